This is an optimization exercise on Yosys and OpenROAD, whose aim is a short achievable clock period and few clock cycles, not a production implementation. RTL that was checked went through simulation tests only; none was proved equivalent to the original. Order is by start time. A run may have started before the one above it ended, and the first run may already hold edits. The series may have gaps, and a smaller design here may also do less where the tests do not look. The RTL of runs 1 to 9 and 12 to 14 was laid out without a check of its function.

<file path="design/flow/run.sh">
#!/bin/bash
# synth_recipe.tcl (not shown) runs the flow's synth.tcl, then flattens the netlist and writes it again
# the make line also repeats each setting of config.mk as NAME=value (left out here)
make -C /OpenROAD-flow-scripts/flow DESIGN_CONFIG=/design/flow/config.mk WORK_HOME=/design/flow/orfs CLKGATE_MAP_FILE= SYNTH_SCRIPT=/design/flow/synth_recipe.tcl finish
</file>
<file path="design/flow/config.mk">
export PLATFORM = sky130hd
export DESIGN_NAME = calc_didactic
export DESIGN_NICKNAME = calc_didactic
export VERILOG_FILES = /design/flow/design.v
export SDC_FILE = /design/flow/constraint.sdc
export NUM_CORES = 4
export LEC_CHECK = 0
export CAP_MARGIN = 20
export CORE_MARGIN = 2
export CORE_UTILIZATION = 40
export SLEW_MARGIN = 20
</file>
<file path="design/flow/constraint.sdc">
create_clock -name core_clock -period 10.0 [get_ports {clk}]
set_input_delay 2.0000 -clock core_clock [delete_from_list [all_inputs] [get_ports {clk}]]
set_output_delay 2.0000 -clock core_clock [all_outputs]
set_load 0.01 [all_outputs]
</file>
<file path="design/flow/design.v">
`timescale 1ns / 1ps
module alu(
        oe,
        opcode,
        in1,
        in2,
        carry,
        out,
        flags
    );
parameter width = 16;
parameter flags_width = 5;
input                       oe;
input [3:0]                 opcode;
input [width-1 : 0]         in1;
input [width-1 : 0]         in2;
input                       carry;
output[width-1 : 0]         out;
output[flags_width-1 : 0]   flags;   
reg [width-1 : 0]           result;
reg                         p, s, z, o, c;
always @(*) begin
    case(opcode)
        0: begin
            {c, result} = in1 + in2 + carry;
            o = (in1[width-1] == in2[width-1]) && (in1[width-1] != result[width-1]);
        end
        1: begin
            {c, result} = in1 - in2 - carry;
            o = (in1[width-1] != in2[width-1]) && (in1[width-1] != result[width-1]);
        end
        2: begin
            {c, result} = in2 - in1 - carry;
            o = (in2[width-1] != in1[width-1]) && (in2[width-1] != result[width-1]);
        end
        4: begin
            result = in1 & in2;
            c = 0;
            o = 0;
        end
        5: begin
            result = in1 | in2;
            c = 0;
            o = 0;
        end
        6: begin
            result = in1 ^ in2;
            c = 0;
            o = 0;
        end
        3: begin
            result = ~(in1 | in2);
            c = 0;
            o = 0;
        end
        7: begin
            result = (in1 << 1) | (in2 << 1);
            c = in1[width-1] | in2[width - 1];
            o = result[width-1] != c;
        end
        8: begin
            result = (in1 >> 1) | (in2 >> 1);
            c = in1[0] | in2[0];
            o = in1[width-1] | in2[width-1];
        end
        9: begin
            result = {in1[width-1], in1[width-1:1]} | {in2[width-1], in2[width-1:1]};
            c = in1[0] | in2[0];
            o = 0;
        end
        default: begin
            result = 0;
            c = 0;
            o = 0;
        end
    endcase
    z = result == 0;
    s = result[width-1];
    p = ~^result;
end
assign out = oe ? result : 0;
assign flags = {p, s, z, o, c};
endmodule
`timescale 1ns / 1ps
module bus(
        alu_in,
        ram_in,
        ram_out,
        io_in,
        io_out,
        regs_in,
        regs_out,
        cp_in,
        cp_out,
        ind_in,
        ind_out,
        am_out,
        aie_out,
        t1_out,
        t2_out,
        offset_in,
        ri_out,
        disp_out
    );
parameter width = 16;
input [width-1 : 0] alu_in;
input [width-1 : 0] ram_in;
input [width-1 : 0] io_in;
input [width-1 : 0] regs_in;
input [width-1 : 0] cp_in;
input [width-1 : 0] ind_in;
input [width-1 : 0] offset_in;
output[width-1 : 0] am_out;
output[width-1 : 0] aie_out;
output[width-1 : 0] t1_out;
output[width-1 : 0] t2_out;
output[width-1 : 0] ri_out;
output[width-1 : 0] ram_out;
output[width-1 : 0] io_out;
output[width-1 : 0] regs_out;
output[width-1 : 0] cp_out;
output[width-1 : 0] ind_out;
output[width-1 : 0] disp_out;
wire [width-1 : 0]  bus;
assign bus = alu_in | ram_in | io_in | regs_in | cp_in | ind_in | offset_in;
assign am_out = bus;
assign aie_out = bus;
assign ram_out = bus;
assign io_out = bus;
assign regs_out = bus;
assign cp_out = bus;
assign ind_out = bus;
assign t1_out = bus;
assign t2_out = bus;
assign ri_out = bus;
assign disp_out = bus;
endmodule
`timescale 1ns / 1ps
module register(
        clk,
        rst,
        oe,
        we,
        in,
        out,
        disp_out
    );
parameter width = 16;
input               clk;
input               rst;
input               oe;
input               we;
input [width-1 : 0] in;
output[width-1 : 0] out;
output[width-1 : 0] disp_out;
reg [width-1 : 0]   data;
always @(posedge clk) begin
    if(rst)
        data <= 0;
    else if(we)
        data <= in;
end
assign out = oe ? data : 0;
assign disp_out = data;
endmodule
`timescale 1ns / 1ps
module registers(
        clk,
        oe,
        we,
        addr,
        in,
        out,
        disp_addr,
        disp_out
    );
parameter width = 16;
parameter depth = 8;
parameter addr_width = 3;
input clk;
input oe;
input we;
input [addr_width-1 : 0]    addr;
input [width-1 : 0]         in;
output[width-1 : 0]         out;
input [addr_width-1 : 0]    disp_addr;
output[width-1 : 0]         disp_out;
reg [width-1 : 0]           regs[depth-1 : 0];
always @(posedge clk) begin
    if(we)
        regs[addr] <= in;
end
assign out = oe ? regs[addr] : 0;
assign disp_out = regs[disp_addr];
endmodule
`timescale 1ns / 1ps
module uc(
        clk,
        rst,
        ri,
        ind,
        regs_addr,
        regs_oe,
        regs_we,
        alu_oe,
        alu_carry,
        alu_opcode,
        ram_oe,
        ram_we,
        io_oe,
        io_we,
        cp_oe,
        cp_we,
        ind_sel,
        ind_oe,
        ind_we,
        am_oe,
        am_we,
        aie_oe,
        aie_we,
        t1_oe,
        t1_we,
        t2_oe,
        t2_we,
        ri_oe,
        ri_we,
        disp_state
    );
parameter word_width =          16;
parameter state_width =         16;
input                           clk;
input                           rst;
input [word_width-1 : 0]        ri;
input [word_width-1 : 0]        ind;
output reg                      alu_oe;
output reg                      alu_carry;
output reg[3 : 0]               alu_opcode;
output reg                      ram_oe;
output reg                      ram_we;
output reg                      io_oe;
output reg                      io_we;
output reg[2 : 0]               regs_addr;
output reg                      regs_oe;
output reg                      regs_we;
output reg                      cp_oe;
output reg                      cp_we;
output reg                      ind_sel;         
output reg                      ind_oe;
output reg                      ind_we;
output reg                      am_oe;
output reg                      am_we;
output reg                      aie_oe;
output reg                      aie_we;
output reg                      t1_oe;
output reg                      t1_we;
output reg                      t2_oe;
output reg                      t2_we;
output reg                      ri_oe;           
output reg                      ri_we;
output[state_width-1 : 0]       disp_state;
wire [0:6]                      cop;
wire                            d;
wire [0:1]                      mod;
wire [0:2]                      rg;
wire [0:2]                      rm;
wire [0:3]							  jump_val;
assign jump_val = {ri[4], ri[5], ri[6], ri[7]};
assign cop  = {ri[0], ri[1], ri[2], ri[3], ri[4], ri[5], ri[6]};
assign d    = {ri[7]};
assign mod  = {ri[8], ri[9]};
assign rg   = {ri[10], ri[11], ri[12]};
assign rm   = {ri[13], ri[14], ri[15]};
reg [state_width-1 : 0] state, state_next;
reg [state_width-1 : 0] decoded_src, decoded_src_next;       
reg [state_width-1 : 0] decoded_dst, decoded_dst_next;       
reg [state_width-1 : 0] decoded_exec, decoded_exec_next;     
reg [state_width-1 : 0] decoded_store, decoded_store_next;   
reg decoded_d, decoded_d_next;                               
always @(posedge clk) begin
    state <= 'h00;
    if(!rst) begin
        state <= state_next;
        if(state == 'h20) begin
            decoded_src <= decoded_src_next;
            decoded_dst <= decoded_dst_next;
            decoded_exec <= decoded_exec_next;
            decoded_store <= decoded_store_next;
            decoded_d <= decoded_d_next;
        end
    end
end
always @(*) begin
    state_next = 'h00;
    decoded_src_next = 'h00;
    decoded_dst_next = 'h00;
    decoded_exec_next = 'h00;
    decoded_store_next = 'h00;
    decoded_d_next = 0;
    alu_oe = 0;
    alu_carry = 0;
    alu_opcode = 0;
    ram_oe = 0;
    ram_we = 0;
    io_oe = 0;
    io_we = 0;
    regs_addr = 0;
    regs_oe = 0;
    regs_we = 0;
    cp_oe = 0;
    cp_we = 0;
    ind_sel = 0;
    ind_oe = 0;
    ind_we = 0;
    am_oe = 0;
    am_we = 0;
    aie_oe = 0;
    aie_we = 0;
    t1_oe = 0;
    t1_we = 0;
    t2_oe = 0;
    t2_we = 0;
    ri_oe = 0;
    ri_we = 0;
    case(state)
        'h00: begin
            state_next = 'h10;
        end
        'h10: begin
            cp_oe = 1;
            am_we = 1;
            state_next = 'h10 + 1;
        end
        'h10 + 'd1: begin
            am_oe = 1;
            state_next = 'h10 + 2;
        end
        'h10 + 'd2: begin
            ram_oe = 1;
            ri_we = 1;
            state_next = 'h20;
        end
        'h20: begin
				if(cop[1] == 0)begin		 
					if(cop[3] == 0) begin	 
						if(cop[0] == 0) begin	 
							if(cop[2] == 0) begin	 
								if(cop[5] == 1)begin				 
									decoded_d_next      = d;
									decoded_dst_next    = (mod == 2'b11) || (d == 1) ? 'h50 : 'h54;
									decoded_exec_next   = 'h60;
									decoded_src_next    = (cop[0:6] == 7'b0000011 && mod != 2'b11) ? 'h130 : ((mod == 2'b11) || (d == 1) ? 'h50 : 'h54);
									decoded_store_next  = (mod == 2'b11) || (d == 1) ? 'h70 : 'h74;
								end
								else begin							 
									decoded_d_next      = d;
									decoded_dst_next    = (mod == 2'b11) || (d == 1) ? 'h50 : 'h54;
									decoded_exec_next   = 'h60;
									decoded_src_next    = (cop[4:6]== 3'b101 && mod != 2'b11) ? 'h60 : ((mod == 2'b11) || (d == 0) ? 'h40 : 'h44);
									decoded_store_next  =  cop[4:6]== 3'b101 ? 'h10 : ((mod == 2'b11) || (d == 1) ? 'h70 : 'h74);
								end
							end
							if(cop[2] == 1) begin	 
								if(cop[5] == 1)begin				 
									decoded_d_next      = d;
									decoded_dst_next    = (mod == 2'b11) || (d == 1) ? 'h50 : 'h54;
									decoded_exec_next   = 'h60;
									decoded_src_next    = 'h110;
									decoded_store_next  = (mod == 2'b11) || (d == 1) ? 'h70 : 'h74;
								end
								else begin							 
									decoded_d_next      = d;
									decoded_dst_next    = (mod == 2'b11) || (d == 1) ? 'h50 : 'h54;
									decoded_exec_next   = 'h60;
									decoded_src_next    = 'h110;
									decoded_store_next  =  cop[4:6]== 3'b101 ? 'h10 : ((mod == 2'b11) || (d == 1) ? 'h70 : 'h74);
								end
							end
						end
						if(cop[0] == 1) begin	 
									decoded_d_next      = d;
									decoded_dst_next    = (mod == 2'b11) || (d == 1) ? 'h50 : 'h54;
									decoded_exec_next   = 'h60;
									decoded_src_next    = (cop[0:6] == 7'b1000011 && mod != 2'b11) ? 'h160 : ((mod == 2'b11) || (d == 1) ? 'h50 : 'h54);
									decoded_store_next  = 'h80;
						end
					end
					if(cop[3] == 1) begin	 
						if(cop[0] == 0) begin	 
							if(cop[2] == 0) begin	 
								 decoded_d_next      = 0;
								 decoded_dst_next    = mod == 2'b11 ? 'h50 : 'h54;
								 decoded_src_next    = mod == 2'b11 ? 'h40 : 'h44;
								 decoded_exec_next   = 'h60;
								 decoded_store_next  = mod == 2'b11 ? 'h70 : 'h74; 
							end
						end
						if(cop[0] == 1) begin	 
							if(cop[2] == 0) begin	 
								decoded_src_next	  = 'h60;
							end
						end
					end
				end
				if(cop[1] == 1)begin		 
					if(cop[3] == 0) begin	 
						if(cop[0] == 0) begin	 
							if(cop[2] == 0) begin	 
								decoded_d_next      = d;
								decoded_dst_next    = (mod == 2'b11) || (d == 1) ? 'h50 : 'h54;
								decoded_src_next    = (mod == 2'b11) || (d == 0) ? 'h40 : 'h44;
								decoded_exec_next   = 'h64;
								decoded_store_next  = 'h80 ; 
							end
							if(cop[2] == 1) begin	 
								decoded_d_next      = d;
								decoded_dst_next    = (mod == 2'b11) || (d == 1) ? 'h50 : 'h54; 
								decoded_src_next    = 'h110;
								decoded_exec_next   = 'h64;
								decoded_store_next  = 'h80 ;
							end
						end
					end
					if(cop[3] == 1) begin	 
						if(cop[0] == 0) begin	 
							if(cop[2] == 0) begin	 
								decoded_d_next      = d;
								decoded_dst_next    = (mod == 2'b11) || (d == 1) ? 'h50 : 'h54;	 
								decoded_src_next    = (mod == 2'b11) || (d == 0) ? 'h40 : 'h44;
								decoded_exec_next   = 'h64;
								decoded_store_next  = (mod == 2'b11) || (d == 1) ? 'h70 : 'h74;	 
							end
							if(cop[2] == 1) begin	 
								decoded_d_next      = d;
								decoded_dst_next    = (mod == 2'b11) || (d == 1) ? 'h50 : 'h54; 
								decoded_src_next    = 'h110;
								decoded_exec_next   = 'h64;
								decoded_store_next  = (mod == 2'b11) || (d == 1) ? 'h70 : 'h74;
							end
						end
					end
				end			
					case(mod)
						 2'b00: begin
							  state_next = rm[0] ? 'h34 : 'h30;
						 end
						 2'b11: begin
							  state_next = decoded_src_next;
						 end
						 2'b10: begin
							  state_next = 'h90;
						 end
					endcase
        end
		  'h150:begin
				regs_addr = 3;
				regs_oe = 1;
				t2_we = 1;
				state_next = 'h150 + 1;
		  end
		  'h150 + 'd1:begin
				t1_oe = 0;
				t2_oe = 1;
				alu_opcode = 2;
				alu_carry = 1;
				alu_oe = 1;
				regs_addr = 3;
				regs_we = 1;
				t2_we = 1;
				am_we = 1;
				state_next = 'h150 + 2;
		  end
		  'h150 +'d2:begin
				am_oe = 1;
				ind_oe = 1;
				ram_we = 1;
				state_next = 'h120 + 3;
		  end
		  'h120:begin
				regs_addr = 3;
				regs_oe = 1;
				t2_we = 1;
				state_next = 'h120 + 1;
		  end
		  'h120 + 'd1:begin
				t1_oe = 0;
				t2_oe = 1;
				alu_opcode = 2;
				alu_carry = 1;
				alu_oe = 1;
				regs_addr = 3;
				regs_we = 1;
				t2_we = 1;
				am_we = 1;
				state_next = 'h120 + 2;
		  end
		  'h120 +'d2:begin
				am_oe = 1;
				t1_oe = 1;
				t2_oe = 0;
				alu_opcode = 5;
				alu_oe = 1;
				ram_we = 1;
				state_next = 'h120 + 3;
		  end
		  'h120+'d3:begin
				state_next = 'h80;
		  end
		  'h160:begin
				regs_addr = 3;
				regs_oe = 1;
				am_we = 1;
				t2_we = 1;
				state_next = 'h160 +1;
			end	
		  'h160 + 'd1:begin
				t2_oe = 1;
				alu_opcode = 0;
				alu_carry = 1;
				alu_oe = 1;
				regs_addr = 3;
				regs_we = 1;
				am_oe = 1;
				state_next = 'h160+2;
			end
		  'h160+ 'd2:begin
				ram_oe = 1;
				ind_we = 1;
				state_next = decoded_store;
			end
		  'h130:begin
				regs_addr = 3;
				regs_oe = 1;
				am_we = 1;
				t2_we = 1;
				state_next = 'h130 +1;
			end
			'h130 + 'd1:begin
				t1_oe = 0;
				t2_oe = 1;
				alu_opcode = 0;
				alu_carry = 1;
				alu_oe = 1;
				regs_addr = 3;
				regs_we = 1;
				am_oe = 1;
				state_next = 'h130+2;
			end
			'h130+ 'd2:begin
				ram_oe = 1;
				t2_we = 1;
				if(mod == 2'b11)
					state_next = 'h130+4;
				else
					state_next = 'h130+3;
			end
			'h130+ 'd3:begin
				t1_oe = 1;
				t2_oe = 0;
				alu_opcode = 5;
				alu_oe = 1;
				am_we = 1;
				state_next = 'h130+4;
			end
			'h130+ 'd4:begin
				t1_oe = 0;
				t2_oe = 1;
				alu_opcode = 5;
				alu_oe = 1;
				t1_we = 1;
				state_next = decoded_store;
			end
		  'h90: begin
				cp_oe = 1;
				t1_we = 1;
				state_next = 'h90 + 1;
		  end
		  'h90 + 'd1: begin
				t1_oe = 1;
            t2_oe = 0;
            alu_carry = 1;
            alu_opcode = 0;
				alu_oe = 1;
				cp_we = 1;
				state_next = rm[0] ? 'h34 : 'h30;
		  end
		  'h34: begin
            regs_addr = rm;
            regs_oe = 1;
            if(decoded_d)
                t2_we = 1;
            else
                t1_we = 1;
            if(mod == 2'b10)
					state_next = 'h100;
				else
					if(cop[2] == 1)
						state_next = 'h110;
					else
						state_next = decoded_src;
        end
		  'h30: begin
            regs_addr = rm[1] ? 7 : 6;
            regs_oe = 1;
            t1_we = 1;
            state_next = 'h30 + 1;
        end
        'h30 + 'd1: begin
            regs_addr = rm[2] ? 5 : 4;
            regs_oe = 1;
            t2_we = 1;
            state_next = 'h30 + 2;
        end
        'h30 + 'd2: begin
            t1_oe = 1;
            t2_oe = 1;
            alu_carry = 0;
            alu_opcode = 0;
            alu_oe = 1;
            if(decoded_d)
                t2_we = 1;
            else
                t1_we = 1;
				if(mod == 2'b10)
					state_next = 'h100;
				else
					if(cop[2] == 1)
						state_next = 'h110;
					else
						state_next = decoded_src;
        end
		  'h100: begin
				cp_oe = 1;
            am_we = 1;
				state_next = 'h100 + 1;
		  end
		  'h100 + 'd1: begin
				am_oe = 1;
				state_next = 'h100 + 2;
		  end
		  'h100 + 'd2: begin
				ram_oe = 1;
				if(decoded_d)
                t1_we = 1;
            else
                t2_we = 1;
				state_next = 'h100 + 3;
		  end
		  'h100 + 'd3: begin
				t1_oe = 1;
            t2_oe = 1;
            alu_carry = 0;
            alu_opcode = 0;
            alu_oe = 1;
            if(decoded_d)
                t2_we = 1;
            else
                t1_we = 1;
				if(cop[2] == 1)
					state_next = 'h110;
				else	
					state_next = decoded_src;
		  end
		  'h110: begin
				cp_oe = 1;
				t2_we = 1;
				state_next = 'h110 + 1;
		  end
		  'h110 + 'd1: begin
				t1_oe = 0;
				t2_oe = 1;
				alu_carry = 1;
            alu_opcode = 0;
				alu_oe = 1;
				cp_we = 1;
				state_next = 'h110 + 2;
		  end
		  'h110 + 'd2: begin
				cp_oe = 1;
				am_we = 1;
				state_next = 'h110 + 3;
		  end
		  'h110 + 'd3: begin
				am_oe = 1;
				state_next = 'h110 + 4;
		  end
		  'h110 + 'd4: begin
				ram_oe = 1;
				if(decoded_d)
                t1_we = 1;
            else
                t2_we = 1;
				state_next = decoded_dst;
		  end
        'h40: begin
            regs_addr = decoded_d ? rm : rg;
            regs_oe = 1;
            t2_we = 1;
            state_next = decoded_dst;
        end
        'h44: begin
            t1_oe = 0;
            t2_oe = 1;
            alu_opcode = 5;
            alu_oe = 1;
            am_we = 1;
            state_next = 'h44 + 1;
        end
        'h44 + 'd1: begin
            am_oe = 1;
            state_next = 'h44 + 2;
        end
        'h44 + 'd2: begin
            ram_oe = 1;
            t2_we = 1;
            state_next = decoded_dst;
        end
        'h50: begin
            regs_addr = decoded_d ? rg : rm;
            regs_oe = 1;
            t1_we = 1;
				if(cop[0:6] == 2)
					state_next = 'h120;
				else	if(cop[0:6] == 3)
					state_next = 'h130;
				else	if(cop[0:6] == 7'b1000010)
					state_next = 'h150;
				else	if(cop[0:6] == 7'b1000011)
					state_next = 'h160;
				else
					state_next = decoded_exec;
        end
        'h54: begin
            t1_oe = 1;
            t2_oe = 0;
            alu_opcode = 5;
            alu_oe = 1;
            am_we = 1;
            state_next = 'h54 + 1;
        end
        'h54 + 'd1: begin
            am_oe = 1;
            state_next = 'h54 + 2;
        end
        'h54 + 'd2: begin
            ram_oe = 1;
            t1_we = 1;
				if(cop[0:6] == 2)
					state_next = 'h120;
				else	if(cop[0:6] == 3)
					state_next = 'h130;
				else	if(cop[0:6] == 7'b1000010)
					state_next = 'h150;
				else	if(cop[0:6] == 7'b1000011)
					state_next = 'h160;
				else
					state_next = decoded_exec;
        end
        'h60: begin
					if(cop[0] == 0) begin  
						if(cop[3] == 1) begin
							t1_oe = 1;
							case(cop[4:6])
								 3'b000: begin                                
									  alu_carry = 1;
									  alu_opcode = 0;
								 end
								 3'b001: begin                                
									  alu_carry = 1;
									  alu_opcode = 1;
								 end
								 3'b010: begin                                
									  alu_carry = 0;
									  alu_opcode = 2;
								 end
								 3'b011: begin                                
									  alu_opcode = 3;
								 end
								 3'b100: alu_opcode = 7;                   
								 3'b101: alu_opcode = 8;                   
								 3'b110: alu_opcode = 9;                   
							endcase
							ind_sel = 1;
							ind_we = 1;
						end
						else begin
							case(cop[4:6])
								3'b000: begin												 
									t2_oe = 1;
									alu_opcode = 5;
								end
								3'b101:begin												 
									t1_oe = 1;
									alu_opcode = 5;
									cp_we = 1;
								end
							endcase
						end
						alu_oe = 1;
						t1_we = 1;
						state_next = decoded_store;
					end
					else begin 
						case(jump_val)
							4'b0000: begin									 
								if( (ind[4] | ind[2]) == 1 )
									state_next = 'h140;
								else state_next = 'h80;
							end
							4'b0001: begin									 
								if( ind[3] == 1 )
									state_next = 'h140;
								else state_next = 'h80;
							end
							4'b0010: begin									 
								if( ((ind[1]^ind[3]) | ind[2]) == 1 )
									state_next = 'h140;
								else state_next = 'h80;
							end
							4'b0011: begin									 
								if( (ind[1]^ind[3]) == 1 )
									state_next = 'h140;
								else state_next = 'h80;
							end
							4'b0100: begin									 
								if( ind[2] == 1 )
									state_next = 'h140;
								else state_next = 'h80;
							end
							4'b0101: begin									 
								if( ind[1] == 1 )
									state_next = 'h140;
								else state_next = 'h80;
							end
							4'b0110: begin									 
								if( ind[3] == 1 )
									state_next = 'h140;
								else state_next = 'h80;
							end
							4'b0111: begin									 
								if( ind[4] == 1 )
									state_next = 'h140;
								else state_next = 'h80;
							end
							4'b1000: begin									 
								if( (ind[4] | ind[2] ) == 0 )
									state_next = 'h140;
								else state_next = 'h80;
							end
							4'b1001: begin									 
								if( ind[0] == 0 )
									state_next = 'h140;
								else state_next = 'h80;
							end
							4'b1010: begin									 
								if( ((ind[1]^ind[3]) | ind[2]) == 0 )
									state_next = 'h140;
								else state_next = 'h80;
							end
							4'b1011: begin									 
								if( (ind[1]^ind[3]) == 0 )
									state_next = 'h140;
								else state_next = 'h80;
							end
							4'b1100: begin									 
								if( ind[2] == 0 )
									state_next = 'h140;
								else state_next = 'h80;
							end
							4'b1101: begin									 
								if( ind[1] == 0 )
									state_next = 'h140;
								else state_next = 'h80;
							end
							4'b1110: begin									 
								if( ind[3] == 0 )
									state_next = 'h140;
								else state_next = 'h80;
							end
							4'b1111: begin									 
								if( ind[4] == 0 )
									state_next = 'h140;
								else state_next = 'h80;
							end
						endcase
					end
        end
        'h64: begin
            t1_oe = 1;
            t2_oe = 1;
            case(cop[4:6])
                3'b000: begin                                
                    alu_carry = 0;
                    alu_opcode = 0;
                end
                3'b001: begin                                
                    alu_carry = ind[0];
                    alu_opcode = 0;
                end
                3'b010: begin                                
                    alu_carry = 0;
                    alu_opcode = 1;
                end
                3'b011: begin                                
                    alu_carry = ind[0];
                    alu_opcode = 1;
                end
                3'b100: alu_opcode = 4;                   
                3'b101: alu_opcode = 5;                    
                3'b110: alu_opcode = 6;                   
            endcase
            alu_oe = 1;
            t1_we = 1;
            ind_sel = 1;
            ind_we = 1;
            state_next = decoded_store;
        end
		  'h140:begin
				cp_oe = 1;
				t1_we = 1;
				state_next = 'h140 + 1;
		  end
		  'h140 + 'd1:begin
				ri_oe = 1;
				t2_we = 1;
				state_next = 'h140 + 2;
		  end
		  'h140 + 'd2:begin
				t1_oe = 1;
				t2_oe = 1;
				alu_opcode = 0;
				alu_carry = 0;
				alu_oe = 1;
				cp_we = 1;
				state_next = 'h10;
		  end
        'h70: begin
            t1_oe = 1;
            t2_oe = 0;
            alu_opcode = 5;
            alu_oe = 1;
            regs_addr = decoded_d ? rg : rm;
            regs_we = 1;
            state_next = 'h80;
        end
        'h74: begin
            t1_oe = 1;
            t2_oe = 0;
            alu_opcode = 5;
            alu_oe = 1;
            am_oe = 1;
            ram_we = 1;
            state_next = 'h74 + 1;
        end
        'h74 + 'd1: begin
            state_next = 'h80;
        end
        'h80: begin
            cp_oe = 1;
            t1_we = 1;
            state_next = 'h80 + 1;
        end
        'h80 + 'd1: begin
            t1_oe = 1;
            cp_we = 1;
            alu_oe = 1;
            alu_carry = 1;
            alu_opcode = 0;
            state_next = 'h10;
        end
        default: ;
    endcase
end
assign disp_state = state;
endmodule
`timescale 1ns / 1ps
module calc_didactic(
        clk,
        rst,
        mem_addr,
        mem_we,
        mem_wdata,
        mem_rdata
    );
parameter addr_width = 10;
parameter word_width = 16;
input                       clk;
input                       rst;
output[addr_width-1 : 0]    mem_addr;
output                      mem_we;
output[word_width-1 : 0]    mem_wdata;
input [word_width-1 : 0]    mem_rdata;
wire[word_width-1 : 0]      disp_cp, disp_ind, disp_am, disp_aie, disp_t1, disp_t2, disp_ri, disp_mag;
wire[word_width-1 : 0]      disp_state, disp_reg_data;
wire[word_width-1 : 0]      io_in;
wire                        io_oe, io_we;
wire                        cp_oe;
wire                        cp_we;
wire[word_width-1 : 0]      cp_in;
wire[word_width-1 : 0]      cp_out;
register #(word_width) cp(clk, rst, cp_oe, cp_we, cp_in, cp_out, disp_cp);
wire                        ind_oe;
wire                        ind_we;
wire[word_width-1 : 0]      ind_in;
wire[word_width-1 : 0]      ind_out;
register #(word_width) ind(clk, rst, ind_oe, ind_we, ind_in, ind_out, disp_ind);
wire                        am_oe;
wire                        am_we;
wire[word_width-1 : 0]      am_in;
wire[word_width-1 : 0]      am_out;
register #(word_width) am(clk, rst, am_oe, am_we, am_in, am_out, disp_am);
wire                        aie_oe;
wire                        aie_we;
wire[word_width-1 : 0]      aie_in;
wire[word_width-1 : 0]      aie_out;
register #(word_width) aie(clk, rst, aie_oe, aie_we, aie_in, aie_out, disp_aie);
wire                        t1_oe;
wire                        t1_we;
wire[word_width-1 : 0]      t1_in;
wire[word_width-1 : 0]      t1_out;
register #(word_width) t1(clk, rst, t1_oe, t1_we, t1_in, t1_out, disp_t1);
wire                        t2_oe;
wire                        t2_we;
wire[word_width-1 : 0]      t2_in;
wire[word_width-1 : 0]      t2_out;
register #(word_width) t2(clk, rst, t2_oe, t2_we, t2_in, t2_out, disp_t2);
wire                        ri_oe;
wire                        ri_we;
wire[word_width-1 : 0]      ri_in;
wire[word_width-1 : 0]      ri_out;
register #(word_width) ri(clk, rst, ri_oe, ri_we, ri_in, ri_out, disp_ri);
wire                        alu_oe;
wire[3 : 0]                 alu_opcode;
wire                        alu_carry;
wire[word_width-1 : 0]      alu_out;
wire[4 : 0]                 alu_flags;
alu #(word_width, 5) alu(alu_oe, alu_opcode, t1_out, t2_out, alu_carry, alu_out, alu_flags);
wire                        ram_oe;
wire                        ram_we;
wire[word_width-1 : 0]      ram_in;
wire[word_width-1 : 0]      ram_out;
assign mem_addr = am_out[addr_width-1 : 0];
assign mem_we = ram_we;
assign mem_wdata = ram_in;
assign ram_out = ram_oe ? mem_rdata : 0;
wire                        regs_oe;
wire                        regs_we;
wire[2 : 0]                 regs_addr;
wire[word_width-1 : 0]      regs_in;
wire[word_width-1 : 0]      regs_out;
registers #(word_width) regs(clk, regs_oe, regs_we, regs_addr, regs_in, regs_out, 3'b000, disp_reg_data);
wire                        ind_sel;
wire[word_width-1 : 0]      ind_mag;
assign ind_in = ind_sel ? alu_flags : ind_mag;
wire[word_width-1 : 0]      offset_out;
assign offset_out = {{8{ri_out[8]}}, ri_out[8], ri_out[9], ri_out[10], ri_out[11], ri_out[12], ri_out[13], ri_out[14], ri_out[15]};
bus #(word_width) mag(alu_out, ram_out, ram_in, {word_width{1'b0}}, io_in, regs_out, regs_in, cp_out, cp_in, ind_out, ind_mag, am_in, aie_in, t1_in, t2_in, offset_out, ri_in, disp_mag);
uc #(word_width) uc(clk, rst, disp_ri, disp_ind, regs_addr, regs_oe, regs_we, alu_oe, alu_carry, alu_opcode, ram_oe, ram_we, io_oe, io_we, cp_oe, cp_we, ind_sel, ind_oe, ind_we, am_oe, am_we, aie_oe, aie_we, t1_oe, t1_we, t2_oe, t2_we, ri_oe, ri_we, disp_state);
endmodule
</file>
==> flow_metrics.py, run 1 <==
metrics = {
    "logic_synthesis": {
        "syn_area_mm2": 0.01648,
        "synth.distinct_cells": 115,
        "netlist_instances": 1833,
        "synthArstFlopShare_pct": 0,
        "yosysSeqAreaShare_pct": 37.60,
        "synth-seq-cells": 239,
        "synth_warnings": 4,
        "synth_area_per_cell_um2": 8.990,
        "ys.flop_type": "edfxtp_1",
        "syn_nets": 1953,
        "synth_edf_count": 141,
    },
    "worst_setup_path": {
        "worst_r2r_startpoint": "uc.state[1]$_SDFF_PP0_",
        "ff2ff_path_depth": 25,
        "crit_arrival_ns": 7.54,
        "required_ns": 8.00,
        "start_kind": "flip-flop",
        "r2r-end": "ind.data[4]$_SDFFE_PP0P_",
        "critPathKind": "reg2out",
        "r2r_slack_ns": 2.82,
        "end_kind": "output port",
        "crit_path_max_fanout": 27,
    },
    "min_path": {
        "hold_end": "ind.data[7]$_SDFFE_PP0P_",
        "hold_start": "ind.data[7]$_SDFFE_PP0P_",
        "hold_class": "reg2reg",
        "holdPathStages": 2,
    },
    "outcome": {
        "status": "timing/DRC/antenna clean",
    },
    "timing": {
        "worst_pin_slew_ns": 1.053,
        "finalCritPeriodShare_pct": 95.38,
        "finalHoldViolCount": 0,
        "rsz0062_at_grt": "false",
        "setup_viol": 0,
        "relSlewSlack_pct": 29.66,
        "setup_tns_ns": 0,
        "report.final.slew_viol_count": 0,
        "max_freq_ghz": 0.1048,
        "layout_min_cycle_time_ns": 9.538,
        "hold_slack_ns": 0.4553,
        "skew_ns": 0.03501,
    },
    "cells_and_area": {
        "regArea_mm2": 0.006196,
        "syn2layout_area_growth_pct": 11.70,
        "final_cell_mix": "nand2_1 (221), nor2_1 (162), edfxtp_1 (141)",
        "largest_reg_flops": 128,
        "max_flop_register": "regs.regs",
        "final_cell_count_no_fill": 2397,
        "n_antenna_cell": 0,
        "final_layout_size_suffix_gt1_share_pct": 10.03,
        "fin_nets": 1965,
        "mostFrequentLayoutCell": "nand2_1",
        "fill_cells": 3985,
        "multi_input_area_mm2": 0.009424,
    },
    "routing": {
        "drt_wl_total_mm": 57.52,
        "drc": 0,
        "first_pass_iters": 6,
        "wire_per_inst_um": 24.00,
        "drt-initial-drc-count": 1543,
        "viasPerCell": 6.110,
        "vias": 14646,
        "ant_nets": 0,
    },
    "floorplan": {
        "dieWidth_um": 207.0,
        "die_y_um": 207.0,
        "start_util_pct": 40.45,
        "die_area_mm2": 0.04283,
        "coreArea_mm2": 0.04074,
        "io_pins": 45,
        "row_count": 74,
    },
    "grt": {
        "antenna_found_initial": 0,
        "grt_start_max_net_pins": 81,
        "grt_pass1_wl_mm": 86.93,
        "grt_pass1_vias": 14173,
        "grt.total_usage_pct": 26.77,
        "globalRouteOverflowTotal": 0,
    },
    "clock_tree": {
        "holdBufCountCts": 0,
        "cts_tree": "done",
        "post-cts-setup-buffer-count": 0,
        "cts.sinks": 239,
        "cts_resized": 0,
        "clockBufferDepth": 3,
        "htreeDepth": 1,
        "cts_root_buffer": "clkbuf_16",
        "clk_latency_ns": 0.57,
        "cts-buffers-inserted": 26,
        "clk_pin_slew_worst_paths_ns": 0.07,
    },
    "placement": {
        "place_inst": 2349,
        "dp_hpwl_mm": 43.02,
        "gp_congestion": 0.9718,
        "portBuffers": 44,
    },
    "job": {
        "drv_cap": 0,
    },
}
-- synth_stat cells, types with 11 or more instances --
cell	count	area share, %
a211oi_1	77	3.5
a21o_1	22	1.0
a21oi_1	98	3.0
a221o_1	13	0.79
a221oi_1	18	0.96
a31oi_1	16	0.61
and2_1	31	1.2
and3_1	13	0.49
buf_2	30	0.91
clkbuf_1	70	1.6
dfxtp_1	98	12
edfxtp_1	141	26
ha_1	96	7.3
inv_1	103	2.3
mux2i_1	23	1.4
mux4_2	13	1.8
nand2_1	221	5.0
nand2b_1	24	0.91
nand3_1	53	1.6
nand4_1	13	0.49
nor2_1	164	3.7
nor2b_1	16	0.61
nor3_1	38	1.2
nor3b_1	11	0.50
nor4_1	13	0.49
o211ai_1	23	1.0
o21ai_0	74	2.2
o22ai_1	19	0.72
or3_1	12	0.46
xnor2_1	29	1.5
xor2_1	14	0.74
-- per-stage QoR --
| step | setup slack (ns) | utilization (%) | cell area [um^2] |
|---|---|---|---|
| after global routing | 0.2318 | 45.18 | 18410 |
| after global placement | 1.335 | 43.13 | 17570 |
| after detailed placement | 1.321 | 43.13 | 17570 |
| final | 0.4616 | 45.18 | 18410 |
| after CTS | 0.6669 | 45.17 | 18400 |
| after floorplan | 3.006 | - | 16480 |
-- metal layers --
metal	routed length, um	part of all wire, %	vias to the layer above	track usage [%]
met1	23840	41	7074	35.06
met4	2220	3.9	0	9.802
li1	-	-	6822	-
met3	4783	8.3	139	5.824
met5	0	0	-	0
met2	26680	46	611	43.45
-- cells by family after synthesis --
kind of cell,count (synthesis),share of synthesized area [%]
mux,38,3.311
xor+xnor,44,2.384
buf+inv,226,5.748
compound gates,513,22.46
flops,239,37.60
fa+ha+maj,102,8.018
simple gates,671,20.48
-- area by class of cell --
class	instances	share of cell area [%]
well taps	532	3.616
inverters	105	2.148
multi-input cells	1368	51.20
repair buffers	105	4.854
clock inverters	17	0.8837
flip-flops and latches	239	33.66
clock buffers	31	3.637
-- worst max-delay path by stage --
stage	startpoint	end	slack (ns)	cells past startpoint
after global placement	uc.state[1]$_SDFF_PP0_	mem_wdata[14]	1.34	22
after floorplan	uc.state[2]$_SDFF_PP0_	mem_wdata[15]	3.01	21
final	uc.state[1]$_SDFF_PP0_	mem_wdata[6]	0.46	21
after CTS	uc.state[1]$_SDFF_PP0_	mem_wdata[14]	0.67	22
after detailed placement	uc.state[1]$_SDFF_PP0_	mem_wdata[14]	1.32	22
after global routing	uc.state[0]$_SDFF_PP0_	mem_wdata[10]	0.23	20
-- worst max-delay path: stages, from the launching register on --
cell and delay [ns]:
dfxtp_1 0.63, or4_1 0.84, nor4_1 0.44, a211o_1 0.21
or2_2 0.52, nand2_1 0.25, inv_1 0.18, fa_1 0.22
inv_1 0.06, fa_1 0.44, a21boi_0 0.27, o21a_1 0.17
nor2_1 0.06, o21bai_1 0.18, xor2_1 0.11, a22oi_1 0.21
o311ai_1 0.13, a2111oi_0 0.80, buf_4 0.28, o21a_2 0.24
inv_1 0.18, clkdlybuf4s50_1 0.52
Power of run 1 is not shown: the default activity estimate is doubtful for this run.
==> inputs of run 2 (changes only) <==
==> design/flow/design.v (replaced) <==
module alu(
    input             op1,
    input      [2:0]  op3,
    input             cf,
    input      [15:0] in1,
    input      [15:0] in2,
    output reg [15:0] out,
    output     [4:0]  flags      
);
reg        c, o;
reg [16:0] sum;
reg [15:0] x, y;
reg        ci, sub, arith;
always @(*) begin
    x = in1;
    y = in2;
    ci = 1'b0;
    sub = 1'b0;
    arith = 1'b0;
    if (op1) begin
        case (op3)
            3'd0: begin arith = 1; ci = 1'b1; end                                
            3'd1: begin arith = 1; sub = 1; y = ~in2; ci = 1'b0; end             
            3'd2: begin arith = 1; sub = 1; x = in2; y = ~in1; ci = 1'b1; end    
            3'd7: begin arith = 1; end                                          
            default: ;
        endcase
    end else begin
        case (op3)
            3'd0: begin arith = 1; end                                          
            3'd1: begin arith = 1; ci = cf; end                                 
            3'd2: begin arith = 1; sub = 1; y = ~in2; ci = 1'b1; end            
            3'd3: begin arith = 1; sub = 1; y = ~in2; ci = ~cf; end             
            3'd7: begin arith = 1; end
            default: ;
        endcase
    end
    sum = {1'b0, x} + {1'b0, y} + {16'b0, ci};
    out = sum[15:0];
    c = sum[16] ^ sub;
    o = (x[15] == y[15]) && (x[15] != sum[15]);
    if (!arith) begin
        c = 1'b0;
        o = 1'b0;
        if (op1) begin
            case (op3)
                3'd3: out = ~(in1 | in2);
                3'd4: begin out = {in1[14:0], 1'b0} | {in2[14:0], 1'b0}; c = in1[15] | in2[15]; o = out[15] != c; end
                3'd5: begin out = {1'b0, in1[15:1]} | {1'b0, in2[15:1]}; c = in1[0] | in2[0]; o = in1[15] | in2[15]; end
                default: begin out = {in1[15], in1[15:1]} | {in2[15], in2[15:1]}; c = in1[0] | in2[0]; end
            endcase
        end else begin
            case (op3)
                3'd4: out = in1 & in2;
                3'd5: out = in1 | in2;
                default: out = in1 ^ in2;
            endcase
        end
    end
end
assign flags = {~^out, out[15], out == 16'd0, o, c};
endmodule
module calc_didactic(
        clk,
        rst,
        mem_addr,
        mem_we,
        mem_wdata,
        mem_rdata
    );
input           clk;
input           rst;
output [9:0]    mem_addr;
output          mem_we;
output [15:0]   mem_wdata;
input  [15:0]   mem_rdata;
reg  [9:0]  addr_r;
reg         we_r;
reg  [15:0] wdata_r;
reg         fop;         
reg         arr;         
assign mem_addr  = addr_r;
assign mem_we    = we_r;
assign mem_wdata = wdata_r;
reg  [15:0] q0, q1, q2, q3;
reg  [2:0]  cnt;         
reg  [9:0]  hpc;         
reg  [9:0]  fa;          
reg  [15:0] R [0:7];     
reg  [15:0] F;           
localparam S_EX = 2'd0, S_RD1 = 2'd1, S_RD2 = 2'd2;
localparam K_MOVRM = 3'd0,   
           K_POPF  = 3'd1,   
           K_WR    = 3'd2,   
           K_ALU   = 3'd3;   
reg  [1:0]  st;
reg  [2:0]  kind;
reg  [2:0]  kreg;
reg  [9:0]  kaddr;
reg  [15:0] opa;
reg         k_op1;
reg  [2:0]  k_op3;
reg         k_save;
reg         k_dmem;
wire        c0 = q0[0], c1 = q0[1], c2 = q0[2], c3 = q0[3], c5 = q0[5], c6 = q0[6];
wire [2:0]  op3 = {q0[4], q0[5], q0[6]};
wire        d = q0[7];
wire        mod11 = q0[8] & q0[9];
wire        mod10 = q0[8] & ~q0[9];
wire [2:0]  rg = {q0[10], q0[11], q0[12]};
wire [2:0]  rm = {q0[13], q0[14], q0[15]};
wire [3:0]  cond = {q0[4], q0[5], q0[6], q0[7]};
wire [7:0]  off = {q0[8], q0[9], q0[10], q0[11], q0[12], q0[13], q0[14], q0[15]};
wire        is2   = c1;                          
wire        is1   = ~c1 & c3 & ~c0;              
wire        isj   = ~c1 & c3 & c0;               
wire        isf   = ~c1 & ~c3 & c0;              
wire        iss   = ~c1 & ~c3 & ~c0 & c5;        
wire        ismv  = ~c1 & ~c3 & ~c0 & ~c5;       
wire        isjmp = ismv & (op3 == 3'b101);
wire        hasdisp = mod10 & ~isj;
wire        hasimm  = c2 & (is2 | ismv);
wire [2:0]  len = 3'd1 + {2'b0, hasdisp} + {2'b0, hasimm};
wire        ready = (st == S_EX) && (cnt >= len);
wire [15:0] imm = mod10 ? q2 : q1;
wire [2:0]  ia = is1 ? rm : (mod11 ? (d ? rg : rm) : rg);
wire [2:0]  ib = d ? rm : rg;
wire [15:0] ra = R[ia];
wire [15:0] rb = R[ib];
wire [15:0] is_val = R[3];
wire [15:0] is_dec = is_val - 16'd1;
wire [15:0] is_inc = is_val + 16'd1;
wire [9:0]  ea_base = rm[2] ? R[rm][9:0] : R[{2'b11, rm[1]}][9:0] + R[{2'b10, rm[0]}][9:0];
wire [9:0]  ea = ea_base + (mod10 ? q1[9:0] : 10'd0);
reg         cbase;
always @(*) begin
    case (cond[2:0])
        3'd0: cbase = F[4] | F[2];
        3'd1: cbase = cond[3] ? F[0] : F[3];      
        3'd2: cbase = (F[1] ^ F[3]) | F[2];
        3'd3: cbase = F[1] ^ F[3];
        3'd4: cbase = F[2];
        3'd5: cbase = F[1];
        3'd6: cbase = F[3];
        default: cbase = F[4];
    endcase
end
wire        jtaken = cbase ^ cond[3];
wire [9:0]  jtarget = hpc + {{2{off[7]}}, off};
reg         alu_op1;
reg  [2:0]  alu_op3;
reg  [15:0] alu_in1, alu_in2;
wire [15:0] alu_res;
wire [4:0]  alu_flags;
alu alu(.op1(alu_op1), .op3(alu_op3), .cf(F[0]), .in1(alu_in1), .in2(alu_in2),
        .out(alu_res), .flags(alu_flags));
always @(*) begin
    if (st == S_EX) begin
        alu_op1 = is1;
        alu_op3 = op3;
        alu_in1 = ra;
        alu_in2 = is1 ? 16'd0 : (hasimm ? imm : rb);
    end else begin
        alu_op1 = k_op1;
        alu_op3 = k_op3;
        alu_in1 = k_dmem ? mem_rdata : opa;
        alu_in2 = k_dmem ? opa : mem_rdata;
    end
end
reg  [1:0]  st_n;
reg  [2:0]  kind_n;
reg  [2:0]  kreg_n;
reg  [9:0]  kaddr_n;
reg  [15:0] opa_n;
reg         k_op1_n, k_save_n, k_dmem_n;
reg  [2:0]  k_op3_n;
reg         e_req, e_we;
reg  [9:0]  e_addr;
reg  [15:0] e_wdata;
reg         rf_we;
reg  [2:0]  rf_idx;
reg  [15:0] rf_val;
reg         f_we;
reg  [15:0] f_val;
reg         flush;
reg  [9:0]  target;
always @(*) begin
    st_n = st;
    kind_n = kind;
    kreg_n = kreg;
    kaddr_n = kaddr;
    opa_n = opa;
    k_op1_n = k_op1;
    k_op3_n = k_op3;
    k_save_n = k_save;
    k_dmem_n = k_dmem;
    e_req = 1'b0;
    e_we = 1'b0;
    e_addr = ea;
    e_wdata = ra;
    rf_we = 1'b0;
    rf_idx = ia;
    rf_val = alu_res;
    f_we = 1'b0;
    f_val = {11'b0, alu_flags};
    flush = 1'b0;
    target = jtarget;
    case (st)
        S_EX: if (ready) begin
            if (isj) begin
                flush = jtaken;
            end else if (isjmp) begin
                flush = 1'b1;
                target = ra[9:0];
            end else if (isf) begin
                if (c6) begin                                    
                    rf_we = 1'b1; rf_idx = 3'd3; rf_val = is_inc;
                    e_req = 1'b1; e_addr = is_val[9:0];
                    kind_n = K_POPF; st_n = S_RD1;
                end else begin                                   
                    rf_we = 1'b1; rf_idx = 3'd3; rf_val = is_dec;
                    e_req = 1'b1; e_we = 1'b1; e_addr = is_dec[9:0]; e_wdata = F;
                end
            end else if (iss) begin
                if (c6) begin                                    
                    rf_we = 1'b1; rf_idx = 3'd3; rf_val = is_inc;
                    e_req = 1'b1; e_addr = is_val[9:0];
                    st_n = S_RD1;
                    if (mod11 | d) begin
                        kind_n = K_MOVRM; kreg_n = ia;
                    end else begin
                        kind_n = K_WR; kaddr_n = ea;
                    end
                end else begin                                   
                    rf_we = 1'b1; rf_idx = 3'd3; rf_val = is_dec;
                    if (mod11 | d) begin
                        e_req = 1'b1; e_we = 1'b1; e_addr = is_dec[9:0]; e_wdata = ra;
                    end else begin
                        e_req = 1'b1; e_addr = ea;
                        kind_n = K_WR; kaddr_n = is_dec[9:0]; st_n = S_RD1;
                    end
                end
            end else if (ismv) begin
                if (mod11) begin
                    rf_we = 1'b1; rf_val = hasimm ? imm : rb;
                end else if (hasimm) begin
                    e_req = 1'b1; e_we = 1'b1; e_wdata = imm;
                end else if (d) begin
                    e_req = 1'b1;
                    kind_n = K_MOVRM; kreg_n = ia; st_n = S_RD1;
                end else begin
                    e_req = 1'b1; e_we = 1'b1; e_wdata = ra;
                end
            end else if (is2 | is1) begin
                if (mod11) begin
                    f_we = 1'b1;
                    rf_we = is1 | c3;
                end else begin
                    e_req = 1'b1;
                    kind_n = K_ALU; st_n = S_RD1;
                    kreg_n = ia; kaddr_n = ea;
                    k_op1_n = is1; k_op3_n = op3;
                    k_save_n = is1 | c3;
                    k_dmem_n = is1 | ~d | hasimm;
                    opa_n = is1 ? 16'd0 : (hasimm ? imm : ra);
                end
            end
        end
        S_RD1: st_n = S_RD2;
        default: begin                                           
            st_n = S_EX;
            case (kind)
                K_MOVRM: begin
                    rf_we = 1'b1; rf_idx = kreg; rf_val = mem_rdata;
                end
                K_POPF: begin
                    f_we = 1'b1; f_val = mem_rdata;
                end
                K_WR: begin
                    e_req = 1'b1; e_we = 1'b1; e_addr = kaddr; e_wdata = mem_rdata;
                end
                default: begin                                   
                    f_we = 1'b1;
                    if (k_save) begin
                        if (k_dmem) begin
                            e_req = 1'b1; e_we = 1'b1; e_addr = kaddr; e_wdata = alu_res;
                        end else begin
                            rf_we = 1'b1; rf_idx = kreg;
                        end
                    end
                end
            endcase
        end
    endcase
end
wire [2:0]  k = ready ? len : 3'd0;
reg  [15:0] s0, s1, s2, s3;
reg  [15:0] n0, n1, n2, n3;
reg  [2:0]  cnt_n;
wire [2:0]  cnt_k = cnt - k;
wire        arr_n = fop & ~flush;
wire        space = ({1'b0, cnt_n} + {3'b0, arr_n}) < 4'd4;
always @(*) begin
    case (k)
        3'd0: begin s0 = q0; s1 = q1; s2 = q2; s3 = q3; end
        3'd1: begin s0 = q1; s1 = q2; s2 = q3; s3 = q3; end
        3'd2: begin s0 = q2; s1 = q3; s2 = q3; s3 = q3; end
        default: begin s0 = q3; s1 = q3; s2 = q3; s3 = q3; end
    endcase
    n0 = s0; n1 = s1; n2 = s2; n3 = s3;
    if (arr) begin
        case (cnt_k[1:0])
            2'd0: n0 = mem_rdata;
            2'd1: n1 = mem_rdata;
            2'd2: n2 = mem_rdata;
            default: n3 = mem_rdata;
        endcase
    end
    cnt_n = flush ? 3'd0 : cnt_k + {2'b0, arr};
end
always @(posedge clk) begin
    q0 <= n0;
    q1 <= n1;
    q2 <= n2;
    q3 <= n3;
    if (rf_we)
        R[rf_idx] <= rf_val;
    if (st != S_EX) begin
        kind <= kind;
    end
    kind <= kind_n;
    kreg <= kreg_n;
    kaddr <= kaddr_n;
    opa <= opa_n;
    k_op1 <= k_op1_n;
    k_op3 <= k_op3_n;
    k_save <= k_save_n;
    k_dmem <= k_dmem_n;
    if (rst) begin
        cnt <= 3'd0;
        hpc <= 10'd0;
        fa <= 10'd1;
        addr_r <= 10'd0;
        we_r <= 1'b0;
        fop <= 1'b1;
        arr <= 1'b0;
        st <= S_EX;
        F <= 16'd0;
    end else begin
        cnt <= cnt_n;
        hpc <= flush ? target : hpc + {7'b0, k};
        arr <= arr_n;
        st <= st_n;
        if (f_we)
            F <= f_val;
        if (e_req) begin
            addr_r <= e_addr;
            we_r <= e_we;
            wdata_r <= e_wdata;
            fop <= 1'b0;
        end else if (flush) begin
            addr_r <= target;
            we_r <= 1'b0;
            fop <= 1'b1;
            fa <= target + 10'd1;
        end else if (space) begin
            addr_r <= fa;
            we_r <= 1'b0;
            fop <= 1'b1;
            fa <= fa + 10'd1;
        end else begin
            we_r <= 1'b0;
            fop <= 1'b0;
        end
    end
end
endmodule
==> run 2 against run 1 <==
Still clean on timing, DRC and antenna. Largest cell class unchanged. Register-to-register slack worse by 0.85 ns. Fmax grew 19%. Non-clock buffer count grew 19. Cell count is 39% higher. Sequential share of layout area shrank 2.0 points. Die area rose by 37%. First-iteration DRC count is 110% higher. Global-route usage grew 4.1 points.
==> flow_metrics.py, run 2 <==
metrics = {
    "timing": {
        "relSlewSlack_pct": 25.46,
        "setup_tns_ns": 0,
        "skew_ns": 0.02632,
        "report.final.slew_viol_count": 0,
        "finalHoldViolCount": 0,
        "rsz0062_at_grt": "false",
        "worst_pin_slew_ns": 1.111,
        "finalCritPeriodShare_pct": 80.32,
        "layout_min_cycle_time_ns": 8.032,
        "max_freq_ghz": 0.1245,
        "setup_viol": 0,
        "fin_ws_ns": 1.968,
    },
    "logic_synthesis": {
        "yosysTopAreaCellShare_pct": 26.10,
        "ys_top_cells_by_area": "edfxtp_1 (26%), dfxtp_1 (9.0%), ha_1 (5.5%)",
        "netlist_instances": 2582,
        "synth-seq-cells": 299,
        "yosysSeqAreaShare_pct": 35.11,
        "ys_top_cells_by_count": "nand2_1 (308), a21oi_1 (209), nor2_1 (199)",
        "synth_warnings": 2,
        "ys.flop_type": "edfxtp_1",
        "synth.distinct_cells": 90,
        "synth_area_per_cell_um2": 8.779,
        "synth_edf_count": 197,
        "synth_most_common_cell": "nand2_1",
        "syn_area_mm2": 0.02267,
        "syn_nets": 2706,
        "yosys.area.top_type": "edfxtp_1",
        "synthArstFlopShare_pct": 0,
    },
    "job": {
        "drv_cap": 0,
    },
    "grt": {
        "grt_pass1_vias": 20509,
        "antenna_found_initial": 3,
        "grt.total_usage_pct": 30.87,
        "grt_start_max_net_pins": 51,
        "grt_pass1_wl_mm": 137.0,
        "globalRouteOverflowTotal": 0,
    },
    "clock_tree": {
        "post-cts-setup-buffer-count": 0,
        "cts_resized": 0,
        "htreeDepth": 2,
        "clk_latency_ns": 0.58,
        "cts-buffers-inserted": 36,
        "clockBufferDepth": 3,
        "cts_root_buffer": "clkbuf_16",
        "cts.sinks": 299,
        "holdBufCountCts": 0,
        "cts_tree": "done",
        "clk_pin_slew_worst_paths_ns": 0.07,
    },
    "routing": {
        "drc": 0,
        "vias": 21666,
        "wire_per_inst_um": 27.86,
        "drt_wl_total_mm": 92.92,
        "ant_nets": 0,
        "viasPerCell": 6.497,
        "first_pass_iters": 9,
        "drt-initial-drc-count": 3279,
    },
    "placement": {
        "dp_hpwl_mm": 67.98,
        "pre_cts_slack_ns": 2.202,
        "gp_congestion": 0.9882,
        "portBuffers": 44,
    },
    "worst_setup_path": {
        "crit_path_max_fanout": 32,
        "required_ns": 10.43,
        "critPathKind": "reg2reg",
        "slowest_stage": "inv_2",
        "crit_arrival_ns": 8.46,
        "slowest_delay_ns": 0.68,
        "crit_top_cell": "a21oi_1",
        "end_kind": "flip-flop",
        "start_kind": "flip-flop",
    },
    "cells_and_area": {
        "syn2layout_area_growth_pct": 10.78,
        "mostFrequentLayoutCell": "nand2_1",
        "final_cell_mix": "nand2_1 (308), a21oi_1 (208), edfxtp_1 (197)",
        "fin_nets": 2674,
        "max_flop_register": "R",
        "final_layout_size_suffix_gt1_share_pct": 10.47,
        "largest_reg_flops": 128,
    },
    "floorplan": {
        "start_util_pct": 40.35,
        "coreArea_mm2": 0.05617,
        "row_count": 87,
        "die_y_um": 242.0,
        "io_pins": 45,
        "dieWidth_um": 242.0,
        "die_area_mm2": 0.05859,
    },
    "outcome": {
        "status": "timing/DRC/antenna clean",
    },
    "min_path": {
        "hold_class": "reg2reg",
    },
}
[run 2: cell types whose count changed after synthesis, moves of 22 or more]
cell      before  now
a21oi_1       98  209
a22oi_1       10   47
buf_1          9   40
buf_2         30    4
clkbuf_1      70  147
edfxtp_1     141  197
inv_1        103   81
mux2_2         2   36
mux2i_1       23   95
mux4_2        13   41
nand2_1      221  308
nor2_1       164  199
o21ai_0       74  187
xnor2_1       29   51
[run 2: worst paths after layout]
path | from | to | slack [ns] | cells past startpoint
max | q0[3]$_DFF_P_ | F[4]$_SDFFE_PP0P_ | 1.97 | 26
min | addr_r[0]$_SDFFE_PP0P_ | addr_r[0]$_SDFFE_PP0P_ | 0.43 | 2
max reg2reg | q0[3]$_DFF_P_ | F[4]$_SDFFE_PP0P_ | 1.97 | 26
min reg2reg | addr_r[0]$_SDFFE_PP0P_ | addr_r[0]$_SDFFE_PP0P_ | 0.43 | 2
[run 2: per-stage QoR]
step	util, %	area [um^2]	instances	hold WS (ns)
2_1_floorplan	-	22670	2582	0.4064
3_3_place_gp	42.66	23960	3267	0.4320
3_5_place_dp	42.66	23960	3267	0.4295
4_1_cts	44.65	25080	3333	0.4376
5_1_grt	44.70	25110	3334	0.4723
6_report	44.71	25110	3335	0.4338
[run 2: worst max-delay path, delay by kind of cell, from the launching register on]
kind / cells / cell delay [ns]
xor+xnor: 4 / 0.61
flops: 1 / 0.62
fa+ha+maj: 2 / 0.65
buf+inv: 3 / 1.17
simple gates: 5 / 1.93
compound gates: 12 / 2.83
[run 2: layer usage]
| layer | global-route usage (%) | vias up | wire, um |
|---|---|---|---|
| met5 | 0 | - | 0 |
| met4 | 15.47 | 0 | 5342 |
| met3 | 5.528 | 270 | 9637 |
| met2 | 47.41 | 1355 | 40320 |
| met1 | 41.77 | 10423 | 37620 |
| li1 | - | 9618 | - |
[run 2: kinds of logic (layout without fill, tap and decap cells)]
| family | Yosys count | in the layout | share of synthesized area (%) |
|---|---|---|---|
| adders and majority gates | 106 | 106 | 6.083 |
| xor gates and xnor gates | 82 | 82 | 3.168 |
| DFF | 299 | 299 | 35.11 |
| buffers and inverters | 282 | 278 | 4.758 |
| muxes | 172 | 172 | 10.06 |
| other | 0 | 1 | 0 |
| AOI/OAI and AO/OA | 837 | 837 | 24.42 |
| and+or+nand+nor | 804 | 804 | 16.41 |
[run 2: cell type report]
class | instances | area [um^2]
fill | 5458 | 31060
multi-input combinational | 2001 | 13700
sequential | 299 | 7960
timing repair buffer | 124 | 1056
clock buffer | 48 | 987.2
tap | 756 | 945.9
inverter | 88 | 330.3
clock inverter | 18 | 131.4
antenna | 1 | 2.502
Power of run 2 is left out: the tool's default activity adds up to more than one toggle a clock period on the data nets, which glitch-free logic cannot reach.
==> inputs of run 3 (changes only) <==
--- a/design/flow/config.mk
+++ b/design/flow/config.mk
@@ -5,7 +5,9 @@
 export SDC_FILE = /design/flow/constraint.sdc
 export NUM_CORES = 4
 export LEC_CHECK = 0
+export ABC_CLOCK_PERIOD_IN_PS = 3000
 export CAP_MARGIN = 20
 export CORE_MARGIN = 2
 export CORE_UTILIZATION = 40
+export SETUP_SLACK_MARGIN = 5
 export SLEW_MARGIN = 20
==> run 3 against run 2 <==
Die area unchanged. Synthesized cell count unchanged. Critical path depth increased by 2. Cell area increased by 13%. First-iteration DRC count decreased by 5.3%. Global-route usage increased by 0.45 points. Via count increased by 6.3%. Sequential cell count unchanged. Critical path type unchanged. Critical endpoint unchanged.
==> flow_metrics.py, run 3 <==
metrics = {
    "outcome": {
        "status": "timing/DRC/antenna clean",
    },
    "cells_and_area": {
        "fill_cells": 5161,
        "max_flop_register": "R",
        "largest_reg_flops": 128,
        "syn2layout_area_growth_pct": 24.97,
        "final_layout_size_suffix_gt1_share_pct": 23.63,
        "fin_nets": 2843,
        "final_cell_mix": "nand2_1 (304), buf_4 (198), edfxtp_1 (197)",
        "mostFrequentLayoutCell": "nand2_1",
    },
    "worst_setup_path": {
        "slowest_stage": "or3b_4",
        "crit_path_max_fanout": 7,
        "start_kind": "flip-flop",
        "crit_arrival_ns": 6.17,
        "worst_r2r_startpoint": "q0[1]$_DFF_P_",
        "slowest_delay_ns": 0.52,
        "cp_top_family": "compound AO/OA/AOI/OAI gates",
        "required_ns": 10.42,
        "end_kind": "flip-flop",
        "crit_buf_inv": 4,
        "setup.worst_path.start": "q0[1]$_DFF_P_",
        "critPathKind": "reg2reg",
    },
    "logic_synthesis": {
        "synth-seq-cells": 299,
        "yosysSeqAreaShare_pct": 35.11,
        "synthArstFlopShare_pct": 0,
        "synth_area_per_cell_um2": 8.779,
        "synth_most_common_cell": "nand2_1",
        "syn_area_mm2": 0.02267,
        "yosysTopAreaCellShare_pct": 26.10,
        "netlist_instances": 2582,
        "synth_warnings": 2,
        "synth_edf_count": 197,
        "yosys.area.top_type": "edfxtp_1",
        "syn_nets": 2706,
        "ys.flop_type": "edfxtp_1",
        "ys_top_cells_by_area": "edfxtp_1 (26%), dfxtp_1 (9.0%), ha_1 (5.5%)",
        "ys_top_cells_by_count": "nand2_1 (308), a21oi_1 (209), nor2_1 (199)",
        "synth.distinct_cells": 90,
    },
    "grt": {
        "grt-busiest-layer": "met2",
        "grt_use_met3_pct": 5.827,
        "antenna_found_initial": 4,
        "grt_start_max_net_pins": 55,
        "grt_pass1_wl_mm": 139.7,
        "use_met1_pct": 42.70,
        "grt_pass1_vias": 21078,
        "globalRouteOverflowTotal": 0,
        "grt.total_usage_pct": 31.32,
        "grtUsageMet2_pct": 47.15,
    },
    "timing": {
        "finalHoldViolCount": 0,
        "skew_ns": 0.02937,
        "worst_pin_slew_ns": 1.121,
        "setup_tns_ns": 0,
        "layout_min_cycle_time_ns": 5.757,
        "setup_viol": 0,
        "rsz0062_at_grt": "true",
        "max_freq_ghz": 0.1737,
        "finalCritPeriodShare_pct": 57.57,
        "relSlewSlack_pct": 23.13,
        "report.final.slew_viol_count": 0,
    },
    "min_path": {
        "hold_class": "reg2reg",
        "hold_start": "addr_r[0]$_SDFFE_PP0P_",
    },
    "routing": {
        "viasPerCell": 6.573,
        "first_pass_iters": 7,
        "drt-initial-drc-count": 3104,
        "ant_nets": 0,
        "wire_per_inst_um": 27.70,
        "vias": 23032,
        "drt_wl_total_mm": 97.08,
        "drc": 0,
    },
    "floorplan": {
        "die_area_mm2": 0.05859,
        "dieWidth_um": 242.0,
        "row_count": 87,
        "io_pins": 45,
        "die_y_um": 242.0,
        "start_util_pct": 40.35,
        "coreArea_mm2": 0.05617,
    },
    "job": {
        "drv_cap": 0,
    },
    "clock_tree": {
        "clockBufferDepth": 3,
        "htreeDepth": 2,
        "cts-buffers-inserted": 36,
        "clk_pin_slew_worst_paths_ns": 0.07,
        "cts_root_buffer": "clkbuf_16",
        "cts.sinks": 299,
        "cts_tree": "done",
        "clk_latency_ns": 0.58,
    },
    "placement": {
        "dp_hpwl_mm": 66.05,
        "portBuffers": 44,
        "gp_congestion": 0.9696,
    },
}
-- run 3: kinds of logic (layout without fill, tap and decap cells) --
kind of cell    Yosys count  in the layout  synth area share [%]
compound gates          837            837                 24.42
xor+xnor                 82             82                 3.168
fa+ha+maj               106            106                 6.083
buf+inv                 282            445                 4.758
flops                   299            299                 35.11
mux                     172            172                 10.06
other cells               0              2                     0
simple gates            804            805                 16.41
-- run 3: through the flow --
step | worst slack (ns) | utilization (%) | instances | instance area (um^2) | hold slack [ns]
6_report | 4.243 | 50.43 | 3504 | 28330 | 0.4501
3_3_place_gp | 2.825 | 42.85 | 3261 | 24070 | 0.4334
3_5_place_dp | 2.658 | 42.86 | 3261 | 24070 | 0.4354
2_1_floorplan | 4.330 | - | 2582 | 22860 | 0.4074
4_1_cts | 4.378 | 48.61 | 3451 | 27310 | 0.4433
5_1_grt | 4.078 | 50.42 | 3502 | 28320 | 0.4763
-- run 3: worst paths after layout --
check	end	slack [ns]	cells past startpoint
max	F[4]$_SDFFE_PP0P_	4.24	28
min	addr_r[0]$_SDFFE_PP0P_	0.45	2
max reg2reg	F[4]$_SDFFE_PP0P_	4.24	28
min reg2reg	addr_r[0]$_SDFFE_PP0P_	0.45	2
-- run 3: what timing repair did --
| action | 4_1_cts | 5_1_grt |
|---|---|---|
| hold buffers | 0 | 0 |
| endpoints found under the setup margin | 414 | 224 |
| pin swaps | 78 | 72 |
| buffers inserted | 121 | 46 |
| gates resized for setup | 259 | 111 |
| hold endpoints to repair | 0 | 0 |
| cloned | 4 | 3 |
-- run 3: cell type report --
class,count,area [um^2],area share (%)
tap,756,945.9,3.339
inverter,88,422.9,1.493
clock inverter,20,210.2,0.7421
timing repair buffer,290,2690,9.496
clock buffer,45,1006,3.551
timing repair inverter,2,16.27,0.05742
antenna,2,5.005,0.01767
sequential,299,7976,28.16
multi-input combinational,2002,15050,53.14
-- run 3: tightest hold or removal path, stage by stage (launching register included) --
cell     delay (ns)
dfxtp_1        0.31
nand2_1        0.05
nand2_1        0.04
-- run 3: per-layer routing --
metal  share of wire, %  wire length (um)
met1                 40             38410
met2                 42             41230
met3                 11             11140
met4                6.5              6287
met5              0.011                11
Power of run 3 is left out for the same reason.
==> inputs of run 4 (changes only) <==
==> design/flow/design.v (replaced) <==
module alu(
    input             op1,
    input      [2:0]  op3,
    input             cf,
    input      [15:0] in1,
    input      [15:0] in2,
    output reg [15:0] out,
    output     [4:0]  flags      
);
reg        c, o;
reg [16:0] sum;
reg [15:0] x, y;
reg        ci, sub, arith;
always @(*) begin
    x = in1;
    y = in2;
    ci = 1'b0;
    sub = 1'b0;
    arith = 1'b0;
    if (op1) begin
        case (op3)
            3'd0: begin arith = 1; ci = 1'b1; end                                
            3'd1: begin arith = 1; sub = 1; y = ~in2; ci = 1'b0; end             
            3'd2: begin arith = 1; sub = 1; x = in2; y = ~in1; ci = 1'b1; end    
            3'd7: begin arith = 1; end                                          
            default: ;
        endcase
    end else begin
        case (op3)
            3'd0: begin arith = 1; end                                          
            3'd1: begin arith = 1; ci = cf; end                                 
            3'd2: begin arith = 1; sub = 1; y = ~in2; ci = 1'b1; end            
            3'd3: begin arith = 1; sub = 1; y = ~in2; ci = ~cf; end             
            3'd7: begin arith = 1; end
            default: ;
        endcase
    end
    sum = {1'b0, x} + {1'b0, y} + {16'b0, ci};
    out = sum[15:0];
    c = sum[16] ^ sub;
    o = (x[15] == y[15]) && (x[15] != sum[15]);
    if (!arith) begin
        c = 1'b0;
        o = 1'b0;
        if (op1) begin
            case (op3)
                3'd3: out = ~(in1 | in2);
                3'd4: begin out = {in1[14:0], 1'b0} | {in2[14:0], 1'b0}; c = in1[15] | in2[15]; o = out[15] != c; end
                3'd5: begin out = {1'b0, in1[15:1]} | {1'b0, in2[15:1]}; c = in1[0] | in2[0]; o = in1[15] | in2[15]; end
                default: begin out = {in1[15], in1[15:1]} | {in2[15], in2[15:1]}; c = in1[0] | in2[0]; end
            endcase
        end else begin
            case (op3)
                3'd4: out = in1 & in2;
                3'd5: out = in1 | in2;
                default: out = in1 ^ in2;
            endcase
        end
    end
end
assign flags = {~^out, out[15], out == 16'd0, o, c};
endmodule
module calc_didactic(
        clk,
        rst,
        mem_addr,
        mem_we,
        mem_wdata,
        mem_rdata
    );
input           clk;
input           rst;
output [9:0]    mem_addr;
output          mem_we;
output [15:0]   mem_wdata;
input  [15:0]   mem_rdata;
reg  [9:0]  addr_r;
reg         we_r;
reg  [15:0] wdata_r;
reg         fop;         
reg         arr;         
assign mem_addr  = addr_r;
assign mem_we    = we_r;
assign mem_wdata = wdata_r;
reg  [15:0] q0, q1, q2, q3;
reg  [2:0]  cnt;         
reg  [9:0]  hpc;         
reg  [9:0]  fa;          
reg  [15:0] R [0:7];     
reg  [15:0] F;           
localparam S_ID = 2'd0, S_W1 = 2'd1, S_W2 = 2'd2;
reg  [1:0]  st;
reg  [15:0] mdr;
reg         xv;          
reg         x_alu;       
reg         x_op1;
reg  [2:0]  x_op3;
reg  [15:0] x_a, x_b;
reg         x_ma;        
reg         x_mb;        
reg         x_rwe;       
reg  [2:0]  x_reg;
reg         x_fld;       
reg         x_mwe;       
reg  [9:0]  x_addr;
wire        c0 = q0[0], c1 = q0[1], c2 = q0[2], c3 = q0[3], c5 = q0[5], c6 = q0[6];
wire [2:0]  op3 = {q0[4], q0[5], q0[6]};
wire        d = q0[7];
wire        mod11 = q0[8] & q0[9];
wire        mod10 = q0[8] & ~q0[9];
wire [2:0]  rg = {q0[10], q0[11], q0[12]};
wire [2:0]  rm = {q0[13], q0[14], q0[15]};
wire [3:0]  cond = {q0[4], q0[5], q0[6], q0[7]};
wire [7:0]  off = {q0[8], q0[9], q0[10], q0[11], q0[12], q0[13], q0[14], q0[15]};
wire        is2   = c1;                          
wire        is1   = ~c1 & c3 & ~c0;              
wire        isj   = ~c1 & c3 & c0;               
wire        isf   = ~c1 & ~c3 & c0;              
wire        iss   = ~c1 & ~c3 & ~c0 & c5;        
wire        ismv  = ~c1 & ~c3 & ~c0 & ~c5;       
wire        isjmp = ismv & (op3 == 3'b101);
wire        hasdisp = mod10 & ~isj;
wire        hasimm  = c2 & (is2 | ismv);
wire [2:0]  len = 3'd1 + {2'b0, hasdisp} + {2'b0, hasimm};
wire        avail = (st == S_ID) && (cnt >= len);
wire [15:0] imm = mod10 ? q2 : q1;
wire [2:0]  ia = is1 ? rm : (mod11 ? (d ? rg : rm) : rg);
wire [2:0]  ib = d ? rm : rg;
wire        x_exec = xv & (st == S_ID);
wire        x_wreg = x_exec & x_rwe;
wire [15:0] x_val;
wire [15:0] ra = (x_wreg && x_reg == ia) ? x_val : R[ia];
wire [15:0] rb = (x_wreg && x_reg == ib) ? x_val : R[ib];
wire [15:0] is_val = R[3];
wire [15:0] is_dec = is_val - 16'd1;
wire [15:0] is_inc = is_val + 16'd1;
wire [2:0]  eb = {2'b11, rm[1]};
wire [2:0]  ex = {2'b10, rm[0]};
wire [9:0]  ea_base = rm[2] ? R[rm][9:0] : R[eb][9:0] + R[ex][9:0];
wire [9:0]  ea = ea_base + (mod10 ? q1[9:0] : 10'd0);
reg         cbase;
always @(*) begin
    case (cond[2:0])
        3'd0: cbase = F[4] | F[2];
        3'd1: cbase = cond[3] ? F[0] : F[3];      
        3'd2: cbase = (F[1] ^ F[3]) | F[2];
        3'd3: cbase = F[1] ^ F[3];
        3'd4: cbase = F[2];
        3'd5: cbase = F[1];
        3'd6: cbase = F[3];
        default: cbase = F[4];
    endcase
end
wire        jtaken = cbase ^ cond[3];
wire [9:0]  jtarget = hpc + {{2{off[7]}}, off};
wire [15:0] alu_in1 = x_ma ? mdr : x_a;
wire [15:0] alu_in2 = x_mb ? mdr : x_b;
wire [15:0] alu_res;
wire [4:0]  alu_flags;
alu alu(.op1(x_op1), .op3(x_op3), .cf(F[0]), .in1(alu_in1), .in2(alu_in2),
        .out(alu_res), .flags(alu_flags));
assign x_val = x_alu ? alu_res : alu_in2;
wire        x_fwe = x_exec & (x_alu | x_fld);        
wire        x_port = x_exec & x_mwe;                 
wire        id_mem = ~mod11 & ((is2 | is1) | (ismv & ~isjmp) | (iss & ~d));
wire        id_port = isf | (iss & (c6 | ~(mod11 | d) | ~c6)) | (ismv & ~isjmp & ~mod11) | ((is2 | is1) & ~mod11);
wire        use_ea = id_mem;
wire        use_is = isf | iss;
wire        hz_reg = x_wreg & ((use_ea & (rm[2] ? (x_reg == rm) : (x_reg == eb || x_reg == ex))) |
                               (use_is & (x_reg == 3'd3)) |
                               (isjmp & (x_reg == ia)));
wire        hz_flag = x_fwe & (isj | (isf & ~c6));
wire        hz_port = x_port & id_port;
wire        go = avail & ~hz_reg & ~hz_flag & ~hz_port;
reg  [1:0]  st_n;
reg         xv_n, x_alu_n, x_op1_n, x_ma_n, x_mb_n, x_rwe_n, x_fld_n, x_mwe_n;
reg  [2:0]  x_op3_n, x_reg_n;
reg  [15:0] x_a_n, x_b_n;
reg  [9:0]  x_addr_n;
reg         e_req, e_we;
reg  [9:0]  e_addr;
reg  [15:0] e_wdata;
reg         is_we;
reg  [15:0] is_nv;
reg         flush;
reg  [9:0]  target;
always @(*) begin
    st_n = st;
    xv_n = 1'b0;
    x_alu_n = 1'b0;
    x_op1_n = is1;
    x_op3_n = op3;
    x_ma_n = 1'b0;
    x_mb_n = 1'b0;
    x_rwe_n = 1'b0;
    x_fld_n = 1'b0;
    x_mwe_n = 1'b0;
    x_reg_n = ia;
    x_a_n = ra;
    x_b_n = is1 ? 16'd0 : (hasimm ? imm : rb);
    x_addr_n = ea;
    e_req = 1'b0;
    e_we = 1'b0;
    e_addr = ea;
    e_wdata = ra;
    is_we = 1'b0;
    is_nv = is_inc;
    flush = 1'b0;
    target = jtarget;
    case (st)
        S_ID: begin
            if (x_port) begin
                e_req = 1'b1; e_we = 1'b1; e_addr = x_addr; e_wdata = x_val;
            end
            if (go) begin
                if (isj) begin
                    flush = jtaken;
                end else if (isjmp) begin
                    flush = 1'b1;
                    target = ra[9:0];
                end else if (isf) begin
                    if (c6) begin                                
                        is_we = 1'b1; is_nv = is_inc;
                        e_req = 1'b1; e_addr = is_val[9:0];
                        st_n = S_W1;
                        xv_n = 1'b1; x_fld_n = 1'b1;
                    end else begin                               
                        is_we = 1'b1; is_nv = is_dec;
                        e_req = 1'b1; e_we = 1'b1; e_addr = is_dec[9:0]; e_wdata = F;
                    end
                end else if (iss) begin
                    if (c6) begin                                
                        is_we = 1'b1; is_nv = is_inc;
                        e_req = 1'b1; e_addr = is_val[9:0];
                        st_n = S_W1;
                        xv_n = 1'b1; x_mb_n = 1'b1;
                        if (mod11 | d) x_rwe_n = 1'b1;           
                        else           x_mwe_n = 1'b1;           
                    end else begin                               
                        is_we = 1'b1; is_nv = is_dec;
                        if (mod11 | d) begin
                            e_req = 1'b1; e_we = 1'b1; e_addr = is_dec[9:0]; e_wdata = ra;
                        end else begin
                            e_req = 1'b1;
                            st_n = S_W1;
                            xv_n = 1'b1; x_mb_n = 1'b1; x_mwe_n = 1'b1; x_addr_n = is_dec[9:0];
                        end
                    end
                end else if (ismv) begin
                    if (mod11) begin
                        xv_n = 1'b1; x_rwe_n = 1'b1;             
                    end else if (hasimm) begin
                        e_req = 1'b1; e_we = 1'b1; e_wdata = imm;
                    end else if (d) begin
                        e_req = 1'b1;
                        st_n = S_W1;
                        xv_n = 1'b1; x_mb_n = 1'b1; x_rwe_n = 1'b1;
                    end else begin
                        e_req = 1'b1; e_we = 1'b1; e_wdata = ra;
                    end
                end else if (is2 | is1) begin
                    xv_n = 1'b1; x_alu_n = 1'b1;
                    if (mod11) begin
                        x_rwe_n = is1 | c3;
                    end else begin
                        e_req = 1'b1;
                        st_n = S_W1;
                        if (is1 | ~d | hasimm) begin             
                            x_ma_n = 1'b1;
                            x_b_n = is1 ? 16'd0 : (hasimm ? imm : ra);
                            x_mwe_n = is1 | c3;
                        end else begin                           
                            x_mb_n = 1'b1;
                            x_rwe_n = c3;
                        end
                    end
                end
            end
        end
        S_W1: begin
            st_n = S_W2;
            xv_n = xv;
        end
        default: begin                                           
            st_n = S_ID;
            xv_n = xv;
        end
    endcase
end
wire [2:0]  k = go ? len : 3'd0;
reg  [15:0] s0, s1, s2, s3;
reg  [15:0] n0, n1, n2, n3;
reg  [2:0]  cnt_n;
wire [2:0]  cnt_k = cnt - k;
wire        arr_n = fop & ~flush;
wire        space = ({1'b0, cnt_n} + {3'b0, arr_n}) < 4'd4;
always @(*) begin
    case (k)
        3'd0: begin s0 = q0; s1 = q1; s2 = q2; s3 = q3; end
        3'd1: begin s0 = q1; s1 = q2; s2 = q3; s3 = q3; end
        3'd2: begin s0 = q2; s1 = q3; s2 = q3; s3 = q3; end
        default: begin s0 = q3; s1 = q3; s2 = q3; s3 = q3; end
    endcase
    n0 = s0; n1 = s1; n2 = s2; n3 = s3;
    if (arr) begin
        case (cnt_k[1:0])
            2'd0: n0 = mem_rdata;
            2'd1: n1 = mem_rdata;
            2'd2: n2 = mem_rdata;
            default: n3 = mem_rdata;
        endcase
    end
    cnt_n = flush ? 3'd0 : cnt_k + {2'b0, arr};
end
always @(posedge clk) begin
    q0 <= n0;
    q1 <= n1;
    q2 <= n2;
    q3 <= n3;
    if (x_wreg && !(is_we && x_reg == 3'd3))
        R[x_reg] <= x_val;
    if (is_we)
        R[3] <= is_nv;
    if (st == S_W2)
        mdr <= mem_rdata;
    if (st == S_ID) begin
        x_alu <= x_alu_n;
        x_op1 <= x_op1_n;
        x_op3 <= x_op3_n;
        x_a <= x_a_n;
        x_b <= x_b_n;
        x_ma <= x_ma_n;
        x_mb <= x_mb_n;
        x_rwe <= x_rwe_n;
        x_reg <= x_reg_n;
        x_fld <= x_fld_n;
        x_mwe <= x_mwe_n;
        x_addr <= x_addr_n;
    end
    if (rst) begin
        cnt <= 3'd0;
        hpc <= 10'd0;
        fa <= 10'd1;
        addr_r <= 10'd0;
        we_r <= 1'b0;
        fop <= 1'b1;
        arr <= 1'b0;
        st <= S_ID;
        xv <= 1'b0;
        F <= 16'd0;
    end else begin
        cnt <= cnt_n;
        hpc <= flush ? target : hpc + {7'b0, k};
        arr <= arr_n;
        st <= st_n;
        xv <= xv_n;
        if (x_exec && x_fld)
            F <= mdr;
        else if (x_exec && x_alu)
            F <= {11'b0, alu_flags};
        if (e_req) begin
            addr_r <= e_addr;
            we_r <= e_we;
            wdata_r <= e_wdata;
            fop <= 1'b0;
            if (flush)
                fa <= target;
        end else if (flush) begin
            addr_r <= target;
            we_r <= 1'b0;
            fop <= 1'b1;
            fa <= target + 10'd1;
        end else if (space) begin
            addr_r <= fa;
            we_r <= 1'b0;
            fop <= 1'b1;
            fa <= fa + 10'd1;
        end else begin
            we_r <= 1'b0;
            fop <= 1'b0;
        end
    end
end
endmodule
--- a/design/flow/config.mk
+++ b/design/flow/config.mk
@@ -5,7 +5,7 @@
 export SDC_FILE = /design/flow/constraint.sdc
 export NUM_CORES = 4
 export LEC_CHECK = 0
-export ABC_CLOCK_PERIOD_IN_PS = 3000
+export ABC_CLOCK_PERIOD_IN_PS = 2000
 export CAP_MARGIN = 20
 export CORE_MARGIN = 2
 export CORE_UTILIZATION = 40
==> run 4 against run 3 <==
Global-route usage down 2.0 points. Non-clock buffer count down 93. Core utilization decreased by 2.9 points. Setup slack better by 0.49 ns. Highest routed layer is now met4.
==> flow_metrics.py, run 4 <==
metrics = {
    "cells_and_area": {
        "fin_nets": 2940,
        "largest_reg_flops": 128,
        "fill_cells": 5608,
        "syn2layout_area_growth_pct": 17.08,
        "max_flop_register": "R",
        "final_cell_area_mm2": 0.02874,
        "mostFrequentLayoutCell": "nand2_1",
        "final_cell_mix": "nand2_1 (304), nor2_1 (262), edfxtp_1 (231)",
        "final_layout_size_suffix_gt1_share_pct": 16.29,
    },
    "timing": {
        "relSlewSlack_pct": 21.12,
        "finalCritPeriodShare_pct": 52.68,
        "setup_viol": 0,
        "skew_ns": 0.02804,
        "rsz0062_at_grt": "true",
        "report.final.slew_viol_count": 0,
        "worst_pin_slew_ns": 1.183,
        "layout_min_cycle_time_ns": 5.268,
        "finalHoldViolCount": 0,
        "max_freq_ghz": 0.1898,
        "setup_tns_ns": 0,
    },
    "logic_synthesis": {
        "netlist_instances": 2788,
        "synth_most_common_cell": "nand2_1",
        "synth_area_per_cell_um2": 8.803,
        "synth.distinct_cells": 109,
        "ys_top_cells_by_area": "edfxtp_1 (28%), dfxtp_1 (8.4%), nand2_1 (4.7%)",
        "synth_edf_count": 231,
        "synth_warnings": 2,
        "syn_nets": 2904,
        "yosysTopAreaCellShare_pct": 28.26,
        "synthArstFlopShare_pct": 0,
        "yosys.area.top_type": "edfxtp_1",
        "yosysSeqAreaShare_pct": 36.66,
        "synth-seq-cells": 334,
        "ys.flop_type": "edfxtp_1",
        "syn_area_mm2": 0.02454,
        "ys_top_cells_by_count": "nand2_1 (306), nor2_1 (271), edfxtp_1 (231)",
    },
    "worst_setup_path": {
        "required_ns": 10.46,
        "critPathKind": "reg2reg",
        "crit_path_max_fanout": 9,
        "crit_arrival_ns": 5.73,
        "start_kind": "flip-flop",
        "end_kind": "flip-flop",
    },
    "grt": {
        "grt_pass1_vias": 21671,
        "grt_start_max_net_pins": 60,
        "grt_pass1_wl_mm": 140.5,
        "grt.total_usage_pct": 29.36,
        "globalRouteOverflowTotal": 0,
        "antenna_found_initial": 0,
    },
    "routing": {
        "vias": 23304,
        "wire_per_inst_um": 26.74,
        "drc": 0,
        "first_pass_iters": 7,
        "viasPerCell": 6.407,
        "drt-initial-drc-count": 2594,
        "ant_nets": 0,
        "drt_wl_total_mm": 97.27,
    },
    "floorplan": {
        "die_y_um": 251.7,
        "die_area_mm2": 0.06336,
        "io_pins": 45,
        "dieWidth_um": 251.7,
        "start_util_pct": 40.59,
        "coreArea_mm2": 0.06047,
        "row_count": 90,
    },
    "outcome": {
        "status": "timing/DRC/antenna clean",
    },
    "clock_tree": {
        "htreeDepth": 2,
        "cts-buffers-inserted": 38,
        "cts.sinks": 334,
        "clk_pin_slew_worst_paths_ns": 0.07,
        "cts_root_buffer": "clkbuf_16",
        "clockBufferDepth": 3,
        "clk_latency_ns": 0.58,
        "cts_tree": "done",
    },
    "placement": {
        "dp_hpwl_mm": 66.97,
        "portBuffers": 44,
        "gp_congestion": 0.9967,
        "place_area_mm2": 0.02580,
    },
    "job": {
        "drv_cap": 0,
    },
    "min_path": {
        "hold_class": "reg2reg",
    },
}
-- run 4: path summary, 6_finish.rpt --
check | depth (start not counted) | end | slack, ns | startpoint
worst max register to register | 25 | fa[8]$_SDFFE_PP0P_ | 4.73 | q0[9]$_DFF_P_
worst min-delay path | 2 | q2[13]$_DFF_P_ | 0.51 | q2[13]$_DFF_P_
worst min register to register | 2 | q2[13]$_DFF_P_ | 0.51 | q2[13]$_DFF_P_
worst max-delay path | 25 | fa[8]$_SDFFE_PP0P_ | 4.73 | q0[9]$_DFF_P_
-- run 4: per-stage QoR --
step	setup WS [ns]	hold WS (ns)	utilization [%]	cells
4_1_cts	4.965	0.5013	46.33	3598
3_3_place_gp	2.918	0.4821	42.63	3467
6_report	4.732	0.5072	47.52	3637
3_5_place_dp	2.663	0.4938	42.67	3468
5_1_grt	4.596	0.5336	47.52	3636
2_1_floorplan	4.286	0.4544	-	2788
-- run 4: cell families after synthesis --
family	share of synthesized area (%)
buffers and inverters	5.363
XOR/XNOR	3.161
flip-flops	36.66
AND/OR/NAND/NOR	17.85
AO/OA/AOI/OAI	22.05
multiplexers	9.706
adder cells (fa/ha/maj)	5.210
-- run 4: timing repair --
item,in CTS,in global routing
gates cloned,10,6
hold buffers,0,0
gates resized for setup,86,83
pin swaps,16,26
setup endpoints to repair,199,40
setup buffers,50,32
-- run 4: worst max-delay path, stage by stage (launching register included) --
cell	delay (ns)
dfxtp_2	0.38
nor2b_4	0.16
buf_6	0.12
nand2_1	0.08
ha_4	0.34
clkinv_8	0.07
ha_4	0.25
nand2b_4	0.11
a211oi_4	0.06
nor4_4	0.38
nand3_4	0.15
o21bai_4	0.25
or2_1	0.27
bufinv_8	0.20
fa_2	0.44
inv_2	0.10
ha_4	0.14
xor2_2	0.18
xnor2_2	0.17
inv_2	0.08
a31oi_4	0.23
and2_4	0.24
buf_6	0.11
nor2_4	0.05
a22o_1	0.26
a221o_1	0.31
-- run 4: per-layer routing --
layer  wire, um  vias to the layer above  track usage, %
li1           -                    10452               -
met1      38490                    11362           37.33
met2      44450                     1208           48.02
met3       7749                      282           4.405
met4       6578                        0           16.11
met5          0                        -               0
-- run 4: final cells by class --
cell class / count / area, um^2 / area share, %
multi-input cells: 2129 / 14940 / 52.01
flip-flops and latches: 334 / 9021 / 31.39
repair buffers: 197 / 1916 / 6.666
clock buffers: 44 / 994.7 / 3.462
well taps: 782 / 978.4 / 3.405
inverters: 121 / 524.3 / 1.824
clock inverters: 26 / 335.3 / 1.167
repair inverters: 3 / 18.77 / 0.06531
diodes: 1 / 2.502 / 0.008709
Power of run 4 is left out for the same reason.
==> inputs of run 5 (changes only) <==
--- a/design/flow/design.v
+++ b/design/flow/design.v
@@ -287,12 +287,22 @@
         end
     endcase
 end
+reg  [15:0] ic_data [0:63];
+reg  [3:0]  ic_tag  [0:63];
+reg  [63:0] ic_v;
+reg         fetched;     
+reg  [9:0]  fetch_a;
+wire [5:0]  fidx = fa[5:0];
+wire        ic_hit = ic_v[fidx] && (ic_tag[fidx] == fa[9:6]);
+wire [15:0] ic_word = ic_data[fidx];
 wire [2:0]  k = go ? len : 3'd0;
 reg  [15:0] s0, s1, s2, s3;
 reg  [15:0] n0, n1, n2, n3;
 reg  [2:0]  cnt_n;
 wire [2:0]  cnt_k = cnt - k;
+wire [2:0]  cnt_a = cnt_k + {2'b0, arr};
 wire        arr_n = fop & ~flush;
+wire        hit_ins = ic_hit & ~fop & ~flush & (cnt_a < 3'd4);
 wire        space = ({1'b0, cnt_n} + {3'b0, arr_n}) < 4'd4;
 always @(*) begin
     case (k)
@@ -310,7 +320,37 @@
             default: n3 = mem_rdata;
         endcase
     end
-    cnt_n = flush ? 3'd0 : cnt_k + {2'b0, arr};
+    if (hit_ins) begin
+        case (cnt_a[1:0])
+            2'd0: n0 = ic_word;
+            2'd1: n1 = ic_word;
+            2'd2: n2 = ic_word;
+            default: n3 = ic_word;
+        endcase
+    end
+    cnt_n = flush ? 3'd0 : cnt_a + {2'b0, hit_ins};
+end
+wire [5:0]  widx = addr_r[5:0];
+wire        fill = fetched;
+wire [5:0]  fl_idx = fetch_a[5:0];
+wire        w_kill = we_r && ((fill && fl_idx == widx) ? (fetch_a[9:6] == addr_r[9:6])
+                                                       : (ic_tag[widx] == addr_r[9:6]));
+always @(posedge clk) begin
+    if (fill) begin
+        ic_data[fl_idx] <= mem_rdata;
+        ic_tag[fl_idx] <= fetch_a[9:6];
+    end
+    fetch_a <= addr_r;
+    if (rst) begin
+        ic_v <= 64'd0;
+        fetched <= 1'b0;
+    end else begin
+        fetched <= fop;
+        if (fill)
+            ic_v[fl_idx] <= 1'b1;
+        if (w_kill)
+            ic_v[widx] <= 1'b0;
+    end
 end
 always @(posedge clk) begin
     q0 <= n0;
@@ -363,22 +403,18 @@
             we_r <= e_we;
             wdata_r <= e_wdata;
             fop <= 1'b0;
-            if (flush)
-                fa <= target;
-        end else if (flush) begin
-            addr_r <= target;
-            we_r <= 1'b0;
-            fop <= 1'b1;
-            fa <= target + 10'd1;
-        end else if (space) begin
+        end else if (!flush && !ic_hit && space) begin
             addr_r <= fa;
             we_r <= 1'b0;
             fop <= 1'b1;
-            fa <= fa + 10'd1;
         end else begin
             we_r <= 1'b0;
             fop <= 1'b0;
         end
+        if (flush)
+            fa <= target;
+        else if (hit_ins || (!e_req && !ic_hit && space))
+            fa <= fa + 10'd1;
     end
 end
 endmodule
==> run 5 against run 4 <==
Critical path depth is 8 higher. Register-to-register slack worse by 0.94 ns. Die area grew to 3.2 times the previous value. Clock skew rose by 0.037 ns.
==> flow_metrics.py, run 5 <==
metrics = {
    "placement": {
        "gp_congestion": 0.9147,
        "pre_cts_slack_ns": 2.191,
        "dp_hpwl_mm": 146.7,
        "portBuffers": 44,
    },
    "routing": {
        "first_pass_iters": 7,
        "drt-initial-drc-count": 6178,
        "drc": 0,
        "vias": 50257,
        "viasPerCell": 6.079,
        "ant_nets": 0,
        "drt_wl_total_mm": 236.3,
        "wire_per_inst_um": 28.59,
    },
    "clock_tree": {
        "cts_root_buffer": "clkbuf_16",
        "cts_tree": "done",
        "htreeDepth": 4,
        "cts.sinks": 1701,
        "holdBufCountCts": 0,
        "cts-buffers-inserted": 175,
        "clk_pin_slew_worst_paths_ns": 0.06,
        "clockBufferDepth": 3,
        "clk_latency_ns": 0.86,
    },
    "worst_setup_path": {
        "crit_top_cell": "ha_4",
        "r2r_slack_ns": 3.79,
        "cp_top_family": "simple AND/OR/NAND/NOR gates",
        "slowest_delay_ns": 0.55,
        "critPathKind": "reg2reg",
        "crit_arrival_ns": 6.90,
        "crit_path_max_fanout": 4,
        "ff2ff_path_depth": 33,
        "required_ns": 10.69,
        "end_kind": "flip-flop",
        "worst_r2r_startpoint": "q0[3]$_DFF_P_",
        "crit_buf_inv": 6,
        "slowest_stage": "or4_4",
        "start_kind": "flip-flop",
    },
    "floorplan": {
        "row_count": 163,
        "coreArea_mm2": 0.1978,
        "die_area_mm2": 0.2032,
        "start_util_pct": 40.36,
        "dieWidth_um": 450.8,
        "die_y_um": 450.8,
        "io_pins": 45,
    },
    "grt": {
        "globalRouteOverflowTotal": 0,
        "grt_pass1_wl_mm": 344.4,
        "grt_start_max_net_pins": 126,
        "antenna_found_initial": 6,
        "grt_pass1_vias": 49701,
        "grt.total_usage_pct": 22.90,
    },
    "logic_synthesis": {
        "syn_area_mm2": 0.07984,
        "synth.distinct_cells": 93,
        "synth_area_per_cell_um2": 14.92,
        "synth_warnings": 2,
        "syn_nets": 5480,
        "yosysSeqAreaShare_pct": 61.39,
        "ys_top_cells_by_area": "edfxtp_1 (56%), mux4_2 (14%), dfxtp_1 (5.2%)",
        "synth_edf_count": 1495,
        "ys.flop_type": "edfxtp_1",
        "yosysTopAreaCellShare_pct": 56.23,
        "ys_top_cells_by_count": "edfxtp_1 (1,495), mux4_2 (502), nand2_1 (390)",
        "yosys.area.top_type": "edfxtp_1",
        "synth_most_common_cell": "edfxtp_1",
        "synthArstFlopShare_pct": 0,
        "netlist_instances": 5352,
        "synth-seq-cells": 1701,
    },
    "timing": {
        "layout_min_cycle_time_ns": 6.210,
        "hold_slack_ns": 0.5080,
        "worst_pin_slew_ns": 1.245,
        "fin_ws_ns": 3.790,
        "finalCritPeriodShare_pct": 62.10,
        "relSlewSlack_pct": 16.10,
        "report.final.slew_viol_count": 0,
        "setup_viol": 0,
        "setup_tns_ns": 0,
        "finalHoldViolCount": 0,
        "skew_ns": 0.06514,
        "rsz0062_at_grt": "true",
        "max_freq_ghz": 0.1610,
    },
    "cells_and_area": {
        "final_util_pct": 45.96,
        "final_cell_mix": "edfxtp_1 (1,495), mux4_2 (502), nand2_1 (389)",
        "largest_reg_flops": 1024,
        "final_layout_size_suffix_gt1_share_pct": 23.50,
        "top_regs": "ic_data (1024), ic_tag (256), R (128)",
        "fill_cells": 17159,
        "fin_nets": 5610,
        "syn2layout_area_growth_pct": 13.87,
        "max_flop_register": "ic_data",
        "mostFrequentLayoutCell": "edfxtp_1",
    },
    "min_path": {
        "hold_end": "ic_v[0]$_SDFF_PP0_",
        "holdPathStages": 2,
        "hold_start": "ic_v[0]$_SDFF_PP0_",
        "hold_class": "reg2reg",
    },
    "job": {
        "drv_cap": 0,
    },
    "outcome": {
        "status": "timing/DRC/antenna clean",
    },
}
-- run 5: worst min-delay path, stage by stage (launching register included) --
cell and delay (ns):
dfxtp_1 0.31, nor2_1 0.10, nor3_1 0.05
-- run 5: cells by family after synthesis --
| family | Yosys count | synth area share [%] |
|---|---|---|
| AND/OR/NAND/NOR | 1164 | 6.756 |
| buffers and inverters | 486 | 2.514 |
| flip-flops | 1701 | 61.39 |
| multiplexers | 851 | 18.78 |
| XOR/XNOR | 110 | 1.207 |
| AO/OA/AOI/OAI | 930 | 7.557 |
| adder cells (fa/ha/maj) | 110 | 1.790 |
-- run 5: worst max-delay path by stage --
stage	from	slack [ns]	endpoint	cells after the start
global placement	q0[1]$_DFF_P_	2.35	addr_r[9]$_SDFFE_PP0N_	32
detailed placement	q0[1]$_DFF_P_	2.19	flip-flop	33
global route	q0[3]$_DFF_P_	3.59	flip-flop	33
CTS	q0[3]$_DFF_P_	3.82	flip-flop	33
floorplan	q0[3]$_DFF_P_	3.14	flip-flop	39
finish	q0[3]$_DFF_P_	3.79	flip-flop	33
-- run 5: repair_timing --
action                     4_1_cts  5_1_grt
pin swaps                       29       26
resized for setup               83       67
cloned                           5        2
setup endpoints to repair      304      188
buffers inserted                58       17
-- run 5: area by class of cell --
type                    instances  area, um^2  share of cell area (%)
well taps                    2640        3303                   3.633
clock inverters               107        1057                   1.163
repair buffers                303        2613                   2.874
multi-input cells            3166       29760                   32.73
repair inverters                1       8.758                0.009634
inverters                     134       544.3                  0.5987
clock buffers                 214        4568                   5.025
diodes                          1       2.502                0.002752
flip-flops and latches       1701       49060                   53.96
-- run 5: per-stage QoR --
| stage | cells | cell area [um^2] |
|---|---|---|
| 3_5_place_dp | 7861 | 83830 |
| 3_3_place_gp | 7861 | 83830 |
| 4_1_cts | 8245 | 90360 |
| 5_1_grt | 8267 | 90910 |
| 6_report | 8267 | 90910 |
| 2_1_floorplan | 5352 | 80090 |
-- run 5: per-layer routing --
metal,track usage (%),vias to the layer above,share of wire [%]
li1,-,21477,-
met1,31.31,26112,41
met2,37.46,2240,48
met3,3.441,428,7.2
met4,7.682,0,3.5
met5,0,-,0
Power of run 5 is not shown: the default activity estimate is doubtful for this run.
==> inputs of run 6 (changes only) <==
--- a/design/flow/design.v
+++ b/design/flow/design.v
@@ -82,7 +82,9 @@
 assign mem_addr  = addr_r;
 assign mem_we    = we_r;
 assign mem_wdata = wdata_r;
-reg  [15:0] q0, q1, q2, q3;
+localparam QD = 6;       
+reg  [15:0] q [0:QD-1];
+wire [15:0] q0 = q[0], q1 = q[1], q2 = q[2];
 reg  [2:0]  cnt;         
 reg  [9:0]  hpc;         
 reg  [9:0]  fa;          
@@ -296,37 +298,24 @@
 wire        ic_hit = ic_v[fidx] && (ic_tag[fidx] == fa[9:6]);
 wire [15:0] ic_word = ic_data[fidx];
 wire [2:0]  k = go ? len : 3'd0;
-reg  [15:0] s0, s1, s2, s3;
-reg  [15:0] n0, n1, n2, n3;
-reg  [2:0]  cnt_n;
 wire [2:0]  cnt_k = cnt - k;
 wire [2:0]  cnt_a = cnt_k + {2'b0, arr};
 wire        arr_n = fop & ~flush;
-wire        hit_ins = ic_hit & ~fop & ~flush & (cnt_a < 3'd4);
-wire        space = ({1'b0, cnt_n} + {3'b0, arr_n}) < 4'd4;
+wire [3:0]  occ = {1'b0, cnt} + {3'b0, arr};
+wire        hit_ins = ic_hit & ~fop & (occ < QD);
+wire        space = (occ + {3'b0, fop}) < QD;
+reg  [15:0] nq [0:QD-1];
+reg  [2:0]  cnt_n;
+integer     qi;
 always @(*) begin
-    case (k)
-        3'd0: begin s0 = q0; s1 = q1; s2 = q2; s3 = q3; end
-        3'd1: begin s0 = q1; s1 = q2; s2 = q3; s3 = q3; end
-        3'd2: begin s0 = q2; s1 = q3; s2 = q3; s3 = q3; end
-        default: begin s0 = q3; s1 = q3; s2 = q3; s3 = q3; end
-    endcase
-    n0 = s0; n1 = s1; n2 = s2; n3 = s3;
-    if (arr) begin
-        case (cnt_k[1:0])
-            2'd0: n0 = mem_rdata;
-            2'd1: n1 = mem_rdata;
-            2'd2: n2 = mem_rdata;
-            default: n3 = mem_rdata;
-        endcase
-    end
-    if (hit_ins) begin
-        case (cnt_a[1:0])
-            2'd0: n0 = ic_word;
-            2'd1: n1 = ic_word;
-            2'd2: n2 = ic_word;
-            default: n3 = ic_word;
-        endcase
+    for (qi = 0; qi < QD; qi = qi + 1) begin
+        nq[qi] = q[qi];
+        if (qi + k < QD)
+            nq[qi] = q[qi + k];
+        if (arr && cnt_k == qi)
+            nq[qi] = mem_rdata;
+        if (hit_ins && cnt_a == qi)
+            nq[qi] = ic_word;
     end
     cnt_n = flush ? 3'd0 : cnt_a + {2'b0, hit_ins};
 end
@@ -353,10 +342,8 @@
     end
 end
 always @(posedge clk) begin
-    q0 <= n0;
-    q1 <= n1;
-    q2 <= n2;
-    q3 <= n3;
+    for (qi = 0; qi < QD; qi = qi + 1)
+        q[qi] <= nq[qi];
     if (x_wreg && !(is_we && x_reg == 3'd3))
         R[x_reg] <= x_val;
     if (is_we)
==> run 6 against run 5 <==
Core utilization rose by 0.53 points. First-iteration DRC count rose by 28%. Register-to-register slack improved by 1.3 ns. Cell area rose by 5.9%. Via count rose by 10%. Die area rose by 4.4%. Global-route usage rose by 2.0 points. Sequential cell count rose by 35. Fmax rose by 26%.
==> flow_metrics.py, run 6 <==
metrics = {
    "floorplan": {
        "dieWidth_um": 460.5,
        "io_pins": 45,
        "die_area_mm2": 0.2121,
        "coreArea_mm2": 0.2071,
        "row_count": 167,
        "start_util_pct": 40.26,
        "die_y_um": 460.5,
    },
    "cells_and_area": {
        "top_regs": "ic_data (1024), ic_tag (256), R (128)",
        "max_flop_register": "ic_data",
        "mostFrequentLayoutCell": "edfxtp_1",
        "fill_cells": 17918,
        "final_cell_mix": "edfxtp_1 (1,591), mux4_2 (519), nand2_1 (419)",
        "syn2layout_area_growth_pct": 15.47,
        "fin_nets": 6097,
        "largest_reg_flops": 1024,
        "final_layout_size_suffix_gt1_share_pct": 23.56,
        "final_cell_area_mm2": 0.09627,
    },
    "timing": {
        "skew_ns": 0.05645,
        "worst_pin_slew_ns": 1.118,
        "setup_viol": 0,
        "finalHoldViolCount": 0,
        "relSlewSlack_pct": 24.81,
        "finalCritPeriodShare_pct": 49.44,
        "layout_min_cycle_time_ns": 4.944,
        "setup_tns_ns": 0,
        "rsz0062_at_grt": "true",
        "report.final.slew_viol_count": 0,
        "max_freq_ghz": 0.2023,
    },
    "logic_synthesis": {
        "netlist_instances": 5783,
        "synth_area_per_cell_um2": 14.42,
        "ys_top_cells_by_count": "edfxtp_1 (1,591), mux4_2 (519), nand2_1 (425)",
        "synth.distinct_cells": 90,
        "ys_top_cells_by_area": "edfxtp_1 (57%), mux4_2 (14%), dfxtp_1 (3.5%)",
        "yosysSeqAreaShare_pct": 60.79,
        "yosys.area.top_type": "edfxtp_1",
        "synth_warnings": 4,
        "synth-seq-cells": 1736,
        "syn_nets": 5919,
        "ys.flop_type": "edfxtp_1",
        "yosysTopAreaCellShare_pct": 57.30,
        "syn_area_mm2": 0.08337,
        "synthArstFlopShare_pct": 0,
        "synth_edf_count": 1591,
        "synth_most_common_cell": "edfxtp_1",
    },
    "clock_tree": {
        "cts.sinks": 1736,
        "cts_root_buffer": "clkbuf_16",
        "clk_latency_ns": 0.86,
        "clockBufferDepth": 3,
        "clk_pin_slew_worst_paths_ns": 0.06,
        "cts-buffers-inserted": 179,
        "htreeDepth": 4,
        "cts_tree": "done",
    },
    "min_path": {
        "hold_start": "st[1]$_SDFFE_PP0P_",
        "hold_end": "st[1]$_SDFFE_PP0P_",
        "hold_class": "reg2reg",
        "holdPathStages": 1,
    },
    "routing": {
        "viasPerCell": 6.221,
        "ant_nets": 0,
        "wire_per_inst_um": 30.17,
        "drc": 0,
        "first_pass_iters": 8,
        "drt_wl_total_mm": 268.6,
        "vias": 55388,
        "drt-initial-drc-count": 7914,
    },
    "worst_setup_path": {
        "crit_arrival_ns": 5.49,
        "r2r_slack_ns": 5.06,
        "critPathKind": "reg2reg",
        "start_kind": "flip-flop",
        "required_ns": 10.55,
        "end_kind": "flip-flop",
        "ff2ff_path_depth": 22,
        "r2r-end": "q[2][1]$_DFFE_PP_",
        "crit_path_max_fanout": 8,
        "worst_r2r_startpoint": "q[0][0]$_DFFE_PN_",
    },
    "outcome": {
        "status": "timing/DRC/antenna clean",
    },
    "grt": {
        "grt_pass1_wl_mm": 385.1,
        "globalRouteOverflowTotal": 0,
        "grt_start_max_net_pins": 129,
        "antenna_found_initial": 9,
        "grt_pass1_vias": 53452,
        "grt.total_usage_pct": 24.91,
    },
    "job": {
        "drv_cap": 0,
    },
    "placement": {
        "place_area_mm2": 0.08766,
        "dp_hpwl_mm": 161.1,
        "portBuffers": 44,
        "gp_congestion": 0.9256,
    },
}
## run 6: per-layer routing
metal | vias up | wire length, um | GRT usage (%)
met5 | - | 56 | 0
met4 | 8 | 8869 | 7.880
met3 | 457 | 25860 | 4.815
met2 | 3045 | 122600 | 38.39
met1 | 28566 | 111200 | 35.57
li1 | 23312 | - | -
## run 6: worst max-delay path, cell delays in order, from the launching register on
cell	delay, ns
edfxtp_1	0.45
nor3_2	0.17
o21a_2	0.17
buf_12	0.11
clkinvlp_4	0.10
ha_4	0.29
inv_4	0.04
ha_4	0.25
o21ai_2	0.04
a221o_1	0.33
or4_4	0.44
a21oi_4	0.18
nor2b_4	0.21
buf_12	0.14
fa_2	0.46
inv_2	0.11
ha_4	0.17
buf_12	0.11
xnor2_4	0.13
nand4_1	0.20
buf_12	0.20
nand3b_1	0.16
buf_6	0.18
## run 6: logic make-up (layout without fill, tap and decap cells)
family / after synthesis / count (layout) / share of synthesized area [%]
AO/OA/AOI/OAI: 1132 / 1132 / 8.497
AND/OR/NAND/NOR: 1338 / 1342 / 7.447
other: 0 / 2 / 0
flip-flops: 1736 / 1736 / 60.79
adder cells (fa/ha/maj): 119 / 119 / 1.846
buffers and inverters: 524 / 850 / 2.505
multiplexers: 807 / 807 / 17.57
XOR/XNOR: 127 / 127 / 1.351
## run 6: worst max-delay path by stage
stage                     slack (ns)          startpoint                     to  cells after the start
after floorplan                 4.80   q[0][0]$_DFFE_PN_      q[2][0]$_DFFE_PP_                     23
after global placement          3.17   q[0][5]$_DFFE_PN_     q[3][13]$_DFFE_PP_                     24
after detailed placement        3.06   q[0][5]$_DFFE_PN_     q[3][15]$_DFFE_PP_                     20
after CTS                       4.94   q[0][3]$_DFFE_PN_     q[1][12]$_DFFE_PP_                     21
after global routing            4.88  x_mb$_SDFFCE_PP0P_  wdata_r[15]$_DFFE_PP_                     19
final                           5.06   q[0][0]$_DFFE_PN_      q[2][1]$_DFFE_PP_                     22
## run 6: layout make-up
| class | count | area [um^2] | share of cell area, % |
|---|---|---|---|
| Antenna cell | 2 | 5.005 | 0.005199 |
| Clock buffer | 233 | 4800 | 4.986 |
| Clock inverter | 100 | 1166 | 1.211 |
| Inverter | 111 | 470.5 | 0.4887 |
| Multi-Input combinational cell | 3527 | 31690 | 32.92 |
| Sequential cell | 1736 | 50720 | 52.69 |
| Tap cell | 2788 | 3488 | 3.624 |
| Timing Repair Buffer | 405 | 3923 | 4.075 |
| Timing Repair inverter | 1 | 5.005 | 0.005199 |
## run 6: what timing repair did
item | CTS | global route
gates resized for setup | 135 | 92
setup endpoints to repair | 418 | 283
hold buffers | 0 | 0
gates cloned | 12 | 6
endpoints found under the hold margin | 0 | 0
setup buffers | 90 | 52
pin swaps | 32 | 36
## run 6: through the flow
step | hold slack [ns] | worst slack, ns | util [%] | std cells
2_1_floorplan | 0.3922 | 4.799 | - | 5783
3_3_place_gp | 0.4151 | 3.168 | 42.33 | 8408
3_5_place_dp | 0.4164 | 3.056 | 42.33 | 8408
4_1_cts | 0.4246 | 4.944 | 46.03 | 8843
5_1_grt | 0.4785 | 4.876 | 46.49 | 8902
6_report | 0.4258 | 5.056 | 46.49 | 8903
Power of run 6 is not shown: the default activity estimate is doubtful for this run.
==> inputs of run 7 (changes only) <==
--- a/design/flow/design.v
+++ b/design/flow/design.v
@@ -1,64 +1,31 @@
 module alu(
-    input             op1,
-    input      [2:0]  op3,
-    input             cf,
     input      [15:0] in1,
     input      [15:0] in2,
-    output reg [15:0] out,
-    output     [4:0]  flags      
+    input             swp,
+    input             inv,
+    input             ci,
+    input      [7:0]  fsel,      
+    output     [15:0] out,
+    output            c,
+    output            o
 );
-reg        c, o;
-reg [16:0] sum;
-reg [15:0] x, y;
-reg        ci, sub, arith;
-always @(*) begin
-    x = in1;
-    y = in2;
-    ci = 1'b0;
-    sub = 1'b0;
-    arith = 1'b0;
-    if (op1) begin
-        case (op3)
-            3'd0: begin arith = 1; ci = 1'b1; end                                
-            3'd1: begin arith = 1; sub = 1; y = ~in2; ci = 1'b0; end             
-            3'd2: begin arith = 1; sub = 1; x = in2; y = ~in1; ci = 1'b1; end    
-            3'd7: begin arith = 1; end                                          
-            default: ;
-        endcase
-    end else begin
-        case (op3)
-            3'd0: begin arith = 1; end                                          
-            3'd1: begin arith = 1; ci = cf; end                                 
-            3'd2: begin arith = 1; sub = 1; y = ~in2; ci = 1'b1; end            
-            3'd3: begin arith = 1; sub = 1; y = ~in2; ci = ~cf; end             
-            3'd7: begin arith = 1; end
-            default: ;
-        endcase
-    end
-    sum = {1'b0, x} + {1'b0, y} + {16'b0, ci};
-    out = sum[15:0];
-    c = sum[16] ^ sub;
-    o = (x[15] == y[15]) && (x[15] != sum[15]);
-    if (!arith) begin
-        c = 1'b0;
-        o = 1'b0;
-        if (op1) begin
-            case (op3)
-                3'd3: out = ~(in1 | in2);
-                3'd4: begin out = {in1[14:0], 1'b0} | {in2[14:0], 1'b0}; c = in1[15] | in2[15]; o = out[15] != c; end
-                3'd5: begin out = {1'b0, in1[15:1]} | {1'b0, in2[15:1]}; c = in1[0] | in2[0]; o = in1[15] | in2[15]; end
-                default: begin out = {in1[15], in1[15:1]} | {in2[15], in2[15:1]}; c = in1[0] | in2[0]; end
-            endcase
-        end else begin
-            case (op3)
-                3'd4: out = in1 & in2;
-                3'd5: out = in1 | in2;
-                default: out = in1 ^ in2;
-            endcase
-        end
-    end
-end
-assign flags = {~^out, out[15], out == 16'd0, o, c};
+wire [15:0] x = swp ? in2 : in1;
+wire [15:0] y = (swp ? in1 : in2) ^ {16{inv}};
+wire [16:0] sum = {1'b0, x} + {1'b0, y} + {16'b0, ci};
+assign out = ({16{fsel[0]}} & sum[15:0]) |
+             ({16{fsel[1]}} & (in1 & in2)) |
+             ({16{fsel[2]}} & (in1 | in2)) |
+             ({16{fsel[3]}} & (in1 ^ in2)) |
+             ({16{fsel[4]}} & ~in1) |
+             ({16{fsel[5]}} & {in1[14:0], 1'b0}) |
+             ({16{fsel[6]}} & {1'b0, in1[15:1]}) |
+             ({16{fsel[7]}} & {in1[15], in1[15:1]});
+assign c = (fsel[0] & (sum[16] ^ inv)) |
+           (fsel[5] & in1[15]) |
+           ((fsel[6] | fsel[7]) & in1[0]);
+assign o = (fsel[0] & (x[15] == y[15]) & (x[15] != sum[15])) |
+           (fsel[5] & (in1[14] ^ in1[15])) |
+           (fsel[6] & in1[15]);
 endmodule
 module calc_didactic(
         clk,
@@ -84,19 +51,25 @@
 assign mem_wdata = wdata_r;
 localparam QD = 6;       
 reg  [15:0] q [0:QD-1];
+reg  [QD-1:0] qv;        
 wire [15:0] q0 = q[0], q1 = q[1], q2 = q[2];
-reg  [2:0]  cnt;         
 reg  [9:0]  hpc;         
 reg  [9:0]  fa;          
 reg  [15:0] R [0:7];     
-reg  [15:0] F;           
+reg         f_lazy;
+reg  [15:0] f_raw;
+reg  [15:0] f_res;
+reg         f_c, f_o;
+wire [15:0] F = f_lazy ? {11'b0, ~^f_res, f_res[15], f_res == 16'd0, f_o, f_c} : f_raw;
+wire        cf = f_lazy ? f_c : f_raw[0];
 localparam S_ID = 2'd0, S_W1 = 2'd1, S_W2 = 2'd2;
 reg  [1:0]  st;
 reg  [15:0] mdr;
 reg         xv;          
 reg         x_alu;       
-reg         x_op1;
-reg  [2:0]  x_op3;
+reg         x_swp, x_inv;    
+reg  [1:0]  x_cis;           
+reg  [7:0]  x_fsel;          
 reg  [15:0] x_a, x_b;
 reg         x_ma;        
 reg         x_mb;        
@@ -123,8 +96,10 @@
 wire        isjmp = ismv & (op3 == 3'b101);
 wire        hasdisp = mod10 & ~isj;
 wire        hasimm  = c2 & (is2 | ismv);
-wire [2:0]  len = 3'd1 + {2'b0, hasdisp} + {2'b0, hasimm};
-wire        avail = (st == S_ID) && (cnt >= len);
+wire        l1 = ~hasdisp & ~hasimm;
+wire        l2 = hasdisp ^ hasimm;
+wire        l3 = hasdisp & hasimm;
+wire        avail = (st == S_ID) && ((l1 & qv[0]) | (l2 & qv[1]) | (l3 & qv[2]));
 wire [15:0] imm = mod10 ? q2 : q1;
 wire [2:0]  ia = is1 ? rm : (mod11 ? (d ? rg : rm) : rg);
 wire [2:0]  ib = d ? rm : rg;
@@ -155,12 +130,44 @@
 end
 wire        jtaken = cbase ^ cond[3];
 wire [9:0]  jtarget = hpc + {{2{off[7]}}, off};
+reg         d_swp, d_inv;
+reg  [1:0]  d_cis;
+reg  [7:0]  d_fsel;
+always @(*) begin
+    d_swp = 1'b0;
+    d_inv = 1'b0;
+    d_cis = 2'd0;
+    d_fsel = 8'b0000_0001;
+    if (is1) begin
+        case (op3)
+            3'd0: d_cis = 2'd1;                                  
+            3'd1: d_inv = 1'b1;                                  
+            3'd2: begin d_swp = 1'b1; d_inv = 1'b1; d_cis = 2'd1; end    
+            3'd3: d_fsel = 8'b0001_0000;                         
+            3'd4: d_fsel = 8'b0010_0000;                         
+            3'd5: d_fsel = 8'b0100_0000;                         
+            3'd6: d_fsel = 8'b1000_0000;                         
+            default: ;                                           
+        endcase
+    end else begin
+        case (op3)
+            3'd1: d_cis = 2'd2;                                  
+            3'd2: begin d_inv = 1'b1; d_cis = 2'd1; end          
+            3'd3: begin d_inv = 1'b1; d_cis = 2'd3; end          
+            3'd4: d_fsel = 8'b0000_0010;                         
+            3'd5: d_fsel = 8'b0000_0100;                         
+            3'd6: d_fsel = 8'b0000_1000;                         
+            default: ;                                           
+        endcase
+    end
+end
 wire [15:0] alu_in1 = x_ma ? mdr : x_a;
 wire [15:0] alu_in2 = x_mb ? mdr : x_b;
 wire [15:0] alu_res;
-wire [4:0]  alu_flags;
-alu alu(.op1(x_op1), .op3(x_op3), .cf(F[0]), .in1(alu_in1), .in2(alu_in2),
-        .out(alu_res), .flags(alu_flags));
+wire        alu_c, alu_o;
+wire        alu_ci = x_cis[1] ? (cf ^ x_cis[0]) : x_cis[0];
+alu alu(.in1(alu_in1), .in2(alu_in2), .swp(x_swp), .inv(x_inv), .ci(alu_ci),
+        .fsel(x_fsel), .out(alu_res), .c(alu_c), .o(alu_o));
 assign x_val = x_alu ? alu_res : alu_in2;
 wire        x_fwe = x_exec & (x_alu | x_fld);        
 wire        x_port = x_exec & x_mwe;                 
@@ -175,8 +182,8 @@
 wire        hz_port = x_port & id_port;
 wire        go = avail & ~hz_reg & ~hz_flag & ~hz_port;
 reg  [1:0]  st_n;
-reg         xv_n, x_alu_n, x_op1_n, x_ma_n, x_mb_n, x_rwe_n, x_fld_n, x_mwe_n;
-reg  [2:0]  x_op3_n, x_reg_n;
+reg         xv_n, x_alu_n, x_ma_n, x_mb_n, x_rwe_n, x_fld_n, x_mwe_n;
+reg  [2:0]  x_reg_n;
 reg  [15:0] x_a_n, x_b_n;
 reg  [9:0]  x_addr_n;
 reg         e_req, e_we;
@@ -190,8 +197,6 @@
     st_n = st;
     xv_n = 1'b0;
     x_alu_n = 1'b0;
-    x_op1_n = is1;
-    x_op3_n = op3;
     x_ma_n = 1'b0;
     x_mb_n = 1'b0;
     x_rwe_n = 1'b0;
@@ -219,7 +224,7 @@
                     flush = jtaken;
                 end else if (isjmp) begin
                     flush = 1'b1;
-                    target = ra[9:0];
+                    target = R[ia][9:0];
                 end else if (isf) begin
                     if (c6) begin                                
                         is_we = 1'b1; is_nv = is_inc;
@@ -297,27 +302,31 @@
 wire [5:0]  fidx = fa[5:0];
 wire        ic_hit = ic_v[fidx] && (ic_tag[fidx] == fa[9:6]);
 wire [15:0] ic_word = ic_data[fidx];
-wire [2:0]  k = go ? len : 3'd0;
-wire [2:0]  cnt_k = cnt - k;
-wire [2:0]  cnt_a = cnt_k + {2'b0, arr};
+wire        k1 = go & l1, k2 = go & l2, k3 = go & l3, k0 = ~go;
 wire        arr_n = fop & ~flush;
-wire [3:0]  occ = {1'b0, cnt} + {3'b0, arr};
-wire        hit_ins = ic_hit & ~fop & (occ < QD);
-wire        space = (occ + {3'b0, fop}) < QD;
+wire        hit_ins = ic_hit & ~fop & ~arr & ~qv[QD-1];
+wire        space = arr ? (fop ? ~qv[QD-3] : ~qv[QD-2]) : (fop ? ~qv[QD-2] : ~qv[QD-1]);
+wire        ins = arr | hit_ins;
+wire [15:0] ins_word = arr ? mem_rdata : ic_word;
 reg  [15:0] nq [0:QD-1];
-reg  [2:0]  cnt_n;
+reg  [QD-1:0] sv, nqv;
 integer     qi;
 always @(*) begin
     for (qi = 0; qi < QD; qi = qi + 1) begin
-        nq[qi] = q[qi];
-        if (qi + k < QD)
-            nq[qi] = q[qi + k];
-        if (arr && cnt_k == qi)
-            nq[qi] = mem_rdata;
-        if (hit_ins && cnt_a == qi)
-            nq[qi] = ic_word;
+        sv[qi] = (k0 & qv[qi]) | (k1 & (qi + 1 < QD ? qv[qi + 1] : 1'b0)) |
+                 (k2 & (qi + 2 < QD ? qv[qi + 2] : 1'b0)) | (k3 & (qi + 3 < QD ? qv[qi + 3] : 1'b0));
+        nq[qi] = ({16{k0}} & q[qi]) | ({16{k1}} & q[qi + 1 < QD ? qi + 1 : QD - 1]) |
+                 ({16{k2}} & q[qi + 2 < QD ? qi + 2 : QD - 1]) | ({16{k3}} & q[qi + 3 < QD ? qi + 3 : QD - 1]);
     end
-    cnt_n = flush ? 3'd0 : cnt_a + {2'b0, hit_ins};
+    for (qi = 0; qi < QD; qi = qi + 1) begin
+        nqv[qi] = sv[qi];
+        if (ins && !sv[qi] && (qi == 0 || sv[qi == 0 ? 0 : qi - 1])) begin
+            nq[qi] = ins_word;
+            nqv[qi] = 1'b1;
+        end
+    end
+    if (flush)
+        nqv = {QD{1'b0}};
 end
 wire [5:0]  widx = addr_r[5:0];
 wire        fill = fetched;
@@ -352,8 +361,10 @@
         mdr <= mem_rdata;
     if (st == S_ID) begin
         x_alu <= x_alu_n;
-        x_op1 <= x_op1_n;
-        x_op3 <= x_op3_n;
+        x_swp <= d_swp;
+        x_inv <= d_inv;
+        x_cis <= d_cis;
+        x_fsel <= d_fsel;
         x_a <= x_a_n;
         x_b <= x_b_n;
         x_ma <= x_ma_n;
@@ -365,7 +376,7 @@
         x_addr <= x_addr_n;
     end
     if (rst) begin
-        cnt <= 3'd0;
+        qv <= {QD{1'b0}};
         hpc <= 10'd0;
         fa <= 10'd1;
         addr_r <= 10'd0;
@@ -374,17 +385,24 @@
         arr <= 1'b0;
         st <= S_ID;
         xv <= 1'b0;
-        F <= 16'd0;
+        f_lazy <= 1'b0;
+        f_raw <= 16'd0;
     end else begin
-        cnt <= cnt_n;
-        hpc <= flush ? target : hpc + {7'b0, k};
+        qv <= nqv;
+        hpc <= flush ? target : k1 ? hpc + 10'd1 : k2 ? hpc + 10'd2 : k3 ? hpc + 10'd3 : hpc;
         arr <= arr_n;
         st <= st_n;
         xv <= xv_n;
         if (x_exec && x_fld)
-            F <= mdr;
-        else if (x_exec && x_alu)
-            F <= {11'b0, alu_flags};
+        begin
+            f_lazy <= 1'b0;
+            f_raw <= mdr;
+        end else if (x_exec && x_alu) begin
+            f_lazy <= 1'b1;
+            f_res <= alu_res;
+            f_c <= alu_c;
+            f_o <= alu_o;
+        end
         if (e_req) begin
             addr_r <= e_addr;
             we_r <= e_we;
==> run 7 against run 6 <==
Cell count shrank 8.4%. First-iteration DRC count shrank 19%. Die area shrank 2.7%. Routed wire length shrank 12%. Cell area shrank 5.2%. Critical path depth shrank 10. Largest cell class unchanged. Highest routed layer unchanged. Clock-buffer cell count shrank 1. Non-clock buffer count shrank 184. Via count shrank 10%. Synthesized area shrank 2.7%. Critical endpoint is now wdata_r[4]$_DFFE_PP_.
==> flow_metrics.py, run 7 <==
metrics = {
    "logic_synthesis": {
        "synth_area_per_cell_um2": 15.32,
        "yosysSeqAreaShare_pct": 62.28,
        "ys_top_cells_by_area": "edfxtp_1 (56%), mux4_2 (14%), dfxtp_1 (6.0%)",
        "synth_edf_count": 1521,
        "synthArstFlopShare_pct": 0,
        "synth.distinct_cells": 98,
        "netlist_instances": 5294,
        "synth_most_common_cell": "edfxtp_1",
        "syn_area_mm2": 0.08111,
        "yosys.area.top_type": "edfxtp_1",
        "ys_top_cells_by_count": "edfxtp_1 (1,521), mux4_2 (521), nand2_1 (350)",
        "syn_nets": 5418,
        "synth-seq-cells": 1763,
        "yosysTopAreaCellShare_pct": 56.31,
        "ys.flop_type": "edfxtp_1",
        "synth_warnings": 3,
    },
    "cells_and_area": {
        "final_cell_mix": "edfxtp_1 (1,521), mux4_2 (521), nand2_1 (346)",
        "final_cell_count_no_fill": 8157,
        "final_cell_area_mm2": 0.09124,
        "fin_nets": 5458,
        "max_flop_register": "ic_data",
        "final_layout_size_suffix_gt1_share_pct": 21.64,
        "mostFrequentLayoutCell": "edfxtp_1",
        "syn2layout_area_growth_pct": 12.49,
        "largest_reg_flops": 1024,
        "top_regs": "ic_data (1024), ic_tag (256), R (128)",
    },
    "floorplan": {
        "io_pins": 45,
        "dieWidth_um": 454.3,
        "coreArea_mm2": 0.2019,
        "start_util_pct": 40.17,
        "die_area_mm2": 0.2064,
        "die_y_um": 454.3,
        "row_count": 165,
    },
    "min_path": {
        "hold_class": "reg2reg",
        "hold_start": "f_raw[2]$_SDFFE_PP0P_",
    },
    "job": {
        "drv_cap": 0,
    },
    "routing": {
        "viasPerCell": 6.088,
        "drc": 0,
        "wire_per_inst_um": 28.91,
        "first_pass_iters": 10,
        "drt_wl_total_mm": 235.8,
        "drt-initial-drc-count": 6380,
        "vias": 49662,
        "ant_nets": 0,
    },
    "timing": {
        "layout_min_cycle_time_ns": 4.890,
        "report.final.slew_viol_count": 0,
        "relSlewSlack_pct": 21.41,
        "worst_pin_slew_ns": 1.179,
        "setup_tns_ns": 0,
        "setup_viol": 0,
        "finalHoldViolCount": 0,
        "skew_ns": 0.06884,
        "finalCritPeriodShare_pct": 48.90,
        "max_freq_ghz": 0.2045,
        "rsz0062_at_grt": "true",
    },
    "grt": {
        "globalRouteOverflowTotal": 0,
        "grt.total_usage_pct": 22.57,
        "grt_pass1_vias": 48610,
        "grt_start_max_net_pins": 124,
        "grt_pass1_wl_mm": 342.5,
        "antenna_found_initial": 6,
    },
    "worst_setup_path": {
        "cp_top_family": "multiplexers",
        "crit_arrival_ns": 5.40,
        "end_kind": "flip-flop",
        "crit_buf_inv": 3,
        "crit_chain": "or3b_2 > nand3_1 > buf_4 > and2_1 > inv_2 > buf_4 > mux4_2 > mux2i_1 > a21oi_1 > a21oi_1 > o32ai_1 > a221o_1",
        "slowest_stage": "mux2i_1",
        "start_kind": "flip-flop",
        "critPathKind": "reg2reg",
        "required_ns": 10.51,
        "worst_r2r_startpoint": "q[0][1]$_DFF_P_",
        "slowest_delay_ns": 0.60,
        "setup.worst_path.start": "q[0][1]$_DFF_P_",
        "crit_path_max_fanout": 56,
    },
    "placement": {
        "dp_hpwl_mm": 147.4,
        "gp_congestion": 0.9046,
        "place_inst": 7814,
        "place_area_mm2": 0.08483,
        "portBuffers": 44,
    },
    "clock_tree": {
        "cts_tree": "done",
        "clockBufferDepth": 3,
        "cts.sinks": 1763,
        "holdBufCountCts": 0,
        "cts_root_buffer": "clkbuf_16",
        "cts-buffers-inserted": 182,
        "clk_pin_slew_worst_paths_ns": 0.06,
        "clk_latency_ns": 0.86,
        "htreeDepth": 4,
    },
    "outcome": {
        "status": "timing/DRC/antenna clean",
    },
}
run 7: cell count changes after synthesis, moves of 48 or more:
cell / delta
a21oi_1: -134
nand2_1: -75
o21ai_0: -63
nor2_1: -81
edfxtp_1: -70
nor4b_1: -48
dfxtp_1: +97
nor3_1: -56
run 7: per-layer routing:
metal | track usage (%) | share of wire, % | up-vias
met5 | 0 | 0.0098 | -
met4 | 7.900 | 3.7 | 4
met3 | 3.278 | 7.6 | 443
met2 | 36.34 | 48 | 2364
met1 | 31.33 | 41 | 25673
li1 | - | - | 21178
run 7: repair_timing:
action                                  in CTS  in global routing
resized for setup                           31                 52
pin swaps                                    2                  2
endpoints found under the setup margin     217                210
endpoints found under the hold margin        0                  0
gates cloned                                 0                  1
setup buffers                                5                  2
run 7: cells by family (layout without fill, tap and decap cells):
group                      Yosys count  count (layout)  synth area share [%]
muxes                              841             841                 18.73
other                                0               1                     0
and+or+nand+nor                   1078            1078                 6.164
xor gates and xnor gates           114             114                 1.231
DFF                               1763            1763                 62.28
adders and majority gates          106             106                 1.681
AOI/OAI and AO/OA                  883             883                 7.270
buffers and inverters              509             699                 2.639
run 7: worst paths after layout:
path | end | slack [ns] | cells after the start
worst min register to register | f_raw[2]$_SDFFE_PP0P_ | 0.45 | 2
worst min-delay path | f_raw[2]$_SDFFE_PP0P_ | 0.45 | 2
worst max register to register | wdata_r[4]$_DFFE_PP_ | 5.11 | 12
worst max-delay path | wdata_r[4]$_DFFE_PP_ | 5.11 | 12
run 7: final cells by class:
| type | instances | area (um^2) |
|---|---|---|
| clock inverter | 102 | 1135 |
| timing repair buffer | 221 | 1851 |
| tap | 2672 | 3343 |
| multi-input combinational | 3022 | 28980 |
| clock buffer | 232 | 4833 |
| inverter | 144 | 545.5 |
| fill | 17501 | 110700 |
| sequential | 1763 | 50560 |
| antenna | 1 | 2.502 |
run 7: tightest hold or removal path: stages, from the launching register on:
cell	delay, ns
dfxtp_1	0.31
nand2_1	0.05
a21oi_1	0.05
run 7: metrics by stage:
| stage | hold slack [ns] | setup slack [ns] | utilization [%] |
|---|---|---|---|
| 3_5_place_dp | 0.4489 | 3.978 | 42.02 |
| 3_3_place_gp | 0.4492 | 3.847 | 42.01 |
| 2_1_floorplan | 0.3922 | 5.149 | - |
| 5_1_grt | 0.4881 | 4.965 | 45.19 |
| 4_1_cts | 0.4574 | 4.968 | 45.06 |
| 6_report | 0.4544 | 5.110 | 45.19 |
Power of run 7 is not shown: the default activity estimate is doubtful for this run.
==> inputs of run 8 (changes only) <==
==> design/flow/flow/run.sh (new file) <==
#!/bin/bash
set -euo pipefail
MARGIN=${MARGIN:-7}
sed -E "s/SETUP_SLACK_MARGIN=[-0-9.]+/SETUP_SLACK_MARGIN=${MARGIN}/" standard.sh > standard_margin.sh
grep -c "SETUP_SLACK_MARGIN=${MARGIN}" standard_margin.sh > margin.txt
bash standard_margin.sh > standard.log 2>&1
==> design/flow/standard.sh (new file) <==
#!/bin/bash
# synth_recipe.tcl (not shown) runs the flow's synth.tcl, then flattens the netlist and writes it again
# the make line also repeats each setting of config.mk as NAME=value (left out here)
make -C /OpenROAD-flow-scripts/flow DESIGN_CONFIG=/design/flow/config.mk WORK_HOME=/design/flow/orfs CLKGATE_MAP_FILE= SYNTH_SCRIPT=/design/flow/synth_recipe.tcl "${@:-finish}"
removed: design/flow/run.sh
==> run 8 against run 7 <==
Still clean. Worst hold slack improved by 0.017 ns. Cell area rose by 8.8%. Critical path depth rose by 6. Cell count rose by 5.0%.
==> flow_metrics.py, run 8 <==
metrics = {
    "logic_synthesis": {
        "synth_most_common_cell": "edfxtp_1",
        "syn_area_mm2": 0.08111,
        "synth_compound_area_share_pct": 7.270,
        "synth_xor_area_share_pct": 1.231,
        "ys.flop_type": "edfxtp_1",
        "synth-seq-cells": 1763,
        "ys_top_cells_by_area": "edfxtp_1 (56%), mux4_2 (14%), dfxtp_1 (6.0%)",
        "synth_warnings": 3,
        "synth_area_per_cell_um2": 15.32,
        "synthMuxAreaShare_pct": 18.73,
        "ys_top_cells_by_count": "edfxtp_1 (1,521), mux4_2 (521), nand2_1 (350)",
        "synth.distinct_cells": 98,
        "synth_edf_count": 1521,
        "yosysSeqAreaShare_pct": 62.28,
        "yosysTopAreaCellShare_pct": 56.31,
        "syn_nets": 5418,
        "netlist_instances": 5294,
        "yosys.area.top_type": "edfxtp_1",
        "synth-simple-area-share_pct": 6.164,
        "synth_fa_ha_area_share_pct": 1.681,
        "synthArstFlopShare_pct": 0,
        "synth_top_family_by_area": "multiplexers",
    },
    "job": {
        "drv_cap": 0,
    },
    "cells_and_area": {
        "top_regs": "ic_data (1024), ic_tag (256), R (128)",
        "max_flop_register": "ic_data",
        "final_cell_mix": "edfxtp_1 (1,521), mux4_2 (533), buf_4 (329)",
        "mostFrequentLayoutCell": "edfxtp_1",
        "final_cell_count_no_fill": 8563,
        "final_layout_size_suffix_gt1_share_pct": 34.51,
        "largest_reg_flops": 1024,
        "fin_nets": 5859,
        "syn2layout_area_growth_pct": 22.36,
    },
    "routing": {
        "wire_per_inst_um": 29.76,
        "drc": 0,
        "first_pass_iters": 8,
        "drt_wl_total_mm": 254.8,
        "viasPerCell": 6.132,
        "vias": 52511,
        "drt-initial-drc-count": 6764,
        "ant_nets": 0,
    },
    "timing": {
        "finalCritPeriodShare_pct": 43.94,
        "max_freq_ghz": 0.2276,
        "setup_tns_ns": 0,
        "hold_slack_ns": 0.4718,
        "report.final.slew_viol_count": 0,
        "skew_ns": 0.08217,
        "rsz0062_at_grt": "true",
        "layout_min_cycle_time_ns": 4.394,
        "relSlewSlack_pct": 23.07,
        "setup_viol": 0,
        "worst_pin_slew_ns": 1.154,
        "finalHoldViolCount": 0,
    },
    "worst_setup_path": {
        "crit_chain": "buf_12 > buf_6 > buf_6 > mux2i_4 > mux2i_1 > xor2_1 > ha_2 > nand2_4 > nor4_4 > o21a_1 > o31a_1 > o221ai_4 > a2111o_1 > a31oi_4 > buf_6 > o221a_4 > o31a_1 > a2bb2oi_4",
        "slowest_stage": "a2111o_1",
        "critPathKind": "reg2reg",
        "required_ns": 10.66,
        "r2r_slack_ns": 5.61,
        "cp_top_family": "compound AO/OA/AOI/OAI gates",
        "crit_top_cell": "buf_6",
        "crit_buf_inv": 4,
        "start_kind": "flip-flop",
        "slowest_delay_ns": 0.45,
        "crit_path_max_fanout": 6,
        "crit_arrival_ns": 5.06,
        "end_kind": "flip-flop",
    },
    "min_path": {
        "hold_class": "reg2reg",
    },
    "floorplan": {
        "start_util_pct": 40.17,
        "io_pins": 45,
        "die_area_mm2": 0.2064,
        "row_count": 165,
        "die_y_um": 454.3,
        "coreArea_mm2": 0.2019,
        "dieWidth_um": 454.3,
    },
    "placement": {
        "gp_congestion": 0.8996,
        "dp_hpwl_mm": 147.8,
        "portBuffers": 44,
        "place_inst": 7804,
    },
    "clock_tree": {
        "cts.sinks": 1763,
        "clk_latency_ns": 0.85,
        "clockBufferDepth": 3,
        "holdBufCountCts": 0,
        "cts_tree": "done",
        "clk_pin_slew_worst_paths_ns": 0.06,
        "cts_root_buffer": "clkbuf_16",
        "cts-buffers-inserted": 182,
        "htreeDepth": 4,
    },
    "grt": {
        "grt-busiest-layer": "met2",
        "grt.total_usage_pct": 24.10,
        "antenna_found_initial": 11,
        "grt_pass1_vias": 51264,
        "grtUsageMet2_pct": 38.85,
        "grt_pass1_wl_mm": 362.5,
        "grt_start_max_net_pins": 70,
        "globalRouteOverflowTotal": 0,
        "grt_use_met3_pct": 3.917,
        "use_met1_pct": 32.78,
    },
    "outcome": {
        "status": "timing/DRC/antenna clean",
    },
}
run 8: cell families (layout without fill, tap and decap cells):
family,after synthesis,count (layout)
AO/OA/AOI/OAI,883,884
XOR/XNOR,114,114
adder cells (fa/ha/maj),106,106
buffers and inverters,509,1094
flip-flops,1763,1763
multiplexers,841,841
other,0,2
AND/OR/NAND/NOR,1078,1087
run 8: final timing paths:
path / start / end / cells past startpoint
worst min register to register: f_raw[10]$_SDFFE_PP0P_ / f_raw[10]$_SDFFE_PP0P_ / 2
worst min-delay path: f_raw[10]$_SDFFE_PP0P_ / f_raw[10]$_SDFFE_PP0P_ / 2
worst max-delay path: x_mb$_SDFFCE_PP0P_ / wdata_r[14]$_DFFE_PP_ / 18
worst max register to register: x_mb$_SDFFCE_PP0P_ / wdata_r[14]$_DFFE_PP_ / 18
run 8: final cells by class:
type                            instances  area, um^2
Antenna cell                            2       5.005
Timing Repair inverter                  1       8.758
Sequential cell                      1763       50610
Clock buffer                          230        4796
Tap cell                             2672        3343
Timing Repair Buffer                  611        6832
Clock inverter                        108        1045
Inverter                              144       584.3
Multi-Input combinational cell       3032       32030
Fill cell                           16693      102700
run 8: through the flow:
step / instance area [um^2] / util [%] / setup slack [ns]
finish: 99250 / 49.16 / 5.606
global route: 99240 / 49.15 / 5.454
CTS: 96890 / 47.99 / 5.708
detailed placement: 85550 / 42.37 / 4.097
global placement: 85540 / 42.37 / 4.100
floorplan: 82990 / - / 6.150
run 8: tightest hold or removal path: cells and delay by family (launching register included):
family             cells  cell delay [ns]
and+or+nand+nor        1             0.05
DFF                    1             0.32
AOI/OAI and AO/OA      1             0.05
run 8: layer usage:
layer | share of wire (%) | vias up
li1 | - | 22032
met1 | 40 | 27338
met2 | 48 | 2616
met3 | 8.3 | 513
met4 | 4.4 | 12
met5 | 0.026 | -
run 8: repair_timing:
action / 4_1_cts / 5_1_grt
pin swaps: 114 / 147
setup buffers: 255 / 116
gates resized for setup: 656 / 271
hold endpoints to repair: 0 / 0
cloned: 36 / 12
setup endpoints to repair: 517 / 477
Power of run 8 is not shown: the default activity estimate is doubtful for this run.
==> inputs of run 9 (changes only) <==
--- a/design/flow/design.v
+++ b/design/flow/design.v
@@ -73,6 +73,8 @@
 reg  [15:0] x_a, x_b;
 reg         x_ma;        
 reg         x_mb;        
+reg         x_fa, x_fb;  
+reg  [15:0] lres;        
 reg         x_rwe;       
 reg  [2:0]  x_reg;
 reg         x_fld;       
@@ -106,8 +108,10 @@
 wire        x_exec = xv & (st == S_ID);
 wire        x_wreg = x_exec & x_rwe;
 wire [15:0] x_val;
-wire [15:0] ra = (x_wreg && x_reg == ia) ? x_val : R[ia];
-wire [15:0] rb = (x_wreg && x_reg == ib) ? x_val : R[ib];
+wire        fwd_a = x_wreg && x_reg == ia;
+wire        fwd_b = x_wreg && x_reg == ib;
+wire [15:0] ra = R[ia];
+wire [15:0] rb = R[ib];
 wire [15:0] is_val = R[3];
 wire [15:0] is_dec = is_val - 16'd1;
 wire [15:0] is_inc = is_val + 16'd1;
@@ -115,21 +119,31 @@
 wire [2:0]  ex = {2'b10, rm[0]};
 wire [9:0]  ea_base = rm[2] ? R[rm][9:0] : R[eb][9:0] + R[ex][9:0];
 wire [9:0]  ea = ea_base + (mod10 ? q1[9:0] : 10'd0);
-reg         cbase;
-always @(*) begin
-    case (cond[2:0])
-        3'd0: cbase = F[4] | F[2];
-        3'd1: cbase = cond[3] ? F[0] : F[3];      
-        3'd2: cbase = (F[1] ^ F[3]) | F[2];
-        3'd3: cbase = F[1] ^ F[3];
-        3'd4: cbase = F[2];
-        3'd5: cbase = F[1];
-        3'd6: cbase = F[3];
-        default: cbase = F[4];
-    endcase
-end
-wire        jtaken = cbase ^ cond[3];
+function jcond;
+    input [3:0] cc;
+    input [4:0] f;       
+    reg         b;
+    begin
+        case (cc[2:0])
+            3'd0: b = f[4] | f[2];
+            3'd1: b = cc[3] ? f[0] : f[3];       
+            3'd2: b = (f[1] ^ f[3]) | f[2];
+            3'd3: b = f[1] ^ f[3];
+            3'd4: b = f[2];
+            3'd5: b = f[1];
+            3'd6: b = f[3];
+            default: b = f[4];
+        endcase
+        jcond = b ^ cc[3];
+    end
+endfunction
+wire        jtaken = jcond(cond, F[4:0]);
 wire [9:0]  jtarget = hpc + {{2{off[7]}}, off};
+reg         jv;
+reg         j_pred;
+reg  [3:0]  j_cond;
+reg  [9:0]  j_alt;       
+wire        j_miss = jv & (jcond(j_cond, F[4:0]) ^ j_pred);
 reg         d_swp, d_inv;
 reg  [1:0]  d_cis;
 reg  [7:0]  d_fsel;
@@ -161,8 +175,8 @@
         endcase
     end
 end
-wire [15:0] alu_in1 = x_ma ? mdr : x_a;
-wire [15:0] alu_in2 = x_mb ? mdr : x_b;
+wire [15:0] alu_in1 = x_ma ? mdr : x_fa ? lres : x_a;
+wire [15:0] alu_in2 = x_mb ? mdr : x_fb ? lres : x_b;
 wire [15:0] alu_res;
 wire        alu_c, alu_o;
 wire        alu_ci = x_cis[1] ? (cf ^ x_cis[0]) : x_cis[0];
@@ -177,10 +191,12 @@
 wire        use_is = isf | iss;
 wire        hz_reg = x_wreg & ((use_ea & (rm[2] ? (x_reg == rm) : (x_reg == eb || x_reg == ex))) |
                                (use_is & (x_reg == 3'd3)) |
-                               (isjmp & (x_reg == ia)));
-wire        hz_flag = x_fwe & (isj | (isf & ~c6));
+                               (isjmp & (x_reg == ia))) |
+                    (fwd_a & ((iss & ~c6 & (mod11 | d)) | (ismv & ~mod11 & ~hasimm & ~d)));
+wire        hz_flag = x_fwe & isf & ~c6;
 wire        hz_port = x_port & id_port;
-wire        go = avail & ~hz_reg & ~hz_flag & ~hz_port;
+wire        go = avail & ~hz_reg & ~hz_flag & ~hz_port & ~j_miss;
+wire        j_defer = go & isj & x_fwe;
 reg  [1:0]  st_n;
 reg         xv_n, x_alu_n, x_ma_n, x_mb_n, x_rwe_n, x_fld_n, x_mwe_n;
 reg  [2:0]  x_reg_n;
@@ -221,7 +237,7 @@
             end
             if (go) begin
                 if (isj) begin
-                    flush = jtaken;
+                    flush = ~x_fwe & jtaken;
                 end else if (isjmp) begin
                     flush = 1'b1;
                     target = R[ia][9:0];
@@ -293,14 +309,20 @@
             xv_n = xv;
         end
     endcase
+    if (j_miss) begin
+        flush = 1'b1;
+        target = j_alt;
+    end
 end
-reg  [15:0] ic_data [0:63];
-reg  [3:0]  ic_tag  [0:63];
-reg  [63:0] ic_v;
+localparam ICB = 5;      
+localparam ICN = 1 << ICB;
+reg  [15:0] ic_data [0:ICN-1];
+reg  [9-ICB:0] ic_tag [0:ICN-1];
+reg  [ICN-1:0] ic_v;
 reg         fetched;     
 reg  [9:0]  fetch_a;
-wire [5:0]  fidx = fa[5:0];
-wire        ic_hit = ic_v[fidx] && (ic_tag[fidx] == fa[9:6]);
+wire [ICB-1:0] fidx = fa[ICB-1:0];
+wire        ic_hit = ic_v[fidx] && (ic_tag[fidx] == fa[9:ICB]);
 wire [15:0] ic_word = ic_data[fidx];
 wire        k1 = go & l1, k2 = go & l2, k3 = go & l3, k0 = ~go;
 wire        arr_n = fop & ~flush;
@@ -328,19 +350,19 @@
     if (flush)
         nqv = {QD{1'b0}};
 end
-wire [5:0]  widx = addr_r[5:0];
+wire [ICB-1:0] widx = addr_r[ICB-1:0];
 wire        fill = fetched;
-wire [5:0]  fl_idx = fetch_a[5:0];
-wire        w_kill = we_r && ((fill && fl_idx == widx) ? (fetch_a[9:6] == addr_r[9:6])
-                                                       : (ic_tag[widx] == addr_r[9:6]));
+wire [ICB-1:0] fl_idx = fetch_a[ICB-1:0];
+wire        w_kill = we_r && ((fill && fl_idx == widx) ? (fetch_a[9:ICB] == addr_r[9:ICB])
+                                                       : (ic_tag[widx] == addr_r[9:ICB]));
 always @(posedge clk) begin
     if (fill) begin
         ic_data[fl_idx] <= mem_rdata;
-        ic_tag[fl_idx] <= fetch_a[9:6];
+        ic_tag[fl_idx] <= fetch_a[9:ICB];
     end
     fetch_a <= addr_r;
     if (rst) begin
-        ic_v <= 64'd0;
+        ic_v <= {ICN{1'b0}};
         fetched <= 1'b0;
     end else begin
         fetched <= fop;
@@ -355,6 +377,8 @@
         q[qi] <= nq[qi];
     if (x_wreg && !(is_we && x_reg == 3'd3))
         R[x_reg] <= x_val;
+    if (x_wreg)
+        lres <= x_val;
     if (is_we)
         R[3] <= is_nv;
     if (st == S_W2)
@@ -367,6 +391,9 @@
         x_fsel <= d_fsel;
         x_a <= x_a_n;
         x_b <= x_b_n;
+        x_fa <= fwd_a;
+        x_fb <= (is2 & ~mod11 & ~hasimm & ~d) ? fwd_a :
+                (((is2 | ismv) & mod11 & ~hasimm) ? fwd_b : 1'b0);
         x_ma <= x_ma_n;
         x_mb <= x_mb_n;
         x_rwe <= x_rwe_n;
@@ -385,6 +412,7 @@
         arr <= 1'b0;
         st <= S_ID;
         xv <= 1'b0;
+        jv <= 1'b0;
         f_lazy <= 1'b0;
         f_raw <= 16'd0;
     end else begin
@@ -393,6 +421,12 @@
         arr <= arr_n;
         st <= st_n;
         xv <= xv_n;
+        jv <= j_defer;
+        if (j_defer) begin
+            j_pred <= 1'b0;
+            j_cond <= cond;
+            j_alt <= jtarget;
+        end
         if (x_exec && x_fld)
         begin
             f_lazy <= 1'b0;
==> run 9 against run 8 <==
Die area down 29%. Critical endpoint is now addr_r[9]$_SDFFE_PP0N_. Largest cell class unchanged. Non-clock buffer count down 3. Setup slack better by 0.17 ns. Synthesized cell count down 17%. Highest routed layer unchanged.
==> flow_metrics.py, run 9 <==
metrics = {
    "routing": {
        "vias": 42145,
        "drt_wl_total_mm": 193.3,
        "viasPerCell": 6.153,
        "first_pass_iters": 10,
        "wire_per_inst_um": 28.22,
        "drt-initial-drc-count": 5500,
        "ant_nets": 0,
        "drc": 0,
    },
    "logic_synthesis": {
        "synth_warnings": 3,
        "synth.distinct_cells": 102,
        "synth_area_per_cell_um2": 13.00,
        "yosysTopAreaCellShare_pct": 49.51,
        "yosysSeqAreaShare_pct": 56.81,
        "ys_top_cells_by_area": "edfxtp_1 (50%), mux4_2 (11%), dfxtp_1 (7.3%)",
        "synth_most_common_cell": "edfxtp_1",
        "yosys.area.top_type": "edfxtp_1",
        "netlist_instances": 4409,
        "synthArstFlopShare_pct": 0,
        "ys_top_cells_by_count": "edfxtp_1 (945), nand2_1 (430), mux4_2 (291)",
        "syn_nets": 4534,
        "synth_edf_count": 945,
        "syn_area_mm2": 0.05732,
        "ys.flop_type": "edfxtp_1",
        "synth-seq-cells": 1154,
    },
    "timing": {
        "layout_min_cycle_time_ns": 4.226,
        "finalHoldViolCount": 0,
        "finalCritPeriodShare_pct": 42.26,
        "fin_ws_ns": 5.774,
        "worst_pin_slew_ns": 1.348,
        "skew_ns": 0.04608,
        "setup_viol": 0,
        "rsz0062_at_grt": "true",
        "hold_slack_ns": 0.4187,
        "max_freq_ghz": 0.2366,
        "setup_tns_ns": 0,
        "relSlewSlack_pct": 9.176,
        "report.final.slew_viol_count": 0,
    },
    "floorplan": {
        "io_pins": 45,
        "dieWidth_um": 382.6,
        "start_util_pct": 40.39,
        "die_area_mm2": 0.1463,
        "row_count": 138,
        "die_y_um": 382.6,
        "coreArea_mm2": 0.1419,
    },
    "worst_setup_path": {
        "end_kind": "flip-flop",
        "slowest_delay_ns": 0.47,
        "crit_chain": "buf_12 > buf_4 > mux2_2 > ha_4 > o21a_4 > and2_1 > o21a_1 > nor3_1 > o31ai_4 > ha_4 > nor3_4 > nor2_2 > a31o_4 > a21oi_2 > xnor2_1 > xnor2_1 > o21ai_2 > a221oi_4 > a211oi_2",
        "ff2ff_path_depth": 19,
        "crit_path_max_fanout": 5,
        "r2r-end": "addr_r[9]$_SDFFE_PP0N_",
        "r2r_slack_ns": 5.77,
        "worst_r2r_startpoint": "q[0][14]$_DFF_P_",
        "start_kind": "flip-flop",
        "slowest_stage": "a221oi_4",
        "critPathKind": "reg2reg",
        "required_ns": 10.63,
        "crit_arrival_ns": 4.86,
    },
    "cells_and_area": {
        "max_flop_register": "ic_data",
        "mostFrequentLayoutCell": "edfxtp_1",
        "largest_reg_flops": 512,
        "fin_nets": 4978,
        "fill_cells": 11739,
        "syn2layout_area_growth_pct": 28.48,
        "top_regs": "ic_data (512), ic_tag (160), R (128)",
        "final_layout_size_suffix_gt1_share_pct": 34.64,
        "final_cell_mix": "edfxtp_1 (945), nand2_1 (385), buf_4 (294)",
    },
    "min_path": {
        "holdPathStages": 0,
        "hold_end": "fetch_a[5]$_DFF_P_",
        "hold_start": "addr_r[5]$_SDFFE_PP0N_",
        "hold_class": "reg2reg",
    },
    "clock_tree": {
        "cts.sinks": 1154,
        "cts_root_buffer": "clkbuf_16",
        "cts_tree": "done",
        "cts-buffers-inserted": 117,
        "htreeDepth": 3,
        "clk_pin_slew_worst_paths_ns": 0.06,
        "clockBufferDepth": 3,
        "clk_latency_ns": 0.77,
    },
    "grt": {
        "grt.total_usage_pct": 25.39,
        "grt_pass1_wl_mm": 276.1,
        "grt_start_max_net_pins": 62,
        "antenna_found_initial": 4,
        "grt_pass1_vias": 40034,
        "globalRouteOverflowTotal": 0,
    },
    "placement": {
        "gp_congestion": 0.9568,
        "portBuffers": 44,
        "pre_cts_slack_ns": 4.055,
        "dp_hpwl_mm": 110.2,
    },
    "job": {
        "drv_cap": 0,
    },
    "outcome": {
        "status": "timing/DRC/antenna clean",
    },
}
==> run 9: changes by cell type in the layout (fill, tap and decap cells not counted), sizes merged, moves of 21 or more <==
cell and change:
nor4 +22, nand2 +80, dfxtp -33, o21ai +37, nor2 -25, nor3 +21
edfxtp -576, mux4 -243, and3 -23, clkbuf -62, clkinv -55
==> run 9: final cells by class <==
cell class / count / area [um^2] / area share, %
Clock inverter: 53 / 661.9 / 0.8988
Sequential cell: 1154 / 32670 / 44.36
Multi-Input combinational cell: 2841 / 26920 / 36.55
Antenna cell: 3 / 7.507 / 0.01019
Clock buffer: 170 / 3331 / 4.523
Inverter: 130 / 558.0 / 0.7578
Timing Repair Buffer: 608 / 7121 / 9.669
Tap cell: 1890 / 2365 / 3.211
Timing Repair inverter: 1 / 16.27 / 0.02209
==> run 9: what timing repair did <==
action / 4_1_cts / 5_1_grt
pin swaps: 201 / 159
gates cloned: 57 / 12
gates resized for setup: 729 / 296
endpoints found under the setup margin: 616 / 478
setup buffers: 306 / 102
hold buffers: 0 / 0
==> run 9: kinds of logic after synthesis <==
| kind of cell | after synthesis | synth area share, % |
|---|---|---|
| XOR/XNOR | 112 | 1.711 |
| flip-flops | 1154 | 56.81 |
| buffers and inverters | 433 | 3.076 |
| adder cells (fa/ha/maj) | 107 | 2.401 |
| AO/OA/AOI/OAI | 871 | 9.963 |
| AND/OR/NAND/NOR | 1146 | 9.369 |
| multiplexers | 586 | 16.67 |
==> run 9: stage by stage <==
| stage | instances | instance area [um^2] | utilization, % |
|---|---|---|---|
| after floorplan | 4409 | 58540 | - |
| after CTS | 6732 | 71290 | 50.23 |
| final | 6850 | 73640 | 51.89 |
| after global routing | 6847 | 73640 | 51.88 |
| after global placement | 6145 | 60530 | 42.65 |
| after detailed placement | 6146 | 60540 | 42.66 |
==> run 9: metal layers <==
layer  track usage, %  part of all wire (%)
met3            4.635                   8.6
met4            10.89                   5.2
met1            33.68                    39
met5                0                0.0062
met2            40.92                    47
==> run 9: worst max path at each step <==
stage | startpoint | slack, ns | to
floorplan | x_fa$_DFFE_PP_ | 5.88 | wdata_r[15]$_DFFE_PP_
detailed placement | q[0][3]$_DFF_P_ | 4.06 | x_addr[5]$_DFFE_PP_
global route | ex$_DFF_P_ | 5.66 | addr_r[9]$_SDFFE_PP0N_
global placement | q[0][3]$_DFF_P_ | 4.14 | x_addr[5]$_DFFE_PP_
CTS | ex$_DFF_P_ | 5.77 | addr_r[9]$_SDFFE_PP0N_
finish | q[0][14]$_DFF_P_ | 5.77 | addr_r[9]$_SDFFE_PP0N_
==> run 9: worst max-delay path, delay by kind of cell, from the launching register on <==
family	cells	cell delay, ns
buffers and inverters	2	0.23
AO/OA/AOI/OAI	8	1.68
AND/OR/NAND/NOR	4	0.58
XOR/XNOR	2	0.32
adder cells (fa/ha/maj)	2	0.59
multiplexers	1	0.35
flip-flops	1	0.36
Power of run 9 is not shown: the default activity estimate is doubtful for this run.
==> inputs of run 10 (changes only) <==
==> design/flow/design.v (replaced) <==
module alu(
    input      [15:0] in1,
    input      [15:0] in2,
    input      [15:0] dat,
    input             invx,
    input             invy,
    input             ci,
    input      [9:0]  fsel,      
    output     [15:0] out,
    output            c,
    output            o
);
wire [15:0] x = in1 ^ {16{invx}};
wire [15:0] y = in2 ^ {16{invy}};
wire [16:0] sum = {1'b0, x} + {1'b0, y} + {16'b0, ci};
assign out = ({16{fsel[0]}} & sum[15:0]) |
             ({16{fsel[1]}} & (in1 & in2)) |
             ({16{fsel[2]}} & (in1 | in2)) |
             ({16{fsel[3]}} & (in1 ^ in2)) |
             ({16{fsel[4]}} & ~in1) |
             ({16{fsel[5]}} & {in1[14:0], 1'b0}) |
             ({16{fsel[6]}} & {1'b0, in1[15:1]}) |
             ({16{fsel[7]}} & {in1[15], in1[15:1]}) |
             ({16{fsel[8]}} & in2) |
             ({16{fsel[9]}} & dat);
assign c = (fsel[0] & (sum[16] ^ (invx | invy))) |
           (fsel[5] & in1[15]) |
           ((fsel[6] | fsel[7]) & in1[0]);
assign o = (fsel[0] & (x[15] == y[15]) & (x[15] != sum[15])) |
           (fsel[5] & (in1[14] ^ in1[15])) |
           (fsel[6] & in1[15]);
endmodule
module calc_didactic(
        clk,
        rst,
        mem_addr,
        mem_we,
        mem_wdata,
        mem_rdata
    );
input           clk;
input           rst;
output [9:0]    mem_addr;
output          mem_we;
output [15:0]   mem_wdata;
input  [15:0]   mem_rdata;
reg  [9:0]  addr_r;
reg         we_r;
reg  [15:0] wdata_r;
reg         fop;         
reg         arr;         
reg         fdup;        
assign mem_addr  = addr_r;
assign mem_we    = we_r;
assign mem_wdata = wdata_r;
localparam QD = 6;       
reg  [15:0] q [0:QD-1];
reg  [QD-1:0] qv;        
reg  [1:0]  qp [0:QD-1]; 
wire [15:0] q0 = q[0], q1 = q[1], q2 = q[2];
reg  [9:0]  hpc;         
reg  [9:0]  fa;          
reg  [15:0] R [0:7];     
reg         f_lazy;
reg  [15:0] f_raw;
reg  [15:0] f_res;
reg         f_c, f_o;
wire [15:0] F = f_lazy ? {11'b0, ~^f_res, f_res[15], f_res == 16'd0, f_o, f_c} : f_raw;
wire        cf = f_lazy ? f_c : f_raw[0];
localparam S_ID = 2'd0, S_W1 = 2'd1, S_W2 = 2'd2;
reg  [1:0]  st;
reg         xv;          
reg         x_alu;       
reg         x_invx, x_invy;  
reg  [1:0]  x_cis;           
reg  [9:0]  x_fsel;          
reg  [15:0] x_a, x_b;
reg         x_ma;        
reg         x_mb;        
reg         x_fa, x_fb;  
reg  [15:0] lres;        
reg         x_rwe;       
reg  [2:0]  x_reg;
reg         x_fld;       
reg         x_mwe;       
reg  [9:0]  x_addr;
wire        c0 = q0[0], c1 = q0[1], c2 = q0[2], c3 = q0[3], c5 = q0[5], c6 = q0[6];
wire [2:0]  op3 = {q0[4], q0[5], q0[6]};
wire        d = q0[7];
wire        mod11 = q0[8] & q0[9];
wire        mod10 = q0[8] & ~q0[9];
wire [2:0]  rg = {q0[10], q0[11], q0[12]};
wire [2:0]  rm = {q0[13], q0[14], q0[15]};
wire [3:0]  cond = {q0[4], q0[5], q0[6], q0[7]};
wire [7:0]  off = {q0[8], q0[9], q0[10], q0[11], q0[12], q0[13], q0[14], q0[15]};
wire        is2   = c1;                          
wire        is1   = ~c1 & c3 & ~c0;              
wire        isj   = ~c1 & c3 & c0;               
wire        isf   = ~c1 & ~c3 & c0;              
wire        iss   = ~c1 & ~c3 & ~c0 & c5;        
wire        ismv  = ~c1 & ~c3 & ~c0 & ~c5;       
wire        isjmp = ismv & (op3 == 3'b101);
wire        hasdisp = qp[0][0];
wire        hasimm  = qp[0][1];
wire        lg2 = hasdisp | hasimm;                      
wire        lg3 = hasdisp & hasimm;                      
wire        x_dir = x_mb & ~x_alu;
wire        idc = (st == S_ID) | ((st == S_W2) & xv & x_dir);       
wire        avail = idc && qv[0] && (~lg2 | qv[1]) && (~lg3 | qv[2]);
wire [15:0] imm = mod10 ? q2 : q1;
wire [2:0]  ia = is1 ? rm : (mod11 ? (d ? rg : rm) : rg);
wire [2:0]  ib = d ? rm : rg;
wire        x_exec = xv & ((st == S_ID) | ((st == S_W2) & x_dir));
wire        x_wreg = x_exec & x_rwe;
wire [15:0] x_val;
wire        fwd_a = x_wreg && x_reg == ia;
wire        fwd_b = x_wreg && x_reg == ib;
wire [15:0] ra = R[ia];
wire [15:0] rb = R[ib];
wire [15:0] is_val = R[3];
wire [15:0] is_dec = is_val - 16'd1;
wire [15:0] is_inc = is_val + 16'd1;
wire [2:0]  eb = {2'b11, rm[1]};
wire [2:0]  ex = {2'b10, rm[0]};
reg  [9:0]  bsum [0:3];
reg         bsum_old;
always @(posedge clk) begin
    bsum[0] <= R[6][9:0] + R[4][9:0];
    bsum[1] <= R[6][9:0] + R[5][9:0];
    bsum[2] <= R[7][9:0] + R[4][9:0];
    bsum[3] <= R[7][9:0] + R[5][9:0];
    bsum_old <= x_wreg & x_reg[2];
end
wire [9:0]  ea_base = rm[2] ? R[rm][9:0] : bsum[{rm[1], rm[0]}];
wire [9:0]  ea = ea_base + (mod10 ? q1[9:0] : 10'd0);
function jcond;
    input [3:0] cc;
    input [4:0] f;       
    reg         b;
    begin
        case (cc[2:0])
            3'd0: b = f[4] | f[2];
            3'd1: b = cc[3] ? f[0] : f[3];       
            3'd2: b = (f[1] ^ f[3]) | f[2];
            3'd3: b = f[1] ^ f[3];
            3'd4: b = f[2];
            3'd5: b = f[1];
            3'd6: b = f[3];
            default: b = f[4];
        endcase
        jcond = b ^ cc[3];
    end
endfunction
wire        jtaken = jcond(cond, F[4:0]);
wire [9:0]  jtarget = hpc + {{2{off[7]}}, off};
reg         jv;
reg         j_pred;
reg  [3:0]  j_cond;
reg  [9:0]  j_alt;       
wire        j_miss = jv & (jcond(j_cond, F[4:0]) ^ j_pred);
reg         d_invx, d_invy;
reg  [1:0]  d_cis;
reg  [9:0]  d_fsel;
always @(*) begin
    d_invx = 1'b0;
    d_invy = 1'b0;
    d_cis = 2'd0;
    d_fsel = 10'b00_0000_0001;
    if (~(is1 | is2)) begin
        d_fsel = x_mb_n ? 10'b10_0000_0000 : 10'b01_0000_0000;   
    end else if (is1) begin
        case (op3)
            3'd0: d_cis = 2'd1;                                  
            3'd1: d_invy = 1'b1;                                 
            3'd2: begin d_invx = 1'b1; d_cis = 2'd1; end         
            3'd3: d_fsel = 10'b00_0001_0000;                         
            3'd4: d_fsel = 10'b00_0010_0000;                         
            3'd5: d_fsel = 10'b00_0100_0000;                         
            3'd6: d_fsel = 10'b00_1000_0000;                         
            default: ;                                           
        endcase
    end else begin
        case (op3)
            3'd1: d_cis = 2'd2;                                  
            3'd2: begin d_invy = 1'b1; d_cis = 2'd1; end         
            3'd3: begin d_invy = 1'b1; d_cis = 2'd3; end         
            3'd4: d_fsel = 10'b00_0000_0010;                         
            3'd5: d_fsel = 10'b00_0000_0100;                         
            3'd6: d_fsel = 10'b00_0000_1000;                         
            default: ;                                           
        endcase
    end
end
wire [15:0] alu_in1 = x_fa ? lres : x_a;
wire [15:0] alu_in2 = x_fb ? lres : x_b;
wire [15:0] alu_res;
wire        alu_c, alu_o;
wire        alu_ci = x_cis[1] ? (cf ^ x_cis[0]) : x_cis[0];
alu alu(.in1(alu_in1), .in2(alu_in2), .dat(mem_rdata), .invx(x_invx), .invy(x_invy),
        .ci(alu_ci), .fsel(x_fsel), .out(alu_res), .c(alu_c), .o(alu_o));
assign x_val = alu_res;
wire        x_fwe = x_exec & (x_alu | x_fld);        
wire        x_port = x_exec & x_mwe;                 
wire        pushf = isf & ~c6;
wire        popf  = isf & c6;
wire        push  = iss & ~c6;
wire        pop   = iss & c6;
wire        stkreg = mod11 | d;                          
wire        mov   = ismv & ~isjmp;
wire        alu2  = is2 | is1;
wire        mdst  = is1 | ~d | hasimm;                   
wire        id_read  = popf | pop | (push & ~stkreg) | (mov & ~mod11 & ~hasimm & d) | (alu2 & ~mod11);
wire        id_write = pushf | (push & stkreg) | (mov & ~mod11 & (hasimm | ~d));
wire        id_port  = id_read | id_write;
wire [9:0]  id_addr  = (popf | pop) ? is_val[9:0] : (pushf | (push & stkreg)) ? is_dec[9:0] : ea;
wire [15:0] id_wdata = pushf ? F : (mov & hasimm) ? imm : ra;
wire        id_uop   = popf | pop | (push & ~stkreg) | (mov & (mod11 | (~hasimm & d))) | alu2;
wire        id_is    = isf | iss;                        
wire [15:0] id_isv   = (popf | pop) ? is_inc : is_dec;
wire        use_ea = ~mod11 & (alu2 | mov | (iss & ~d));
wire        hz_reg = (use_ea & ~rm[2] & bsum_old) |
                     x_wreg & ((use_ea & (rm[2] ? (x_reg == rm) : (x_reg == eb || x_reg == ex))) |
                               (id_is & (x_reg == 3'd3)) |
                               (isjmp & (x_reg == ia))) |
                     (fwd_a & ((push & stkreg) | (mov & ~mod11 & ~hasimm & ~d)));
wire        hz_flag = x_fwe & pushf;
wire        hz_port = x_port & id_port;
wire        go = avail & ~hz_reg & ~hz_flag & ~hz_port & ~j_miss;
wire        j_defer = go & isj & x_fwe;
wire        x_alu_n = alu2;
wire        x_ma_n  = alu2 & ~mod11 & mdst;
wire        x_mb_n  = popf | pop | (push & ~stkreg) | (mov & ~mod11) | (alu2 & ~mod11 & ~mdst);
wire        x_rwe_n = (pop & stkreg) | mov |
                      (alu2 & (mod11 ? (is1 | c3) : (~mdst & c3)));
wire        x_fld_n = popf;
wire        x_mwe_n = ((pop | push) & ~stkreg) | (alu2 & ~mod11 & mdst & (is1 | c3));
wire [2:0]  x_reg_n = ia;
wire [9:0]  x_addr_n = push ? is_dec[9:0] : ea;
wire [15:0] x_a_n = ra;
wire [15:0] x_b_n = is1 ? 16'd0 : hasimm ? imm : (~mod11 & ~d) ? ra : rb;
wire        x_fb_n = (is2 & ~mod11 & ~hasimm & ~d) ? fwd_a :
                     (((is2 | ismv) & mod11 & ~hasimm) ? fwd_b : 1'b0);
wire        id_exec = (st == S_ID);
wire        e_req   = x_port | (go & id_port);
wire        e_we    = x_port | id_write;
wire [9:0]  e_addr  = x_port ? x_addr : id_addr;
wire [15:0] e_wdata = x_port ? x_val : id_wdata;
wire        is_we   = go & id_is;
wire [15:0] is_nv   = id_isv;
wire        flush   = j_miss | (go & ((isj & ~x_fwe & jtaken) | isjmp));
wire [9:0]  target  = j_miss ? j_alt : isjmp ? R[ia][9:0] : jtarget;
wire [1:0]  st_n    = idc ? ((go & id_read) ? S_W1 : S_ID) : (st == S_W1) ? S_W2 : S_ID;
wire        xv_n    = idc ? (go & id_uop) : xv;
localparam ICB = 5;      
localparam ICN = 1 << ICB;
reg  [15:0] ic_data [0:ICN-1];
reg  [9-ICB:0] ic_tag [0:ICN-1];
reg  [ICN-1:0] ic_v;
reg         fetched;     
reg  [9:0]  fetch_a;
wire [ICB-1:0] fidx = fa[ICB-1:0];
wire        ic_hit = ic_v[fidx] && (ic_tag[fidx] == fa[9:ICB]);
wire [15:0] ic_word = ic_data[fidx];
wire [9:0]  fa1 = fa + 10'd1;
wire [ICB-1:0] fidx1 = fa1[ICB-1:0];
wire        ic_hit1 = ic_v[fidx1] && (ic_tag[fidx1] == fa1[9:ICB]);
wire [15:0] ic_word1 = ic_data[fidx1];
wire        k1 = go & ~lg2, k2 = go & lg2 & ~lg3, k3 = go & lg3, k0 = ~go;
wire        arr_n = fop & ~flush & ~(fdup & hit_ins);
wire        hit_ins = ic_hit & (~fop | fdup) & ~arr & ~qv[QD-1];
wire        pfetch = ~e_req & ~flush & ~ic_hit & space;
wire        hit2 = hit_ins & ic_hit1 & ~qv[QD-2];
wire        space = arr ? (fop ? ~qv[QD-3] : ~qv[QD-2]) : (fop ? ~qv[QD-2] : ~qv[QD-1]);
wire        ins = arr | hit_ins;
wire [15:0] ins_word = arr ? mem_rdata : ic_word;
function [1:0] predec;
    input [15:0] w;
    begin
        predec[0] = w[8] & ~w[9] & ~(~w[1] & w[3] & w[0]);                  
        predec[1] = w[2] & (w[1] | (~w[3] & ~w[0] & ~w[5]));                 
    end
endfunction
wire [1:0]  ins_pd = predec(ins_word);
wire [1:0]  ins_pd1 = predec(ic_word1);
reg  [1:0]  nqp [0:QD-1];
reg  [15:0] nq [0:QD-1];
reg  [QD-1:0] sv, nqv;
integer     qi;
always @(*) begin
    for (qi = 0; qi < QD; qi = qi + 1) begin
        sv[qi] = (k0 & qv[qi]) | (k1 & (qi + 1 < QD ? qv[qi + 1] : 1'b0)) |
                 (k2 & (qi + 2 < QD ? qv[qi + 2] : 1'b0)) | (k3 & (qi + 3 < QD ? qv[qi + 3] : 1'b0));
        nq[qi] = ({16{k0}} & q[qi]) | ({16{k1}} & q[qi + 1 < QD ? qi + 1 : QD - 1]) |
                 ({16{k2}} & q[qi + 2 < QD ? qi + 2 : QD - 1]) | ({16{k3}} & q[qi + 3 < QD ? qi + 3 : QD - 1]);
        nqp[qi] = ({2{k0}} & qp[qi]) | ({2{k1}} & qp[qi + 1 < QD ? qi + 1 : QD - 1]) |
                  ({2{k2}} & qp[qi + 2 < QD ? qi + 2 : QD - 1]) | ({2{k3}} & qp[qi + 3 < QD ? qi + 3 : QD - 1]);
    end
    for (qi = 0; qi < QD; qi = qi + 1) begin
        nqv[qi] = sv[qi];
        if (ins && !sv[qi] && (qi == 0 || sv[qi == 0 ? 0 : qi - 1])) begin
            nq[qi] = ins_word;
            nqp[qi] = ins_pd;
            nqv[qi] = 1'b1;
        end
        if (hit2 && qi >= 1 && !sv[qi] && !sv[qi == 0 ? 0 : qi - 1] && (qi == 1 || sv[qi < 2 ? 0 : qi - 2])) begin
            nq[qi] = ic_word1;
            nqp[qi] = ins_pd1;
            nqv[qi] = 1'b1;
        end
    end
    if (flush)
        nqv = {QD{1'b0}};
end
wire [ICB-1:0] widx = addr_r[ICB-1:0];
wire        fill = fetched;
wire [ICB-1:0] fl_idx = fetch_a[ICB-1:0];
wire        w_kill = we_r && ((fill && fl_idx == widx) ? (fetch_a[9:ICB] == addr_r[9:ICB])
                                                       : (ic_tag[widx] == addr_r[9:ICB]));
always @(posedge clk) begin
    if (fill) begin
        ic_data[fl_idx] <= mem_rdata;
        ic_tag[fl_idx] <= fetch_a[9:ICB];
    end
    fetch_a <= addr_r;
    if (rst) begin
        ic_v <= {ICN{1'b0}};
        fetched <= 1'b0;
    end else begin
        fetched <= fop;
        if (fill)
            ic_v[fl_idx] <= 1'b1;
        if (w_kill)
            ic_v[widx] <= 1'b0;
    end
end
always @(posedge clk) begin
    for (qi = 0; qi < QD; qi = qi + 1) begin
        q[qi] <= nq[qi];
        qp[qi] <= nqp[qi];
    end
    if (x_wreg && !(is_we && x_reg == 3'd3))
        R[x_reg] <= x_val;
    if (x_wreg)
        lres <= x_val;
    if (is_we)
        R[3] <= is_nv;
    if (st == S_W2 && !x_dir) begin
        if (x_ma)
            x_a <= mem_rdata;
        if (x_mb)
            x_b <= mem_rdata;
    end
    if (idc) begin
        x_alu <= x_alu_n;
        x_invx <= d_invx;
        x_invy <= d_invy;
        x_cis <= d_cis;
        x_fsel <= d_fsel;
        x_a <= x_a_n;
        x_b <= x_b_n;
        x_fa <= fwd_a & ~x_ma_n;
        x_fb <= x_fb_n;
        x_ma <= x_ma_n;
        x_mb <= x_mb_n;
        x_rwe <= x_rwe_n;
        x_reg <= x_reg_n;
        x_fld <= x_fld_n;
        x_mwe <= x_mwe_n;
        x_addr <= x_addr_n;
    end
    if (rst) begin
        qv <= {QD{1'b0}};
        hpc <= 10'd0;
        fa <= 10'd1;
        addr_r <= 10'd0;
        we_r <= 1'b0;
        fop <= 1'b1;
        fdup <= 1'b0;
        arr <= 1'b0;
        st <= S_ID;
        xv <= 1'b0;
        jv <= 1'b0;
        f_lazy <= 1'b0;
        f_raw <= 16'd0;
    end else begin
        qv <= nqv;
        hpc <= flush ? target : k1 ? hpc + 10'd1 : k2 ? hpc + 10'd2 : k3 ? hpc + 10'd3 : hpc;
        arr <= arr_n;
        st <= st_n;
        xv <= xv_n;
        jv <= j_defer;
        if (j_defer) begin
            j_pred <= 1'b0;
            j_cond <= cond;
            j_alt <= jtarget;
        end
        if (x_exec && x_fld)
        begin
            f_lazy <= 1'b0;
            f_raw <= mem_rdata;
        end else if (x_exec && x_alu) begin
            f_lazy <= 1'b1;
            f_res <= alu_res;
            f_c <= alu_c;
            f_o <= alu_o;
        end
        wdata_r <= e_wdata;
        fdup <= ~e_req & flush;
        if (e_req) begin
            addr_r <= e_addr;
            we_r <= e_we;
            fop <= 1'b0;
        end else if (flush) begin
            addr_r <= target;
            we_r <= 1'b0;
            fop <= 1'b1;
        end else if (pfetch) begin
            addr_r <= fdup ? fa1 : fa;
            we_r <= 1'b0;
            fop <= 1'b1;
        end else begin
            we_r <= 1'b0;
            fop <= 1'b0;
        end
        if (flush)
            fa <= target;
        else if (hit2)
            fa <= fa + 10'd2;
        else if (hit_ins)
            fa <= fa + 10'd1;
        else if (fdup)
            fa <= pfetch ? fa + 10'd2 : fa + 10'd1;
        else if (pfetch)
            fa <= fa + 10'd1;
    end
end
endmodule
--- a/design/flow/config.mk
+++ b/design/flow/config.mk
@@ -6,8 +6,8 @@
 export NUM_CORES = 4
 export LEC_CHECK = 0
 export ABC_CLOCK_PERIOD_IN_PS = 2000
-export CAP_MARGIN = 20
+export CAP_MARGIN = 30
 export CORE_MARGIN = 2
 export CORE_UTILIZATION = 40
 export SETUP_SLACK_MARGIN = 5
-export SLEW_MARGIN = 20
+export SLEW_MARGIN = 30
==> run 10 against run 9 <==
Still clean. Synthesized area rose by 14%. Global-route usage rose by 1.9 points. Non-clock buffer count rose by 35. Cell count rose by 14%. Core utilization fell by 0.49 points. Sequential cell count rose by 39. First-iteration DRC count rose by 22%. Critical path type unchanged.
==> flow_metrics.py, run 10 <==
metrics = {
    "routing": {
        "drt_wl_total_mm": 236.2,
        "drc": 0,
        "viasPerCell": 6.432,
        "ant_nets": 0,
        "drt-initial-drc-count": 6691,
        "first_pass_iters": 10,
        "wire_per_inst_um": 30.33,
        "vias": 50088,
    },
    "logic_synthesis": {
        "synth_compound_area_share_pct": 9.245,
        "netlist_instances": 5073,
        "synth_warnings": 6,
        "yosysSeqAreaShare_pct": 50.80,
        "yosys.area.top_type": "edfxtp_1",
        "ys_top_cells_by_area": "edfxtp_1 (43%), mux4_2 (17%), dfxtp_1 (8.0%)",
        "synth_xor_area_share_pct": 2.384,
        "synth_top_family_by_area": "multiplexers",
        "synth_most_common_cell": "edfxtp_1",
        "ys.flop_type": "edfxtp_1",
        "syn_area_mm2": 0.06535,
        "synth-seq-cells": 1193,
        "syn_nets": 5223,
        "ys_top_cells_by_count": "edfxtp_1 (931), nand2_1 (510), mux4_2 (491)",
        "synth_edf_count": 931,
        "synth_fa_ha_area_share_pct": 2.619,
        "synth.distinct_cells": 94,
        "yosysTopAreaCellShare_pct": 42.78,
        "synth-simple-area-share_pct": 8.173,
        "synth_area_per_cell_um2": 12.88,
        "synthArstFlopShare_pct": 0,
        "synthMuxAreaShare_pct": 23.49,
    },
    "clock_tree": {
        "clk_latency_ns": 0.83,
        "clockBufferDepth": 3,
        "cts_root_buffer": "clkbuf_16",
        "cts_tree": "done",
        "cts.sinks": 1193,
        "holdBufCountCts": 0,
        "clk_pin_slew_worst_paths_ns": 0.07,
        "cts-buffers-inserted": 134,
        "htreeDepth": 4,
    },
    "worst_setup_path": {
        "end_kind": "flip-flop",
        "required_ns": 10.71,
        "critPathKind": "reg2reg",
        "r2r_slack_ns": 5.74,
        "crit_arrival_ns": 4.97,
        "crit_path_max_fanout": 5,
        "start_kind": "flip-flop",
    },
    "floorplan": {
        "dieWidth_um": 408.2,
        "io_pins": 45,
        "row_count": 148,
        "die_y_um": 408.2,
        "die_area_mm2": 0.1666,
        "coreArea_mm2": 0.1626,
        "start_util_pct": 40.20,
    },
    "placement": {
        "gp_congestion": 0.9148,
        "portBuffers": 44,
        "dp_hpwl_mm": 132.6,
    },
    "timing": {
        "finalHoldViolCount": 0,
        "layout_min_cycle_time_ns": 4.260,
        "setup_tns_ns": 0,
        "rsz0062_at_grt": "true",
        "report.final.slew_viol_count": 0,
        "setup_viol": 0,
        "finalCritPeriodShare_pct": 42.60,
        "worst_pin_slew_ns": 1.185,
        "max_freq_ghz": 0.2347,
        "skew_ns": 0.05257,
        "relSlewSlack_pct": 20.17,
    },
    "cells_and_area": {
        "syn2layout_area_growth_pct": 27.86,
        "top_regs": "ic_data (512), ic_tag (160), R (128)",
        "fin_nets": 5655,
        "final_cell_mix": "edfxtp_1 (931), mux4_2 (491), nand2_1 (444)",
        "mostFrequentLayoutCell": "edfxtp_1",
        "largest_reg_flops": 512,
        "max_flop_register": "ic_data",
        "final_layout_size_suffix_gt1_share_pct": 38.59,
    },
    "grt": {
        "grt.total_usage_pct": 27.31,
        "antenna_found_initial": 7,
        "grt_pass1_vias": 48440,
        "globalRouteOverflowTotal": 0,
        "grt_pass1_wl_mm": 337.0,
        "grt_start_max_net_pins": 125,
    },
    "job": {
        "drv_cap": 0,
    },
    "outcome": {
        "status": "timing/DRC/antenna clean",
    },
    "min_path": {
        "hold_class": "reg2reg",
    },
}
run 10: timing repair:
| item | in CTS | in global routing |
|---|---|---|
| gates resized for setup | 850 | 453 |
| endpoints found under the setup margin | 493 | 462 |
| setup buffers | 311 | 98 |
| gates cloned | 65 | 15 |
| pin swaps | 155 | 199 |
run 10: kinds of logic after synthesis:
kind of cell,count (synthesis)
adders and majority gates,132
muxes,911
AOI/OAI and AO/OA,938
buffers and inverters,542
and+or+nand+nor,1180
xor gates and xnor gates,177
DFF,1193
run 10: final cells by class:
type / instances / area [um^2]
Multi-Input combinational cell: 3356 / 34710
Timing Repair inverter: 8 / 66.31
Timing Repair Buffer: 643 / 7621
Fill cell: 13405 / 79030
Clock inverter: 75 / 768.2
Antenna cell: 2 / 5.005
Clock buffer: 166 / 3608
Sequential cell: 1193 / 33330
Tap cell: 2175 / 2721
Inverter: 169 / 734.5
run 10: path summary, 6_finish.rpt:
check             depth (start not counted)              startpoint                  to
setup reg to reg                         16      fa[0]$_SDFFE_PP1N_  fa[9]$_SDFFE_PP0N_
hold / removal                            0  addr_r[7]$_SDFFE_PP0N_  fetch_a[7]$_DFF_P_
setup / recovery                         16      fa[0]$_SDFFE_PP1N_  fa[9]$_SDFFE_PP0N_
hold reg to reg                           0  addr_r[7]$_SDFFE_PP0N_  fetch_a[7]$_DFF_P_
run 10: per-stage QoR:
stage / instances / instance area [um^2] / hold WS, ns / util, % / setup WS [ns]
3_5_place_dp: 7053 / 69060 / 0.4424 / 42.48 / 4.158
3_3_place_gp: 7051 / 69010 / 0.4365 / 42.45 / 4.163
5_1_grt: 7785 / 83550 / 0.4031 / 51.39 / 5.648
6_report: 7787 / 83560 / 0.4069 / 51.39 / 5.740
2_1_floorplan: 5073 / 66530 / 0.3922 / - / 6.279
4_1_cts: 7670 / 80570 / 0.4109 / 49.56 / 5.882
run 10: worst max-delay path, cell delays in order (launching register included):
cell and delay (ns):
dfxtp_4 0.36, ha_4 0.37, buf_12 0.15, buf_16 0.12, mux4_2 0.49, mux4_2 0.53
xnor2_2 0.16, o31ai_2 0.22, and4b_1 0.27, nor2b_4 0.16, nand4b_1 0.14, buf_4 0.18
o31ai_4 0.06, buf_6 0.17, nor2_4 0.04, or4_4 0.51, a41oi_2 0.18
run 10: routing by layer:
metal | track usage, % | wire length [um] | up-vias | share of wire [%]
met1 | 35.67 | 86810 | 25347 | 37
met5 | 0 | 51 | - | 0.022
met2 | 43.94 | 112000 | 3316 | 47
li1 | - | - | 20676 | -
met3 | 4.955 | 24040 | 741 | 10
met4 | 13.32 | 13280 | 8 | 5.6
Testbench counts for the RTL of run 10, summed over its fixed seeds: cycles 19,075.
Power of run 10 is not shown: the default activity estimate is doubtful for this run.
==> inputs of run 11 (changes only) <==
--- a/design/flow/config.mk
+++ b/design/flow/config.mk
@@ -8,6 +8,6 @@
 export ABC_CLOCK_PERIOD_IN_PS = 2000
 export CAP_MARGIN = 30
 export CORE_MARGIN = 2
-export CORE_UTILIZATION = 40
+export CORE_UTILIZATION = 55
 export SETUP_SLACK_MARGIN = 5
 export SLEW_MARGIN = 30
==> run 11 against run 10 <==
Register-to-register slack gained 0.08 ns. Clock-buffer cell count fell by 2. Setup slack better by 0.078 ns. Sequential cell count is the same. Synthesized area did not move. Clock skew decreased by 0.024 ns. Non-clock buffer count increased by 9. Critical path type unchanged. Highest routed layer is now met4.
==> flow_metrics.py, run 11 <==
metrics = {
    "logic_synthesis": {
        "synth_area_per_cell_um2": 12.88,
        "yosys.area.top_type": "edfxtp_1",
        "synth_warnings": 6,
        "synth_edf_count": 931,
        "synth_most_common_cell": "edfxtp_1",
        "yosysTopAreaCellShare_pct": 42.78,
        "syn_area_mm2": 0.06535,
        "synthArstFlopShare_pct": 0,
        "ys_top_cells_by_area": "edfxtp_1 (43%), mux4_2 (17%), dfxtp_1 (8.0%)",
        "ys.flop_type": "edfxtp_1",
        "syn_nets": 5223,
        "netlist_instances": 5073,
        "synth-seq-cells": 1193,
        "ys_top_cells_by_count": "edfxtp_1 (931), nand2_1 (510), mux4_2 (491)",
        "yosysSeqAreaShare_pct": 50.80,
        "synth.distinct_cells": 94,
    },
    "cells_and_area": {
        "final_util_pct": 69.89,
        "final_layout_size_suffix_gt1_share_pct": 36.45,
        "syn2layout_area_growth_pct": 26.11,
        "final_cell_mix": "edfxtp_1 (931), mux4_2 (491), nand2_1 (471)",
        "top_regs": "ic_data (512), ic_tag (160), R (128)",
        "max_flop_register": "ic_data",
        "fin_nets": 5660,
        "largest_reg_flops": 512,
        "mostFrequentLayoutCell": "edfxtp_1",
    },
    "timing": {
        "max_freq_ghz": 0.2391,
        "rsz0062_at_grt": "true",
        "skew_ns": 0.02828,
        "worst_pin_slew_ns": 0.9821,
        "setup_tns_ns": 0,
        "report.final.slew_viol_count": 0,
        "layout_min_cycle_time_ns": 4.182,
        "setup_viol": 0,
        "finalCritPeriodShare_pct": 41.82,
        "relSlewSlack_pct": 32.66,
        "finalHoldViolCount": 0,
    },
    "routing": {
        "drt-initial-drc-count": 6954,
        "drt_wl_total_mm": 235.9,
        "wire_per_inst_um": 32.96,
        "ant_nets": 0,
        "vias": 49763,
        "drc": 0,
        "viasPerCell": 6.952,
        "first_pass_iters": 8,
    },
    "placement": {
        "gp_congestion": 0.9284,
        "dp_hpwl_mm": 133.4,
        "portBuffers": 44,
    },
    "floorplan": {
        "start_util_pct": 55.42,
        "dieWidth_um": 348.7,
        "die_y_um": 348.7,
        "coreArea_mm2": 0.1179,
        "die_area_mm2": 0.1216,
        "io_pins": 45,
        "row_count": 126,
    },
    "worst_setup_path": {
        "crit_arrival_ns": 4.90,
        "required_ns": 10.72,
        "end_kind": "flip-flop",
        "crit_path_max_fanout": 6,
        "start_kind": "flip-flop",
        "critPathKind": "reg2reg",
    },
    "grt": {
        "grt_pass1_vias": 47657,
        "globalRouteOverflowTotal": 0,
        "grt.total_usage_pct": 37.94,
        "grt_start_max_net_pins": 60,
        "antenna_found_initial": 9,
        "grt_pass1_wl_mm": 333.3,
    },
    "clock_tree": {
        "cts.sinks": 1193,
        "clockBufferDepth": 3,
        "cts-buffers-inserted": 136,
        "clk_pin_slew_worst_paths_ns": 0.06,
        "htreeDepth": 4,
        "holdBufCountCts": 0,
        "clk_latency_ns": 0.81,
        "cts_root_buffer": "clkbuf_16",
        "cts_tree": "done",
    },
    "job": {
        "drv_cap": 0,
    },
    "outcome": {
        "status": "timing/DRC/antenna clean",
    },
    "min_path": {
        "hold_class": "reg2reg",
    },
}
-- run 11: cell type report --
| cell class | count | area (um^2) |
|---|---|---|
| Fill cell | 7965 | 35510 |
| Timing Repair Buffer | 652 | 7916 |
| Timing Repair inverter | 12 | 151.4 |
| Tap cell | 1536 | 1922 |
| Antenna cell | 1 | 2.502 |
| Inverter | 169 | 764.5 |
| Clock buffer | 164 | 3590 |
| Sequential cell | 1193 | 33330 |
| Multi-Input combinational cell | 3346 | 33860 |
| Clock inverter | 85 | 887.1 |
-- run 11: kinds of logic (layout without fill, tap and decap cells) --
group	Yosys count	in the layout	share of synthesized area (%)
muxes	911	911	23.49
other	0	1	0
adders and majority gates	132	132	2.619
buffers and inverters	542	1082	3.285
AOI/OAI and AO/OA	938	939	9.245
DFF	1193	1193	50.80
and+or+nand+nor	1180	1187	8.173
xor gates and xnor gates	177	177	2.384
-- run 11: metrics by stage --
stage / hold slack, ns / cell area, um^2 / setup slack, ns / instances
2_1_floorplan: 0.3922 / 66530 / 6.279 / 5073
3_3_place_gp: 0.4388 / 68270 / 3.693 / 6420
3_5_place_dp: 0.4473 / 68370 / 3.718 / 6423
4_1_cts: 0.4416 / 79530 / 5.945 / 7015
5_1_grt: 0.4322 / 82410 / 5.752 / 7157
6_report: 0.4399 / 82420 / 5.818 / 7158
-- run 11: final timing paths --
check / start / endpoint / slack [ns] / cells after the start
worst max-delay path: fa[0]$_SDFFE_PP1N_ / fa[9]$_SDFFE_PP0N_ / 5.82 / 16
worst min-delay path: addr_r[8]$_SDFFE_PP0N_ / fetch_a[8]$_DFF_P_ / 0.44 / 0
worst max register to register: fa[0]$_SDFFE_PP1N_ / fa[9]$_SDFFE_PP0N_ / 5.82 / 16
worst min register to register: addr_r[8]$_SDFFE_PP0N_ / fetch_a[8]$_DFF_P_ / 0.44 / 0
-- run 11: timing repair --
| item | 4_1_cts | 5_1_grt |
|---|---|---|
| buffers inserted | 279 | 125 |
| endpoints found under the setup margin | 524 | 464 |
| gates resized for setup | 762 | 356 |
| cloned | 64 | 16 |
| pin swaps | 117 | 150 |
-- run 11: metal layers --
layer / vias up / GRT usage (%) / share of wire (%)
met5: - / 0 / 0
met1: 24982 / 50.59 / 37
li1: 20677 / - / -
met4: 0 / 20.13 / 6.6
met3: 779 / 7.116 / 10
met2: 3325 / 59.49 / 46
-- run 11: worst max-delay path, cell delays in order (launching register included) --
cell and delay (ns):
dfxtp_4 0.39, ha_4 0.40, buf_12 0.16, buf_12 0.12, mux4_2 0.51, mux4_2 0.53, mux2i_4 0.25, xnor2_1 0.15
and4b_1 0.24, nor2b_2 0.15, nand4b_1 0.11, buf_6 0.15, o31ai_4 0.05, buf_6 0.16, nor2_2 0.07, or4_4 0.49
a41oi_2 0.17
Power of run 11 is not shown: the default activity estimate is doubtful for this run.
==> inputs of run 12 (changes only) <==
--- a/design/flow/design.v
+++ b/design/flow/design.v
@@ -10,8 +10,8 @@
     output            c,
     output            o
 );
-wire [15:0] x = in1 ^ {16{invx}};
-wire [15:0] y = in2 ^ {16{invy}};
+wire [15:0] x = in1;
+wire [15:0] y = in2;
 wire [16:0] sum = {1'b0, x} + {1'b0, y} + {16'b0, ci};
 assign out = ({16{fsel[0]}} & sum[15:0]) |
              ({16{fsel[1]}} & (in1 & in2)) |
@@ -77,8 +77,6 @@
 reg  [15:0] x_a, x_b;
 reg         x_ma;        
 reg         x_mb;        
-reg         x_fa, x_fb;  
-reg  [15:0] lres;        
 reg         x_rwe;       
 reg  [2:0]  x_reg;
 reg         x_fld;       
@@ -104,13 +102,13 @@
 wire        hasimm  = qp[0][1];
 wire        lg2 = hasdisp | hasimm;                      
 wire        lg3 = hasdisp & hasimm;                      
-wire        x_dir = x_mb & ~x_alu;
-wire        idc = (st == S_ID) | ((st == S_W2) & xv & x_dir);       
+wire        w2 = (st == S_W2);
+wire        idc = (st == S_ID) | w2;                                  
 wire        avail = idc && qv[0] && (~lg2 | qv[1]) && (~lg3 | qv[2]);
 wire [15:0] imm = mod10 ? q2 : q1;
 wire [2:0]  ia = is1 ? rm : (mod11 ? (d ? rg : rm) : rg);
 wire [2:0]  ib = d ? rm : rg;
-wire        x_exec = xv & ((st == S_ID) | ((st == S_W2) & x_dir));
+wire        x_exec = xv & idc;
 wire        x_wreg = x_exec & x_rwe;
 wire [15:0] x_val;
 wire        fwd_a = x_wreg && x_reg == ia;
@@ -153,10 +151,12 @@
 endfunction
 wire        jtaken = jcond(cond, F[4:0]);
 wire [9:0]  jtarget = hpc + {{2{off[7]}}, off};
+wire [9:0]  jtarget1 = hpc + {{2{off[7]}}, off} + 10'd1;
 reg         jv;
 reg         j_pred;
 reg  [3:0]  j_cond;
 reg  [9:0]  j_alt;       
+reg  [9:0]  j_alt1;      
 wire        j_miss = jv & (jcond(j_cond, F[4:0]) ^ j_pred);
 reg         d_invx, d_invy;
 reg  [1:0]  d_cis;
@@ -191,8 +191,8 @@
         endcase
     end
 end
-wire [15:0] alu_in1 = x_fa ? lres : x_a;
-wire [15:0] alu_in2 = x_fb ? lres : x_b;
+wire [15:0] alu_in1 = (w2 & x_ma) ? mem_rdata ^ {16{x_invx}} : x_a;
+wire [15:0] alu_in2 = (w2 & x_mb) ? mem_rdata ^ {16{x_invy}} : x_b;
 wire [15:0] alu_res;
 wire        alu_c, alu_o;
 wire        alu_ci = x_cis[1] ? (cf ^ x_cis[0]) : x_cis[0];
@@ -225,7 +225,8 @@
                      (fwd_a & ((push & stkreg) | (mov & ~mod11 & ~hasimm & ~d)));
 wire        hz_flag = x_fwe & pushf;
 wire        hz_port = x_port & id_port;
-wire        go = avail & ~hz_reg & ~hz_flag & ~hz_port & ~j_miss;
+wire        go_q = avail & ~hz_reg & ~hz_flag & ~hz_port;
+wire        go = go_q & ~j_miss;
 wire        j_defer = go & isj & x_fwe;
 wire        x_alu_n = alu2;
 wire        x_ma_n  = alu2 & ~mod11 & mdst;
@@ -265,7 +266,13 @@
 wire [ICB-1:0] fidx1 = fa1[ICB-1:0];
 wire        ic_hit1 = ic_v[fidx1] && (ic_tag[fidx1] == fa1[9:ICB]);
 wire [15:0] ic_word1 = ic_data[fidx1];
-wire        k1 = go & ~lg2, k2 = go & lg2 & ~lg3, k3 = go & lg3, k0 = ~go;
+wire [ICB-1:0] jidx0 = j_alt[ICB-1:0];
+wire [ICB-1:0] jidx1 = j_alt1[ICB-1:0];
+wire        jl_hit0 = ic_v[jidx0] && (ic_tag[jidx0] == j_alt[9:ICB]);
+wire        jl_hit1 = jl_hit0 && ic_v[jidx1] && (ic_tag[jidx1] == j_alt1[9:ICB]);
+wire        jl_ins0 = j_miss & jl_hit0;
+wire        jl_ins1 = j_miss & jl_hit1;
+wire        k1 = go_q & ~lg2, k2 = go_q & lg2 & ~lg3, k3 = go_q & lg3, k0 = ~go_q;
 wire        arr_n = fop & ~flush & ~(fdup & hit_ins);
 wire        hit_ins = ic_hit & (~fop | fdup) & ~arr & ~qv[QD-1];
 wire        pfetch = ~e_req & ~flush & ~ic_hit & space;
@@ -308,8 +315,19 @@
             nqv[qi] = 1'b1;
         end
     end
-    if (flush)
+    if (flush) begin
         nqv = {QD{1'b0}};
+        if (jl_ins0) begin
+            nq[0] = ic_data[jidx0];
+            nqp[0] = predec(ic_data[jidx0]);
+            nqv[0] = 1'b1;
+        end
+        if (jl_ins1) begin
+            nq[1] = ic_data[jidx1];
+            nqp[1] = predec(ic_data[jidx1]);
+            nqv[1] = 1'b1;
+        end
+    end
 end
 wire [ICB-1:0] widx = addr_r[ICB-1:0];
 wire        fill = fetched;
@@ -340,26 +358,16 @@
     end
     if (x_wreg && !(is_we && x_reg == 3'd3))
         R[x_reg] <= x_val;
-    if (x_wreg)
-        lres <= x_val;
     if (is_we)
         R[3] <= is_nv;
-    if (st == S_W2 && !x_dir) begin
-        if (x_ma)
-            x_a <= mem_rdata;
-        if (x_mb)
-            x_b <= mem_rdata;
-    end
     if (idc) begin
         x_alu <= x_alu_n;
         x_invx <= d_invx;
         x_invy <= d_invy;
         x_cis <= d_cis;
         x_fsel <= d_fsel;
-        x_a <= x_a_n;
-        x_b <= x_b_n;
-        x_fa <= fwd_a & ~x_ma_n;
-        x_fb <= x_fb_n;
+        x_a <= (fwd_a ? x_val : x_a_n) ^ {16{d_invx}};
+        x_b <= (x_fb_n ? x_val : x_b_n) ^ {16{d_invy}};
         x_ma <= x_ma_n;
         x_mb <= x_mb_n;
         x_rwe <= x_rwe_n;
@@ -393,6 +401,7 @@
             j_pred <= 1'b0;
             j_cond <= cond;
             j_alt <= jtarget;
+            j_alt1 <= jtarget1;
         end
         if (x_exec && x_fld)
         begin
@@ -405,12 +414,12 @@
             f_o <= alu_o;
         end
         wdata_r <= e_wdata;
-        fdup <= ~e_req & flush;
+        fdup <= ~e_req & flush & ~jl_ins0;
         if (e_req) begin
             addr_r <= e_addr;
             we_r <= e_we;
             fop <= 1'b0;
-        end else if (flush) begin
+        end else if (flush && !jl_ins0) begin
             addr_r <= target;
             we_r <= 1'b0;
             fop <= 1'b1;
@@ -422,7 +431,11 @@
             we_r <= 1'b0;
             fop <= 1'b0;
         end
-        if (flush)
+        if (jl_ins1)
+            fa <= j_alt + 10'd2;
+        else if (jl_ins0)
+            fa <= j_alt1;
+        else if (flush)
             fa <= target;
         else if (hit2)
             fa <= fa + 10'd2;
--- a/design/flow/config.mk
+++ b/design/flow/config.mk
@@ -8,6 +8,6 @@
 export ABC_CLOCK_PERIOD_IN_PS = 2000
 export CAP_MARGIN = 30
 export CORE_MARGIN = 2
-export CORE_UTILIZATION = 55
+export CORE_UTILIZATION = 40
 export SETUP_SLACK_MARGIN = 5
 export SLEW_MARGIN = 30
==> run 12 against run 11 <==
Critical path depth grew 3. Clock-buffer cell count up 18. Non-clock buffer count grew 33. Sequential cell count rose by 2. Routed wire length up 33%. Core utilization decreased by 20 points. Fmax shrank 11%. Sequential share of layout area decreased by 5.9 points. Global-route usage fell by 7.2 points. First-iteration DRC count up 36%. Critical path type is now in2reg. Largest cell class unchanged. Highest routed layer is now met5.
==> flow_metrics.py, run 12 <==
metrics = {
    "outcome": {
        "status": "timing/DRC/antenna clean",
    },
    "worst_setup_path": {
        "worst_r2r_startpoint": "st[0]$_SDFF_PP0_",
        "required_ns": 10.51,
        "ff2ff_path_depth": 20,
        "crit_end": "x_b[12]$_DFFE_PN_",
        "start_kind": "primary input",
        "crit_path_max_fanout": 4,
        "r2r_slack_ns": 5.79,
        "end_kind": "flip-flop",
        "critPathKind": "in2reg",
        "r2r-end": "x_b[12]$_DFFE_PN_",
        "crit_arrival_ns": 5.20,
        "setup.worst_path.start": "mem_rdata[0]",
    },
    "floorplan": {
        "io_pins": 45,
        "dieWidth_um": 445.1,
        "start_util_pct": 40.33,
        "coreArea_mm2": 0.1930,
        "die_y_um": 445.1,
        "row_count": 161,
        "die_area_mm2": 0.1981,
    },
    "routing": {
        "viasPerCell": 6.878,
        "vias": 61692,
        "drt_wl_total_mm": 312.8,
        "ant_nets": 0,
        "first_pass_iters": 8,
        "drc": 0,
        "drt-initial-drc-count": 9439,
        "wire_per_inst_um": 34.88,
    },
    "clock_tree": {
        "cts_tree": "done",
        "htreeDepth": 4,
        "cts.sinks": 1195,
        "clk_pin_slew_worst_paths_ns": 0.06,
        "clockBufferDepth": 3,
        "cts_root_buffer": "clkbuf_16",
        "cts-buffers-inserted": 142,
        "clk_latency_ns": 0.84,
    },
    "placement": {
        "gp_congestion": 0.9403,
        "place_area_mm2": 0.08197,
        "place_inst": 8199,
        "dp_hpwl_mm": 176.6,
        "portBuffers": 44,
    },
    "timing": {
        "setup_tns_ns": 0,
        "rsz0062_at_grt": "true",
        "layout_min_cycle_time_ns": 4.694,
        "skew_ns": 0.06528,
        "finalHoldViolCount": 0,
        "setup_viol": 0,
        "max_freq_ghz": 0.2130,
        "relSlewSlack_pct": 30.00,
        "report.final.slew_viol_count": 0,
        "worst_pin_slew_ns": 1.049,
        "finalCritPeriodShare_pct": 46.94,
    },
    "cells_and_area": {
        "fin_nets": 6458,
        "fill_cells": 16025,
        "syn2layout_area_growth_pct": 23.95,
        "largest_reg_flops": 512,
        "regArea_mm2": 0.03333,
        "mostFrequentLayoutCell": "edfxtp_1",
        "final_cell_area_mm2": 0.09648,
        "final_cell_mix": "edfxtp_1 (923), mux4_2 (911), nand2_1 (398)",
        "multi_input_area_mm2": 0.04610,
        "max_flop_register": "ic_data",
        "final_layout_size_suffix_gt1_share_pct": 40.30,
        "final_cell_count_no_fill": 8969,
        "top_regs": "ic_data (512), ic_tag (160), R (128)",
    },
    "grt": {
        "antenna_found_initial": 8,
        "grt_pass1_vias": 58672,
        "grt_pass1_wl_mm": 438.6,
        "grt.total_usage_pct": 30.72,
        "globalRouteOverflowTotal": 0,
        "grt_start_max_net_pins": 83,
    },
    "logic_synthesis": {
        "synth_warnings": 6,
        "netlist_instances": 5962,
        "yosys.area.top_type": "edfxtp_1",
        "synth_area_per_cell_um2": 13.06,
        "ys_top_cells_by_area": "edfxtp_1 (36%), mux4_2 (26%), dfxtp_1 (7.0%)",
        "synth_edf_count": 923,
        "synthArstFlopShare_pct": 0,
        "synth.distinct_cells": 107,
        "ys.flop_type": "edfxtp_1",
        "yosysTopAreaCellShare_pct": 35.61,
        "ys_top_cells_by_count": "edfxtp_1 (923), mux4_2 (911), nand2_1 (459)",
        "synth-seq-cells": 1195,
        "syn_nets": 6099,
        "yosysSeqAreaShare_pct": 42.61,
        "syn_area_mm2": 0.07783,
        "synth_most_common_cell": "edfxtp_1",
    },
    "min_path": {
        "hold_class": "reg2reg",
        "hold_start": "st[1]$_SDFF_PP0_",
    },
    "job": {
        "drv_cap": 0,
    },
}
[run 12: cell types whose count changed in the layout (fill, tap and decap cells not counted), sizes merged, moves of 46 or more]
cell and change:
a211oi +75, a21oi +63, mux2i +51, mux4 +420, nand2 -46, nor2 +61, nor3 +49, o21ai +47
[run 12: metal layers]
layer | global-route usage, % | routed length [um] | up-vias
li1 | - | - | 24601
met1 | 39.72 | 112100 | 31426
met2 | 46.48 | 139900 | 4648
met3 | 9.480 | 41210 | 1009
met4 | 15.94 | 19470 | 8
met5 | 0 | 87 | -
[run 12: how the worst min path moves through the flow]
| stage | to | slack [ns] | cells past startpoint |
|---|---|---|---|
| global route | st[1]$_SDFF_PP0_ | 0.43 | 1 |
| finish | st[1]$_SDFF_PP0_ | 0.42 | 1 |
| floorplan | st[1]$_SDFF_PP0_ | 0.39 | 1 |
| detailed placement | st[1]$_SDFF_PP0_ | 0.41 | 1 |
| global placement | st[1]$_SDFF_PP0_ | 0.40 | 1 |
| CTS | st[1]$_SDFF_PP0_ | 0.42 | 1 |
[run 12: kinds of logic (layout without fill, tap and decap cells)]
kind of cell / count (synthesis) / after routing / share of synthesized area (%)
other: 0 / 4 / 0
flip-flops: 1195 / 1195 / 42.61
multiplexers: 1373 / 1373 / 32.41
adder cells (fa/ha/maj): 119 / 119 / 1.990
buffers and inverters: 643 / 1102 / 3.562
AO/OA/AOI/OAI: 1087 / 1089 / 8.865
XOR/XNOR: 237 / 237 / 2.696
AND/OR/NAND/NOR: 1308 / 1324 / 7.870
[run 12: layout make-up]
type / instances / share of cell area, %
Antenna cell: 4 / 0.01038
Clock buffer: 182 / 3.913
Clock inverter: 80 / 0.9649
Inverter: 152 / 0.6446
Multi-Input combinational cell: 4142 / 47.79
Sequential cell: 1195 / 34.55
Tap cell: 2526 / 3.276
Timing Repair Buffer: 685 / 8.833
Timing Repair inverter: 3 / 0.02594
[run 12: stage by stage]
| step | hold slack [ns] | setup WS, ns | utilization, % |
|---|---|---|---|
| 3_3_place_gp | 0.4016 | 3.152 | 42.39 |
| 3_5_place_dp | 0.4109 | 3.095 | 42.47 |
| 2_1_floorplan | 0.3895 | 4.786 | - |
| 5_1_grt | 0.4338 | 5.129 | 49.99 |
| 4_1_cts | 0.4190 | 5.295 | 48.91 |
| 6_report | 0.4195 | 5.306 | 49.99 |
[run 12: timing repair]
item / 4_1_cts / 5_1_grt
gates cloned: 70 / 8
hold endpoints to repair: 0 / 0
setup buffers: 356 / 70
resized for setup: 774 / 279
hold buffers: 0 / 0
setup endpoints to repair: 476 / 469
pin swaps: 149 / 144
[run 12: critical path, cell delays in order]
cell and delay (ns):
buf_12 0.10, buf_12 0.13, xnor2_4 0.12, o21ai_2 0.18
inv_2 0.07, fa_2 0.39, fa_2 0.36, nor2b_1 0.12
o21ai_1 0.09, a21boi_2 0.17, o21ai_2 0.10, a21boi_2 0.17
o21bai_1 0.09, and3b_2 0.24, o21ai_2 0.16, xor2_2 0.10
a211oi_4 0.32, o22ai_2 0.12, xor2_1 0.16
Power of run 12 is not shown: the default activity estimate is doubtful for this run.
==> inputs of run 13 (changes only) <==
--- a/design/flow/design.v
+++ b/design/flow/design.v
@@ -60,6 +60,7 @@
 wire [15:0] q0 = q[0], q1 = q[1], q2 = q[2];
 reg  [9:0]  hpc;         
 reg  [9:0]  fa;          
+reg  [9:0]  fa1;         
 reg  [15:0] R [0:7];     
 reg         f_lazy;
 reg  [15:0] f_raw;
@@ -102,13 +103,13 @@
 wire        hasimm  = qp[0][1];
 wire        lg2 = hasdisp | hasimm;                      
 wire        lg3 = hasdisp & hasimm;                      
-wire        w2 = (st == S_W2);
-wire        idc = (st == S_ID) | w2;                                  
+wire        x_dir = x_mb & ~x_alu;
+wire        idc = (st == S_ID) | ((st == S_W2) & xv & x_dir);       
 wire        avail = idc && qv[0] && (~lg2 | qv[1]) && (~lg3 | qv[2]);
 wire [15:0] imm = mod10 ? q2 : q1;
 wire [2:0]  ia = is1 ? rm : (mod11 ? (d ? rg : rm) : rg);
 wire [2:0]  ib = d ? rm : rg;
-wire        x_exec = xv & idc;
+wire        x_exec = xv & ((st == S_ID) | ((st == S_W2) & x_dir));
 wire        x_wreg = x_exec & x_rwe;
 wire [15:0] x_val;
 wire        fwd_a = x_wreg && x_reg == ia;
@@ -191,8 +192,8 @@
         endcase
     end
 end
-wire [15:0] alu_in1 = (w2 & x_ma) ? mem_rdata ^ {16{x_invx}} : x_a;
-wire [15:0] alu_in2 = (w2 & x_mb) ? mem_rdata ^ {16{x_invy}} : x_b;
+wire [15:0] alu_in1 = x_a;      
+wire [15:0] alu_in2 = x_b;      
 wire [15:0] alu_res;
 wire        alu_c, alu_o;
 wire        alu_ci = x_cis[1] ? (cf ^ x_cis[0]) : x_cis[0];
@@ -250,6 +251,7 @@
 wire [15:0] is_nv   = id_isv;
 wire        flush   = j_miss | (go & ((isj & ~x_fwe & jtaken) | isjmp));
 wire [9:0]  target  = j_miss ? j_alt : isjmp ? R[ia][9:0] : jtarget;
+wire [9:0]  target1 = j_miss ? j_alt1 : isjmp ? R[ia][9:0] + 10'd1 : jtarget1;
 wire [1:0]  st_n    = idc ? ((go & id_read) ? S_W1 : S_ID) : (st == S_W1) ? S_W2 : S_ID;
 wire        xv_n    = idc ? (go & id_uop) : xv;
 localparam ICB = 5;      
@@ -262,7 +264,6 @@
 wire [ICB-1:0] fidx = fa[ICB-1:0];
 wire        ic_hit = ic_v[fidx] && (ic_tag[fidx] == fa[9:ICB]);
 wire [15:0] ic_word = ic_data[fidx];
-wire [9:0]  fa1 = fa + 10'd1;
 wire [ICB-1:0] fidx1 = fa1[ICB-1:0];
 wire        ic_hit1 = ic_v[fidx1] && (ic_tag[fidx1] == fa1[9:ICB]);
 wire [15:0] ic_word1 = ic_data[fidx1];
@@ -360,6 +361,12 @@
         R[x_reg] <= x_val;
     if (is_we)
         R[3] <= is_nv;
+    if (st == S_W2 && !x_dir) begin
+        if (x_ma)
+            x_a <= mem_rdata ^ {16{x_invx}};
+        if (x_mb)
+            x_b <= mem_rdata ^ {16{x_invy}};
+    end
     if (idc) begin
         x_alu <= x_alu_n;
         x_invx <= d_invx;
@@ -380,6 +387,7 @@
         qv <= {QD{1'b0}};
         hpc <= 10'd0;
         fa <= 10'd1;
+        fa1 <= 10'd2;
         addr_r <= 10'd0;
         we_r <= 1'b0;
         fop <= 1'b1;
@@ -431,20 +439,22 @@
             we_r <= 1'b0;
             fop <= 1'b0;
         end
-        if (jl_ins1)
-            fa <= j_alt + 10'd2;
-        else if (jl_ins0)
+        if (jl_ins1) begin
+            fa <= j_alt1 + 10'd1;
+            fa1 <= j_alt1 + 10'd2;
+        end else if (jl_ins0) begin
             fa <= j_alt1;
-        else if (flush)
+            fa1 <= j_alt1 + 10'd1;
+        end else if (flush) begin
             fa <= target;
-        else if (hit2)
-            fa <= fa + 10'd2;
-        else if (hit_ins)
-            fa <= fa + 10'd1;
-        else if (fdup)
-            fa <= pfetch ? fa + 10'd2 : fa + 10'd1;
-        else if (pfetch)
-            fa <= fa + 10'd1;
+            fa1 <= target1;
+        end else if (hit2 || (fdup && pfetch)) begin
+            fa <= fa1 + 10'd1;
+            fa1 <= fa1 + 10'd2;
+        end else if (hit_ins || fdup || pfetch) begin
+            fa <= fa1;
+            fa1 <= fa1 + 10'd1;
+        end
     end
 end
 endmodule
--- a/design/flow/config.mk
+++ b/design/flow/config.mk
@@ -8,6 +8,6 @@
 export ABC_CLOCK_PERIOD_IN_PS = 2000
 export CAP_MARGIN = 30
 export CORE_MARGIN = 2
-export CORE_UTILIZATION = 40
+export CORE_UTILIZATION = 55
 export SETUP_SLACK_MARGIN = 5
 export SLEW_MARGIN = 30
==> run 13 against run 12 <==
Core utilization grew 19 points. Setup slack gained 0.53 ns. Via count is 7.6% higher. Cell area grew 2.9%. Sequential share of layout area decreased by 0.68 points. Worst hold slack gained 0.026 ns. Fmax increased by 13%. Clock skew shrank 0.015 ns. Non-clock buffer count grew 89. Cell count is 2.1% lower.
==> flow_metrics.py, run 13 <==
metrics = {
    "worst_setup_path": {
        "crit_path_max_fanout": 4,
        "path_depth": 17,
        "slowest_delay_ns": 0.58,
        "crit_buf_inv": 4,
        "end_kind": "flip-flop",
        "crit_top_cell": "buf_12",
        "ff2ff_path_depth": 17,
        "worst_r2r_startpoint": "f_res[15]$_DFFE_PP_",
        "crit_arrival_ns": 4.84,
        "setup.worst_path.start": "f_res[15]$_DFFE_PP_",
        "crit_chain": "inv_1 > ha_1 > xor2_1 > xnor2_1 > xnor2_2 > o21a_2 > and4_4 > or4b_4 > a31oi_4 > buf_12 > buf_12 > nand4_4 > nand2_8 > buf_12 > mux2i_4 > a31oi_1 > o221a_1",
        "critPathKind": "reg2reg",
        "required_ns": 10.68,
        "cp_top_family": "simple AND/OR/NAND/NOR gates",
        "slowest_stage": "or4b_4",
        "start_kind": "flip-flop",
    },
    "grt": {
        "grt-busiest-layer": "met2",
        "antenna_found_initial": 15,
        "grtUsageMet2_pct": 65.28,
        "grt_use_met3_pct": 14.97,
        "grt_start_max_net_pins": 112,
        "grt.total_usage_pct": 44.84,
        "globalRouteOverflowTotal": 0,
        "grt_pass1_wl_mm": 468.0,
        "grt_pass1_vias": 63093,
        "use_met1_pct": 56.74,
    },
    "timing": {
        "worst_pin_slew_ns": 1.101,
        "finalCritPeriodShare_pct": 41.60,
        "skew_ns": 0.05020,
        "relSlewSlack_pct": 25.18,
        "rsz0062_at_grt": "true",
        "report.final.slew_viol_count": 0,
        "setup_viol": 0,
        "setup_tns_ns": 0,
        "max_freq_ghz": 0.2404,
        "layout_min_cycle_time_ns": 4.160,
        "finalHoldViolCount": 0,
    },
    "cells_and_area": {
        "largest_reg_flops": 512,
        "top_regs": "ic_data (512), ic_tag (160), R (128)",
        "mostFrequentLayoutCell": "edfxtp_1",
        "final_cell_mix": "edfxtp_1 (923), mux4_2 (868), nand2_1 (560)",
        "syn2layout_area_growth_pct": 25.08,
        "fin_nets": 6890,
        "final_layout_size_suffix_gt1_share_pct": 40.37,
        "max_flop_register": "ic_data",
    },
    "floorplan": {
        "coreArea_mm2": 0.1435,
        "io_pins": 45,
        "dieWidth_um": 384.0,
        "die_y_um": 384.0,
        "start_util_pct": 55.34,
        "die_area_mm2": 0.1474,
        "row_count": 139,
    },
    "logic_synthesis": {
        "ys.flop_type": "edfxtp_1",
        "netlist_instances": 6352,
        "ys_top_cells_by_count": "edfxtp_1 (923), mux4_2 (868), nand2_1 (593)",
        "yosys.area.top_type": "edfxtp_1",
        "synth-seq-cells": 1210,
        "yosysTopAreaCellShare_pct": 34.91,
        "ys_top_cells_by_area": "edfxtp_1 (35%), mux4_2 (25%), dfxtp_1 (7.2%)",
        "synth_warnings": 6,
        "synth_most_common_cell": "edfxtp_1",
        "synth_edf_count": 923,
        "syn_area_mm2": 0.07940,
        "synthArstFlopShare_pct": 0,
        "synth_area_per_cell_um2": 12.50,
        "yosysSeqAreaShare_pct": 42.14,
        "synth.distinct_cells": 113,
        "syn_nets": 6491,
    },
    "min_path": {
        "hold_class": "reg2reg",
        "holdPathStages": 0,
        "hold_start": "addr_r[5]$_SDFFE_PP0N_",
    },
    "job": {
        "drv_cap": 0,
    },
    "routing": {
        "viasPerCell": 7.561,
        "drc": 0,
        "vias": 66389,
        "ant_nets": 0,
        "drt-initial-drc-count": 10289,
        "wire_per_inst_um": 38.38,
        "drt_wl_total_mm": 337.0,
        "first_pass_iters": 12,
    },
    "clock_tree": {
        "clk_latency_ns": 0.84,
        "clk_pin_slew_worst_paths_ns": 0.06,
        "clockBufferDepth": 3,
        "cts-buffers-inserted": 143,
        "cts_tree": "done",
        "cts_root_buffer": "clkbuf_16",
        "cts.sinks": 1210,
        "holdBufCountCts": 0,
        "htreeDepth": 4,
    },
    "placement": {
        "gp_congestion": 0.9768,
        "portBuffers": 44,
        "dp_hpwl_mm": 192.1,
    },
    "outcome": {
        "status": "timing/DRC/antenna clean",
    },
}
[run 13: worst reg2reg max path, cell delays in order (launching register included)]
cell      delay, ns
edfxtp_1       0.46
inv_1          0.10
ha_1           0.23
xor2_1         0.15
xnor2_1        0.24
xnor2_2        0.19
o21a_2         0.26
and4_4         0.16
or4b_4         0.58
a31oi_4        0.21
buf_12         0.15
buf_12         0.13
nand4_4        0.20
nand2_8        0.18
buf_12         0.12
mux2i_4        0.28
a31oi_1        0.14
o221a_1        0.24
[run 13: metrics by stage]
stage | area, um^2 | hold WS [ns] | setup WS (ns) | utilization, % | cells
finish | 99320 | 0.4459 | 5.840 | 69.22 | 8781
global route | 99290 | 0.4602 | 5.807 | 69.20 | 8769
floorplan | 81520 | 0.3922 | 6.329 | - | 6352
detailed placement | 82770 | 0.4472 | 4.671 | 57.68 | 7921
global placement | 82630 | 0.4420 | 4.466 | 57.59 | 7913
CTS | 96830 | 0.4551 | 5.912 | 67.48 | 8654
[run 13: repair_timing]
item,in CTS,in global routing
setup endpoints to repair,482,465
cloned,79,12
setup buffers,394,102
gates resized for setup,1042,300
pin swaps,274,184
[run 13: routing by layer]
layer  vias up  wire length (um)
met5         -               303
li1      26166                 -
met2      5520            146000
met1     33181            114700
met4        18             29450
met3      1504             46650
[run 13: area by class of cell]
class / instances / area, um^2
multi-input cells: 4467 / 48050
fillers: 9939 / 44170
flip-flops and latches: 1210 / 33630
repair buffers: 774 / 9749
clock buffers: 192 / 3886
well taps: 1903 / 2381
clock inverters: 68 / 865.8
inverters: 152 / 681.9
repair inverters: 3 / 36.28
diodes: 12 / 30.03
[run 13: path summary, 6_finish.rpt]
kind | endpoint | slack [ns]
setup / recovery | fa1[6]$_SDFFE_PP0N_ | 5.84
setup reg to reg | fa1[6]$_SDFFE_PP0N_ | 5.84
hold / removal | fetch_a[5]$_DFF_P_ | 0.45
hold reg to reg | fetch_a[5]$_DFF_P_ | 0.45
[run 13: logic make-up (layout without fill, tap and decap cells)]
group,after synthesis,count (layout),synth area share (%)
DFF,1210,1210,42.14
xor gates and xnor gates,237,237,2.614
AOI/OAI and AO/OA,1290,1296,10.66
adders and majority gates,121,121,1.982
and+or+nand+nor,1531,1548,9.057
muxes,1265,1265,29.78
other,0,12,0
buffers and inverters,698,1189,3.772
Power of run 13 is not shown: the default activity estimate is doubtful for this run.
==> inputs of run 14 (changes only) <==
--- a/design/flow/design.v
+++ b/design/flow/design.v
@@ -1,6 +1,8 @@
 module alu(
     input      [15:0] in1,
     input      [15:0] in2,
+    input      [15:0] lin1,
+    input      [15:0] lin2,
     input      [15:0] dat,
     input             invx,
     input             invy,
@@ -14,21 +16,21 @@
 wire [15:0] y = in2;
 wire [16:0] sum = {1'b0, x} + {1'b0, y} + {16'b0, ci};
 assign out = ({16{fsel[0]}} & sum[15:0]) |
-             ({16{fsel[1]}} & (in1 & in2)) |
-             ({16{fsel[2]}} & (in1 | in2)) |
-             ({16{fsel[3]}} & (in1 ^ in2)) |
-             ({16{fsel[4]}} & ~in1) |
-             ({16{fsel[5]}} & {in1[14:0], 1'b0}) |
-             ({16{fsel[6]}} & {1'b0, in1[15:1]}) |
-             ({16{fsel[7]}} & {in1[15], in1[15:1]}) |
-             ({16{fsel[8]}} & in2) |
+             ({16{fsel[1]}} & (lin1 & lin2)) |
+             ({16{fsel[2]}} & (lin1 | lin2)) |
+             ({16{fsel[3]}} & (lin1 ^ lin2)) |
+             ({16{fsel[4]}} & ~lin1) |
+             ({16{fsel[5]}} & {lin1[14:0], 1'b0}) |
+             ({16{fsel[6]}} & {1'b0, lin1[15:1]}) |
+             ({16{fsel[7]}} & {lin1[15], lin1[15:1]}) |
+             ({16{fsel[8]}} & lin2) |
              ({16{fsel[9]}} & dat);
 assign c = (fsel[0] & (sum[16] ^ (invx | invy))) |
-           (fsel[5] & in1[15]) |
-           ((fsel[6] | fsel[7]) & in1[0]);
+           (fsel[5] & lin1[15]) |
+           ((fsel[6] | fsel[7]) & lin1[0]);
 assign o = (fsel[0] & (x[15] == y[15]) & (x[15] != sum[15])) |
-           (fsel[5] & (in1[14] ^ in1[15])) |
-           (fsel[6] & in1[15]);
+           (fsel[5] & (lin1[14] ^ lin1[15])) |
+           (fsel[6] & lin1[15]);
 endmodule
 module calc_didactic(
         clk,
@@ -56,7 +58,7 @@
 localparam QD = 6;       
 reg  [15:0] q [0:QD-1];
 reg  [QD-1:0] qv;        
-reg  [1:0]  qp [0:QD-1]; 
+reg  [4:0]  qp [0:QD-1]; 
 wire [15:0] q0 = q[0], q1 = q[1], q2 = q[2];
 reg  [9:0]  hpc;         
 reg  [9:0]  fa;          
@@ -67,7 +69,7 @@
 reg  [15:0] f_res;
 reg         f_c, f_o;
 wire [15:0] F = f_lazy ? {11'b0, ~^f_res, f_res[15], f_res == 16'd0, f_o, f_c} : f_raw;
-wire        cf = f_lazy ? f_c : f_raw[0];
+wire        cf = f_c;    
 localparam S_ID = 2'd0, S_W1 = 2'd1, S_W2 = 2'd2;
 reg  [1:0]  st;
 reg         xv;          
@@ -101,9 +103,9 @@
 wire        isjmp = ismv & (op3 == 3'b101);
 wire        hasdisp = qp[0][0];
 wire        hasimm  = qp[0][1];
-wire        lg2 = hasdisp | hasimm;                      
-wire        lg3 = hasdisp & hasimm;                      
-wire        x_dir = x_mb & ~x_alu;
+wire        lg2 = ~qp[0][2];                             
+wire        lg3 = qp[0][4];                              
+wire        x_dir = ~x_fsel[0];
 wire        idc = (st == S_ID) | ((st == S_W2) & xv & x_dir);       
 wire        avail = idc && qv[0] && (~lg2 | qv[1]) && (~lg3 | qv[2]);
 wire [15:0] imm = mod10 ? q2 : q1;
@@ -197,7 +199,9 @@
 wire [15:0] alu_res;
 wire        alu_c, alu_o;
 wire        alu_ci = x_cis[1] ? (cf ^ x_cis[0]) : x_cis[0];
-alu alu(.in1(alu_in1), .in2(alu_in2), .dat(mem_rdata), .invx(x_invx), .invy(x_invy),
+wire [15:0] alu_lin1 = (st == S_W2 && x_ma) ? mem_rdata : x_a;
+wire [15:0] alu_lin2 = (st == S_W2 && x_mb) ? mem_rdata : x_b;
+alu alu(.in1(alu_in1), .in2(alu_in2), .lin1(alu_lin1), .lin2(alu_lin2), .dat(mem_rdata), .invx(x_invx), .invy(x_invy),
         .ci(alu_ci), .fsel(x_fsel), .out(alu_res), .c(alu_c), .o(alu_o));
 assign x_val = alu_res;
 wire        x_fwe = x_exec & (x_alu | x_fld);        
@@ -254,7 +258,7 @@
 wire [9:0]  target1 = j_miss ? j_alt1 : isjmp ? R[ia][9:0] + 10'd1 : jtarget1;
 wire [1:0]  st_n    = idc ? ((go & id_read) ? S_W1 : S_ID) : (st == S_W1) ? S_W2 : S_ID;
 wire        xv_n    = idc ? (go & id_uop) : xv;
-localparam ICB = 5;      
+localparam ICB = 4;      
 localparam ICN = 1 << ICB;
 reg  [15:0] ic_data [0:ICN-1];
 reg  [9-ICB:0] ic_tag [0:ICN-1];
@@ -273,7 +277,6 @@
 wire        jl_hit1 = jl_hit0 && ic_v[jidx1] && (ic_tag[jidx1] == j_alt1[9:ICB]);
 wire        jl_ins0 = j_miss & jl_hit0;
 wire        jl_ins1 = j_miss & jl_hit1;
-wire        k1 = go_q & ~lg2, k2 = go_q & lg2 & ~lg3, k3 = go_q & lg3, k0 = ~go_q;
 wire        arr_n = fop & ~flush & ~(fdup & hit_ins);
 wire        hit_ins = ic_hit & (~fop | fdup) & ~arr & ~qv[QD-1];
 wire        pfetch = ~e_req & ~flush & ~ic_hit & space;
@@ -281,41 +284,64 @@
 wire        space = arr ? (fop ? ~qv[QD-3] : ~qv[QD-2]) : (fop ? ~qv[QD-2] : ~qv[QD-1]);
 wire        ins = arr | hit_ins;
 wire [15:0] ins_word = arr ? mem_rdata : ic_word;
-function [1:0] predec;
+function [4:0] predec;
     input [15:0] w;
     begin
         predec[0] = w[8] & ~w[9] & ~(~w[1] & w[3] & w[0]);                  
         predec[1] = w[2] & (w[1] | (~w[3] & ~w[0] & ~w[5]));                 
+        predec[2] = ~predec[0] & ~predec[1];                                 
+        predec[3] = predec[0] ^ predec[1];
+        predec[4] = predec[0] & predec[1];
     end
 endfunction
-wire [1:0]  ins_pd = predec(ins_word);
-wire [1:0]  ins_pd1 = predec(ic_word1);
-reg  [1:0]  nqp [0:QD-1];
-reg  [15:0] nq [0:QD-1];
-reg  [QD-1:0] sv, nqv;
+wire [4:0]  ins_pd = predec(ins_word);
+wire [4:0]  ins_pd1 = predec(ic_word1);
+reg  [4:0]  nqp [0:QD-1], qps [0:QD-1], qpm [0:QD-1];
+reg  [15:0] nq [0:QD-1], qs [0:QD-1], qm [0:QD-1];
+reg  [QD-1:0] svs, svm, qvs, qvm, nqv;
+wire        m1 = qp[0][2], m2 = qp[0][3], m3 = qp[0][4];
 integer     qi;
 always @(*) begin
     for (qi = 0; qi < QD; qi = qi + 1) begin
-        sv[qi] = (k0 & qv[qi]) | (k1 & (qi + 1 < QD ? qv[qi + 1] : 1'b0)) |
-                 (k2 & (qi + 2 < QD ? qv[qi + 2] : 1'b0)) | (k3 & (qi + 3 < QD ? qv[qi + 3] : 1'b0));
-        nq[qi] = ({16{k0}} & q[qi]) | ({16{k1}} & q[qi + 1 < QD ? qi + 1 : QD - 1]) |
-                 ({16{k2}} & q[qi + 2 < QD ? qi + 2 : QD - 1]) | ({16{k3}} & q[qi + 3 < QD ? qi + 3 : QD - 1]);
-        nqp[qi] = ({2{k0}} & qp[qi]) | ({2{k1}} & qp[qi + 1 < QD ? qi + 1 : QD - 1]) |
-                  ({2{k2}} & qp[qi + 2 < QD ? qi + 2 : QD - 1]) | ({2{k3}} & qp[qi + 3 < QD ? qi + 3 : QD - 1]);
+        svs[qi] = qv[qi];
+        qs[qi] = q[qi];
+        qps[qi] = qp[qi];
+        svm[qi] = (m1 & (qi + 1 < QD ? qv[qi + 1] : 1'b0)) |
+                  (m2 & (qi + 2 < QD ? qv[qi + 2] : 1'b0)) | (m3 & (qi + 3 < QD ? qv[qi + 3] : 1'b0));
+        qm[qi] = ({16{m1}} & q[qi + 1 < QD ? qi + 1 : QD - 1]) |
+                 ({16{m2}} & q[qi + 2 < QD ? qi + 2 : QD - 1]) | ({16{m3}} & q[qi + 3 < QD ? qi + 3 : QD - 1]);
+        qpm[qi] = ({5{m1}} & qp[qi + 1 < QD ? qi + 1 : QD - 1]) |
+                  ({5{m2}} & qp[qi + 2 < QD ? qi + 2 : QD - 1]) | ({5{m3}} & qp[qi + 3 < QD ? qi + 3 : QD - 1]);
     end
     for (qi = 0; qi < QD; qi = qi + 1) begin
-        nqv[qi] = sv[qi];
-        if (ins && !sv[qi] && (qi == 0 || sv[qi == 0 ? 0 : qi - 1])) begin
-            nq[qi] = ins_word;
-            nqp[qi] = ins_pd;
-            nqv[qi] = 1'b1;
+        qvs[qi] = svs[qi];
+        qvm[qi] = svm[qi];
+        if (ins && !svs[qi] && (qi == 0 || svs[qi == 0 ? 0 : qi - 1])) begin
+            qs[qi] = ins_word;
+            qps[qi] = ins_pd;
+            qvs[qi] = 1'b1;
         end
-        if (hit2 && qi >= 1 && !sv[qi] && !sv[qi == 0 ? 0 : qi - 1] && (qi == 1 || sv[qi < 2 ? 0 : qi - 2])) begin
-            nq[qi] = ic_word1;
-            nqp[qi] = ins_pd1;
-            nqv[qi] = 1'b1;
+        if (hit2 && qi >= 1 && !svs[qi] && !svs[qi == 0 ? 0 : qi - 1] && (qi == 1 || svs[qi < 2 ? 0 : qi - 2])) begin
+            qs[qi] = ic_word1;
+            qps[qi] = ins_pd1;
+            qvs[qi] = 1'b1;
         end
+        if (ins && !svm[qi] && (qi == 0 || svm[qi == 0 ? 0 : qi - 1])) begin
+            qm[qi] = ins_word;
+            qpm[qi] = ins_pd;
+            qvm[qi] = 1'b1;
+        end
+        if (hit2 && qi >= 1 && !svm[qi] && !svm[qi == 0 ? 0 : qi - 1] && (qi == 1 || svm[qi < 2 ? 0 : qi - 2])) begin
+            qm[qi] = ic_word1;
+            qpm[qi] = ins_pd1;
+            qvm[qi] = 1'b1;
+        end
+    end
+    for (qi = 0; qi < QD; qi = qi + 1) begin
+        nq[qi] = go_q ? qm[qi] : qs[qi];
+        nqp[qi] = go_q ? qpm[qi] : qps[qi];
     end
+    nqv = go_q ? qvm : qvs;
     if (flush) begin
         nqv = {QD{1'b0}};
         if (jl_ins0) begin
@@ -383,6 +409,7 @@
         x_mwe <= x_mwe_n;
         x_addr <= x_addr_n;
     end
+    wdata_r <= e_wdata;          
     if (rst) begin
         qv <= {QD{1'b0}};
         hpc <= 10'd0;
@@ -398,9 +425,10 @@
         jv <= 1'b0;
         f_lazy <= 1'b0;
         f_raw <= 16'd0;
+        f_c <= 1'b0;
     end else begin
         qv <= nqv;
-        hpc <= flush ? target : k1 ? hpc + 10'd1 : k2 ? hpc + 10'd2 : k3 ? hpc + 10'd3 : hpc;
+        hpc <= flush ? target : go_q ? (m1 ? hpc + 10'd1 : m2 ? hpc + 10'd2 : hpc + 10'd3) : hpc;
         arr <= arr_n;
         st <= st_n;
         xv <= xv_n;
@@ -415,13 +443,13 @@
         begin
             f_lazy <= 1'b0;
             f_raw <= mem_rdata;
+            f_c <= mem_rdata[0];
         end else if (x_exec && x_alu) begin
             f_lazy <= 1'b1;
             f_res <= alu_res;
             f_c <= alu_c;
             f_o <= alu_o;
         end
-        wdata_r <= e_wdata;
         fdup <= ~e_req & flush & ~jl_ins0;
         if (e_req) begin
             addr_r <= e_addr;
@@ -436,6 +464,7 @@
             we_r <= 1'b0;
             fop <= 1'b1;
         end else begin
+            addr_r <= fa;        
             we_r <= 1'b0;
             fop <= 1'b0;
         end
--- a/design/flow/config.mk
+++ b/design/flow/config.mk
@@ -8,6 +8,6 @@
 export ABC_CLOCK_PERIOD_IN_PS = 2000
 export CAP_MARGIN = 30
 export CORE_MARGIN = 2
-export CORE_UTILIZATION = 55
+export CORE_UTILIZATION = 45
 export SETUP_SLACK_MARGIN = 5
 export SLEW_MARGIN = 30
==> run 14 against run 13 <==
Sequential cell count down 333. Setup slack worse by 0.038 ns. Sequential share of layout area down 3.7 points. Highest routed layer unchanged.
==> flow_metrics.py, run 14 <==
metrics = {
    "outcome": {
        "status": "timing/DRC/antenna clean",
    },
    "worst_setup_path": {
        "required_ns": 10.57,
        "end_kind": "flip-flop",
        "start_kind": "flip-flop",
        "crit_path_max_fanout": 5,
        "critPathKind": "reg2reg",
        "crit_arrival_ns": 4.76,
    },
    "grt": {
        "grt.total_usage_pct": 37.21,
        "grt_start_max_net_pins": 71,
        "globalRouteOverflowTotal": 0,
        "grt_pass1_vias": 51927,
        "grt_pass1_wl_mm": 369.8,
        "antenna_found_initial": 12,
    },
    "cells_and_area": {
        "fin_nets": 5971,
        "top_regs": "ic_data (256), R (128), ic_tag (96)",
        "largest_reg_flops": 256,
        "final_layout_size_suffix_gt1_share_pct": 42.10,
        "max_flop_register": "ic_data",
        "fill_cells": 9856,
        "syn2layout_area_growth_pct": 34.62,
        "final_util_pct": 61.21,
        "mostFrequentLayoutCell": "edfxtp_1",
        "final_cell_mix": "edfxtp_1 (666), mux4_2 (497), nand2_1 (467)",
    },
    "logic_synthesis": {
        "synth_edf_count": 666,
        "ys_top_cells_by_area": "edfxtp_1 (33%), mux4_2 (19%), dfxtp_1 (7.0%)",
        "synth_warnings": 10,
        "synth_most_common_cell": "edfxtp_1",
        "ys.flop_type": "edfxtp_1",
        "yosysTopAreaCellShare_pct": 33.37,
        "syn_area_mm2": 0.05993,
        "synth.distinct_cells": 110,
        "synthArstFlopShare_pct": 0,
        "synth_area_per_cell_um2": 11.30,
        "ys_top_cells_by_count": "edfxtp_1 (666), nand2_1 (534), mux4_2 (495)",
        "synth-seq-cells": 877,
        "netlist_instances": 5302,
        "syn_nets": 5466,
        "yosys.area.top_type": "edfxtp_1",
        "yosysSeqAreaShare_pct": 40.42,
    },
    "timing": {
        "layout_min_cycle_time_ns": 4.198,
        "skew_ns": 0.07424,
        "rsz0062_at_grt": "true",
        "worst_pin_slew_ns": 1.046,
        "finalCritPeriodShare_pct": 41.98,
        "setup_viol": 0,
        "max_freq_ghz": 0.2382,
        "relSlewSlack_pct": 30.29,
        "report.final.slew_viol_count": 0,
        "setup_tns_ns": 0,
        "finalHoldViolCount": 0,
    },
    "floorplan": {
        "die_y_um": 368.9,
        "io_pins": 45,
        "start_util_pct": 45.47,
        "row_count": 133,
        "coreArea_mm2": 0.1318,
        "dieWidth_um": 368.9,
        "die_area_mm2": 0.1361,
    },
    "routing": {
        "viasPerCell": 7.288,
        "drt-initial-drc-count": 9824,
        "ant_nets": 0,
        "wire_per_inst_um": 35.09,
        "drc": 0,
        "first_pass_iters": 12,
        "vias": 55761,
        "drt_wl_total_mm": 268.5,
    },
    "min_path": {
        "hold_class": "reg2reg",
    },
    "clock_tree": {
        "cts_tree": "done",
        "holdBufCountCts": 0,
        "htreeDepth": 3,
        "clk_pin_slew_worst_paths_ns": 0.06,
        "clockBufferDepth": 3,
        "cts-buffers-inserted": 100,
        "clk_latency_ns": 0.78,
        "cts_root_buffer": "clkbuf_16",
        "cts.sinks": 877,
    },
    "placement": {
        "gp_congestion": 0.9526,
        "portBuffers": 44,
        "dp_hpwl_mm": 141.9,
    },
    "job": {
        "drv_cap": 0,
    },
}
## run 14: critical path, cell delays in order (launching register included)
cell and delay, ns:
dfxtp_4 0.44, buf_12 0.17, mux4_2 0.51, mux4_2 0.61
xnor2_2 0.23, nand2_1 0.10, a21o_4 0.23, nor4_4 0.14
buf_6 0.17, buf_6 0.11, buf_12 0.09, buf_16 0.11
o211ai_1 0.18, buf_4 0.29, buf_16 0.17, o211ai_1 0.07
o21ai_1 0.09, mux2i_1 0.29
## run 14: layer usage
layer / global-route usage (%) / wire length (um)
met1: 46.63 / 92580
met2: 55.02 / 112600
met3: 13.55 / 39820
met4: 22.10 / 23160
met5: 0.4274 / 257
## run 14: through the flow
stage               area, um^2  worst slack, ns  hold WS (ns)  cells
floorplan                62350            5.877        0.3922   5302
global placement         63070            4.390        0.4430   6737
detailed placement       63240            4.363        0.4441   6742
CTS                      77000            6.101        0.4462   7499
global route             80670            5.739        0.4565   7648
finish                   80670            5.802        0.4520   7651
## run 14: cells by family (layout without fill, tap and decap cells)
family	count (synthesis)	after routing	synth area share (%)
AO/OA/AOI/OAI	1330	1334	15.25
XOR/XNOR	247	247	3.622
adder cells (fa/ha/maj)	146	146	3.148
AND/OR/NAND/NOR	1288	1308	9.992
buffers and inverters	654	1219	4.341
multiplexers	760	762	23.22
flip-flops	877	877	40.42
other	0	3	0
## run 14: area by class of cell
| class | count | area (um^2) | share of cell area (%) |
|---|---|---|---|
| Antenna cell | 3 | 7.507 | 0.009306 |
| Clock buffer | 126 | 2745 | 3.403 |
| Clock inverter | 62 | 802.0 | 0.9942 |
| Inverter | 163 | 699.4 | 0.8670 |
| Multi-Input combinational cell | 3797 | 38720 | 47.99 |
| Sequential cell | 877 | 24360 | 30.20 |
| Tap cell | 1755 | 2196 | 2.722 |
| Timing Repair Buffer | 862 | 11090 | 13.74 |
| Timing Repair inverter | 6 | 61.31 | 0.07600 |
## run 14: worst paths after layout
kind / from / to / slack, ns / depth (start not counted)
worst min register to register: addr_r[6]$_SDFF_PP0_ / fetch_a[6]$_DFF_P_ / 0.45 / 0
worst min-delay path: addr_r[6]$_SDFF_PP0_ / fetch_a[6]$_DFF_P_ / 0.45 / 0
worst max register to register: flip-flop / q[4][4]$_DFFE_PP_ / 5.80 / 17
worst max-delay path: flip-flop / q[4][4]$_DFFE_PP_ / 5.80 / 17
## run 14: repair_timing
item                                   4_1_cts  5_1_grt
gates resized for setup                   1101      477
gates cloned                               102       13
pin swaps                                  264      250
buffers inserted                           467      133
endpoints found under the hold margin        0        0
setup endpoints to repair                  576      567
Power of run 14 is not shown: the default activity estimate is doubtful for this run.
==> inputs of run 15 (changes only) <==
--- a/design/flow/design.v
+++ b/design/flow/design.v
@@ -14,7 +14,9 @@
 );
 wire [15:0] x = in1;
 wire [15:0] y = in2;
-wire [16:0] sum = {1'b0, x} + {1'b0, y} + {16'b0, ci};
+wire [16:0] sum0 = {1'b0, x} + {1'b0, y};
+wire [16:0] sum1 = {1'b0, x} + {1'b0, y} + 17'd1;
+wire [16:0] sum = ci ? sum1 : sum0;
 assign out = ({16{fsel[0]}} & sum[15:0]) |
              ({16{fsel[1]}} & (lin1 & lin2)) |
              ({16{fsel[2]}} & (lin1 | lin2)) |
==> run 15 against run 14 <==
Global-route usage is 0.33 points lower. Non-clock buffer count shrank 5. Via count is 2.2% lower. Routed wire length decreased by 3.0%. Core utilization fell by 0.81 points. Clock skew fell by 0.044 ns. First-iteration DRC count decreased by 9.1%. Critical path type unchanged.
==> flow_metrics.py, run 15 <==
metrics = {
    "logic_synthesis": {
        "synthArstFlopShare_pct": 0,
        "synth_xor_area_share_pct": 3.669,
        "synth.distinct_cells": 101,
        "syn_nets": 5582,
        "synthMuxAreaShare_pct": 23.95,
        "synth_compound_area_share_pct": 14.19,
        "yosysTopAreaCellShare_pct": 33.12,
        "synth_most_common_cell": "edfxtp_1",
        "synth_area_per_cell_um2": 11.15,
        "synth_warnings": 10,
        "synth_edf_count": 666,
        "yosysSeqAreaShare_pct": 40.11,
        "ys_top_cells_by_count": "edfxtp_1 (666), mux4_2 (519), nand2_1 (486)",
        "ys_top_cells_by_area": "edfxtp_1 (33%), mux4_2 (19%), dfxtp_1 (7.0%)",
        "synth_fa_ha_area_share_pct": 3.133,
        "syn_area_mm2": 0.06039,
        "synth-simple-area-share_pct": 10.71,
        "ys.flop_type": "edfxtp_1",
        "synth_top_family_by_area": "multiplexers",
        "synth-seq-cells": 877,
        "netlist_instances": 5417,
        "yosys.area.top_type": "edfxtp_1",
    },
    "cells_and_area": {
        "fill_cells": 10131,
        "fin_nets": 6106,
        "largest_reg_flops": 256,
        "syn2layout_area_growth_pct": 33.32,
        "final_cell_mix": "edfxtp_1 (666), mux4_2 (519), nand2_1 (438)",
        "max_flop_register": "ic_data",
        "mostFrequentLayoutCell": "edfxtp_1",
        "final_layout_size_suffix_gt1_share_pct": 40.70,
        "final_cell_count_no_fill": 7802,
        "top_regs": "ic_data (256), R (128), ic_tag (96)",
    },
    "floorplan": {
        "start_util_pct": 45.30,
        "row_count": 134,
        "die_area_mm2": 0.1371,
        "die_y_um": 370.3,
        "dieWidth_um": 370.3,
        "coreArea_mm2": 0.1333,
        "io_pins": 45,
    },
    "worst_setup_path": {
        "r2r_slack_ns": 5.89,
        "critPathKind": "reg2reg",
        "required_ns": 10.59,
        "crit_arrival_ns": 4.70,
        "crit_path_max_fanout": 8,
        "start_kind": "flip-flop",
        "end_kind": "flip-flop",
    },
    "placement": {
        "portBuffers": 44,
        "place_inst": 6885,
        "dp_hpwl_mm": 147.1,
        "gp_congestion": 0.9489,
    },
    "clock_tree": {
        "cts.sinks": 877,
        "cts_tree": "done",
        "clk_pin_slew_worst_paths_ns": 0.06,
        "clockBufferDepth": 3,
        "clk_latency_ns": 0.76,
        "cts-buffers-inserted": 102,
        "htreeDepth": 3,
        "cts_root_buffer": "clkbuf_16",
    },
    "routing": {
        "drt-initial-drc-count": 8928,
        "first_pass_iters": 13,
        "viasPerCell": 6.988,
        "ant_nets": 0,
        "drc": 0,
        "wire_per_inst_um": 33.37,
        "vias": 54523,
        "drt_wl_total_mm": 260.3,
    },
    "timing": {
        "worst_pin_slew_ns": 1.147,
        "hold_slack_ns": 0.4598,
        "finalCritPeriodShare_pct": 41.13,
        "relSlewSlack_pct": 22.70,
        "finalHoldViolCount": 0,
        "setup_viol": 0,
        "setup_tns_ns": 0,
        "report.final.slew_viol_count": 0,
        "rsz0062_at_grt": "true",
        "layout_min_cycle_time_ns": 4.113,
        "max_freq_ghz": 0.2431,
        "skew_ns": 0.03040,
    },
    "grt": {
        "grt.total_usage_pct": 36.89,
        "globalRouteOverflowTotal": 0,
        "grt_start_max_net_pins": 98,
        "grt_pass1_vias": 52043,
        "antenna_found_initial": 12,
        "grt_pass1_wl_mm": 369.3,
    },
    "min_path": {
        "hold_class": "reg2reg",
    },
    "outcome": {
        "status": "timing/DRC/antenna clean",
    },
    "job": {
        "drv_cap": 0,
    },
}
==> run 15: layer usage <==
metal | part of all wire, % | vias to the layer above | track usage [%]
met5 | 0.020 | - | 0
met4 | 8.6 | 8 | 24.69
met3 | 13 | 1146 | 11.40
met2 | 44 | 4385 | 55.46
met1 | 34 | 26748 | 45.70
li1 | - | 22236 | -
==> run 15: cell families (layout without fill, tap and decap cells) <==
logic type / count (synthesis) / after routing
xor+xnor: 253 / 253
other cells: 0 / 4
compound gates: 1301 / 1308
mux: 785 / 785
buf+inv: 646 / 1225
fa+ha+maj: 147 / 147
flops: 877 / 877
simple gates: 1408 / 1435
==> run 15: repair_timing <==
action,CTS,global route
hold buffers,0,0
buffers inserted,485,120
pin swaps,362,170
cloned,105,8
gates resized for setup,1189,301
setup endpoints to repair,557,551
==> run 15: layout make-up <==
type	count	area [um^2]	share of cell area, %
antenna	4	10.01	0.01243
timing repair inverter	1	6.256	0.007771
multi-input combinational	3928	38920	48.34
clock inverter	66	638.1	0.7926
timing repair buffer	857	10890	13.53
sequential	877	24340	30.23
clock buffer	127	2696	3.349
inverter	174	793.3	0.9853
tap	1768	2212	2.748
==> run 15: path summary, 6_finish.rpt <==
check | from | to | cells past startpoint
worst max-delay path | flip-flop | qp[3][1]$_DFFE_PP_ | 16
worst min-delay path | f_raw[14]$_SDFFE_PP0P_ | f_raw[14]$_SDFFE_PP0P_ | 2
worst max register to register | flip-flop | qp[3][1]$_DFFE_PP_ | 16
worst min register to register | f_raw[14]$_SDFFE_PP0P_ | f_raw[14]$_SDFFE_PP0P_ | 2
==> run 15: through the flow <==
stage / cell area (um^2) / util (%) / setup slack, ns
2_1_floorplan: 62720 / - / 5.825
3_3_place_gp: 63580 / 47.70 / 4.227
3_5_place_dp: 63730 / 47.81 / 4.200
4_1_cts: 77940 / 58.48 / 6.060
5_1_grt: 80500 / 60.40 / 5.895
6_report: 80510 / 60.40 / 5.887
==> run 15: critical path, cell delays in order, from the launching register on <==
cell	delay (ns)
dfxtp_4	0.43
buf_6	0.13
mux4_2	0.50
mux4_2	0.53
xnor2_2	0.22
o21ai_4	0.11
a2111oi_4	0.40
nand4bb_4	0.19
buf_12	0.18
nor4b_4	0.21
buf_6	0.14
buf_4	0.11
buf_12	0.13
bufbuf_16	0.28
buf_4	0.11
a211oi_2	0.05
a21oi_1	0.19
Testbench counts for the RTL of run 15, summed over its fixed seeds: cycles 18,030.
Power of run 15 is not shown: the default activity estimate is doubtful for this run.
==> inputs of run 16 (changes only) <==
==> design/flow/flow/run.sh (replaced) <==
#!/bin/bash
set -euo pipefail
MARGIN=${MARGIN:-9}
sed -E "s/SETUP_SLACK_MARGIN=[-0-9.]+/SETUP_SLACK_MARGIN=${MARGIN}/" standard.sh > standard_margin.sh
grep -c "SETUP_SLACK_MARGIN=${MARGIN}" standard_margin.sh > margin.txt
bash standard_margin.sh > standard.log 2>&1
--- a/design/flow/config.mk
+++ b/design/flow/config.mk
@@ -8,6 +8,6 @@
 export ABC_CLOCK_PERIOD_IN_PS = 2000
 export CAP_MARGIN = 30
 export CORE_MARGIN = 2
-export CORE_UTILIZATION = 45
+export CORE_UTILIZATION = 40
 export SETUP_SLACK_MARGIN = 5
 export SLEW_MARGIN = 30
==> run 16 against run 15 <==
First-iteration DRC count increased by 12%. Cell area grew 8.2%. Clock skew grew 0.022 ns. Routed wire length up 8.8%. Fmax up 0.32%. Core utilization shrank 2.3 points. Critical path depth is 3 higher. Still clean. Cell count up 6.6%. Worst hold slack got worse by 0.024 ns. Highest routed layer unchanged. Critical endpoint is now q[3][8]$_DFFE_PP_. Clock-buffer cell count grew 6.
==> flow_metrics.py, run 16 <==
metrics = {
    "cells_and_area": {
        "max_flop_register": "ic_data",
        "fin_nets": 6365,
        "final_cell_area_mm2": 0.08711,
        "final_cell_count_no_fill": 8317,
        "syn2layout_area_growth_pct": 44.25,
        "top_regs": "ic_data (256), R (128), ic_tag (96)",
        "final_layout_size_suffix_gt1_share_pct": 47.66,
        "mostFrequentLayoutCell": "edfxtp_1",
        "largest_reg_flops": 256,
        "final_cell_mix": "edfxtp_1 (666), mux4_2 (519), buf_4 (456)",
    },
    "outcome": {
        "status": "timing/DRC/antenna clean",
    },
    "timing": {
        "rsz0062_at_grt": "true",
        "layout_min_cycle_time_ns": 4.100,
        "finalHoldViolCount": 0,
        "relSlewSlack_pct": 5.045,
        "setup_viol": 0,
        "max_freq_ghz": 0.2439,
        "report.final.slew_viol_count": 0,
        "skew_ns": 0.05279,
        "hold_slack_ns": 0.4353,
        "worst_pin_slew_ns": 1.424,
        "finalCritPeriodShare_pct": 41.00,
        "setup_tns_ns": 0,
    },
    "placement": {
        "place_inst": 7113,
        "gp_congestion": 0.9217,
        "dp_hpwl_mm": 146.6,
        "place_area_mm2": 0.06486,
        "portBuffers": 44,
    },
    "routing": {
        "ant_nets": 0,
        "wire_per_inst_um": 34.04,
        "first_pass_iters": 13,
        "drc": 0,
        "drt-initial-drc-count": 10005,
        "vias": 57309,
        "drt_wl_total_mm": 283.1,
        "viasPerCell": 6.891,
    },
    "clock_tree": {
        "htreeDepth": 3,
        "clockBufferDepth": 3,
        "holdBufCountCts": 0,
        "cts.sinks": 877,
        "cts-buffers-inserted": 103,
        "clk_latency_ns": 0.77,
        "clk_pin_slew_worst_paths_ns": 0.07,
        "cts_root_buffer": "clkbuf_16",
        "cts_tree": "done",
    },
    "logic_synthesis": {
        "synth_warnings": 10,
        "synth_area_per_cell_um2": 11.15,
        "syn_area_mm2": 0.06039,
        "ys_top_cells_by_count": "edfxtp_1 (666), mux4_2 (519), nand2_1 (486)",
        "syn_nets": 5582,
        "synth.distinct_cells": 101,
        "ys.flop_type": "edfxtp_1",
        "yosysSeqAreaShare_pct": 40.11,
        "synth-seq-cells": 877,
        "synth_most_common_cell": "edfxtp_1",
        "yosysTopAreaCellShare_pct": 33.12,
        "ys_top_cells_by_area": "edfxtp_1 (33%), mux4_2 (19%), dfxtp_1 (7.0%)",
        "netlist_instances": 5417,
        "synth_edf_count": 666,
        "synthArstFlopShare_pct": 0,
        "yosys.area.top_type": "edfxtp_1",
    },
    "worst_setup_path": {
        "crit_path_max_fanout": 7,
        "start_kind": "flip-flop",
        "critPathKind": "reg2reg",
        "required_ns": 10.58,
        "crit_arrival_ns": 4.68,
        "end_kind": "flip-flop",
    },
    "job": {
        "drv_cap": 0,
    },
    "floorplan": {
        "io_pins": 45,
        "die_area_mm2": 0.1541,
        "die_y_um": 392.5,
        "coreArea_mm2": 0.1500,
        "dieWidth_um": 392.5,
        "start_util_pct": 40.27,
        "row_count": 142,
    },
    "grt": {
        "grt_start_max_net_pins": 101,
        "grt_pass1_vias": 53102,
        "globalRouteOverflowTotal": 0,
        "grt_pass1_wl_mm": 386.6,
        "antenna_found_initial": 17,
        "grt.total_usage_pct": 34.70,
    },
    "min_path": {
        "hold_class": "reg2reg",
    },
}
## run 16: cell counts after synthesis
No cell type changed its count.
## run 16: timing repair
action	4_1_cts	5_1_grt
resized for setup	1376	567
endpoints found under the setup margin	1457	1505
setup buffers	649	190
pin swaps	336	311
cloned	140	17
## run 16: kinds of logic (layout without fill, tap and decap cells)
group | Yosys count | in the layout | share of synthesized area (%)
DFF | 877 | 877 | 40.11
muxes | 785 | 785 | 23.95
adders and majority gates | 147 | 147 | 3.133
buffers and inverters | 646 | 1476 | 4.233
AOI/OAI and AO/OA | 1301 | 1307 | 14.19
other | 0 | 11 | 0
xor gates and xnor gates | 253 | 253 | 3.669
and+or+nand+nor | 1408 | 1445 | 10.71
## run 16: stage by stage
stage	util [%]	setup WS, ns
floorplan	-	5.825
global placement	43.17	3.496
detailed placement	43.25	4.102
CTS	55.08	6.057
global route	58.07	5.834
finish	58.09	5.900
## run 16: worst paths after layout
path | start | end | slack [ns] | depth (start not counted)
max | flip-flop | q[3][8]$_DFFE_PP_ | 5.90 | 19
min reg2reg | addr_r[7]$_SDFF_PP0_ | fetch_a[7]$_DFF_P_ | 0.44 | 0
max reg2reg | flip-flop | q[3][8]$_DFFE_PP_ | 5.90 | 19
min | addr_r[7]$_SDFF_PP0_ | fetch_a[7]$_DFF_P_ | 0.44 | 0
## run 16: routing by layer
layer | track usage (%) | wire length (um)
met3 | 9.600 | 39250
met4 | 25.36 | 28480
met5 | 0 | 160
met1 | 43.08 | 94250
met2 | 51.88 | 121000
## run 16: worst max-delay path: stages (launching register included)
cell,delay (ns)
dfxtp_4,0.39
buf_12,0.13
buf_16,0.15
buf_16,0.15
mux4_2,0.50
mux2i_1,0.18
xnor2_1,0.14
o211ai_1,0.17
a2111oi_4,0.44
buf_4,0.18
nand4bb_4,0.15
buf_12,0.18
nor4b_4,0.26
buf_4,0.17
buf_12,0.14
buf_12,0.16
nor2_4,0.04
a21oi_2,0.10
nor2_1,0.05
a31oi_1,0.21
## run 16: final cells by class
| class | count | area, um^2 |
|---|---|---|
| diodes | 11 | 27.53 |
| clock buffers | 133 | 2935 |
| clock inverters | 62 | 699.4 |
| fillers | 11277 | 62850 |
| inverters | 174 | 845.8 |
| multi-input cells | 3937 | 40700 |
| flip-flops and latches | 877 | 24420 |
| well taps | 2016 | 2522 |
| repair buffers | 1105 | 14930 |
| repair inverters | 2 | 36.28 |
Power of run 16 is not shown: the default activity estimate is doubtful for this run.

## static timing again, ports no longer ideal
The results above use ideal ports. As a check the final layouts listed here were re-extracted and re-timed, cells and wires unchanged. Step 1 (the two cells are an assumption about what drives the block):
set clk [get_ports {clk}]
set_driving_cell -lib_cell sky130_fd_sc_hd__clkbuf_16 $clk
set_driving_cell -lib_cell sky130_fd_sc_hd__buf_2 [delete_from_list [all_inputs] $clk]
Step 2 also shifts input and output timing later by t, the mid clock arrival at the registers, as if the neighbouring blocks saw the same clock. Three values: ideal, step 1, step 2; two values: the first two.
| run | shift t [ns] | setup WS [ns] | worst setup path at the end |
|---|---|---|---|
| run 1 | 0.613 | 0.462 / 0.406 / 1.018 | register to output |
| run 2 | 0.625 | 1.968 / 1.968 / 1.968 | register to register |
| run 3 | 0.621 | 4.243 / 4.243 / 3.667 | input to register |
| run 4 | 0.629 | 4.732 / 4.732 / 4.732 | register to register |
| run 5 | 0.910 | 3.790 / 3.790 / 3.790 | register to register |
| run 6 | 0.913 | 5.056 / 5.056 / 5.056 | register to register |
| run 7 | 0.908 | 5.110 / 5.110 / 5.110 | register to register |
| run 8 | 0.898 | 5.606 / 5.606 / 5.606 | register to register |
| run 9 | 0.830 | 5.774 / 5.774 / 5.774 | register to register |
| run 10 | 0.881 | 5.740 / 5.740 / 5.659 | input to register |
| run 11 | 0.865 | 5.818 / 5.818 / 5.533 | input to register |
| run 12 | 0.897 | 5.306 / 5.348 / 4.450 | input to register |
| run 13 | 0.891 | 5.840 / 5.840 / 5.446 | input to register |
| run 14 | 0.816 | 5.802 / 5.802 / 5.611 | input to register |
| run 15 | 0.821 | 5.887 / 5.887 / 5.398 | input to register |
| run 16 | 0.839 | 5.900 / 5.900 / 5.162 | input to register |
After both steps every run listed still meets setup and hold. For run 12, which loses most, drivers alone change the setup slack by +0.042 ns; drivers and shift together by -0.856 ns.
